What follows belongs to an exercise in optimizing a design on an open flow for small area; a production flow would make more cautious choices. Where RTL was checked, it was by simulation tests only, not by an equivalence proof against the original. Order is by start time. A run may have started before the one above it ended, and the first run may already hold edits. Some runs may be left out. An edit can pass the tests and still lose a function that they never use. The RTL of runs 1 and 2 was laid out without a check of its function. The clock port is modelled as an ideal driver; clocking choices that lean on that would not hold on a real chip.

## config.mk

```make
export PLATFORM = sky130hd
export DESIGN_NAME = hft
export DESIGN_NICKNAME = hft
export VERILOG_FILES = /design/flow/design.v
export SDC_FILE = /design/flow/constraint.sdc
export NUM_CORES = 4
export LEC_CHECK = 0
export CAP_MARGIN = 20
export CORE_MARGIN = 2
export CORE_UTILIZATION = 40
export SLEW_MARGIN = 20
```

## constraint.sdc

```tcl
create_clock -name core_clock -period 10.0 [get_ports {clk}]
set_input_delay 2.0000 -clock core_clock [delete_from_list [all_inputs] [get_ports {clk}]]
set_output_delay 2.0000 -clock core_clock [all_outputs]
set_load 0.01 [all_outputs]
```

## design.v

```verilog
module UART_RX
  #(parameter CLKS_PER_BIT = 217)
  (
   input            i_Rst_L,
   input            i_Clock,
   input            i_RX_Serial,
   output reg       o_RX_DV,
   output reg [7:0] o_RX_Byte
   );
  localparam IDLE         = 3'b000;
  localparam RX_START_BIT = 3'b001;
  localparam RX_DATA_BITS = 3'b010;
  localparam RX_STOP_BIT  = 3'b011;
  localparam CLEANUP      = 3'b100;
  reg [$clog2(CLKS_PER_BIT)-1:0] r_Clock_Count;
  reg [2:0] r_Bit_Index;  
  reg [2:0] r_SM_Main;
  always @(posedge i_Clock)
  begin
    if (~i_Rst_L)
    begin
      r_SM_Main <= 3'b000;
      o_RX_DV   <= 1'b0;
    end
    else
    begin
      case (r_SM_Main)
      IDLE :
        begin
          o_RX_DV       <= 1'b0;
          r_Clock_Count <= 0;
          r_Bit_Index   <= 0;
          if (i_RX_Serial == 1'b0)           
            r_SM_Main <= RX_START_BIT;
          else
            r_SM_Main <= IDLE;
        end
      RX_START_BIT :
        begin
          if (r_Clock_Count == (CLKS_PER_BIT-1)/2)
          begin
            if (i_RX_Serial == 1'b0)
            begin
              r_Clock_Count <= 0;   
              r_SM_Main     <= RX_DATA_BITS;
            end
            else
              r_SM_Main <= IDLE;
          end
          else
          begin
            r_Clock_Count <= r_Clock_Count + 1;
            r_SM_Main     <= RX_START_BIT;
          end
        end  
      RX_DATA_BITS :
        begin
          if (r_Clock_Count < CLKS_PER_BIT-1)
          begin
            r_Clock_Count <= r_Clock_Count + 1;
            r_SM_Main     <= RX_DATA_BITS;
          end
          else
          begin
            r_Clock_Count          <= 0;
            o_RX_Byte[r_Bit_Index] <= i_RX_Serial;
            if (r_Bit_Index < 7)
            begin
              r_Bit_Index <= r_Bit_Index + 1;
              r_SM_Main   <= RX_DATA_BITS;
            end
            else
            begin
              r_Bit_Index <= 0;
              r_SM_Main   <= RX_STOP_BIT;
            end
          end
        end  
      RX_STOP_BIT :
        begin
          if (r_Clock_Count < CLKS_PER_BIT-1)
          begin
            r_Clock_Count <= r_Clock_Count + 1;
            r_SM_Main     <= RX_STOP_BIT;
          end
          else
          begin
            o_RX_DV       <= 1'b1;
            r_Clock_Count <= 0;
            r_SM_Main     <= CLEANUP;
          end
        end  
      CLEANUP :
        begin
          r_SM_Main <= IDLE;
          o_RX_DV   <= 1'b0;
        end
      default :
        r_SM_Main <= IDLE;
    endcase
    end  
  end  
endmodule  
module UART_TX 
  #(parameter CLKS_PER_BIT = 217)
  (
   input       i_Rst_L,
   input       i_Clock,
   input       i_TX_DV,
   input [7:0] i_TX_Byte, 
   output reg  o_TX_Active,
   output reg  o_TX_Serial,
   output reg  o_TX_Done
   );
  localparam IDLE         = 3'b000;
  localparam TX_START_BIT = 3'b001;
  localparam TX_DATA_BITS = 3'b010;
  localparam TX_STOP_BIT  = 3'b011;
  localparam CLEANUP      = 3'b100;
  reg [2:0] r_SM_Main;
  reg [$clog2(CLKS_PER_BIT):0] r_Clock_Count;
  reg [2:0] r_Bit_Index;
  reg [7:0] r_TX_Data;
  always @(posedge i_Clock)
  begin
    if (~i_Rst_L)
    begin
      r_SM_Main <= 3'b000;
      o_TX_Done <= 1'b0;
      o_TX_Active <= 1'b0;
      o_TX_Serial <= 1'b1;
    end
    else
    begin
      case (r_SM_Main)
      IDLE :
        begin
          o_TX_Serial   <= 1'b1;          
          o_TX_Done     <= 1'b0;
          r_Clock_Count <= 0;
          r_Bit_Index   <= 0;
          if (i_TX_DV == 1'b1)
          begin
            o_TX_Active <= 1'b1;
            r_TX_Data   <= i_TX_Byte;
            r_SM_Main   <= TX_START_BIT;
          end
          else
            r_SM_Main <= IDLE;
        end  
      TX_START_BIT :
        begin
          o_TX_Serial <= 1'b0;
          if (r_Clock_Count < CLKS_PER_BIT-1)
          begin
            r_Clock_Count <= r_Clock_Count + 1;
            r_SM_Main     <= TX_START_BIT;
          end
          else
          begin
            r_Clock_Count <= 0;
            r_SM_Main     <= TX_DATA_BITS;
          end
        end  
      TX_DATA_BITS :
        begin
          o_TX_Serial <= r_TX_Data[r_Bit_Index];
          if (r_Clock_Count < CLKS_PER_BIT-1)
          begin
            r_Clock_Count <= r_Clock_Count + 1;
            r_SM_Main     <= TX_DATA_BITS;
          end
          else
          begin
            r_Clock_Count <= 0;
            if (r_Bit_Index < 7)
            begin
              r_Bit_Index <= r_Bit_Index + 1;
              r_SM_Main   <= TX_DATA_BITS;
            end
            else
            begin
              r_Bit_Index <= 0;
              r_SM_Main   <= TX_STOP_BIT;
            end
          end 
        end  
      TX_STOP_BIT :
        begin
          o_TX_Serial <= 1'b1;
          if (r_Clock_Count < CLKS_PER_BIT-1)
          begin
            r_Clock_Count <= r_Clock_Count + 1;
            r_SM_Main     <= TX_STOP_BIT;
          end
          else
          begin
            o_TX_Done     <= 1'b1;
            r_Clock_Count <= 0;
            r_SM_Main     <= CLEANUP;
            o_TX_Active   <= 1'b0;
          end 
        end  
      CLEANUP :
        begin
          r_SM_Main <= IDLE;
        end
      default :
        r_SM_Main <= IDLE;
    endcase
    end  
  end  
endmodule
module uart(
input clk,
input reset_n,
input rx,
output tx,
output reg [7:0] algo_addr, 
output reg [31:0] algo_buyprice,
output reg [31:0] algo_sellprice,
output reg [31:0] algo_buyvol,
output reg [31:0] algo_sellvol,
output reg rx_dv,
input [7:0] tx_addr,
input [7:0] tx_buysell,
input [31:0] tx_timestamp,
input tx_dv,
output reg tx_busy
);
wire uart_rx_dv;
wire [7:0] uart_rx_data;
reg [4:0] rx_state;
reg [7:0] rx_start;
reg [7:0] rx_addr;
reg [31:0] rx_buyprice;
reg [31:0] rx_sellprice;
reg [31:0] rx_buyvol;
reg [31:0] rx_sellvol;
reg [7:0] rx_stop;
always@(posedge clk)
begin
if(~reset_n)
begin
	rx_state <= 0;
	rx_dv <= 0;
end
else
begin
	case (rx_state)
	0:
	begin
	rx_dv <= 0;
		if(uart_rx_dv) 
			begin
			rx_start <= uart_rx_data;
			rx_state <= 1;
			end
		else rx_state <= 0;
	end
	1:
	begin
		if(rx_start == 8'd240)  
			begin
			rx_state <= 2;
			rx_start <= 0;
			end
		else 
		begin
		rx_state <= 0;  
		rx_start <=0;
		end 
	end
	2:
	begin
		if(uart_rx_dv)
			begin
			rx_addr <= uart_rx_data;
			rx_state <= 3;
			end
		else rx_state <= 2;
	end
	3: 
	begin
		if(uart_rx_dv) 
			begin
			rx_buyprice[23:16] <= uart_rx_data;
			rx_state <= 4;
			end
		else rx_state <=3;
	end
	4:
		begin
			if(uart_rx_dv)
				begin
				rx_buyprice[31:24] <= uart_rx_data;
				rx_state <= 5;
				end
			else rx_state <= 4;
		end
	5:
		begin  
			if(uart_rx_dv)
				begin
				rx_buyprice[7:0] <= uart_rx_data;
				rx_state <= 6;
				end
			else rx_state <= 5;
		end
	6:
		begin
			if(uart_rx_dv)
				begin
				rx_buyprice[15:8] <= uart_rx_data;
				rx_state <= 7;
				end
			else rx_state <= 6;
		end
	7:  
		begin
			if(uart_rx_dv)
			begin
				rx_sellprice[23:16] <= uart_rx_data;
				rx_state <= 8;
			end
			else rx_state <= 7;
		end
	8:
		begin
			if(uart_rx_dv)
			begin
				rx_sellprice[31:24] <= uart_rx_data;
				rx_state <= 9;
			end
			else rx_state <= 8;
		end
	9:
		begin
			if(uart_rx_dv) 
			begin
				rx_sellprice[7:0] <= uart_rx_data;
				rx_state <= 10;
			end
			else rx_state <= 9;
		end
	10:
		begin
			if(uart_rx_dv)
			begin
				rx_sellprice[15:8] <= uart_rx_data;
				rx_state <= 11;
			end
			else rx_state <= 10;
		end
	11:  
		begin
			if(uart_rx_dv)
			begin
				rx_buyvol[23:16] <= uart_rx_data;
				rx_state <= 12;
			end
			else rx_state <= 11;
		end
	12:
		begin
			if(uart_rx_dv)
			begin
				rx_buyvol[31:24] <= uart_rx_data;
				rx_state <=13;
			end
			else rx_state <= 12;
		end
	13:
		begin 
			if(uart_rx_dv)
			begin
				rx_buyvol[7:0] <= uart_rx_data;
				rx_state <= 14;
			end
			else rx_state <= 13;
		end
	14:
		begin
			if(uart_rx_dv)
			begin
				rx_buyvol[15:8] <= uart_rx_data;
				rx_state <= 15;
			end
			else rx_state <= 14;
		end
	15: 
		begin
			if(uart_rx_dv)
			begin
				rx_sellvol[23:16] <= uart_rx_data;
				rx_state <= 16;
			end
			else rx_state <= 15;
		end
	16:
		begin
			if(uart_rx_dv)
			begin
				rx_sellvol[31:24] <= uart_rx_data;
				rx_state <= 17;
			end
			else rx_state <= 16;
		end
	17:
		begin 
			if(uart_rx_dv)
			begin
				rx_sellvol[7:0] <= uart_rx_data;
				rx_state <= 18;
			end
			else rx_state <= 17;
		end
	18:
		begin
			if(uart_rx_dv)
			begin
				rx_sellvol[15:8] <= uart_rx_data;
				rx_state <= 19;
			end
			else rx_state <= 18;
		end
	19:  
	begin
		if(uart_rx_dv)
		begin
			rx_stop <= uart_rx_data;
			rx_state <= 20;
		end
		else rx_state <= 19;
	end
	20:
	begin
		if(rx_stop == 8'd15)  
		begin
			algo_addr <= rx_addr;
			algo_buyprice <= rx_buyprice;
			algo_sellprice <= rx_sellprice;
			algo_buyvol <= rx_buyvol;
			algo_sellvol <= rx_sellvol;
			rx_dv <= 1;
			rx_state <= 0;
			rx_stop <=0;
		end
		else  
		begin
			algo_addr <= 0;
			algo_buyprice <= 0;
			algo_sellprice <= 0;
			algo_buyvol <= 0;
			algo_sellvol <= 0;
			rx_dv <= 0;
			rx_state <= 0;
			rx_stop <= 0;
		end
	end
	endcase
end
end
reg uart_tx_dv;
reg [7:0] uart_tx_data;
wire uart_tx_busy;
wire uart_tx_done;
reg [7:0] uart_tx_addr;
reg [7:0] uart_tx_buysell;
reg [31:0] uart_tx_timestamp;
reg [5:0] tx_state;
localparam [7:0] uart_tx_start = 8'b10000000;
localparam [7:0] uart_tx_stop =  8'b00000001;
reg [6:0] cnt;
always@(posedge clk)
begin
if(~reset_n)
begin
	tx_state <= 0;
	tx_busy <= 0;
	uart_tx_dv <= 0;
end
else
begin
	case (tx_state)
	0:
	begin
	uart_tx_dv <= 0;
		if(tx_dv)  
		begin
		uart_tx_addr <= tx_addr;
		uart_tx_buysell <= tx_buysell;
		uart_tx_timestamp <= tx_timestamp;
		tx_state <= 1;
		tx_busy <= 1;
		end
		else tx_state <= 0;
	end
	1:  
	begin
		if(!uart_tx_busy)
		begin
			uart_tx_data <= uart_tx_start;
			uart_tx_dv <= 1;
			cnt <= 2;
			tx_state <= 9;
		end
		else tx_state <= 1;
	end
	2:  
	begin
		if(uart_tx_done)
		begin
			uart_tx_data <= uart_tx_addr;
			uart_tx_dv <= 1;
			cnt <= 3;
			tx_state <= 9;
		end
		else begin
		tx_state <= 2;
		uart_tx_dv <= 0;
		end
	end
	3:  
	begin
		if(uart_tx_done)
		begin
			uart_tx_data <= uart_tx_buysell;
			uart_tx_dv <= 1;
			cnt <= 4;
			tx_state <= 9;
		end
		else begin
		tx_state <= 3;
		uart_tx_dv <= 0;
		end
	end
	4: 
	begin
		if(uart_tx_done)
		begin
			uart_tx_data <= uart_tx_timestamp[7:0];
			uart_tx_dv <= 1;
			cnt <= 5;
			tx_state <= 9;
		end
		else begin
		tx_state <= 4;
		uart_tx_dv <= 0;
		end
	end
	5:
	begin
		if(uart_tx_done)
		begin
			uart_tx_data <= uart_tx_timestamp[15:8];
			uart_tx_dv <= 1;
			cnt <= 6;
			tx_state <= 9;
		end
		else begin
		tx_state <= 5;
		uart_tx_dv <= 0;
		end
	end
	6:
	begin
		if(uart_tx_done)
		begin
			uart_tx_data <= uart_tx_timestamp[24:16];
			uart_tx_dv <= 1;
			cnt <= 7;
			tx_state <= 9;
		end
		else begin
		tx_state <= 6;
		uart_tx_dv <= 0;
		end
	end
	7:
	begin
		if(uart_tx_done)
		begin
			uart_tx_data <= uart_tx_timestamp[31:25];
			uart_tx_dv <= 1;
			cnt <= 8;
			tx_state <= 9;
		end
		else begin
		tx_state <= 7;
		uart_tx_dv <= 0;
		end
	end
	8:  
	begin
		if(uart_tx_done)
		begin
			uart_tx_data <= uart_tx_stop;
			uart_tx_dv <= 1;
			tx_state <= 0;
			tx_busy <= 0;
		end
		else begin
		tx_state <= 8;
		uart_tx_dv <= 0;
		end
	end
	9:  
	begin
		tx_state <= 10;
	end
	10:
	begin
		tx_state <= cnt;
	end
	endcase
end
end
UART_RX urx0(
.i_Rst_L (reset_n),
.i_Clock (clk),
.i_RX_Serial (rx),
.o_RX_DV (uart_rx_dv),
.o_RX_Byte (uart_rx_data)
  );
UART_TX utx0(
.i_Rst_L (reset_n),
.i_Clock (clk),
.i_TX_DV (uart_tx_dv),
.i_TX_Byte (uart_tx_data), 
.o_TX_Active (uart_tx_busy),
.o_TX_Serial (tx),
.o_TX_Done (uart_tx_done)
  );
endmodule
module rx_mux(
input clk,
input reset_n,
input [7:0] addr,
input [31:0] rx_buyprice,
input [31:0] rx_sellprice,
input [31:0] rx_buyvol,
input [31:0] rx_sellvol,
input rx_dv,
output reg [7:0] addr0,
output reg [31:0] rx_buyprice0,
output reg [31:0] rx_sellprice0,
output reg [31:0] rx_buyvol0,
output reg [31:0] rx_sellvol0,
output reg rx_dv0
);
reg [3:0] sm;
always@(posedge clk)
begin
if(~reset_n)
begin
	sm <= 0;
	rx_dv0 <= 0;
end
else
begin
	case (sm)
	0:
	begin
		if(rx_dv) 
		begin
			case(addr)
			0:
			begin
			rx_buyprice0 <= rx_buyprice;
			rx_sellprice0 <= rx_sellprice;
			rx_buyvol0 <= rx_buyvol;
			rx_sellvol0 <= rx_sellvol;
			rx_dv0 <= 1;
			sm <= 1;
			end
			endcase
		end
		else
		begin
			sm <= 0;  
		end
	end
	1:
	begin
		sm <= 2;  
		rx_buyprice0 <= 0;
		rx_sellprice0 <= 0;
		rx_buyvol0 <= 0;
		rx_sellvol0 <= 0;
		rx_dv0 <= 0;
	end
	2:
	begin
		sm <= 0;  
	end
	endcase
end
end
endmodule
module tx_mux(
input clk,
input reset_n,
input [7:0] tx_addr0,
input [7:0] tx_buysell0,
input [31:0] tx_timestamp0,
input tx_dv0,
output reg [7:0] tx_addr,
output reg [7:0] tx_buysell,
output reg [31:0] tx_timestamp,
output reg tx_dv,
input tx_busy
);
reg [3:0] sm;
always@(posedge clk)
begin
if(~reset_n)
begin
	sm <= 0;
	tx_dv <= 0;
end
else
begin
	case (sm)
	0:
	begin
		if(tx_dv0)sm <= 1;
		else sm <= 0;  
	end
	1:
	begin
	tx_addr <= tx_addr0;  
	tx_buysell <= tx_buysell0;
	tx_timestamp <= tx_timestamp0;
	tx_dv <= 1;
	sm <= 2;
	end
	2:
	begin
	tx_addr <= tx_addr0;
	tx_buysell <= tx_buysell0;
	tx_timestamp <= tx_timestamp0;
	tx_dv <= 1;
	sm <= 3;	
	end
	3:
	begin
	tx_addr <= 0;
	tx_buysell <= 0;
	tx_timestamp <= 0;
	tx_dv <= 0;	
	sm <= 0;
	end
	endcase
end
end
endmodule
module timestamp(
input clk,
input reset_n,
input rx_dv,
input tx_dv_in,  
output reg [31:0] tx_timestamp,
output reg tx_dv_out  
);
reg [31:0] counter;
reg [3:0] state;
always@(posedge clk)
begin
if(~reset_n)
begin
	state <= 0;
	counter <= 0;
	tx_dv_out <= 0;
end
else
begin
	case (state)
	0:
	begin
		if(rx_dv) state <= 1;
		else 
		begin
			state <= 0;
			counter <= 0;
			tx_dv_out <= 0;
		end
	end
	1:
	begin
		if(tx_dv_in)
		begin
			state <= 0;
			tx_timestamp <= counter;
			tx_dv_out <= 1;
		end
		else 
		begin
		counter <= counter + 1;
		state <= 1;
		tx_dv_out <= 0;
		end
	end
	endcase
end
end
endmodule
module system(
input clk,
input reset_n,
input [7:0] addr0, 
input [31:0] rx_buyprice0,
input [31:0] rx_sellprice0,
input [31:0] rx_buyvol0,
input [31:0] rx_sellvol0,
input rx_dv0,
output reg [7:0] tx_addr0,
output reg [7:0] tx_buysell0,
output  [31:0] tx_timestamp0,
output  tx_dv0
);
reg [31:0] regged_buyprice;
reg [3:0] counter;
reg loopback_test;
always@(posedge clk)
begin
if(~reset_n)
begin
	tx_addr0 <= 0;
	tx_buysell0 <= 0;
	counter <= 0;
	loopback_test <= 0;
end
else
begin
tx_addr0 <= 0;
	case (counter)
	0:
	begin
		if(rx_dv0)
		begin
			counter <= 1;
			if(rx_buyvol0 > 32'b00000000000010100000000000000000) tx_buysell0 <= 2;
			else if(rx_sellvol0 > 32'b00000000000010100000000000000000) tx_buysell0 <= 1;
		end
		else
		begin
			counter <= 0;
			tx_buysell0 <= 0;
		end
	end
	1:
	begin
		loopback_test <= 1;
		counter <= 2;
	end
	2:
	begin
	loopback_test <= 0;
		if(tx_dv0)
		begin
			counter <= 0;
		end
	end
	endcase
end
end
timestamp ts0(
.clk (clk),
.reset_n (reset_n),
.rx_dv (rx_dv0),
.tx_dv_in (loopback_test),  
.tx_timestamp (tx_timestamp0),
.tx_dv_out (tx_dv0) 
	);
endmodule
module hft(
input clk,
input rst_n,
input rx,
output tx
	);
wire [7:0] addr;
wire [31:0] rx_buyprice;
wire [31:0] rx_sellprice;
wire [31:0] rx_buyvol;
wire [31:0] rx_sellvol;
wire rx_dv;
wire [7:0] tx_addr; 
wire [7:0] tx_buysell;
wire [31:0] tx_timestamp;
wire tx_dv;
wire tx_busy;
wire [7:0] addr0; 
wire [31:0] rx_buyprice0;
wire [31:0] rx_sellprice0;
wire [31:0] rx_buyvol0;
wire [31:0] rx_sellvol0;
wire rx_dv0;
wire [7:0] tx_addr0; 
wire [7:0] tx_buysell0;
wire [31:0] tx_timestamp0;
wire tx_dv0;
wire reset_n = rst_n;
uart uu0(
.clk (clk),
.reset_n (reset_n),
.rx (rx),  
.tx (tx),
.algo_addr (addr),  
.algo_buyprice (rx_buyprice),
.algo_sellprice (rx_sellprice),
.algo_buyvol (rx_buyvol),
.algo_sellvol (rx_sellvol),
.rx_dv (rx_dv),
.tx_addr (tx_addr),  
.tx_buysell (tx_buysell),
.tx_timestamp (tx_timestamp),
.tx_dv (tx_dv),
.tx_busy (tx_busy)
	);
rx_mux rum0(
.clk (clk),
.reset_n (reset_n),
.addr (addr),  
.rx_buyprice (rx_buyprice),
.rx_sellprice (rx_sellprice),
.rx_buyvol (rx_buyvol),
.rx_sellvol (rx_sellvol),
.rx_dv (rx_dv),
.addr0 (addr0),  
.rx_buyprice0 (rx_buyprice0),
.rx_sellprice0 (rx_sellprice0),
.rx_buyvol0 (rx_buyvol0),
.rx_sellvol0 (rx_sellvol0),
.rx_dv0 (rx_dv0)
	);
tx_mux tux0(
.clk (clk),
.reset_n (reset_n),
.tx_addr0 (tx_addr0),  
.tx_buysell0 (tx_buysell0),
.tx_timestamp0 (tx_timestamp0),
.tx_dv0 (tx_dv0),
.tx_addr (tx_addr),  
.tx_buysell (tx_buysell),
.tx_timestamp (tx_timestamp),
.tx_dv (tx_dv),
.tx_busy (tx_busy)
	);
system sys0(
.clk (clk),
.reset_n (reset_n),
.addr0 (addr0),  
.rx_buyprice0 (rx_buyprice0),
.rx_sellprice0 (rx_sellprice0),
.rx_buyvol0 (rx_buyvol0),
.rx_sellvol0 (rx_sellvol0),
.rx_dv0 (rx_dv0),
.tx_addr0 (tx_addr0),  
.tx_buysell0 (tx_buysell0),
.tx_timestamp0 (tx_timestamp0),
.tx_dv0 (tx_dv0)
	);
endmodule
```

## run.sh

```bash
#!/bin/bash
# synth_recipe.tcl (not shown) runs the flow's synth.tcl, then flattens the netlist and writes it again
# the make line also repeats each setting of config.mk as NAME=value (left out here)
make -C /OpenROAD-flow-scripts/flow DESIGN_CONFIG=/design/flow/config.mk WORK_HOME=/design/flow/orfs CLKGATE_MAP_FILE= SYNTH_SCRIPT=/design/flow/synth_recipe.tcl finish
```

==> out/results.txt, run 1 <==
Status = complete, no violations
Most common cell in the synthesized netlist = edfxtp_1
IO buf count = 3
Total CTS buffers = 44
CP max FO = 31
Mux contribution to synthesized area = 2.370%
Crit end category = register
Antenna violations before repair = 1
CTS tree = done
P&R area growth vs syn = 11.87%
Post-Synth Simple-Gate Area = 16.78%
H-Tree Depth = 2
Largest family of logic cells by synthesized area = simple AND/OR/NAND/NOR gates
Synth Cell Area = 17420 um^2
Cells after Synth = 1255
Slew Limit Fails = 0
Period minus WS final = 4.079 ns
Filler cell count = 3767
RSZ-0062 raised after global routing = false
Post-synthesis adder-cell area fraction = 1.437%
GPL Wtd Cong = 0.8297
Clock Sinks = 438
DP HPWL = 18.06 mm
Main synth FF type = edfxtp_1
First-pass GRT wire length = 48.40 mm
Chip height = 212.7 um
Synth cell count leaders = 372 x edfxtp_1, 111 x nor2b_1, 101 x nor2_1
Slew headroom = 28.70%
Max-cap violations = 0
# hold bufs at CTS = 0
Crit path launch type = primary input
Clk latency of the worst-skew pair = 0.56 ns
Placed Instances = 1801
Final Skew = 0.02261 ns
Clock Tree Buf Depth = 3
Clock transition at path regs = 0.06 ns
Post-CTS sizing = 0
Ys Warns = 7
Area leader, netlist = edfxtp_1
Synth Register Bits = 438
Share of the synthesized area in the top cell type = 64.13%
Share of layout cells above drive strength 1 = 8.475%
Sequential share of the synthesized area = 71.71%
Routed vias = 9246
Initial Util = 40.44%
DRC violations left = 0
Area of the core = 43080 um^2
FP Rows = 76
Largest net degree at the start of global routing = 74
Async SR Flop Fraction = 0%
Total GRT Usage = 13.49%
Synth area leaders = edfxtp_1 64%, dfxtp_1 7.6%, nor2b_1 4.0%
Final setup viols = 0
Final WL = 29.08 mm
Hold slack final = 0.4133 ns
Die area = 45230 um^2
Root buffer cell = clkbuf_16
Register area = 12490 um^2
DR WL/cell = 15.44 um
Compound-cell area share of the yosys netlist = 4.669%
Die width = 212.7 um
Synthesized netlist net count = 1278
Multi-input logic area = 4672 um^2
Non-Filler Instances = 1883
WP data arrival = 4.26 ns
Antenna diode count = 0
Crit path kind = primary input to register
Avg Inst Size Synth = 13.88 um^2
Post-synth EDFFs = 372
Synth unique cells = 67
Drt initial violations = 573
Post-layout util = 45.24%
Worst slew pin tran = 1.061 ns
Critical Path RT = 10.18 ns
Vias in the first global route = 9155
Fmax = 0.2451 GHz
Setup bufs post-CTS = 0
Tcrit/Tclk final = 40.79%
Antenna Nets Post-Route = 0
Vias per cell = 4.910
Setup TNS = 0 ns
Synth Area in XOR/XNOR = 1.307%
IO Pins = 4
HP Class = register to register
Endpoints failing hold = 0
1st-pass router iterations = 5
Gr ovfl total = 0
Nets = 1285
## stage by stage
| stage | worst slack [ns] | instance area (um^2) |
|---|---|---|
| finish | 5.921 | 19490 |
| CTS | 5.904 | 19470 |
| floorplan | 3.945 | 17420 |
| global route | 5.810 | 19490 |
| global placement | 5.375 | 18080 |
| detailed placement | 5.323 | 18080 |
## worst paths after layout
check,start,endpoint,slack (ns),depth (start not counted)
max,rst_n,uu0.rx_sellvol[25],5.92,5
min,uu0.uart_tx_data[0],uu0.utx0.r_TX_Data[0],0.41,0
max reg2reg,uu0.rx_state[1],uu0.rx_stop[6],7.02,5
min reg2reg,uu0.uart_tx_data[0],uu0.utx0.r_TX_Data[0],0.41,0
## per-layer routing
metal / global-route usage [%] / vias to the layer above / routed length (um)
met4: 4.365 / 0 / 546
met3: 2.530 / 40 / 1212
li1: - / 4601 / -
met2: 21.74 / 156 / 13650
met5: 0 / - / 0
met1: 18.53 / 4449 / 13670
## final cells by class
type | instances | area share, %
well taps | 585 | 3.756
inverters | 24 | 0.4623
flip-flops and latches | 438 | 64.11
multi-input cells | 741 | 23.98
clock buffers | 56 | 5.933
repair buffers | 13 | 0.5394
clock inverters | 26 | 1.226
## state kept, by name, indices dropped and copies added (netlist names), 32 cells and up
| signal | count |
|---|---|
| rum0.rx_buyvol0 | 32 |
| rum0.rx_sellvol0 | 32 |
| sys0.ts0.counter | 32 |
| uu0.algo_buyvol | 32 |
| uu0.algo_sellvol | 32 |
| uu0.rx_buyvol | 32 |
| uu0.rx_sellvol | 32 |
## worst max-delay path: stages
cell and delay [ns]:
clkdlybuf4s50_1 0.45, buf_4 0.35, and2_1 0.32, nand3_1 0.22
nor3_1 0.89
## cells by family after synthesis
| logic type | Yosys count |
|---|---|
| adders and majority gates | 20 |
| xor gates and xnor gates | 26 |
| muxes | 30 |
| AOI/OAI and AO/OA | 125 |
| DFF | 438 |
| and+or+nand+nor | 539 |
| other | 1 |
| buffers and inverters | 76 |
## cells in the final DEF (no fill, tap or decap), types with 7 or more instances in the layout
cell       count
a21oi_1       32
and2_1        94
and3_1        11
buf_4         10
clkbuf_1      11
clkbuf_16     44
clkinv_1       7
clkinv_2      10
dfxtp_1       66
edfxtp_1     372
ha_1          18
inv_1         23
mux2_2        10
mux2i_1       12
mux4_2         8
nand2_1       74
nand2b_1      18
nand3_1       35
nand4_1       21
nor2_1        97
nor2b_1      111
nor3_1        21
nor4_1        23
o21ai_0       30
xnor2_1       12
xor2_1        14
Power of run 1 is not shown: the default activity estimate is doubtful for this run.
==> inputs of run 2 (changes only) <==
==> design.v (replaced) <==
module hft(
  input  clk,
  input  rst_n,
  input  rx,
  output tx
);
  reg [3:0] rph;
  reg [7:0] rcnt;
  wire rterm = (rcnt == 8'd216);
  wire rdata = (rph >= 4'd2) && (rph <= 4'd9);
  wire [2:0] ridx = rph[2:0] - 3'd2;        
  wire samp = rdata && rterm;                
  wire bev  = (rph == 4'd10) && rterm;       
  always @(posedge clk) begin
    if (!rst_n) begin
      rph <= 4'd0;
    end else begin
      case (rph)
        4'd0: begin
          rcnt <= 8'd108;
          if (!rx) rph <= 4'd1;
        end
        4'd11: rph <= 4'd0;
        default: begin
          rcnt <= rterm ? 8'd0 : rcnt + 8'd1;
          if (rterm) begin
            if (rph == 4'd1 && rx) rph <= 4'd0;
            else rph <= rph + 4'd1;
          end
        end
      endcase
    end
  end
  reg [4:0] pb;
  reg       ok;         
  reg [1:0] cmp;        
  reg       buy;        
  wire chk_start = (pb == 5'd0);
  wire chk_addr  = (pb == 5'd1);
  wire chk_stop  = (pb == 5'd18);
  wire exp_bit   = chk_start ? ridx[2] : chk_stop ? ~ridx[2] : 1'b0;
  wire vol       = (pb >= 5'd10) && (pb <= 5'd17);
  wire [1:0] vb  = pb[1:0] ^ 2'b10;          
  wire kbit      = (ridx == 3'd1) || (ridx == 3'd3);
  wire [1:0] prev = (vb == 2'd0 && ridx == 3'd0) ? 2'b00 : cmp;
  wire accept    = bev && chk_stop && ok;
  always @(posedge clk) begin
    if (!rst_n) begin
      pb <= 5'd0;
    end else begin
      if (rph == 4'd0 && chk_start) ok <= 1'b1;
      else if (samp && (chk_start || chk_addr || chk_stop) && (rx != exp_bit)) ok <= 1'b0;
      if (samp && vol) begin
        case (vb)
          2'd0: cmp <= (rx && !kbit) ? 2'b10 : (!rx && kbit) ? 2'b01 : prev;
          2'd1: if (rx) cmp <= 2'b10;
          default: if (rx && cmp == 2'b00) cmp <= 2'b10;
        endcase
      end
      if (bev && pb == 5'd13) buy <= cmp[1];
      if (bev) begin
        if (chk_start) pb <= ok ? 5'd1 : 5'd0;
        else if (chk_stop) pb <= 5'd0;
        else pb <= pb + 5'd1;
      end
    end
  end
  reg [3:0] tbi;
  reg [2:0] tby;
  reg [7:0] tcnt;
  wire tterm = (tcnt == 8'd216);
  wire sell = cmp[1];
  reg dbit;
  always @(*) begin
    case ({tby, tbi})
      {3'd0, 4'd8}: dbit = 1'b1;
      {3'd2, 4'd1}: dbit = sell & ~buy;
      {3'd2, 4'd2}: dbit = buy;
      {3'd3, 4'd1}: dbit = 1'b1;
      {3'd7, 4'd1}: dbit = 1'b1;
      default:      dbit = 1'b0;
    endcase
  end
  assign tx = (tbi == 4'd0) ? 1'b0 : (tbi >= 4'd9) ? 1'b1 : dbit;
  localparam [7:0] LEAD = 8'd216 - 8'd11;
  always @(posedge clk) begin
    if (!rst_n) begin
      tbi <= 4'd10;
    end else if (accept) begin
      tbi <= 4'd15;
      tby <= 3'd0;
      tcnt <= LEAD;
    end else if (tbi != 4'd10) begin
      tcnt <= tterm ? ((tbi == 4'd8) ? 8'd254 : 8'd0) : tcnt + 8'd1;
      if (tterm) begin
        if (tbi == 4'd9) begin
          tbi <= (tby == 3'd7) ? 4'd10 : 4'd0;
          tby <= tby + 3'd1;
        end else begin
          tbi <= tbi + 4'd1;
        end
      end
    end
  end
endmodule
==> out/results.txt, run 2 <==
Status = complete, no violations
CP max FO = 6 (-81%)
Vias per cell = 5.564 (+13%)
Final setup viols = 0 (unchanged)
Ys Warns = 1 (-6)
DRC violations left = 0 (unchanged)
Avg Inst Size Synth = 9.543 um^2 (-31%)
Routed vias = 1953 (-79%)
Synth cell count leaders = 25 x ha_1, 23 x edfxtp_1, 20 x nand2_1
Final Skew = 0.009944 ns (-0.01267 ns)
Area of the core = 6314 um^2 (-85%)
Worst slew pin tran = 0.7484 ns (-0.3130 ns)
IO buf count = 3 (unchanged)
Initial Util = 40.96% (+0.53 points)
P&R area growth vs syn = 6.822%
Async SR Flop Fraction = 0% (unchanged)
Clock Sinks = 36 (-92%)
First-pass GRT wire length = 8.956 mm (-81%)
Synth Cell Area = 2586 um^2 (-85%)
IO Pins = 4 (unchanged)
Share of the synthesized area in the top cell type = 26.71% (-37 points)
H-Tree Depth = 2 (unchanged)
Slew headroom = 50.01% (+21 points)
Synth area leaders = edfxtp_1 27%, ha_1 12%, dfxtp_1 10%
DP HPWL = 3.703 mm (-79%)
Most frequent cells in the layout = 25 x ha_1, 23 x edfxtp_1, 20 x nand2_1
Total GRT Usage = 15.51% (+2.0 points)
Crit end category = output pin
Synth unique cells = 53 (-21%)
Period minus WS final = 4.126 ns (+0.04657 ns)
Clock transition at path regs = 0.08 ns (+0.02 ns)
Clk latency of the worst-skew pair = 0.29 ns (-0.27 ns)
1st-pass router iterations = 4 (-1)
Largest net degree at the start of global routing = 22 (-70%)
Cells after Synth = 271 (-78%)
Post-CTS sizing = 0 (unchanged)
Filler cell count = 641 (-83%)
Vias in the first global route = 1873 (-80%)
Register area = 950.9 um^2 (-92%)
DR WL/cell = 14.31 um (-7.4%)
Share of layout cells above drive strength 1 = 7.664% (-0.81 points)
Total CTS buffers = 5 (-89%)
Synth Register Bits = 36 (-92%)
Antenna violations before repair = 0 (-1)
Area leader, netlist = edfxtp_1
Final WL = 5.022 mm (-83%)
Fmax = 0.2424 GHz (-1.1%)
Die area = 7125 um^2 (-84%)
Drt initial violations = 54 (-91%)
Commonest non-fill, non-tap cell in the layout = ha_1
Clock Tree Buf Depth = 2 (-1)
Multi-input logic area = 1514 um^2 (-68%)
Crit path launch type = register
Chip height = 84.41 um (-60%)
Root buffer cell = clkbuf_8
Sequential share of the synthesized area = 36.77% (-35 points)
Gr ovfl total = 0 (unchanged)
HP Class = register to register
Antenna Nets Post-Route = 0 (unchanged)
Synthesized netlist net count = 299 (-77%)
GPL Wtd Cong = 0.8667 (+4.5%)
Setup TNS = 0 ns (unchanged)
# hold bufs at CTS = 0 (unchanged)
Critical Path RT = 8.00 ns (-2.18 ns)
FP Rows = 29 (-62%)
Nets = 301 (-77%)
Most common cell in the synthesized netlist = ha_1
Post-synth EDFFs = 23 (-94%)
CTS tree = done
RSZ-0062 raised after global routing = false
Main synth FF type = edfxtp_1
Antenna diode count = 0 (unchanged)
WP data arrival = 2.13 ns (-2.13 ns)
Tcrit/Tclk final = 41.26% (+0.47 points)
Endpoints failing hold = 0 (unchanged)
Setup bufs post-CTS = 0 (unchanged)
Largest registers = rcnt x8, tcnt x8, pb x5
Max-cap violations = 0 (unchanged)
Die width = 84.41 um (-60%)
Crit path kind = register to output pin
Slew Limit Fails = 0 (unchanged)
==> run 2: final timing paths <==
path	cells past startpoint	start	to	slack [ns]
worst max-delay path	7	tbi[1]	tx	5.87
worst max register to register	6	rcnt[0]	tcnt[3]	7.28
worst min register to register	0	cmp[1]	buy	0.51
worst min-delay path	0	cmp[1]	buy	0.51
==> run 2: stage by stage <==
stage	std cells	instance area (um^2)	worst slack (ns)	hold slack [ns]	util, %
floorplan	271	2586	6.743	0.4511	-
global placement	343	2670	6.196	0.5024	42.29
detailed placement	343	2670	6.174	0.5060	42.29
CTS	351	2763	5.858	0.5238	43.76
global route	351	2763	5.688	0.5544	43.76
finish	351	2763	5.874	0.5140	43.76
==> run 2: area by class of cell <==
type | count | area share [%]
clock buffers | 6 | 2.989
clock inverters | 2 | 0.3623
inverters | 19 | 2.582
multi-input cells | 207 | 54.80
flip-flops and latches | 36 | 34.42
well taps | 77 | 3.487
repair buffers | 4 | 1.359
==> run 2: cells by family (layout without fill, tap and decap cells) <==
logic type / count (synthesis) / after routing / share of synthesized area [%]
simple gates: 110 / 110 / 26.12
compound gates: 59 / 59 / 15.63
flops: 36 / 36 / 36.77
buf+inv: 28 / 31 / 4.693
fa+ha+maj: 25 / 25 / 12.09
xor+xnor: 8 / 8 / 2.709
mux: 5 / 5 / 1.984
==> run 2: layer usage <==
layer  GRT usage, %  vias up  wire (um)
met4          5.195        0         59
met5              0        -          0
li1               -     1000          -
met1          21.93      917       2517
met2          23.95       29       2294
met3          2.950        7        152
==> run 2: critical path: stages, from the launching register on <==
cell	delay, ns
dfxtp_1	0.36
inv_1	0.12
ha_1	0.27
nand2_1	0.06
o21ai_0	0.14
a31oi_1	0.10
o31ai_1	0.20
clkdlybuf4s50_1	0.57
Power of run 2 is not shown: the default activity estimate is doubtful for this run.
==> inputs of run 3 (changes only) <==
==> design.v (replaced) <==
module hft(
  input  clk,
  input  rst_n,
  input  rx,
  output tx
);
  localparam [7:0] K_START = 8'd214;    
  localparam [7:0] K_LEAD  = 8'd58;     
  localparam [7:0] K_GAP   = 8'd182;    
  reg [3:0] rph;
  reg [7:0] rcnt;
  wire rterm = ({rcnt[7:6], rcnt[3:0]} == 6'b011100);
  wire ridle = (rph == 4'd0);
  wire [2:0] ridx = rph[2:0];
  wire samp = rph[3] && rterm;               
  wire bev  = (rph == 4'd2) && rterm;        
  always @(posedge clk) begin
    rcnt <= ridle ? K_START : {rcnt[6:0], rcnt[7] ^ rcnt[4]};
    if (!rst_n) begin
      rph <= 4'd0;
    end else begin
      case (rph)
        4'd0: if (!rx) rph <= 4'd1;
        4'd1: if (rterm) rph <= rx ? 4'd0 : 4'd8;
        4'd2: if (rterm) rph <= 4'd3;
        4'd3: rph <= 4'd0;
        4'd15: if (rterm) rph <= 4'd2;
        default: if (rterm) rph <= {1'b1, ridx[2] ^ (ridx[1] & ridx[0]), ridx[1] ^ ridx[0], ~ridx[0]};
      endcase
    end
  end
  reg [2:0] pg;
  reg [1:0] ps;
  reg       ok;         
  reg       gt, lt;     
  reg       buy;        
  wire g0 = ~pg[2] & ~pg[0];
  wire chk_start = g0 & ps[0];
  wire chk_addr  = g0 & ~ps[0];
  wire chk_stop  = pg[2] & ~pg[1];
  wire exp_bit   = chk_start ? ridx[2] : chk_stop ? ~ridx[2] : 1'b0;
  wire vol       = pg[2] & pg[1];
  wire kbit      = ridx[0] & ~ridx[2];       
  wire accept    = bev && chk_stop && ok;
  always @(posedge clk) begin
    if (ridle && chk_start) ok <= 1'b1;
    else if (samp && (g0 || chk_stop) && (rx != exp_bit)) ok <= 1'b0;
    if (samp && vol) begin
      case (ps)
        2'b00: begin                         
          if (rx != kbit) begin gt <= rx; lt <= ~rx; end
          else if (ridx == 3'd0) begin gt <= 1'b0; lt <= 1'b0; end
        end
        2'b01: if (rx) begin gt <= 1'b1; lt <= 1'b0; end    
        default: if (rx && !lt) gt <= 1'b1;                 
      endcase
    end
    if (bev && pg == 3'b111 && ps == 2'b10) buy <= gt;
    if (!rst_n) begin
      pg <= 3'b000;
      ps <= 2'b11;
    end else if (bev) begin
      if (chk_start) begin
        if (ok) ps <= 2'b10;
      end else if (chk_stop) begin
        pg <= 3'b000;
        ps <= 2'b11;
      end else begin
        ps <= {ps[0], ~ps[1]};
        if (ps == 2'b10) pg <= {pg[1:0], ~pg[2]};
      end
    end
  end
  reg [3:0] tph;
  reg [2:0] tby;
  reg [7:0] tcnt;
  wire tterm = ({tcnt[7:6], tcnt[3:0]} == 6'b011100);
  reg dbit;
  always @(*) begin
    case ({tby, tph[2:0]})
      {3'd0, 3'd7}: dbit = 1'b1;
      {3'd2, 3'd0}: dbit = gt & ~buy;
      {3'd2, 3'd1}: dbit = buy;
      {3'd3, 3'd0}: dbit = 1'b1;
      {3'd7, 3'd0}: dbit = 1'b1;
      default:      dbit = 1'b0;
    endcase
  end
  assign tx = tph[3] ? dbit : (tph != 4'd7);
  always @(posedge clk) begin
    if (accept) tcnt <= K_LEAD;
    else if (tph == 4'd1 && tterm) tcnt <= K_GAP;
    else tcnt <= {tcnt[6:0], tcnt[7] ^ tcnt[4]};
    if (!rst_n) begin
      tph <= 4'd0;
    end else if (accept) begin
      tph <= 4'd6;
      tby <= 3'd0;
    end else if (tterm) begin
      case (tph)
        4'd0: ;
        4'd1: begin
          tph <= (tby == 3'd7) ? 4'd0 : 4'd6;
          tby <= {tby[2] ^ (tby[1] & tby[0]), tby[1] ^ tby[0], ~tby[0]};
        end
        4'd6: tph <= 4'd7;
        4'd7: tph <= 4'd8;
        4'd15: tph <= 4'd1;
        default: tph <= {1'b1, tph[2] ^ (tph[1] & tph[0]), tph[1] ^ tph[0], ~tph[0]};
      endcase
    end
  end
endmodule
==> out/results.txt, run 3 <==
Clock transition at path regs = 0.07 ns (about the same)
Crit path kind = register to output pin
Routed vias = 1394 (-29%)
# hold bufs at CTS = 0 (unchanged)
Final WL = 3.426 mm (-32%)
Setup bufs post-CTS = 0 (unchanged)
Endpoints failing hold = 0 (unchanged)
Area of the core = 4384 um^2 (-31%)
Cells after Synth = 199 (-27%)
Clock Tree Buf Depth = 2 (unchanged)
GPL Wtd Cong = 0.8067 (-6.9%)
RSZ-0062 raised after global routing = false
Antenna violations before repair = 0 (unchanged)
Area leader, netlist = dfxtp_1
Status = complete, no violations
Most common cell in the synthesized netlist = dfxtp_1
First-pass GRT wire length = 5.975 mm (-33%)
Post-layout util = 45.52% (+1.8 points)
Crit path launch type = register
Share of the synthesized area in the top cell type = 32.56% (+5.9 points)
P&R area growth vs syn = 8.209%
Avg Inst Size Synth = 9.268 um^2 (-2.9%)
Setup TNS = 0 ns (unchanged)
Largest net degree at the start of global routing = 15 (-32%)
Vias in the first global route = 1336 (-29%)
Dpl cell area = 1909 um^2 (-28%)
Synth Cell Area = 1844 um^2 (-29%)
Antenna diode count = 0 (unchanged)
Tcrit/Tclk final = 41.54% (+0.29 points)
Die width = 71.90 um (-15%)
Final setup viols = 0 (unchanged)
FP Rows = 24 (-17%)
Max-cap violations = 0 (unchanged)
Total GRT Usage = 14.74% (-0.77 points)
IO buf count = 3 (unchanged)
Worst slew pin tran = 0.6452 ns (-0.1032 ns)
Antenna Nets Post-Route = 0 (unchanged)
DRC violations left = 0 (unchanged)
Main synth FF type = dfxtp_1
Synth cell count leaders = 30 x dfxtp_1, 16 x nor2_1, 12 x inv_1
HP Class = register to register
Initial Util = 42.07% (+1.1 points)
Largest registers = rcnt x8, tcnt x8
Ys Warns = 1 (unchanged)
Async SR Flop Fraction = 0% (unchanged)
Hold slack final = 0.4174 ns (-0.09660 ns)
H-Tree Depth = 2 (unchanged)
Sequential share of the synthesized area = 42.33% (+5.6 points)
Crit end category = output pin
Post-synth EDFFs = 6 (-74%)
Clk latency of the worst-skew pair = 0.28 ns (about the same)
Drt initial violations = 119 (+120%)
Gr ovfl total = 0 (unchanged)
DR WL/cell = 13.38 um (-6.5%)
WP data arrival = 2.15 ns (+0.02 ns)
Slew headroom = 56.75% (+6.7 points)
Root buffer cell = clkbuf_8
Most frequent cells in the layout = 30 x dfxtp_1, 16 x nor2_1, 12 x inv_1
Vias per cell = 5.445 (-2.1%)
Share of layout cells above drive strength 1 = 10.78% (+3.1 points)
Total CTS buffers = 5 (unchanged)
Critical Path RT = 8.00 ns (about the same)
Fmax = 0.2407 GHz (-0.69%)
Post-route cell area = 1996 um^2 (-28%)
Chip height = 71.90 um (-15%)
Die area = 5170 um^2 (-27%)
Synth Register Bits = 36 (unchanged)
Nets = 217 (-28%)
CP max FO = 7 (+1)
1st-pass router iterations = 4 (unchanged)
Final Skew = 0.008643 ns (-0.001302 ns)
Synth area leaders = dfxtp_1 33%, edfxtp_1 9.8%, ha_1 7.5%
CTS tree = done
Post-CTS sizing = 0 (unchanged)
IO Pins = 4 (unchanged)
Clock Sinks = 36 (unchanged)
Slew Limit Fails = 0 (unchanged)
DP HPWL = 2.485 mm (-33%)
Synth unique cells = 53 (unchanged)
Synthesized netlist net count = 213 (-29%)
Commonest non-fill, non-tap cell in the layout = dfxtp_1
Filler cell count = 434 (-32%)
Period minus WS final = 4.154 ns (+0.02850 ns)
[run 3: cell count changes after synthesis, sizes merged, moves of 6 or more]
| cell | before | now |
|---|---|---|
| nand3 | 12 | 4 |
| ha | 25 | 11 |
| nand3b | 9 | 1 |
| edfxtp | 23 | 6 |
| dfxtp | 13 | 30 |
| inv | 19 | 12 |
| nor3b | 7 | 1 |
| nand2 | 20 | 12 |
| or2 | 0 | 9 |
[run 3: worst paths after layout]
check	start	end	slack, ns	depth (start not counted)
setup / recovery	tph[0]	tx	5.85	6
hold / removal	rcnt[5]	rcnt[6]	0.42	1
setup reg to reg	rph[0]	tby[2]	7.56	7
hold reg to reg	rcnt[5]	rcnt[6]	0.42	1
[run 3: final cells by class]
type | count | area [um^2] | area share, %
sequential | 36 | 780.7 | 39.12
tap | 52 | 65.06 | 3.260
inverter | 12 | 45.04 | 2.257
clock buffer | 7 | 76.32 | 3.824
timing repair buffer | 3 | 30.03 | 1.505
clock inverter | 1 | 5.005 | 0.2508
multi-input combinational | 145 | 993.5 | 49.78
[run 3: per-stage QoR]
| step | cells | setup slack (ns) |
|---|---|---|
| after global placement | 248 | 6.259 |
| after detailed placement | 248 | 6.150 |
| final | 256 | 5.846 |
| after global routing | 256 | 5.662 |
| after CTS | 256 | 5.830 |
| after floorplan | 199 | 6.741 |
[run 3: metal layers]
layer / up-vias / part of all wire [%] / GRT usage, %
met3: 4 / 3.4 / 4.861
met1: 646 / 50 / 18.44
met5: - / 0 / 0
li1: 718 / - / -
met2: 26 / 45 / 23.97
met4: 0 / 1.3 / 5.031
[run 3: critical path, stage by stage (launching register included)]
cell,delay [ns]
dfxtp_1,0.45
ha_1,0.29
nand2_1,0.07
o32ai_1,0.24
a21boi_0,0.13
o21ai_0,0.15
clkdlybuf4s50_1,0.55
[run 3: cells by family (layout without fill, tap and decap cells)]
logic type	count (synthesis)	in the layout	synth area share [%]
AOI/OAI and AO/OA	49	49	18.32
xor gates and xnor gates	3	3	1.425
adders and majority gates	11	11	7.463
buffers and inverters	18	23	4.070
DFF	36	36	42.33
muxes	3	3	1.696
and+or+nand+nor	79	79	24.70
Power of run 3 is not shown: the default activity estimate is doubtful for this run.
==> inputs of run 4 (changes only) <==
--- a/design.v
+++ b/design.v
@@ -6,8 +6,10 @@
 );
-  localparam [7:0] K_START = 8'd214;    
-  localparam [7:0] K_LEAD  = 8'd58;     
-  localparam [7:0] K_GAP   = 8'd182;    
+  localparam [7:0] RP      = 8'b10101010;
+  localparam [7:0] K_START = 8'he6;     
+  localparam [7:0] T_RX    = 8'he2;     
+  localparam [7:0] T_TX    = 8'haa;     
   reg [3:0] rph;
-  reg [7:0] rcnt;
-  wire rterm = ({rcnt[7:6], rcnt[3:0]} == 6'b011100);
+  reg [7:0] rq;
+  wire [7:0] r = rq ^ RP;
+  wire rterm = ({r[7:6], r[4:0]} == {T_RX[7:6], T_RX[4:0]});
   wire ridle = (rph == 4'd0);
@@ -17,3 +19,3 @@
   always @(posedge clk) begin
-    rcnt <= ridle ? K_START : {rcnt[6:0], rcnt[7] ^ rcnt[4]};
+    rq <= (ridle ? K_START : {r[6:0], r[7] ^ r[4]}) ^ RP;
     if (!rst_n) begin
@@ -75,4 +77,6 @@
   reg [2:0] tby;
-  reg [7:0] tcnt;
-  wire tterm = ({tcnt[7:6], tcnt[3:0]} == 6'b011100);
+  reg [7:0] t;
+  wire tterm = ({t[7:2], t[0]} == {T_TX[7:2], T_TX[0]});
+  wire tidle = (tph == 4'd0);
+  wire tgap  = (tph == 4'd6);
   reg dbit;
@@ -90,5 +94,3 @@
   always @(posedge clk) begin
-    if (accept) tcnt <= K_LEAD;
-    else if (tph == 4'd1 && tterm) tcnt <= K_GAP;
-    else tcnt <= {tcnt[6:0], tcnt[7] ^ tcnt[4]};
+    t <= {t[6:0], tidle ? r[0] : (t[7] ^ (t[4] & ~tgap))};
     if (!rst_n) begin
@@ -96,3 +98,3 @@
     end else if (accept) begin
-      tph <= 4'd6;
+      tph <= 4'd5;
       tby <= 3'd0;
@@ -105,3 +107,3 @@
         end
-        4'd6: tph <= 4'd7;
+        4'd5, 4'd6: tph <= 4'd7;
         4'd7: tph <= 4'd8;
--- a/config.mk
+++ b/config.mk
@@ -10,2 +10,6 @@
 export CORE_UTILIZATION = 40
+export CTS_BUF_LIST = sky130_fd_sc_hd__clkbuf_4
+export CTS_CLUSTER_DIAMETER = 100
+export CTS_CLUSTER_SIZE = 40
+export HOLD_SLACK_MARGIN = 0
 export SLEW_MARGIN = 20
==> out/results.txt, run 4 <==
Status = complete, no violations
Clk latency of the worst-skew pair = 0.33 ns (+0.05 ns)
Crit path kind = register to output pin
Flop-to-flop setup slack = 7.99 ns (+0.43 ns)
Synth area leaders = dfxtp_1 33%, edfxtp_1 9.8%, ha_1 7.5%
Commonest non-fill, non-tap cell in the layout = dfxtp_1
Register-to-Register Path Depth = 5 (-2)
Gr ovfl total = 0 (unchanged)
Vias in the first global route = 1329 (-0.52%)
Crit path largest cell delay = 0.56 ns (about the same)
Synth cell count leaders = 30 x dfxtp_1, 14 x a21oi_1, 14 x nand2_1
Share of the synthesized area in the top cell type = 32.65% (+0.089 points)
1st-pass router iterations = 4 (unchanged)
R2r endpoint = tby[1]
Largest delay share family, worst path = simple AND/OR/NAND/NOR gates
Area of the core = 4384 um^2 (unchanged)
Die width = 71.81 um (-0.13%)
Synth Register Bits = 36 (unchanged)
Largest net degree at the start of global routing = 14 (-1)
Die area = 5157 um^2 (-0.25%)
P&R area growth vs syn = 6.463%
Clock transition at path regs = 0.10 ns (+0.03 ns)
IO Pins = 4 (unchanged)
Crit end category = output pin
Antenna violations before repair = 0 (unchanged)
Vias per cell = 5.700 (+4.7%)
Largest registers = rq x8, t x8
Post-synth EDFFs = 6 (unchanged)
Final Skew = 0.003038 ns (-0.005604 ns)
HP Class = register to register
Most frequent cells in the layout = 30 x dfxtp_1, 14 x nand2_1, 14 x a21oi_1
Clock Sinks = 36 (unchanged)
Post-CTS sizing = 0 (unchanged)
Filler cell count = 415 (-4.4%)
Root buffer cell = clkbuf_4
GPL Wtd Cong = 0.8709 (+8.0%)
Share of layout cells above drive strength 1 = 7.463% (-3.3 points)
DP HPWL = 2.566 mm (+3.3%)
Cells after Synth = 196 (-1.5%)
Critical Path RT = 8.00 ns (about the same)
Avg Inst Size Synth = 9.384 um^2 (+1.3%)
Ys Warns = 1 (unchanged)
Total GRT Usage = 14.70% (-0.045 points)
Hold Path Stages = 0 (-1)
Tcrit/Tclk final = 43.73% (+2.2 points)
Clock Tree Buf Depth = 2 (unchanged)
Synth unique cells = 52 (-1.9%)
FP Rows = 24 (unchanged)
Period minus WS final = 4.373 ns (+0.2190 ns)
Main synth FF type = dfxtp_1
First-pass GRT wire length = 5.913 mm (-1.0%)
# hold bufs at CTS = 0 (unchanged)
Initial Util = 41.95% (-0.11 points)
Slowest cell on the critical path = clkdlybuf4s50_1
Sequential share of the synthesized area = 42.45% (+0.12 points)
Slew Limit Fails = 0 (unchanged)
Async SR Flop Fraction = 0% (unchanged)
CTS tree = done
WP data arrival = 2.37 ns (+0.22 ns)
Total CTS buffers = 5 (unchanged)
Max-cap violations = 0 (unchanged)
Final setup viols = 0 (unchanged)
H-Tree Depth = 2 (unchanged)
Hold_sp = t[1]
CP max FO = 6 (-1)
R2R Path Start = rph[0]
Routed vias = 1442 (+3.4%)
Fmax = 0.2287 GHz (-5.0%)
Hold Path End = t[2]
Area leader, netlist = dfxtp_1
Most common cell in the synthesized netlist = dfxtp_1
CP Cell Sequence = ha_1 > and2_1 > nand2_1 > or4_1 > o221ai_1 > clkdlybuf4s50_1
Antenna diode count = 0 (unchanged)
Setup TNS = 0 ns (unchanged)
DR WL/cell = 13.80 um (+3.1%)
Endpoints failing hold = 0 (unchanged)
Drt initial violations = 89 (-25%)
Setup bufs post-CTS = 0 (unchanged)
Final WL = 3.491 mm (+1.9%)
CP Buf/Inv Count = 1 (unchanged)
IO buf count = 3 (unchanged)
Chip height = 71.81 um (-0.13%)
DRC violations left = 0 (unchanged)
Slew headroom = 69.20% (+12 points)
Nets = 214 (-1.4%)
RSZ-0062 raised after global routing = false
Crit path launch type = register
Worst slew pin tran = 0.4606 ns (-0.1846 ns)
Synthesized netlist net count = 210 (-1.4%)
Antenna Nets Post-Route = 0 (unchanged)
Synth Cell Area = 1839 um^2 (-0.27%)
## run 4: changes by cell type after synthesis, sizes merged, moves of 3 or more
cell / previous run / this run
inv: 12 / 9
o21a: 3 / 0
nor2: 16 / 13
or2: 9 / 1
a21oi: 10 / 16
nand2b: 10 / 7
nor2b: 3 / 6
## run 4: cell families after synthesis
family	synth area share (%)
AND/OR/NAND/NOR	25.85
XOR/XNOR	1.429
buffers and inverters	3.537
adder cells (fa/ha/maj)	7.483
multiplexers	1.633
flip-flops	42.45
AO/OA/AOI/OAI	17.62
## run 4: worst max path at each step
| stage | slack (ns) | to | cells after the start | from |
|---|---|---|---|---|
| after floorplan | 6.64 | tx | 5 | tph[0] |
| after global placement | 6.07 | tx | 6 | tph[0] |
| after detailed placement | 6.00 | tx | 6 | tph[0] |
| after CTS | 5.61 | tx | 6 | tph[0] |
| after global routing | 5.47 | tx | 6 | tph[0] |
| final | 5.63 | tx | 6 | tph[0] |
## run 4: metal layers
metal / share of wire, % / GRT usage, % / vias up / wire [um]
met4: 2.3 / 7.128 / 0 / 82
li1: - / - / 726 / -
met5: 0 / 0 / - / 0
met1: 49 / 19.34 / 673 / 1704
met3: 4.0 / 4.501 / 9 / 140
met2: 45 / 21.91 / 34 / 1563
## run 4: through the flow
| stage | utilization, % | cell area [um^2] | hold slack [ns] | worst slack [ns] | instances |
|---|---|---|---|---|---|
| after global placement | 43.41 | 1903 | 0.3132 | 6.066 | 245 |
| after CTS | 44.66 | 1958 | 0.3426 | 5.607 | 253 |
| after global routing | 44.66 | 1958 | 0.3556 | 5.469 | 253 |
| final | 44.66 | 1958 | 0.3374 | 5.627 | 253 |
| after floorplan | - | 1839 | 0.3096 | 6.641 | 196 |
| after detailed placement | 43.41 | 1903 | 0.3200 | 5.996 | 245 |
## run 4: area by class of cell
cell class                      count  area, um^2  area share (%)
Sequential cell                    36       780.7           39.87
Tap cell                           52       65.06           3.323
Clock inverter                      2       10.01          0.5112
Timing Repair Buffer                3       30.03           1.534
Clock buffer                        6       45.04           2.300
Inverter                            9       33.78           1.725
Multi-Input combinational cell    145       993.5           50.73
Power of run 4 is not shown: the default activity estimate is doubtful for this run.
==> inputs of run 5 (changes only) <==
--- a/config.mk
+++ b/config.mk
@@ -10,6 +10,2 @@
 export CORE_UTILIZATION = 40
-export CTS_BUF_LIST = sky130_fd_sc_hd__clkbuf_4
-export CTS_CLUSTER_DIAMETER = 100
-export CTS_CLUSTER_SIZE = 40
-export HOLD_SLACK_MARGIN = 0
 export SLEW_MARGIN = 20
==> out/results.txt, run 5 <==
Avg Inst Size Synth = 9.384 um^2 (unchanged)
Area leader, netlist = dfxtp_1
Die width = 71.81 um (unchanged)
Root buffer cell = clkbuf_8
Total GRT Usage = 14.67% (-0.029 points)
Commonest non-fill, non-tap cell in the layout = dfxtp_1
IO Pins = 4 (unchanged)
Period minus WS final = 4.299 ns (-0.07395 ns)
Hold_sp = t[1]
Setup bufs post-CTS = 0 (unchanged)
Flop-to-flop setup slack = 7.97 ns (-0.02 ns)
Antenna violations before repair = 0 (unchanged)
Drt initial violations = 72 (-19%)
Hold Path Stages = 0 (unchanged)
Vias in the first global route = 1339 (+0.75%)
Post-CTS sizing = 0 (unchanged)
Cells after Synth = 196 (unchanged)
IO buf count = 3 (unchanged)
Setup TNS = 0 ns (unchanged)
First-pass GRT wire length = 5.899 mm (-0.24%)
Routed vias = 1430 (-0.83%)
R2R Path Start = rph[0]
# hold bufs at CTS = 0 (unchanged)
Tcrit/Tclk final = 42.99% (-0.74 points)
Slew headroom = 69.38% (+0.18 points)
Max-cap violations = 0 (unchanged)
Largest registers = rq x8, t x8
Clock transition at path regs = 0.07 ns (-0.03 ns)
Hold Path End = t[2]
CP max FO = 6 (unchanged)
Clock Tree Buf Depth = 2 (unchanged)
Most common cell in the synthesized netlist = dfxtp_1
Final setup viols = 0 (unchanged)
R2r endpoint = tby[1]
1st-pass router iterations = 4 (unchanged)
Die area = 5157 um^2 (unchanged)
Fmax = 0.2326 GHz (+1.7%)
CTS tree = done
GPL Wtd Cong = 0.8709 (unchanged)
Worst slew pin tran = 0.4578 ns (-0.002715 ns)
Synth area leaders = dfxtp_1 33%, edfxtp_1 9.8%, ha_1 7.5%
Slew Limit Fails = 0 (unchanged)
WP data arrival = 2.30 ns (-0.07 ns)
Register-to-Register Path Depth = 5 (unchanged)
Vias per cell = 5.652 (-0.83%)
Largest net degree at the start of global routing = 14 (unchanged)
Ys Warns = 1 (unchanged)
Share of layout cells above drive strength 1 = 7.463% (unchanged)
Endpoints failing hold = 0 (unchanged)
Main synth FF type = dfxtp_1
Share of the synthesized area in the top cell type = 32.65% (unchanged)
Async SR Flop Fraction = 0% (unchanged)
Synth cell count leaders = 30 x dfxtp_1, 14 x a21oi_1, 14 x nand2_1
Crit path kind = register to output pin
Critical Path RT = 8.00 ns (about the same)
RSZ-0062 raised after global routing = false
Antenna Nets Post-Route = 0 (unchanged)
Post-route setup slack = 5.701 ns (+0.07395 ns)
Initial Util = 41.95% (unchanged)
Status = complete, no violations
Crit path launch type = register
Sequential share of the synthesized area = 42.45% (unchanged)
Post-synth EDFFs = 6 (unchanged)
P&R area growth vs syn = 8.503%
H-Tree Depth = 2 (unchanged)
Gr ovfl total = 0 (unchanged)
Most frequent cells in the layout = 30 x dfxtp_1, 14 x nand2_1, 14 x a21oi_1
Final Skew = 0.003576 ns (+0.0005381 ns)
Antenna diode count = 0 (unchanged)
Crit end category = output pin
Nets = 214 (unchanged)
Non-Filler Instances = 253 (unchanged)
Placed Instances = 245 (unchanged)
Total CTS buffers = 5 (unchanged)
Synth unique cells = 52 (unchanged)
Area of the core = 4384 um^2 (unchanged)
Chip height = 71.81 um (unchanged)
HP Class = register to register
Final WL = 3.516 mm (+0.72%)
DRC violations left = 0 (unchanged)
Synthesized netlist net count = 210 (unchanged)
DP HPWL = 2.566 mm (unchanged)
Synth Register Bits = 36 (unchanged)
FP Rows = 24 (unchanged)
Synth Cell Area = 1839 um^2 (unchanged)
Clk latency of the worst-skew pair = 0.28 ns (-0.05 ns)
Clock Sinks = 36 (unchanged)
DR WL/cell = 13.90 um (+0.72%)
Post-placement worst setup slack = 5.996 ns (unchanged)
[run 5: cell families (layout without fill, tap and decap cells)]
kind of cell	Yosys count	count (layout)	share of synthesized area [%]
and+or+nand+nor	80	80	25.85
AOI/OAI and AO/OA	48	48	17.62
DFF	36	36	42.45
buffers and inverters	15	20	3.537
adders and majority gates	11	11	7.483
xor gates and xnor gates	3	3	1.429
muxes	3	3	1.633
[run 5: area by class of cell]
cell class	instances	area, um^2
Sequential cell	36	780.7
Multi-Input combinational cell	145	993.5
Fill cell	417	2389
Inverter	9	33.78
Timing Repair Buffer	3	30.03
Clock inverter	1	6.256
Clock buffer	7	86.33
Tap cell	52	65.06
[run 5: critical path, cell delays in order (launching register included)]
cell	delay [ns]
dfxtp_1	0.42
ha_1	0.25
and2_1	0.21
nand2_1	0.08
or4_1	0.41
o221ai_1	0.08
clkdlybuf4s50_1	0.56
[run 5: metrics by stage]
stage	hold slack [ns]	instance area (um^2)	utilization [%]
2_1_floorplan	0.3096	1839	-
3_3_place_gp	0.3132	1903	43.41
3_5_place_dp	0.3200	1903	43.41
4_1_cts	0.3334	1996	45.52
5_1_grt	0.3484	1996	45.52
6_report	0.3288	1996	45.52
[run 5: routing by layer]
layer | GRT usage [%] | up-vias | part of all wire [%]
met5 | 0 | - | 0
met4 | 6.499 | 0 | 2.0
met1 | 19.07 | 676 | 49
met2 | 22.43 | 22 | 45
li1 | - | 724 | -
met3 | 4.501 | 8 | 4.2
[run 5: how the worst max path moves through the flow]
stage,start,endpoint
after floorplan,tph[0],tx
after global placement,tph[0],tx
after detailed placement,tph[0],tx
after CTS,tph[0],tx
after global routing,tph[0],tx
final,tph[0],tx
Power of run 5 is not shown: the default activity estimate is doubtful for this run.
==> inputs of run 6 (changes only) <==
==> flow/run.sh (new file) <==
#!/bin/bash
# Own layout flow: the standard synthesis, then the combinational logic of
# its netlist is re-mapped by ABC for area (registers, their names and cell
# types untouched), then the standard layout steps from the synthesized
# netlist on.
set -euo pipefail
W=$PWD
R=$W/orfs/results/sky130hd/hft/base
LIB=$FLOW_HOME/platforms/sky130hd/lib/sky130_fd_sc_hd__tt_025C_1v80.lib

bash standard.sh synth > standard_synth.log 2>&1

cp $R/1_2_yosys.v $W/std_synth_netlist.v
cat > $W/remap.ys <<EOS
read_liberty -ignore_miss_func $LIB
setattr -mod -set keep_hierarchy 1 sky130_fd_sc_hd__dfxtp_1 sky130_fd_sc_hd__edfxtp_1
read_verilog $W/std_synth_netlist.v
hierarchy -top hft
flatten
rename -hide w:*.*
opt_clean
abc -script $W/flow/area.abc -liberty $LIB $(cat $W/flow/dontuse.txt)
opt_clean
hilomap -singleton -hicell sky130_fd_sc_hd__conb_1 HI -locell sky130_fd_sc_hd__conb_1 LO
setattr -mod -set blackbox 1 sky130_fd_sc_hd__*
tee -o $W/remap_stat.log stat -liberty $LIB
write_verilog -noattr -nohex -nodec $W/remap_netlist.v
EOS
yosys -l $W/remap.log -s $W/remap.ys > /dev/null 2>&1

cp $W/remap_netlist.v $R/1_2_yosys.v
rm -f $R/1_synth.odb $R/1_synth.sdc

bash standard.sh finish > standard_finish.log 2>&1
==> flow/area.abc (new file) <==
strash
&get -n
&fraig -x
&put
dc2
dc2
&get -n
&dch -f
&nf -a -R 1000
&put
==> flow/dontuse.txt (new file) <==
-dont_use sky130_fd_sc_hd__lpflow_bleeder_1 -dont_use sky130_fd_sc_hd__lpflow_clkbufkapwr_1 -dont_use sky130_fd_sc_hd__lpflow_clkbufkapwr_16 -dont_use sky130_fd_sc_hd__lpflow_clkbufkapwr_2 -dont_use sky130_fd_sc_hd__lpflow_clkbufkapwr_4 -dont_use sky130_fd_sc_hd__lpflow_clkbufkapwr_8 -dont_use sky130_fd_sc_hd__lpflow_clkinvkapwr_1 -dont_use sky130_fd_sc_hd__lpflow_clkinvkapwr_16 -dont_use sky130_fd_sc_hd__lpflow_clkinvkapwr_2 -dont_use sky130_fd_sc_hd__lpflow_clkinvkapwr_4 -dont_use sky130_fd_sc_hd__lpflow_clkinvkapwr_8 -dont_use sky130_fd_sc_hd__lpflow_decapkapwr_12 -dont_use sky130_fd_sc_hd__lpflow_decapkapwr_3 -dont_use sky130_fd_sc_hd__lpflow_decapkapwr_4 -dont_use sky130_fd_sc_hd__lpflow_decapkapwr_6 -dont_use sky130_fd_sc_hd__lpflow_decapkapwr_8 -dont_use sky130_fd_sc_hd__lpflow_inputiso0n_1 -dont_use sky130_fd_sc_hd__lpflow_inputiso0p_1 -dont_use sky130_fd_sc_hd__lpflow_inputiso1n_1 -dont_use sky130_fd_sc_hd__lpflow_inputiso1p_1 -dont_use sky130_fd_sc_hd__lpflow_inputisolatch_1 -dont_use sky130_fd_sc_hd__lpflow_isobufsrc_1 -dont_use sky130_fd_sc_hd__lpflow_isobufsrc_16 -dont_use sky130_fd_sc_hd__lpflow_isobufsrc_2 -dont_use sky130_fd_sc_hd__lpflow_isobufsrc_4 -dont_use sky130_fd_sc_hd__lpflow_isobufsrc_8 -dont_use sky130_fd_sc_hd__lpflow_isobufsrckapwr_16 -dont_use sky130_fd_sc_hd__lpflow_lsbuf_lh_hl_isowell_tap_1 -dont_use sky130_fd_sc_hd__lpflow_lsbuf_lh_hl_isowell_tap_2 -dont_use sky130_fd_sc_hd__lpflow_lsbuf_lh_hl_isowell_tap_4 -dont_use sky130_fd_sc_hd__lpflow_lsbuf_lh_isowell_4 -dont_use sky130_fd_sc_hd__lpflow_lsbuf_lh_isowell_tap_1 -dont_use sky130_fd_sc_hd__lpflow_lsbuf_lh_isowell_tap_2 -dont_use sky130_fd_sc_hd__lpflow_lsbuf_lh_isowell_tap_4 -dont_use sky130_fd_sc_hd__probe_p_8 -dont_use sky130_fd_sc_hd__probec_p_8 
==> standard.sh (new file) <==
#!/bin/bash
# synth_recipe.tcl (not shown) runs the flow's synth.tcl, then flattens the netlist and writes it again
# the make line also repeats each setting of config.mk as NAME=value (left out here)
make -C /OpenROAD-flow-scripts/flow DESIGN_CONFIG=/design/flow/config.mk WORK_HOME=/design/flow/orfs CLKGATE_MAP_FILE= SYNTH_SCRIPT=/design/flow/synth_recipe.tcl "${@:-finish}"
removed: run.sh
==> out/results.txt, run 6 <==
IO Pins = 4 (unchanged)
Clock transition at path regs = 0.06 ns (about the same)
Die width = 65.14 um (-9.3%)
P&R area growth vs syn = 13.39%
Most frequent cells in the layout = 30 x dfxtp_1, 17 x nor2_1, 17 x nand2_1
First-pass GRT wire length = 5.071 mm (-14%)
Crit path kind = register to output pin
CTS tree = done
Hold Path Stages = 0 (unchanged)
Setup bufs post-CTS = 0 (unchanged)
Crit path largest cell delay = 0.57 ns (about the same)
Die area = 4243 um^2 (-18%)
Largest registers = rq x8, t x8
Total CTS buffers = 5 (unchanged)
Ys Warns = 1 (unchanged)
Synthesized netlist net count = 165 (-21%)
DRC violations left = 0 (unchanged)
DR WL/cell = 12.83 um (-7.7%)
Register-to-Register Path Depth = 6 (+1)
# hold bufs at CTS = 0 (unchanged)
Critical Path RT = 8.00 ns (about the same)
Clk latency of the worst-skew pair = 0.29 ns (about the same)
Period minus WS final = 4.200 ns (-0.09894 ns)
Setup TNS = 0 ns (unchanged)
Crit end category = output pin
Largest net degree at the start of global routing = 16 (+2)
Vias in the first global route = 1123 (-16%)
Clock Sinks = 36 (unchanged)
Final Skew = 0.007294 ns (+0.003717 ns)
1st-pass router iterations = 4 (unchanged)
Initial Util = 41.15% (-0.80 points)
Post-route cell area = 1695 um^2 (-15%)
Flop-to-flop setup slack = 7.57 ns (-0.40 ns)
HP Class = register to register
Avg Inst Size Synth = 9.230 um^2 (-1.6%)
Routed vias = 1214 (-15%)
Dpl cell area = 1593 um^2 (-16%)
Post-CTS sizing = 0 (unchanged)
R2R Path Start = rq[4]
Worst slew pin tran = 0.8727 ns (+0.4148 ns)
H-Tree Depth = 2 (unchanged)
Cells after Synth = 162 (-17%)
Antenna Nets Post-Route = 0 (unchanged)
Endpoints failing hold = 0 (unchanged)
DP HPWL = 2.074 mm (-19%)
Slowest cell on the critical path = clkdlybuf4s50_1
WP data arrival = 2.20 ns (-0.10 ns)
Total GRT Usage = 15.62% (+0.95 points)
IO buf count = 3 (unchanged)
RSZ-0062 raised after global routing = false
R2r endpoint = tby[1]
FP Rows = 22 (-8.3%)
Nets = 176 (-18%)
Antenna diode count = 0 (unchanged)
Final WL = 2.849 mm (-19%)
GPL Wtd Cong = 0.8469 (-2.8%)
Drt initial violations = 95 (+32%)
CP Cell Sequence = and3_1 > nand2_1 > o32a_1 > o221ai_1 > clkdlybuf4s50_1
Fmax = 0.2381 GHz (+2.4%)
Root buffer cell = clkbuf_8
Vias per cell = 5.468 (-3.3%)
Max-cap violations = 0 (unchanged)
Slew Limit Fails = 0 (unchanged)
Share of layout cells above drive strength 1 = 4.598% (-2.9 points)
Commonest non-fill, non-tap cell in the layout = dfxtp_1
Crit path launch type = register
Final setup viols = 0 (unchanged)
Hold Path End = t[2]
CP max FO = 10 (+4)
Slew headroom = 41.29% (-28 points)
Gr ovfl total = 0 (unchanged)
Area of the core = 3633 um^2 (-17%)
Clock Tree Buf Depth = 2 (unchanged)
Antenna violations before repair = 0 (unchanged)
Tcrit/Tclk final = 42.00% (-0.99 points)
Status = complete, no violations
Hold_sp = t[1]
Synth Cell Area = 1495 um^2 (-19%)
Chip height = 65.14 um (-9.3%)
-- run 6: worst max path at each step --
stage               slack (ns)    from  depth (start not counted)     end
finish                    5.80  tph[0]                          5      tx
global route              5.64  tph[2]                          5      tx
CTS                       5.79  tph[2]                          5      tx
detailed placement        5.85   rst_n                          3  tby[1]
global placement          5.98   rst_n                          3  tby[2]
floorplan                 6.74      rx                          4      gt
-- run 6: per-layer routing --
metal | share of wire [%] | global-route usage, % | routed length [um] | up-vias
met3 | 3.5 | 5.137 | 100 | 7
met2 | 45 | 23.58 | 1296 | 21
li1 | - | - | - | 622
met4 | 2.2 | 7.813 | 63 | 0
met5 | 0 | 0 | 0 | -
met1 | 49 | 20.04 | 1388 | 564
-- run 6: cell type report --
cell class | count | area (um^2)
clock buffers | 7 | 97.59
clock inverters | 1 | 5.005
fillers | 381 | 1938
inverters | 3 | 11.26
multi-input cells | 123 | 703.2
flip-flops and latches | 36 | 780.7
well taps | 48 | 60.06
repair buffers | 4 | 37.54
-- run 6: metrics by stage --
stage,hold slack [ns],instances,setup WS (ns),utilization [%]
global route,0.3545,222,5.635,46.66
global placement,0.3137,214,5.982,43.84
CTS,0.3465,222,5.792,46.66
finish,0.3479,222,5.800,46.66
floorplan,0.3096,162,6.741,-
detailed placement,0.3233,214,5.854,43.84
-- run 6: worst max-delay path: cells and delay by family, from the launching register on --
kind / cells / cell delay (ns)
AO/OA/AOI/OAI: 2 / 0.49
AND/OR/NAND/NOR: 2 / 0.35
flip-flops: 1 / 0.50
buffers and inverters: 1 / 0.57
Power of run 6 is not shown: the default activity estimate is doubtful for this run.
==> inputs of run 7 (changes only) <==
--- a/flow/run.sh
+++ b/flow/run.sh
@@ -33,2 +33,3 @@
 
+export CTS_ARGS="-sink_clustering_enable -repair_clock_nets -sink_clustering_size 40 -sink_clustering_max_diameter 200 -dont_use_dummy_load -buf_list sky130_fd_sc_hd__clkbuf_8"
 bash standard.sh finish > standard_finish.log 2>&1
==> out/results.txt, run 7 <==
Area of the core = 3633 um^2 (unchanged)
Flop-to-flop setup slack = 7.55 ns (-0.02 ns)
Hold Path Stages = 0 (unchanged)
Hold_sp = t[1]
Hold Path End = t[2]
Synth Cell Area = 1495 um^2 (unchanged)
Clock transition at path regs = 0.06 ns (about the same)
Worst slew pin tran = 0.8755 ns (+0.002884 ns)
Most frequent cells in the layout = 30 x dfxtp_1, 17 x nor2_1, 17 x nand2_1
Register-to-Register Path Depth = 6 (unchanged)
1st-pass router iterations = 4 (unchanged)
Total GRT Usage = 15.69% (+0.073 points)
Ys Warns = 1 (unchanged)
Initial Util = 41.15% (unchanged)
Chip height = 65.14 um (unchanged)
Total CTS buffers = 5 (unchanged)
R2R Path Start = rq[4]
Clock Tree Buf Depth = 2 (unchanged)
Clock Sinks = 36 (unchanged)
IO buf count = 3 (unchanged)
Die area = 4243 um^2 (unchanged)
Post-CTS sizing = 0 (unchanged)
Die width = 65.14 um (unchanged)
Cells after Synth = 162 (unchanged)
Final setup viols = 0 (unchanged)
Setup TNS = 0 ns (unchanged)
Crit end category = output pin
Clk latency of the worst-skew pair = 0.28 ns (about the same)
CP Cell Sequence = and3_1 > nand2_1 > o32a_1 > o221ai_1 > clkdlybuf4s50_1
# hold bufs at CTS = 0 (unchanged)
Fmax = 0.2376 GHz (-0.18%)
Period minus WS final = 4.208 ns (+0.007660 ns)
Crit path kind = register to output pin
Crit path largest cell delay = 0.57 ns (about the same)
WP data arrival = 2.21 ns (about the same)
CP max FO = 10 (unchanged)
Synthesized netlist net count = 165 (unchanged)
Avg Inst Size Synth = 9.230 um^2 (unchanged)
Status = complete, no violations
Commonest non-fill, non-tap cell in the layout = dfxtp_1
R2r endpoint = tby[1]
Antenna diode count = 0 (unchanged)
DP HPWL = 2.074 mm (unchanged)
Routed vias = 1203 (-0.91%)
FP Rows = 22 (unchanged)
Filler cell count = 384 (+0.79%)
Slew Limit Fails = 0 (unchanged)
P&R area growth vs syn = 11.13%
Antenna Nets Post-Route = 0 (unchanged)
IO Pins = 4 (unchanged)
Drt initial violations = 99 (+4.2%)
Gr ovfl total = 0 (unchanged)
Largest delay share family, worst path = buffers and inverters
Crit path launch type = register
Dpl cell area = 1593 um^2 (unchanged)
Slew headroom = 41.09% (-0.19 points)
Hold slack final = 0.3400 ns (-0.007870 ns)
Final Skew = 0.008356 ns (+0.001063 ns)
Root buffer cell = clkbuf_8
Antenna violations before repair = 0 (unchanged)
Endpoints failing hold = 0 (unchanged)
CP Buf/Inv Count = 1 (unchanged)
CTS tree = done
Critical Path RT = 8.00 ns (about the same)
Setup bufs post-CTS = 0 (unchanged)
GPL Wtd Cong = 0.8469 (unchanged)
DR WL/cell = 13.00 um (+1.3%)
Vias in the first global route = 1139 (+1.4%)
Max-cap violations = 0 (unchanged)
DRC violations left = 0 (unchanged)
Vias per cell = 5.493 (+0.45%)
HP Class = register to register
H-Tree Depth = 2 (unchanged)
Share of layout cells above drive strength 1 = 3.509% (-1.1 points)
Final WL = 2.846 mm (-0.11%)
Largest net degree at the start of global routing = 16 (unchanged)
Largest registers = rq x8, t x8
Post-route cell area = 1662 um^2 (-2.0%)
Nets = 176 (unchanged)
Tcrit/Tclk final = 42.08% (+0.077 points)
First-pass GRT wire length = 5.078 mm (+0.14%)
Slowest cell on the critical path = clkdlybuf4s50_1
RSZ-0062 raised after global routing = false
-- run 7: worst max path at each step --
stage            from      to  slack [ns]  cells after the start
6_report       tph[2]      tx        5.79                      5
5_1_grt        tph[2]      tx        5.64                      5
4_1_cts        tph[2]      tx        5.80                      5
3_5_place_dp    rst_n  tby[1]        5.85                      3
3_3_place_gp    rst_n  tby[2]        5.98                      3
2_1_floorplan      rx      gt        6.74                      4
-- run 7: layout make-up --
class	instances	area [um^2]	area share (%)
Sequential cell	36	780.7	46.99
Multi-Input combinational cell	123	703.2	42.32
Tap cell	48	60.06	3.614
Timing Repair Buffer	4	37.54	2.259
Inverter	3	11.26	0.6777
Clock buffer	5	68.82	4.142
-- run 7: worst reg2reg max path, stage by stage, from the launching register on --
cell     delay [ns]
dfxtp_1        0.33
or4_1          0.53
nor3_1         0.38
nor4b_1        0.29
buf_4          0.21
nand4_1        0.15
o41ai_1        0.19
-- run 7: stage by stage --
| stage | cells | util (%) | setup slack [ns] |
|---|---|---|---|
| final | 219 | 45.73 | 5.792 |
| after global routing | 219 | 45.73 | 5.638 |
| after CTS | 219 | 45.73 | 5.795 |
| after detailed placement | 214 | 43.84 | 5.854 |
| after global placement | 214 | 43.84 | 5.982 |
| after floorplan | 162 | - | 6.741 |
-- run 7: metal layers --
| layer | up-vias | global-route usage [%] | share of wire (%) | wire (um) |
|---|---|---|---|---|
| li1 | 620 | - | - | - |
| met1 | 563 | 20.04 | 48 | 1379 |
| met2 | 15 | 23.84 | 47 | 1325 |
| met3 | 5 | 4.110 | 3.3 | 94 |
| met4 | 0 | 9.375 | 1.6 | 46 |
| met5 | - | 0 | 0 | 0 |
Power of run 7 is not shown: the default activity estimate is doubtful for this run.
==> inputs of run 8 (changes only) <==
--- a/flow/run.sh
+++ b/flow/run.sh
@@ -33,2 +33,3 @@
 
+# CTS without dummy loads, clkbuf_8 only
 export CTS_ARGS="-sink_clustering_enable -repair_clock_nets -sink_clustering_size 40 -sink_clustering_max_diameter 200 -dont_use_dummy_load -buf_list sky130_fd_sc_hd__clkbuf_8"
==> out/results.txt, run 8 <==
Status = complete, no violations
Root buffer cell = clkbuf_8
Hold Path Stages = 0 (unchanged)
Clock transition at path regs = 0.06 ns (about the same)
IO buf count = 3 (unchanged)
Period minus WS final = 4.208 ns (unchanged)
HP Class = register to register
Routed vias = 1203 (unchanged)
Filler cell count = 384 (unchanged)
Crit path kind = register to output pin
M2 GR Usage = 23.84% (unchanged)
Slew Limit Fails = 0 (unchanged)
Synthesized netlist net count = 165 (unchanged)
Ys Warns = 1 (unchanged)
Drt initial violations = 99 (unchanged)
Met3 Use GR = 4.110% (unchanged)
DRC violations left = 0 (unchanged)
Share of layout cells above drive strength 1 = 3.509% (unchanged)
Clock Sinks = 36 (unchanged)
Area of the core = 3633 um^2 (unchanged)
Setup bufs post-CTS = 0 (unchanged)
Max-cap violations = 0 (unchanged)
Synth Cell Area = 1495 um^2 (unchanged)
Vias per cell = 5.493 (unchanged)
Register-to-Register Path Depth = 6 (unchanged)
1st-pass router iterations = 4 (unchanged)
First-pass GRT wire length = 5.078 mm (unchanged)
Crit path launch type = register
Vias in the first global route = 1139 (unchanged)
Hold Path End = t[2]
Post-CTS sizing = 0 (unchanged)
Antenna diode count = 0 (unchanged)
Crit end category = output pin
Chip height = 65.14 um (unchanged)
CTS tree = done
Largest registers = rq x8, t x8
Antenna Nets Post-Route = 0 (unchanged)
Avg Inst Size Synth = 9.230 um^2 (unchanged)
Antenna violations before repair = 0 (unchanged)
GPL Wtd Cong = 0.8469 (unchanged)
Most frequent cells in the layout = 30 x dfxtp_1, 17 x nor2_1, 17 x nand2_1
R2r endpoint = tby[1]
DP HPWL = 2.074 mm (unchanged)
Clock Tree Buf Depth = 2 (unchanged)
Flop-to-flop setup slack = 7.55 ns (about the same)
Cells after Synth = 162 (unchanged)
Clk latency of the worst-skew pair = 0.28 ns (about the same)
# hold bufs at CTS = 0 (unchanged)
Met1 GRT Util = 20.04% (unchanged)
Initial Util = 41.15% (unchanged)
Die area = 4243 um^2 (unchanged)
Die width = 65.14 um (unchanged)
Total GRT Usage = 15.69% (unchanged)
Critical Path RT = 8.00 ns (about the same)
Nets = 176 (unchanged)
WP data arrival = 2.21 ns (about the same)
Gr ovfl total = 0 (unchanged)
P&R area growth vs syn = 11.13% (unchanged)
Largest net degree at the start of global routing = 16 (unchanged)
FP Rows = 22 (unchanged)
IO Pins = 4 (unchanged)
Total CTS buffers = 5 (unchanged)
R2R Path Start = rq[4]
Slew headroom = 41.09% (unchanged)
Final WL = 2.846 mm (unchanged)
H-Tree Depth = 2 (unchanged)
CP max FO = 10 (unchanged)
DR WL/cell = 13.00 um (unchanged)
Tcrit/Tclk final = 42.08% (unchanged)
Worst slew pin tran = 0.8755 ns (unchanged)
RSZ-0062 raised after global routing = false
GR peak layer = met2
Register area = 780.7 um^2 (unchanged)
Final Skew = 0.008356 ns (unchanged)
Endpoints failing hold = 0 (unchanged)
Multi-input logic area = 703.2 um^2 (unchanged)
Setup TNS = 0 ns (unchanged)
Fmax = 0.2376 GHz (unchanged)
Final setup viols = 0 (unchanged)
Hold_sp = t[1]
Commonest non-fill, non-tap cell in the layout = dfxtp_1
-- run 8: metrics by stage --
stage	cell area [um^2]	instances	util (%)	hold WS [ns]	setup WS, ns
2_1_floorplan	1495	162	-	0.3096	6.741
3_3_place_gp	1593	214	43.84	0.3137	5.982
3_5_place_dp	1593	214	43.84	0.3233	5.854
4_1_cts	1662	219	45.73	0.3465	5.795
5_1_grt	1662	219	45.73	0.3545	5.638
6_report	1662	219	45.73	0.3400	5.792
-- run 8: layout make-up --
type                       instances  share of cell area (%)
sequential                        36                   46.99
timing repair buffer               4                   2.259
clock buffer                       5                   4.142
inverter                           3                  0.6777
tap                               48                   3.614
multi-input combinational        123                   42.32
-- run 8: worst max-delay path by stage --
stage / start / to / slack [ns] / cells past startpoint
after CTS: tph[2] / tx / 5.80 / 5
after floorplan: rx / gt / 6.74 / 4
after global placement: rst_n / tby[2] / 5.98 / 3
after detailed placement: rst_n / tby[1] / 5.85 / 3
after global routing: tph[2] / tx / 5.64 / 5
final: tph[2] / tx / 5.79 / 5
-- run 8: per-layer routing --
layer	part of all wire, %	wire, um	vias up
met3	3.3	94	5
met1	48	1379	563
met5	0	0	-
met4	1.6	46	0
li1	-	-	620
met2	47	1325	15
-- run 8: critical path: stages (launching register included) --
cell             delay, ns
dfxtp_1               0.51
and3_1                0.26
nand2_1               0.09
o32a_1                0.30
o221ai_1              0.19
clkdlybuf4s50_1       0.57
Power of run 8 is not shown: the default activity estimate is doubtful for this run.
==> inputs of run 9 (changes only) <==
--- a/flow/run.sh
+++ b/flow/run.sh
@@ -33,4 +33,28 @@
 
-# CTS without dummy loads, clkbuf_8 only
-export CTS_ARGS="-sink_clustering_enable -repair_clock_nets -sink_clustering_size 40 -sink_clustering_max_diameter 200 -dont_use_dummy_load -buf_list sky130_fd_sc_hd__clkbuf_8"
+bash standard.sh place > standard_place.log 2>&1
+
+# Clock tree: a few clkbuf_8 placed by hand, each driving the flip-flops of
+# one slice of the placement; the CTS step then finds no net to buffer.
+cat > $W/clkins_run.tcl <<EOS
+read_db $R/3_place.odb
+read_liberty $LIB
+read_sdc $R/3_place.sdc
+source $FLOW_HOME/platforms/sky130hd/setRC.tcl
+source $W/flow/clkins.tcl
+clk_insert sky130_fd_sc_hd__clkbuf_8 \$::env(NBUF)
+detailed_placement
+set_propagated_clock [all_clocks]
+estimate_parasitics -placement
+set mx 0
+foreach p [get_pins -hierarchical */CLK] { set s [get_property \$p slew_max]; if {\$s > \$mx} {set mx \$s} }
+puts "MAXCLKSLEW \$mx"
+if {\$mx <= 0.105} { write_db $R/3_place_clk.odb }
+EOS
+for nb in 2 3 4; do
+  NBUF=$nb openroad -no_init -exit $W/clkins_run.tcl > $W/clkins_$nb.log 2>&1
+  if [[ -f $R/3_place_clk.odb ]]; then break; fi
+done
+mv $R/3_place_clk.odb $R/3_place.odb
+
+export CTS_ARGS="-clk_nets clk -repair_clock_nets -dont_use_dummy_load -buf_list sky130_fd_sc_hd__clkbuf_8"
 bash standard.sh finish > standard_finish.log 2>&1
==> flow/clkins.tcl (new file) <==
# Drive the clock sinks from NB buffers of type BUF, each feeding the sinks of
# one vertical slice of the placement, placed at that group's centroid.
proc clk_insert {BUF NB} {
  set block [ord::get_db_block]
  set clknet [$block findNet clk]
  set master [[ord::get_db] findMaster $BUF]
  set sinks {}
  foreach it [$clknet getITerms] {
    set loc [[$it getInst] getLocation]
    lappend sinks [list [lindex $loc 0] [lindex $loc 1] $it]
  }
  set sinks [lsort -integer -index 0 $sinks]
  set n [llength $sinks]
  for {set g 0} {$g < $NB} {incr g} {
    set lo [expr {$g * $n / $NB}]
    set hi [expr {($g + 1) * $n / $NB - 1}]
    set inst [odb::dbInst_create $block $master clkbuf_root_$g]
    set net [odb::dbNet_create $block clknet_root_$g]
    $net setSigType CLOCK
    set sx 0; set sy 0; set k 0
    foreach s [lrange $sinks $lo $hi] {
      set it [lindex $s 2]
      $it disconnect
      $it connect $net
      set sx [expr {$sx + [lindex $s 0]}]; set sy [expr {$sy + [lindex $s 1]}]; incr k
    }
    [$inst findITerm A] connect $clknet
    [$inst findITerm X] connect $net
    $inst setLocation [expr {$sx / $k}] [expr {$sy / $k}]
    $inst setPlacementStatus PLACED
  }
}
==> out/results.txt, run 9 <==
Vias per cell = 5.432 (-1.1%)
Crit path launch type = register
DRC violations left = 0 (unchanged)
Synthesized netlist net count = 165 (unchanged)
Vias in the first global route = 1134 (-0.44%)
DR WL/cell = 12.80 um (-1.5%)
Largest net degree at the start of global routing = 16 (unchanged)
Antenna diode count = 0 (unchanged)
IO Pins = 4 (unchanged)
Die width = 65.14 um (unchanged)
Nets = 177 (+0.57%)
Hold Path Stages = 0 (unchanged)
Hold_sp = t[1]
Total GRT Usage = 14.67% (-1.0 points)
Die area = 4243 um^2 (unchanged)
Gr ovfl total = 0 (unchanged)
Routed vias = 1195 (-0.67%)
Setup TNS = 0 ns (unchanged)
HP Class = register to register
Final Skew = 0.01265 ns (+0.004292 ns)
Hold Path End = t[2]
Area of the core = 3633 um^2 (unchanged)
Antenna violations before repair = 0 (unchanged)
CP Launch Point = tph[2]
Ys Warns = 1 (unchanged)
Placed Instances = 214 (unchanged)
DP HPWL = 2.074 mm (unchanged)
Max-cap violations = 0 (unchanged)
Crit path kind = register to output pin
Final setup viols = 0 (unchanged)
FP Rows = 22 (unchanged)
Slew headroom = 37.68% (-3.4 points)
Critical Path RT = 8.00 ns (about the same)
Clock transition at path regs = 0.08 ns (+0.02 ns)
Largest registers = rq x8, t x8
R2r endpoint = tby[2]
WP data arrival = 2.30 ns (+0.09 ns)
Avg Inst Size Synth = 9.230 um^2 (unchanged)
Register-to-Register Path Depth = 6 (unchanged)
RSZ-0062 raised after global routing = false
Status = complete, no violations
First-pass GRT wire length = 4.995 mm (-1.6%)
Tcrit/Tclk final = 42.98% (+0.90 points)
Cells after Synth = 162 (unchanged)
Endpoints failing hold = 0 (unchanged)
Filler cell count = 387 (+0.78%)
Most frequent cells in the layout = 30 x dfxtp_1, 17 x nor2_1, 17 x nand2_1
Share of layout cells above drive strength 1 = 4.070% (+0.56 points)
Drt initial violations = 90 (-9.1%)
Final WL = 2.817 mm (-1.0%)
Crit end category = output pin
Period minus WS final = 4.298 ns (+0.08969 ns)
Worst slew pin tran = 0.9262 ns (+0.05070 ns)
1st-pass router iterations = 4 (unchanged)
P&R area growth vs syn = 12.05%
Non-Filler Instances = 220 (+0.46%)
Post-CTS sizing = 0 (unchanged)
Setup bufs post-CTS = 0 (unchanged)
Slew Limit Fails = 0 (unchanged)
Flop-to-flop setup slack = 7.53 ns (-0.02 ns)
CP max FO = 10 (unchanged)
CTS tree = done
Fmax = 0.2327 GHz (-2.1%)
Chip height = 65.14 um (unchanged)
# hold bufs at CTS = 0 (unchanged)
Clk latency of the worst-skew pair = 0.37 ns (+0.09 ns)
R2R Path Start = rq[4]
Synth Cell Area = 1495 um^2 (unchanged)
Commonest non-fill, non-tap cell in the layout = dfxtp_1
GPL Wtd Cong = 0.8469 (unchanged)
IO buf count = 3 (unchanged)
Initial Util = 41.15% (unchanged)
Antenna Nets Post-Route = 0 (unchanged)
Total CTS buffers = 3 (-2)
run 9: worst max-delay path by stage:
stage	end
finish	tx
global route	tx
CTS	tx
detailed placement	tby[1]
global placement	tby[2]
floorplan	gt
run 9: final cells by class:
class	count	area (um^2)	area share, %
Timing Repair Buffer	4	37.54	2.240
Inverter	3	11.26	0.6721
Buffer	3	41.29	2.465
Clock buffer	3	41.29	2.465
Tap cell	48	60.06	3.585
Multi-Input combinational cell	123	703.2	41.97
Sequential cell	36	780.7	46.60
run 9: layer usage:
layer / track usage (%) / part of all wire, % / up-vias
met5: 0 / 0 / -
met4: 3.385 / 0.85 / 0
met3: 4.110 / 2.1 / 4
met2: 24.10 / 47 / 11
met1: 19.30 / 50 / 556
li1: - / - / 624
run 9: stage by stage:
step	instance area [um^2]	hold WS (ns)	worst slack (ns)	util, %
final	1675	0.3467	5.702	46.11
after detailed placement	1593	0.3233	5.854	43.84
after global placement	1593	0.3137	5.982	43.84
after global routing	1675	0.3557	5.534	46.11
after floorplan	1495	0.3096	6.741	-
after CTS	1675	0.3533	5.691	46.11
run 9: critical path, cell delays in order (launching register included):
cell             delay (ns)
dfxtp_1                0.51
and3_1                 0.26
nand2_1                0.09
o32a_1                 0.30
o221ai_1               0.19
clkdlybuf4s50_1        0.57
Power of run 9 is not shown: the default activity estimate is doubtful for this run.
==> inputs of run 10 (changes only) <==
--- a/flow/run.sh
+++ b/flow/run.sh
@@ -30,3 +30,12 @@
 
-cp $W/remap_netlist.v $R/1_2_yosys.v
+# Check that the re-mapped logic equals the standard netlist's (flip-flops cut
+# into ports, then a SAT proof); keep the standard netlist otherwise.
+python3 $W/flow/cut.py $W/std_synth_netlist.v $W/cec_a.v
+python3 $W/flow/cut.py $W/remap_netlist.v $W/cec_b.v
+if yosys -l $W/cec.log -p "read_liberty -ignore_miss_func $LIB; read_verilog $W/cec_a.v; rename hft gold; read_verilog $W/cec_b.v; rename hft gate; miter -equiv -flatten -make_assert gold gate miter; hierarchy -top miter; flatten; opt -fast; sat -verify -prove-asserts miter" > /dev/null 2>&1; then
+  cp $W/remap_netlist.v $R/1_2_yosys.v
+  echo "remapped netlist used" > $W/cec_result.log
+else
+  echo "equivalence check failed: standard netlist kept" > $W/cec_result.log
+fi
 rm -f $R/1_synth.odb $R/1_synth.sdc
@@ -35,4 +44,4 @@
 
-# Clock tree: a few clkbuf_8 placed by hand, each driving the flip-flops of
-# one slice of the placement; the CTS step then finds no net to buffer.
+# Clock tree by hand (flow/clkins.tcl): a root buffer and two or more
+# clkbuf_8 leaves; the CTS step then finds no net to buffer.
 cat > $W/clkins_run.tcl <<EOS
@@ -43,3 +52,3 @@
 source $W/flow/clkins.tcl
-clk_insert sky130_fd_sc_hd__clkbuf_8 \$::env(NBUF)
+clk_insert sky130_fd_sc_hd__clkbuf_1 sky130_fd_sc_hd__clkbuf_8 \$::env(NBUF)
 detailed_placement
@@ -50,3 +59,3 @@
 puts "MAXCLKSLEW \$mx"
-if {\$mx <= 0.105} { write_db $R/3_place_clk.odb }
+if {\$mx <= 0.118} { write_db $R/3_place_clk.odb }
 EOS
==> flow/area.abc (replaced) <==
strash
dc2
&get -n
&deepsyn -T 20
&put
&get -n
&dch -f
&nf -a -R 1000
&put
==> flow/clkins.tcl (replaced) <==
# Clock tree by hand: the clock port drives one root buffer (RBUF), which
# drives NB leaf buffers (BUF); each leaf feeds the flip-flops of one vertical
# slice of the placement and sits at their centroid. The port's net then has
# a single sink, so the CTS step leaves it alone.
proc clk_insert {RBUF BUF NB} {
  set block [ord::get_db_block]
  set clknet [$block findNet clk]
  set sinks {}
  foreach it [$clknet getITerms] {
    set loc [[$it getInst] getLocation]
    lappend sinks [list [lindex $loc 0] [lindex $loc 1] $it]
  }
  set sinks [lsort -integer -index 0 $sinks]
  set n [llength $sinks]
  set rnet [odb::dbNet_create $block clknet_root]
  $rnet setSigType CLOCK
  set tx 0; set ty 0
  for {set g 0} {$g < $NB} {incr g} {
    set lo [expr {$g * $n / $NB}]
    set hi [expr {($g + 1) * $n / $NB - 1}]
    set inst [odb::dbInst_create $block [[ord::get_db] findMaster $BUF] clkbuf_leaf_$g]
    set net [odb::dbNet_create $block clknet_leaf_$g]
    $net setSigType CLOCK
    set sx 0; set sy 0; set k 0
    foreach s [lrange $sinks $lo $hi] {
      set it [lindex $s 2]
      $it disconnect
      $it connect $net
      set sx [expr {$sx + [lindex $s 0]}]; set sy [expr {$sy + [lindex $s 1]}]; incr k
    }
    [$inst findITerm A] connect $rnet
    [$inst findITerm X] connect $net
    $inst setLocation [expr {$sx / $k}] [expr {$sy / $k}]
    $inst setPlacementStatus PLACED
    set tx [expr {$tx + $sx / $k}]; set ty [expr {$ty + $sy / $k}]
  }
  set root [odb::dbInst_create $block [[ord::get_db] findMaster $RBUF] clkbuf_root]
  [$root findITerm A] connect $clknet
  [$root findITerm X] connect $rnet
  $root setLocation [expr {$tx / $NB}] [expr {$ty / $NB}]
  $root setPlacementStatus PLACED
}
==> flow/cut.py (new file) <==
# Combinational view of a netlist for the equivalence check in run.sh: each
# flip-flop becomes a top-level input (its Q) and outputs (its D and DE).
# cut.py in.v out.v : replace flop instances by top-level ports (combinational view)
import re,sys
s=open(sys.argv[1]).read()
m=re.search(r'module hft\((.*?)\);',s,re.S)
ports=[]; decl=[]; assigns=[]
def repl(mo):
    typ,name,body=mo.group(1),mo.group(2),mo.group(3)
    conns=dict(re.findall(r'\.(\w+)\(([^()]*)\)',body))
    key=re.sub(r'[^A-Za-z0-9_]','_',name.strip().lstrip('\\'))
    out=[]
    for p,n in conns.items():
        n=n.strip()
        if p=='CLK': continue
        if p=='Q':
            ports.append(f'ffq_{key}'); decl.append(f'  input ffq_{key};'); out.append(f'  assign {n} = ffq_{key} ;')
        else:
            ports.append(f'ffd_{p}_{key}'); decl.append(f'  output ffd_{p}_{key};'); out.append(f'  assign ffd_{p}_{key} = {n} ;')
    return '\n'.join(out)+'\n'
s=re.sub(r'sky130_fd_sc_hd__(e?dfxtp_\d)\s+(\\\S+\s|\S+)\s*\((.*?)\);',repl,s,flags=re.S)
ports.sort()
s=s.replace(m.group(0),'module hft('+m.group(1)+', '+', '.join(ports)+');\n'+'\n'.join(decl),1)
open(sys.argv[2],'w').write(s)
==> out/results.txt, run 10 <==
HP Class = register to register
Post-layout util = 46.12% (about the same)
DR WL/cell = 11.53 um (-10%)
Initial Util = 42.45% (+1.3 points)
Setup bufs post-CTS = 0 (unchanged)
RSZ-0062 raised after global routing = false
Final setup viols = 0 (unchanged)
Ys Warns = 1 (unchanged)
Avg Inst Size Synth = 8.789 um^2 (-4.8%)
Post-placement worst setup slack = 6.248 ns (+0.3939 ns)
CP Buf/Inv Count = 1 (unchanged)
Most frequent cells in the layout = 30 x dfxtp_1, 26 x nor2_1, 20 x nand2_1
Routed vias = 1122 (-6.1%)
Status = complete, no violations
Crit path kind = register to output pin
Antenna Nets Post-Route = 0 (unchanged)
Largest delay share family, worst path = buffers and inverters
Synth Cell Area = 1450 um^2 (-3.0%)
Hold slack final = 0.3402 ns (-0.006538 ns)
Slowest cell on the critical path = clkdlybuf4s50_1
GPL Wtd Cong = 0.7849 (-7.3%)
Commonest non-fill, non-tap cell in the layout = dfxtp_1
Crit path largest cell delay = 0.56 ns (about the same)
FP Rows = 21 (-4.5%)
1st-pass router iterations = 4 (unchanged)
Antenna diode count = 0 (unchanged)
Total GRT Usage = 12.41% (-2.3 points)
Endpoints failing hold = 0 (unchanged)
Synthesized netlist net count = 168 (+1.8%)
Drt initial violations = 64 (-29%)
IO Pins = 4 (unchanged)
Largest registers = rq x8, t x8
Worst slew pin tran = 0.8517 ns (-0.07458 ns)
Final WL = 2.502 mm (-11%)
CP Cell Sequence = o21ai_0 > o2111ai_1 > o211ai_1 > clkdlybuf4s50_1
Period minus WS final = 3.861 ns (-0.4367 ns)
Crit path launch type = register
Chip height = 64.21 um (-1.4%)
Vias in the first global route = 1003 (-12%)
Largest net degree at the start of global routing = 19 (+3)
P&R area growth vs syn = 8.628%
Die area = 4123 um^2 (-2.8%)
Gr ovfl total = 0 (unchanged)
IO buf count = 3 (unchanged)
# hold bufs at CTS = 0 (unchanged)
CP max FO = 7 (-3)
Die width = 64.21 um (-1.4%)
Post-route setup slack = 6.139 ns (+0.4367 ns)
Cells after Synth = 165 (+1.9%)
Vias per cell = 5.171 (-4.8%)
Nets = 176 (-0.56%)
Tcrit/Tclk final = 38.61% (-4.4 points)
Critical Path RT = 8.00 ns (about the same)
Max-cap violations = 0 (unchanged)
Clock transition at path regs = 0.10 ns (+0.02 ns)
First-pass GRT wire length = 4.353 mm (-13%)
Setup TNS = 0 ns (unchanged)
Clk latency of the worst-skew pair = 0.35 ns (-0.02 ns)
Slew Limit Fails = 0 (unchanged)
WP data arrival = 1.86 ns (-0.44 ns)
Area of the core = 3416 um^2 (-6.0%)
Slew headroom = 42.79% (+5.1 points)
DRC violations left = 0 (unchanged)
Crit end category = output pin
Final Skew = 0.002935 ns (-0.009713 ns)
Fmax = 0.2590 GHz (+11%)
Share of layout cells above drive strength 1 = 1.754% (-2.3 points)
Post-CTS sizing = 0 (unchanged)
Antenna violations before repair = 0 (unchanged)
DP HPWL = 1.851 mm (-11%)
-- run 10: final timing paths --
path                              from  endpoint  slack, ns  cells past startpoint
worst max-delay path            tby[0]        tx       6.14                      4
worst min-delay path              t[1]      t[2]       0.34                      0
worst max register to register   rq[4]    tby[0]       6.91                      8
worst min register to register    t[1]      t[2]       0.34                      0
-- run 10: final cells by class --
class | instances | area, um^2
Inverter | 6 | 22.52
Multi-Input combinational cell | 123 | 653.1
Buffer | 3 | 31.28
Sequential cell | 36 | 780.7
Timing Repair Buffer | 3 | 30.03
Tap cell | 46 | 57.56
Fill cell | 344 | 1841
-- run 10: per-stage QoR --
step           cells  cell area (um^2)
3_3_place_gp     214              1538
3_5_place_dp     214              1538
2_1_floorplan    165              1450
5_1_grt          217              1575
6_report         217              1575
4_1_cts          217              1569
-- run 10: per-layer routing --
layer  up-vias  share of wire (%)  global-route usage [%]
li1        602                  -                       -
met1       510                 50                   16.65
met2         8                 47                   22.53
met3         2                2.1                   1.232
met4         0               0.48                  0.7979
met5         -                  0                       0
Power of run 10 is not shown: the default activity estimate is doubtful for this run.
==> inputs of run 11 (changes only) <==
--- a/flow/run.sh
+++ b/flow/run.sh
@@ -42,2 +42,4 @@
 
+# Port buffers as in the standard flow, but the smallest buffer cell.
+export BUFFER_PORTS_ARGS="-buffer_cell sky130_fd_sc_hd__buf_1"
 bash standard.sh place > standard_place.log 2>&1
==> out/results.txt, run 11 <==
Status = complete, no violations
First-pass GRT wire length = 4.491 mm (+3.2%)
Cells after Synth = 165 (unchanged)
IO Pins = 4 (unchanged)
Largest net degree at the start of global routing = 19 (unchanged)
Slew Limit Fails = 0 (unchanged)
Most frequent cells in the layout = 30 x dfxtp_1, 26 x nor2_1, 20 x nand2_1
DP HPWL = 1.862 mm (+0.57%)
Die width = 64.21 um (unchanged)
Period minus WS final = 3.485 ns (-0.3764 ns)
Chip height = 64.21 um (unchanged)
DR WL/cell = 11.99 um (+4.0%)
1st-pass router iterations = 4 (unchanged)
CP Launch Point = tby[0]
WP data arrival = 1.48 ns (-0.38 ns)
CP Cell Sequence = o21ai_0 > o2111ai_1 > o211ai_1 > buf_1
Final Skew = 0.004163 ns (+0.001227 ns)
# hold bufs at CTS = 0 (unchanged)
Nets = 176 (unchanged)
Setup bufs post-CTS = 0 (unchanged)
Setup TNS = 0 ns (unchanged)
Avg Inst Size Synth = 8.789 um^2 (unchanged)
HP Class = register to register
Antenna Nets Post-Route = 0 (unchanged)
Crit path largest cell delay = 0.50 ns (-0.06 ns)
Worst slew pin tran = 0.7472 ns (-0.1045 ns)
Slew headroom = 49.80% (+7.0 points)
Clk latency of the worst-skew pair = 0.36 ns (about the same)
DRC violations left = 0 (unchanged)
Register area = 780.7 um^2 (unchanged)
Initial Util = 42.45% (unchanged)
Filler cell count = 365 (+6.1%)
Final WL = 2.601 mm (+4.0%)
Crit path launch type = register
Largest registers = rq x8, t x8
Antenna violations before repair = 0 (unchanged)
RSZ-0062 raised after global routing = false
P&R area growth vs syn = 7.334%
Flop-to-flop setup slack = 6.97 ns (+0.06 ns)
Endpoints failing hold = 0 (unchanged)
Final setup viols = 0 (unchanged)
IO buf count = 3 (unchanged)
Multi-input logic area = 653.1 um^2 (unchanged)
Max-cap violations = 0 (unchanged)
Synth Cell Area = 1450 um^2 (unchanged)
Crit path kind = register to output pin
Commonest non-fill, non-tap cell in the layout = dfxtp_1
Area of the core = 3416 um^2 (unchanged)
Ys Warns = 1 (unchanged)
FP Rows = 21 (unchanged)
Vias per cell = 5.327 (+3.0%)
Gr ovfl total = 0 (unchanged)
Crit end category = output pin
Die area = 4123 um^2 (unchanged)
R2R Path Start = rq[4]
Fmax = 0.2870 GHz (+11%)
Vias in the first global route = 1053 (+5.0%)
Tcrit/Tclk final = 34.85% (-3.8 points)
CP max FO = 7 (unchanged)
Total GRT Usage = 12.86% (+0.45 points)
Slowest cell on the critical path = edfxtp_1
Clock transition at path regs = 0.11 ns (about the same)
Share of layout cells above drive strength 1 = 1.754% (unchanged)
Post-CTS sizing = 0 (unchanged)
Critical Path RT = 8.00 ns (about the same)
GPL Wtd Cong = 0.8109 (+3.3%)
Antenna diode count = 0 (unchanged)
Drt initial violations = 111 (+73%)
Synthesized netlist net count = 168 (unchanged)
Hold_sp = t[1]
Routed vias = 1156 (+3.0%)
run 11: cell types whose count changed in the layout (fill, tap and decap cells not counted), sizes merged:
cell	change
buf	+3
clkdlybuf4s50	-3
run 11: area by class of cell:
class / count / area share, %
plain buffers: 3 / 2.010
inverters: 6 / 1.447
multi-input cells: 123 / 41.96
flip-flops and latches: 36 / 50.16
well taps: 46 / 3.698
repair buffers: 3 / 0.7235
run 11: worst paths after layout:
kind	end	depth (start not counted)
worst max register to register	tby[1]	8
worst min register to register	t[2]	0
worst max-delay path	tx	4
worst min-delay path	t[2]	0
run 11: routing by layer:
metal  up-vias  wire length [um]  track usage [%]
li1        602                 -                -
met1       533              1209            17.00
met2        19              1284            23.31
met3         2                94            1.585
met4         0                12            1.064
met5         -                 0                0
run 11: through the flow:
step	area (um^2)	util [%]	hold slack, ns	std cells	setup slack (ns)
floorplan	1450	-	0.3096	165	6.983
global placement	1519	44.47	0.3151	214	6.723
detailed placement	1519	44.47	0.3240	214	6.626
CTS	1550	45.38	0.3222	217	6.621
global route	1556	45.57	0.3601	217	6.332
finish	1556	45.57	0.3453	217	6.515
run 11: worst max-delay path, delay by kind of cell, from the launching register on:
family,cells,cell delay (ns)
flops,1,0.50
compound gates,3,0.46
buf+inv,1,0.17
Power of run 11 is not shown: the default activity estimate is doubtful for this run.
==> inputs of run 12 (changes only) <==
--- a/design.v
+++ b/design.v
@@ -75,2 +75,14 @@
   end
+  localparam [3:0] IDLE = 4'd15;
+  localparam [3:0] PRE = 4'd0;
+  localparam [3:0] START = 4'd1;
+  localparam [3:0] D0 = 4'd2;
+  localparam [3:0] D1 = 4'd3;
+  localparam [3:0] D2 = 4'd4;
+  localparam [3:0] D3 = 4'd5;
+  localparam [3:0] D4 = 4'd6;
+  localparam [3:0] D5 = 4'd7;
+  localparam [3:0] D6 = 4'd8;
+  localparam [3:0] D7 = 4'd9;
+  localparam [3:0] STOP = 4'd10;
   reg [3:0] tph;
@@ -79,16 +91,20 @@
   wire tterm = ({t[7:2], t[0]} == {T_TX[7:2], T_TX[0]});
-  wire tidle = (tph == 4'd0);
-  wire tgap  = (tph == 4'd6);
+  wire tidle = (tph == IDLE);
+  wire tgap  = (tph == PRE) && (tby != 3'd0);
   reg dbit;
   always @(*) begin
-    case ({tby, tph[2:0]})
-      {3'd0, 3'd7}: dbit = 1'b1;
-      {3'd2, 3'd0}: dbit = gt & ~buy;
-      {3'd2, 3'd1}: dbit = buy;
-      {3'd3, 3'd0}: dbit = 1'b1;
-      {3'd7, 3'd0}: dbit = 1'b1;
-      default:      dbit = 1'b0;
+    dbit = 1'b0;
+    case (tph)
+      START: dbit = 1'b0;
+      D0: dbit = (tby == 3'd2) ? (gt & ~buy) : (tby[1:0] == 2'b11);
+      D1: dbit = (tby == 3'd2) & buy;
+      D7: dbit = (tby == 3'd0);
+      D2, D3, D4, D5, D6: dbit = 1'b0;
+      default: dbit = 1'b1;
     endcase
   end
-  assign tx = tph[3] ? dbit : (tph != 4'd7);
+  assign tx = dbit;
+  wire tinc = tterm && (tph == STOP);
+  always @(posedge clk)
+    tby <= accept ? 3'd0 : tby ^ {tinc & tby[1] & tby[0], tinc & tby[0], tinc};
   always @(posedge clk) begin
@@ -96,17 +112,22 @@
     if (!rst_n) begin
-      tph <= 4'd0;
+      tph <= IDLE;
     end else if (accept) begin
-      tph <= 4'd5;
-      tby <= 3'd0;
+      tph <= PRE;
     end else if (tterm) begin
       case (tph)
-        4'd0: ;
-        4'd1: begin
-          tph <= (tby == 3'd7) ? 4'd0 : 4'd6;
-          tby <= {tby[2] ^ (tby[1] & tby[0]), tby[1] ^ tby[0], ~tby[0]};
+        IDLE: ;
+        STOP: begin
+          tph <= (tby == 3'd7) ? IDLE : PRE;
         end
-        4'd5, 4'd6: tph <= 4'd7;
-        4'd7: tph <= 4'd8;
-        4'd15: tph <= 4'd1;
-        default: tph <= {1'b1, tph[2] ^ (tph[1] & tph[0]), tph[1] ^ tph[0], ~tph[0]};
+        PRE: tph <= START;
+        START: tph <= D0;
+        D7: tph <= STOP;
+        D0: tph <= D1;
+        D1: tph <= D2;
+        D2: tph <= D3;
+        D3: tph <= D4;
+        D4: tph <= D5;
+        D5: tph <= D6;
+        D6: tph <= D7;
+        default: ;
       endcase
--- a/flow/run.sh
+++ b/flow/run.sh
@@ -13,3 +13,7 @@
 cp $R/1_2_yosys.v $W/std_synth_netlist.v
-cat > $W/remap.ys <<EOS
+
+remap() {
+  local S=$1
+  printf 'strash\ndc2\n&get -n\n&deepsyn -T 20 -S %s\n&put\n&get -n\n&dch -f\n&nf -a -R 1000\n&put\n' $S > $W/area_$S.abc
+  cat > $W/remap_$S.ys <<EOS
 read_liberty -ignore_miss_func $LIB
@@ -21,3 +25,3 @@
 opt_clean
-abc -script $W/flow/area.abc -liberty $LIB $(cat $W/flow/dontuse.txt)
+abc -script $W/area_$S.abc -liberty $LIB $(cat $W/flow/dontuse.txt)
 opt_clean
@@ -25,16 +29,21 @@
 setattr -mod -set blackbox 1 sky130_fd_sc_hd__*
-tee -o $W/remap_stat.log stat -liberty $LIB
-write_verilog -noattr -nohex -nodec $W/remap_netlist.v
+tee -o $W/remap_stat_$S.log stat -liberty $LIB
+write_verilog -noattr -nohex -nodec $W/remap_netlist_$S.v
 EOS
-yosys -l $W/remap.log -s $W/remap.ys > /dev/null 2>&1
-
-# Check that the re-mapped logic equals the standard netlist's (flip-flops cut
-# into ports, then a SAT proof); keep the standard netlist otherwise.
+  yosys -l $W/remap_$S.log -s $W/remap_$S.ys > /dev/null 2>&1 || return 0
+  python3 $W/flow/cut.py $W/remap_netlist_$S.v $W/cec_b_$S.v
+  if yosys -l $W/cec_$S.log -p "read_liberty -ignore_miss_func $LIB; read_verilog $W/cec_a.v; rename hft gold; read_verilog $W/cec_b_$S.v; rename hft gate; miter -equiv -flatten -make_assert gold gate miter; hierarchy -top miter; flatten; opt -fast; sat -verify -prove-asserts miter" > /dev/null 2>&1; then
+    echo "$(grep 'Chip area' $W/remap_stat_$S.log | awk '{print $NF}') $S" >> $W/remap_ok.log
+  fi
+}
 python3 $W/flow/cut.py $W/std_synth_netlist.v $W/cec_a.v
-python3 $W/flow/cut.py $W/remap_netlist.v $W/cec_b.v
-if yosys -l $W/cec.log -p "read_liberty -ignore_miss_func $LIB; read_verilog $W/cec_a.v; rename hft gold; read_verilog $W/cec_b.v; rename hft gate; miter -equiv -flatten -make_assert gold gate miter; hierarchy -top miter; flatten; opt -fast; sat -verify -prove-asserts miter" > /dev/null 2>&1; then
-  cp $W/remap_netlist.v $R/1_2_yosys.v
-  echo "remapped netlist used" > $W/cec_result.log
+: > $W/remap_ok.log
+for S in 1 2 3 4; do remap $S & done
+wait
+BEST=$(sort -n $W/remap_ok.log | head -1 | awk '{print $2}')
+if [[ -n "$BEST" ]]; then
+  cp $W/remap_netlist_$BEST.v $R/1_2_yosys.v
+  echo "remapped netlist from seed $BEST used" > $W/cec_result.log
 else
-  echo "equivalence check failed: standard netlist kept" > $W/cec_result.log
+  echo "no remapped netlist passed the check: standard netlist kept" > $W/cec_result.log
 fi
removed: flow/area.abc
==> out/results.txt, run 12 <==
Crit path launch type = register
Clk latency of the worst-skew pair = 0.37 ns (about the same)
Filler cell count = 360 (-1.4%)
Drt initial violations = 47 (-58%)
Clock transition at path regs = 0.10 ns (about the same)
Slew Limit Fails = 0 (unchanged)
Max-cap violations = 0 (unchanged)
FP Rows = 21 (unchanged)
DR WL/cell = 12.09 um (+0.87%)
Setup bufs post-CTS = 0 (unchanged)
Largest net degree at the start of global routing = 19 (unchanged)
Endpoints failing hold = 0 (unchanged)
IO Pins = 4 (unchanged)
# hold bufs at CTS = 0 (unchanged)
Final WL = 2.527 mm (-2.8%)
Nets = 168 (-4.5%)
Gr ovfl total = 0 (unchanged)
WP data arrival = 1.49 ns (about the same)
Chip height = 63.09 um (-1.8%)
Avg Inst Size Synth = 8.894 um^2 (+1.2%)
RSZ-0062 raised after global routing = false
GPL Wtd Cong = 0.8120 (+0.14%)
CP max FO = 6 (-1)
Total GRT Usage = 12.45% (-0.41 points)
Period minus WS final = 3.493 ns (+0.008590 ns)
Antenna violations before repair = 0 (unchanged)
Die width = 63.09 um (-1.8%)
Vias in the first global route = 1014 (-3.7%)
Largest registers = rq x8, t x8
IO buf count = 3 (unchanged)
DRC violations left = 0 (unchanged)
Vias per cell = 5.325 (about the same)
Crit end category = output pin
DP HPWL = 1.875 mm (+0.72%)
Crit path kind = register to output pin
HP Class = register to register
1st-pass router iterations = 4 (unchanged)
Critical Path RT = 8.00 ns (about the same)
First-pass GRT wire length = 4.236 mm (-5.7%)
Final setup viols = 0 (unchanged)
Commonest non-fill, non-tap cell in the layout = dfxtp_1
Setup TNS = 0 ns (unchanged)
Slew headroom = 39.20% (-11 points)
Antenna Nets Post-Route = 0 (unchanged)
Antenna diode count = 0 (unchanged)
Synth Cell Area = 1396 um^2 (-3.7%)
P&R area growth vs syn = 7.169%
Final Skew = 0.005476 ns (+0.001313 ns)
Tcrit/Tclk final = 34.93% (+0.086 points)
Cells after Synth = 157 (-4.8%)
Status = complete, no violations
Area of the core = 3337 um^2 (-2.3%)
Initial Util = 41.84% (-0.61 points)
Post-CTS sizing = 0 (unchanged)
Worst slew pin tran = 0.9050 ns (+0.1578 ns)
Fmax = 0.2863 GHz (-0.25%)
Routed vias = 1113 (-3.7%)
Synthesized netlist net count = 160 (-4.8%)
Most frequent cells in the layout = 33 x dfxtp_1, 25 x nor2_1, 19 x nand2_1
Ys Warns = 1 (unchanged)
Die area = 3980 um^2 (-3.5%)
Share of layout cells above drive strength 1 = 1.227% (-0.53 points)
## run 12: cell count changes in the layout (fill, tap and decap cells not counted), moves of 2 or more
cell / delta
or3_1: -2
edfxtp_1: -3
nand2b_1: -2
o211ai_1: -2
dfxtp_1: +3
a211oi_1: -2
## run 12: cell type report
| class | count | area [um^2] | area share (%) |
|---|---|---|---|
| Buffer | 3 | 31.28 | 2.090 |
| Sequential cell | 36 | 750.7 | 50.17 |
| Tap cell | 46 | 57.56 | 3.846 |
| Inverter | 6 | 22.52 | 1.505 |
| Timing Repair Buffer | 3 | 11.26 | 0.7525 |
| Multi-Input combinational cell | 115 | 623.1 | 41.64 |
## run 12: final timing paths
kind           from   end  slack, ns  cells past startpoint
max reg2reg   rq[4]   buy       6.91                      8
min reg2reg    t[1]  t[2]       0.35                      0
min            t[1]  t[2]       0.35                      0
max          tby[0]    tx       6.51                      4
## run 12: metrics by stage
stage	hold slack, ns	instances	area [um^2]	util, %	setup WS, ns
floorplan	0.3096	157	1396	-	7.060
global placement	0.3130	206	1465	43.91	6.896
detailed placement	0.3240	206	1465	43.91	6.850
CTS	0.3240	209	1496	44.84	6.856
global route	0.3631	209	1496	44.84	6.322
finish	0.3451	209	1496	44.84	6.507
## run 12: critical path: stages (launching register included)
cell      delay, ns
dfxtp_1        0.37
nor3_1         0.28
a211oi_1       0.12
a22oi_1        0.19
buf_1          0.17
## run 12: routing by layer
metal	global-route usage (%)	up-vias	part of all wire, %
li1	-	573	-
met1	16.16	523	47
met2	22.87	15	49
met3	1.250	2	2.9
met4	1.389	0	0.63
met5	0	-	0
Power of run 12 is not shown: the default activity estimate is doubtful for this run.
==> inputs of run 13 (changes only) <==
--- a/design.v
+++ b/design.v
@@ -37,3 +37,2 @@
   reg       gt, lt;     
-  reg       buy;        
   wire g0 = ~pg[2] & ~pg[0];
@@ -49,8 +48,10 @@
     else if (samp && (g0 || chk_stop) && (rx != exp_bit)) ok <= 1'b0;
-    if (samp && vol) begin
+    if (bev && pg == 3'b011 && ps == 2'b10) begin
+      gt <= 1'b0;
+      lt <= 1'b0;
+    end else if (bev && pg == 3'b111 && ps == 2'b10) begin
+      lt <= gt;
+    end else if (samp && vol && !(gt && lt)) begin
       case (ps)
-        2'b00: begin                         
-          if (rx != kbit) begin gt <= rx; lt <= ~rx; end
-          else if (ridx == 3'd0) begin gt <= 1'b0; lt <= 1'b0; end
-        end
+        2'b00: if (rx != kbit) begin gt <= rx; lt <= ~rx; end   
         2'b01: if (rx) begin gt <= 1'b1; lt <= 1'b0; end    
@@ -59,3 +60,2 @@
     end
-    if (bev && pg == 3'b111 && ps == 2'b10) buy <= gt;
     if (!rst_n) begin
@@ -98,4 +98,4 @@
       START: dbit = 1'b0;
-      D0: dbit = (tby == 3'd2) ? (gt & ~buy) : (tby[1:0] == 2'b11);
-      D1: dbit = (tby == 3'd2) & buy;
+      D0: dbit = (tby == 3'd2) ? (gt & ~lt) : (tby[1:0] == 2'b11);
+      D1: dbit = (tby == 3'd2) & gt & lt;
       D7: dbit = (tby == 3'd0);
==> out/results.txt, run 13 <==
Status = complete, no violations
DRC violations left = 0 (unchanged)
1st-pass router iterations = 5 (+1)
Setup TNS = 0 ns (unchanged)
GR peak layer = met2
CP Buf/Inv Count = 1 (unchanged)
Total GRT Usage = 13.15% (+0.70 points)
CP Cell Sequence = or4_1 > o211ai_1 > buf_1
Antenna Nets Post-Route = 0 (unchanged)
First-pass GRT wire length = 4.443 mm (+4.9%)
Tcrit/Tclk final = 36.22% (+1.3 points)
Antenna diode count = 0 (unchanged)
Chip height = 62.15 um (-1.5%)
P&R area growth vs syn = 7.400%
IO Pins = 4 (unchanged)
Ys Warns = 1 (unchanged)
IO buf count = 3 (unchanged)
Flop-to-flop setup slack = 7.11 ns (+0.20 ns)
Setup bufs post-CTS = 0 (unchanged)
Gr ovfl total = 0 (unchanged)
Non-Filler Instances = 206 (-1.4%)
Synth Cell Area = 1353 um^2 (-3.1%)
DP HPWL = 1.813 mm (-3.3%)
Clk latency of the worst-skew pair = 0.39 ns (+0.02 ns)
Max-cap violations = 0 (unchanged)
Vias in the first global route = 989 (-2.5%)
Placed Instances = 203 (-1.5%)
Slowest cell on the critical path = or4_1
Endpoints failing hold = 0 (unchanged)
Die width = 62.15 um (-1.5%)
Share of layout cells above drive strength 1 = 1.250% (+0.023 points)
Most frequent cells in the layout = 35 x dfxtp_1, 23 x nor2_1, 22 x nand2_1
Die area = 3863 um^2 (-2.9%)
Post-CTS sizing = 0 (unchanged)
Dpl cell area = 1421 um^2 (-3.0%)
Area of the core = 3284 um^2 (-1.6%)
WP data arrival = 1.62 ns (+0.13 ns)
GPL Wtd Cong = 0.8245 (+1.5%)
Initial Util = 41.18% (-0.66 points)
# hold bufs at CTS = 0 (unchanged)
Crit path largest cell delay = 0.56 ns (+0.19 ns)
Post-route cell area = 1453 um^2 (-2.9%)
Fmax = 0.2761 GHz (-3.5%)
M2 GR Usage = 22.15% (-0.73 points)
Critical Path RT = 8.00 ns (about the same)
CP max FO = 9 (+3)
Final Skew = 0.006147 ns (+0.0006711 ns)
Worst slew pin tran = 0.5946 ns (-0.3105 ns)
Met3 Use GR = 1.268% (+0.018 points)
Crit path kind = register to output pin
Commonest non-fill, non-tap cell in the layout = dfxtp_1
Slew Limit Fails = 0 (unchanged)
Largest net degree at the start of global routing = 19 (unchanged)
Final WL = 2.403 mm (-4.9%)
Routed vias = 1069 (-4.0%)
Synthesized netlist net count = 157 (-1.9%)
Antenna violations before repair = 0 (unchanged)
FP Rows = 21 (unchanged)
Largest registers = rq x8, t x8
Drt initial violations = 97 (+110%)
HP Class = register to register
Final setup viols = 0 (unchanged)
Clock transition at path regs = 0.10 ns (about the same)
Post-layout util = 44.23% (-0.62 points)
RSZ-0062 raised after global routing = false
Crit end category = output pin
DR WL/cell = 11.67 um (-3.5%)
Met1 GRT Util = 18.94% (+2.8 points)
Nets = 165 (-1.8%)
Cells after Synth = 154 (-1.9%)
Avg Inst Size Synth = 8.783 um^2 (-1.2%)
Slew headroom = 60.06% (+21 points)
Largest delay share family, worst path = simple AND/OR/NAND/NOR gates
Crit path launch type = register
Period minus WS final = 3.622 ns (+0.1285 ns)
Vias per cell = 5.189 (-2.6%)
-- run 13: area by class of cell --
| cell class | instances | area [um^2] |
|---|---|---|
| buffer | 3 | 31.28 |
| fill | 360 | 1832 |
| inverter | 2 | 7.507 |
| multi-input combinational | 117 | 644.4 |
| sequential | 35 | 700.7 |
| tap | 46 | 57.56 |
| timing repair buffer | 3 | 11.26 |
-- run 13: worst reg2reg max path, stage by stage (launching register included) --
cell	delay [ns]
dfxtp_1	0.34
or4_1	0.52
nor3_1	0.48
mux2_1	0.40
nor2_1	0.32
and3_1	0.23
nand3_1	0.13
nor2_1	0.12
nor3_1	0.07
o22a_1	0.19
-- run 13: routing by layer --
layer,part of all wire [%],vias up,wire length [um]
met5,0,-,0
met4,1.4,0,34
met3,2.8,4,67
met2,44,12,1065
met1,51,489,1235
li1,-,564,-
-- run 13: per-stage QoR --
| step | hold WS (ns) | worst slack [ns] |
|---|---|---|
| after floorplan | 0.3096 | 6.953 |
| after global placement | 0.3142 | 6.823 |
| after detailed placement | 0.3215 | 6.797 |
| after CTS | 0.3215 | 6.801 |
| after global routing | 0.3548 | 6.242 |
| final | 0.3412 | 6.378 |
-- run 13: worst paths after layout --
check	endpoint	startpoint	depth (start not counted)
setup / recovery	tx	tph[1]	3
setup reg to reg	lt	rq[4]	9
hold / removal	t[2]	t[1]	0
hold reg to reg	t[2]	t[1]	0
Power of run 13 is not shown: the default activity estimate is doubtful for this run.
==> inputs of run 14 (changes only) <==
--- a/flow/run.sh
+++ b/flow/run.sh
@@ -55,11 +55,27 @@
 
-# Clock tree by hand (flow/clkins.tcl): a root buffer and two or more
-# clkbuf_8 leaves; the CTS step then finds no net to buffer.
+# Clock tree by hand (flow/clkins.tcl): a root clkbuf_1 and one clkbuf_16
+# leaf driving every flip-flop; the CTS step then finds no net to buffer.
+# After CTS both become inverters (inv_2 root, inv_16 leaf), which are
+# smaller; CTS itself would clone inverters next to each flip-flop.
 cat > $W/clkins_run.tcl <<EOS
 read_db $R/3_place.odb
+source $W/flow/clkins.tcl
+clk_insert sky130_fd_sc_hd__clkbuf_1 sky130_fd_sc_hd__clkbuf_16 1
+detailed_placement
+write_db $R/3_place_clk.odb
+EOS
+openroad -no_init -exit $W/clkins_run.tcl > $W/clkins.log 2>&1
+mv $R/3_place_clk.odb $R/3_place.odb
+
+export CTS_ARGS="-clk_nets clk -repair_clock_nets -dont_use_dummy_load -buf_list sky130_fd_sc_hd__clkbuf_8"
+bash standard.sh cts > standard_cts.log 2>&1
+
+cat > $W/clkswap_run.tcl <<EOS
+read_db $R/4_cts.odb
 read_liberty $LIB
-read_sdc $R/3_place.sdc
+read_sdc $R/4_cts.sdc
 source $FLOW_HOME/platforms/sky130hd/setRC.tcl
-source $W/flow/clkins.tcl
-clk_insert sky130_fd_sc_hd__clkbuf_1 sky130_fd_sc_hd__clkbuf_8 \$::env(NBUF)
+source $W/flow/clkswap.tcl
+clk_swap clkbuf_root sky130_fd_sc_hd__inv_2
+clk_swap clkbuf_leaf_0 sky130_fd_sc_hd__inv_16
 detailed_placement
@@ -70,11 +86,7 @@
 puts "MAXCLKSLEW \$mx"
-if {\$mx <= 0.118} { write_db $R/3_place_clk.odb }
+if {\$mx <= 0.118} { write_db $R/4_cts_inv.odb }
 EOS
-for nb in 2 3 4; do
-  NBUF=$nb openroad -no_init -exit $W/clkins_run.tcl > $W/clkins_$nb.log 2>&1
-  if [[ -f $R/3_place_clk.odb ]]; then break; fi
-done
-mv $R/3_place_clk.odb $R/3_place.odb
+openroad -no_init -exit $W/clkswap_run.tcl > $W/clkswap.log 2>&1
+if [[ -f $R/4_cts_inv.odb ]]; then mv $R/4_cts_inv.odb $R/4_cts.odb; fi
 
-export CTS_ARGS="-clk_nets clk -repair_clock_nets -dont_use_dummy_load -buf_list sky130_fd_sc_hd__clkbuf_8"
 bash standard.sh finish > standard_finish.log 2>&1
==> flow/clkswap.tcl (new file) <==
# Replace a placed buffer by an inverter at the same spot (same input and
# output nets); the clock tree is a root and a leaf, so the two inversions
# cancel.
proc clk_swap {name master} {
  set block [ord::get_db_block]
  set old [$block findInst $name]
  set in [[$old findITerm A] getNet]
  set out [[$old findITerm X] getNet]
  set loc [$old getLocation]
  odb::dbInst_destroy $old
  set new [odb::dbInst_create $block [[ord::get_db] findMaster $master] $name]
  [$new findITerm A] connect $in
  [$new findITerm Y] connect $out
  $new setLocation [lindex $loc 0] [lindex $loc 1]
  $new setPlacementStatus PLACED
}
==> out/results.txt, run 14 <==
Status = complete, no violations
First-pass GRT wire length = 4.347 mm (-2.2%)
Register-to-Register Path Depth = 9 (unchanged)
Die width = 62.15 um (unchanged)
Flop-to-flop setup slack = 7.08 ns (-0.03 ns)
Share of layout cells above drive strength 1 = 1.258% (+0.0079 points)
Slew Limit Fails = 0 (unchanged)
M2 GR Usage = 21.74% (-0.41 points)
Crit end category = output pin
Largest registers = rq x8, t x8
Fmax = 0.2936 GHz (+6.3%)
Final Skew = 0.01289 ns (+0.006746 ns)
Tcrit/Tclk final = 34.06% (-2.2 points)
FP Rows = 21 (unchanged)
Antenna Nets Post-Route = 0 (unchanged)
GR peak layer = met2
Post-route setup slack = 6.594 ns (+0.2159 ns)
Gr ovfl total = 0 (unchanged)
Slew headroom = 58.46% (-1.6 points)
Crit path kind = register to output pin
Slowest cell on the critical path = or4_1
Antenna violations before repair = 0 (unchanged)
# hold bufs at CTS = 0 (unchanged)
CP Cell Sequence = or4_1 > o211ai_1 > buf_1
Hold slack final = 0.3421 ns (+0.0008810 ns)
Crit path largest cell delay = 0.56 ns (about the same)
Commonest non-fill, non-tap cell in the layout = dfxtp_1
Placed Instances = 203 (unchanged)
Synthesized netlist net count = 157 (unchanged)
Non-Filler Instances = 205 (-0.49%)
Most frequent cells in the layout = 35 x dfxtp_1, 23 x nor2_1, 22 x nand2_1
Nets = 164 (-0.61%)
IO Pins = 4 (unchanged)
Synth Cell Area = 1353 um^2 (unchanged)
Setup bufs post-CTS = 0 (unchanged)
Post-placement worst setup slack = 6.797 ns (unchanged)
Area of the core = 3284 um^2 (unchanged)
Endpoints failing hold = 0 (unchanged)
Met1 GRT Util = 19.05% (+0.12 points)
Clock transition at path regs = 0.11 ns (about the same)
Hold Path Stages = 0 (unchanged)
DR WL/cell = 11.45 um (-1.8%)
WP data arrival = 1.41 ns (-0.21 ns)
Setup TNS = 0 ns (unchanged)
R2r endpoint = lt
Drt initial violations = 102 (+5.2%)
Chip height = 62.15 um (unchanged)
Initial Util = 41.18% (unchanged)
Filler cell count = 362 (+0.56%)
HP Class = register to register
Vias in the first global route = 984 (-0.51%)
DP HPWL = 1.813 mm (unchanged)
RSZ-0062 raised after global routing = false
Crit path launch type = register
Final setup viols = 0 (unchanged)
Clk latency of the worst-skew pair = 0.18 ns (-0.21 ns)
Cells after Synth = 154 (unchanged)
Max-cap violations = 0 (unchanged)
DRC violations left = 0 (unchanged)
Hold_sp = t[1]
Vias per cell = 5.156 (-0.64%)
Met3 Use GR = 0.7246% (-0.54 points)
Routed vias = 1057 (-1.1%)
Hold Path End = t[2]
CP max FO = 9 (unchanged)
Post-CTS sizing = 0 (unchanged)
Period minus WS final = 3.406 ns (-0.2159 ns)
GPL Wtd Cong = 0.8245 (unchanged)
R2R Path Start = rq[4]
Total GRT Usage = 12.88% (-0.27 points)
Final WL = 2.348 mm (-2.3%)
Ys Warns = 1 (unchanged)
Avg Inst Size Synth = 8.783 um^2 (unchanged)
Largest net degree at the start of global routing = 36 (+17)
P&R area growth vs syn = 6.846%
Worst slew pin tran = 0.6183 ns (+0.02372 ns)
Die area = 3863 um^2 (unchanged)
IO buf count = 3 (unchanged)
Critical Path RT = 8.00 ns (about the same)
Antenna diode count = 0 (unchanged)
1st-pass router iterations = 5 (unchanged)
[run 14: through the flow]
| step | utilization [%] | instance area (um^2) |
|---|---|---|
| 3_5_place_dp | 43.28 | 1421 |
| 4_1_cts | 44.15 | 1450 |
| 2_1_floorplan | - | 1353 |
| 6_report | 44.00 | 1445 |
| 3_3_place_gp | 43.28 | 1421 |
| 5_1_grt | 44.00 | 1445 |
[run 14: area by class of cell]
cell class	instances	area [um^2]	share of cell area, %
Timing Repair Buffer	3	11.26	0.7792
Sequential cell	35	700.7	48.48
Inverter	4	31.28	2.164
Multi-Input combinational cell	117	644.4	44.59
Tap cell	46	57.56	3.983
[run 14: worst max path at each step]
stage,startpoint,to,slack [ns],depth (start not counted)
final,tph[1],tx,6.59,3
after detailed placement,tph[1],tx,6.80,3
after floorplan,tph[1],tx,6.95,2
after global routing,tph[1],tx,6.47,3
after global placement,tph[1],tx,6.82,3
after CTS,tph[1],tx,6.80,3
[run 14: layer usage]
metal	part of all wire (%)	vias up
li1	-	559
met1	53	489
met2	45	7
met3	1.6	2
met4	0.85	0
met5	0	-
[run 14: critical path, delay by kind of cell (launching register included)]
kind,cells,cell delay [ns]
buffers and inverters,1,0.17
AND/OR/NAND/NOR,1,0.56
flip-flops,1,0.40
AO/OA/AOI/OAI,1,0.11
Power of run 14 is not shown: the default activity estimate is doubtful for this run.
==> inputs of run 15 (changes only) <==
--- a/flow/run.sh
+++ b/flow/run.sh
@@ -78,4 +78,4 @@
 source $W/flow/clkswap.tcl
-clk_swap clkbuf_root sky130_fd_sc_hd__inv_2
-clk_swap clkbuf_leaf_0 sky130_fd_sc_hd__inv_16
+clk_swap clk_root sky130_fd_sc_hd__inv_2
+clk_swap clk_leaf_0 sky130_fd_sc_hd__inv_16
 detailed_placement
--- a/flow/clkins.tcl
+++ b/flow/clkins.tcl
@@ -20,3 +20,3 @@
     set hi [expr {($g + 1) * $n / $NB - 1}]
-    set inst [odb::dbInst_create $block [[ord::get_db] findMaster $BUF] clkbuf_leaf_$g]
+    set inst [odb::dbInst_create $block [[ord::get_db] findMaster $BUF] clk_leaf_$g]
     set net [odb::dbNet_create $block clknet_leaf_$g]
@@ -36,3 +36,3 @@
   }
-  set root [odb::dbInst_create $block [[ord::get_db] findMaster $RBUF] clkbuf_root]
+  set root [odb::dbInst_create $block [[ord::get_db] findMaster $RBUF] clk_root]
   [$root findITerm A] connect $clknet
==> out/results.txt, run 15 <==
Setup bufs post-CTS = 0 (unchanged)
Vias per cell = 5.156 (unchanged)
Crit end category = output pin
Final Skew = 0.01289 ns (unchanged)
Nets = 164 (unchanged)
# hold bufs at CTS = 0 (unchanged)
Largest net degree at the start of global routing = 36 (unchanged)
Max-cap violations = 0 (unchanged)
Setup TNS = 0 ns (unchanged)
Most frequent cells in the layout = 35 x dfxtp_1, 23 x nor2_1, 22 x nand2_1
Hold slack final = 0.3421 ns (unchanged)
Synth Cell Area = 1353 um^2 (unchanged)
Ys Warns = 1 (unchanged)
Final WL = 2.348 mm (unchanged)
Post-CTS sizing = 0 (unchanged)
Tcrit/Tclk final = 34.06% (unchanged)
Worst slew pin tran = 0.6183 ns (unchanged)
Period minus WS final = 3.406 ns (unchanged)
Endpoints failing hold = 0 (unchanged)
Gr ovfl total = 0 (unchanged)
Antenna Nets Post-Route = 0 (unchanged)
Hold Path Stages = 0 (unchanged)
Largest registers = rq x8, t x8
Slowest cell on the critical path = or4_1
CP max FO = 9 (unchanged)
WP data arrival = 1.41 ns (about the same)
First-pass GRT wire length = 4.347 mm (unchanged)
RSZ-0062 raised after global routing = false
Commonest non-fill, non-tap cell in the layout = dfxtp_1
DRC violations left = 0 (unchanged)
DP HPWL = 1.813 mm (unchanged)
IO buf count = 3 (unchanged)
Cells after Synth = 154 (unchanged)
Filler cell count = 362 (unchanged)
Post-layout util = 44.00% (unchanged)
Total GRT Usage = 12.88% (unchanged)
P&R area growth vs syn = 6.846% (unchanged)
Critical Path RT = 8.00 ns (about the same)
Crit path kind = register to output pin
Clock transition at path regs = 0.11 ns (about the same)
FP Rows = 21 (unchanged)
Register-to-Register Path Depth = 9 (unchanged)
Chip height = 62.15 um (unchanged)
Antenna violations before repair = 0 (unchanged)
Fmax = 0.2936 GHz (unchanged)
Crit path launch type = register
GPL Wtd Cong = 0.8245 (unchanged)
Slew Limit Fails = 0 (unchanged)
Slew headroom = 58.46% (unchanged)
Initial Util = 41.18% (unchanged)
1st-pass router iterations = 5 (unchanged)
Die width = 62.15 um (unchanged)
Drt initial violations = 102 (unchanged)
Routed vias = 1057 (unchanged)
Avg Inst Size Synth = 8.783 um^2 (unchanged)
Vias in the first global route = 984 (unchanged)
Antenna diode count = 0 (unchanged)
Die area = 3863 um^2 (unchanged)
IO Pins = 4 (unchanged)
Clk latency of the worst-skew pair = 0.18 ns (about the same)
Final setup viols = 0 (unchanged)
Area of the core = 3284 um^2 (unchanged)
Crit path largest cell delay = 0.56 ns (about the same)
Status = complete, no violations
DR WL/cell = 11.45 um (unchanged)
Synthesized netlist net count = 157 (unchanged)
HP Class = register to register
Share of layout cells above drive strength 1 = 1.258% (unchanged)
CP Cell Sequence = or4_1 > o211ai_1 > buf_1
[run 15: metal layers]
metal,GRT usage [%],vias up,part of all wire [%]
met3,0.7246,2,1.6
met5,0,-,0
met1,19.05,489,53
li1,-,559,-
met4,1.111,0,0.85
met2,21.74,7,45
[run 15: cell type report]
cell class,count,area [um^2],area share [%]
flip-flops and latches,35,700.7,48.48
inverters,4,31.28,2.164
well taps,46,57.56,3.983
repair buffers,3,11.26,0.7792
multi-input cells,117,644.4,44.59
[run 15: critical path: cells and delay by family, from the launching register on]
kind / cells / cell delay, ns
AOI/OAI and AO/OA: 1 / 0.11
DFF: 1 / 0.40
and+or+nand+nor: 1 / 0.56
buffers and inverters: 1 / 0.17
[run 15: final timing paths]
check,startpoint,to,slack [ns]
worst max-delay path,tph[1],tx,6.59
worst min register to register,t[1],t[2],0.34
worst max register to register,rq[4],lt,7.08
worst min-delay path,t[1],t[2],0.34
[run 15: per-stage QoR]
stage | area, um^2 | cells | worst slack [ns]
after floorplan | 1353 | 154 | 6.953
after global placement | 1421 | 203 | 6.823
after detailed placement | 1421 | 203 | 6.797
after CTS | 1450 | 205 | 6.801
after global routing | 1445 | 205 | 6.475
final | 1445 | 205 | 6.594
Power of run 15 is not shown: the default activity estimate is doubtful for this run.
==> inputs of run 16 (changes only) <==
--- a/design.v
+++ b/design.v
@@ -36,3 +36,3 @@
   reg       ok;         
-  reg       gt, lt;     
+  reg       gt, lt;
   wire g0 = ~pg[2] & ~pg[0];
--- a/flow/run.sh
+++ b/flow/run.sh
@@ -41,2 +41,4 @@
 for S in 1 2 3 4; do remap $S & done
+wait
+for S in 5 6 7 8; do remap $S & done
 wait
==> out/results.txt, run 16 <==
Crit path launch type = register
Final Skew = 0.002106 ns (-0.01079 ns)
Max-cap violations = 0 (unchanged)
Status = complete, no violations
P&R area growth vs syn = 7.414%
Dpl cell area = 1426 um^2 (+0.35%)
Post-layout util = 44.15% (+0.15 points)
Chip height = 62.10 um (about the same)
Antenna violations before repair = 0 (unchanged)
Avg Inst Size Synth = 8.599 um^2 (-2.1%)
Vias in the first global route = 935 (-5.0%)
Crit path kind = register to output pin
Final setup viols = 0 (unchanged)
Slowest cell on the critical path = dfxtp_1
CP Cell Sequence = clkinv_1 > a211oi_1 > o21ai_0 > nand4_1 > buf_1
Initial Util = 41.10% (-0.076 points)
Filler cell count = 349 (-3.6%)
GPL Wtd Cong = 0.7581 (-8.1%)
Final WL = 2.359 mm (+0.47%)
Vias per cell = 5.268 (+2.2%)
First-pass GRT wire length = 3.960 mm (-8.9%)
# hold bufs at CTS = 0 (unchanged)
Clk latency of the worst-skew pair = 0.18 ns (about the same)
Synth Cell Area = 1350 um^2 (-0.18%)
Area of the core = 3284 um^2 (unchanged)
HP Class = register to register
Synthesized netlist net count = 160 (+1.9%)
Cells after Synth = 157 (+1.9%)
Slew headroom = 41.19% (-17 points)
Clock transition at path regs = 0.10 ns (about the same)
Total GRT Usage = 12.84% (-0.040 points)
Antenna Nets Post-Route = 0 (unchanged)
Largest registers = rq x8, t x8
Die width = 62.10 um (about the same)
Gr ovfl total = 0 (unchanged)
M2 GR Usage = 23.07% (+1.3 points)
DRC violations left = 0 (unchanged)
Critical Path RT = 8.00 ns (about the same)
Share of layout cells above drive strength 1 = 1.840% (+0.58 points)
Commonest non-fill, non-tap cell in the layout = dfxtp_1
Period minus WS final = 3.416 ns (+0.009980 ns)
Setup bufs post-CTS = 0 (unchanged)
GR peak layer = met2
Multi-input logic area = 638.1 um^2 (-0.97%)
Placed Instances = 207 (+2.0%)
Post-CTS sizing = 0 (unchanged)
Slew Limit Fails = 0 (unchanged)
Most frequent cells in the layout = 35 x dfxtp_1, 23 x nand2_1, 23 x nor2_1
Crit end category = output pin
Die area = 3856 um^2 (-0.18%)
Tcrit/Tclk final = 34.16% (+0.10 points)
Worst slew pin tran = 0.8741 ns (+0.2558 ns)
CP Buf/Inv Count = 2 (+1)
IO buf count = 3 (unchanged)
Fmax = 0.2928 GHz (-0.29%)
RSZ-0062 raised after global routing = false
Drt initial violations = 70 (-31%)
Routed vias = 1101 (+4.2%)
Met1 GRT Util = 17.50% (-1.6 points)
Nets = 168 (+2.4%)
CP max FO = 10 (+1)
Post-route cell area = 1450 um^2 (+0.35%)
Largest delay share family, worst path = flip-flops
Largest net degree at the start of global routing = 36 (unchanged)
Antenna diode count = 0 (unchanged)
Met3 Use GR = 0.8282% (+0.10 points)
IO Pins = 4 (unchanged)
Register area = 700.7 um^2 (unchanged)
Crit path largest cell delay = 0.50 ns (-0.06 ns)
Ys Warns = 1 (unchanged)
DP HPWL = 1.789 mm (-1.3%)
WP data arrival = 1.42 ns (about the same)
DR WL/cell = 11.29 um (-1.5%)
Endpoints failing hold = 0 (unchanged)
Non-Filler Instances = 209 (+2.0%)
1st-pass router iterations = 4 (-1)
Setup TNS = 0 ns (unchanged)
FP Rows = 21 (unchanged)
==> run 16: layer usage <==
metal	part of all wire, %	vias to the layer above
li1	-	576
met1	50	518
met2	47	5
met3	1.9	2
met4	0.81	0
met5	0	-
==> run 16: cell type report <==
cell class                 instances  share of cell area (%)
inverter                           5                   2.416
multi-input combinational        119                   44.00
sequential                        35                   48.32
tap                               46                   3.969
timing repair buffer               4                   1.294
==> run 16: metrics by stage <==
stage / hold slack (ns) / setup WS [ns]
3_5_place_dp: 0.3165 / 6.790
6_report: 0.3370 / 6.584
5_1_grt: 0.3558 / 6.442
2_1_floorplan: 0.3096 / 6.998
4_1_cts: 0.3165 / 6.785
3_3_place_gp: 0.3144 / 6.857
==> run 16: path summary, 6_finish.rpt <==
| kind | startpoint | to | slack, ns | cells past startpoint |
|---|---|---|---|---|
| setup reg to reg | rq[4] | lt | 7.65 | 10 |
| hold / removal | t[1] | t[2] | 0.34 | 0 |
| setup / recovery | tph[0] | tx | 6.58 | 5 |
| hold reg to reg | t[1] | t[2] | 0.34 | 0 |
Power of run 16 is not shown: the default activity estimate is doubtful for this run.
==> inputs of run 17 (changes only) <==
--- a/config.mk
+++ b/config.mk
@@ -10,2 +10,3 @@
 export CORE_UTILIZATION = 40
+export GPL_TIMING_DRIVEN = 0
 export SLEW_MARGIN = 20
==> out/results.txt, run 17 <==
Critical Path RT = 8.00 ns (about the same)
R2R Path Start = rq[4]
Setup bufs post-CTS = 0 (unchanged)
Routed vias = 1121 (+1.8%)
Initial Util = 41.10% (unchanged)
# hold bufs at CTS = 0 (unchanged)
Synthesized netlist net count = 160 (unchanged)
Vias per cell = 5.389 (+2.3%)
1st-pass router iterations = 4 (unchanged)
Crit path launch type = register
Register-to-Register Path Depth = 9 (-1)
Endpoints failing hold = 0 (unchanged)
Slowest cell on the critical path = dfxtp_1
Area of the core = 3284 um^2 (unchanged)
Antenna diode count = 0 (unchanged)
DR WL/cell = 11.73 um (+3.9%)
Antenna violations before repair = 0 (unchanged)
Avg Inst Size Synth = 8.599 um^2 (unchanged)
Clock transition at path regs = 0.10 ns (about the same)
Drt initial violations = 46 (-34%)
Total GRT Usage = 14.04% (+1.2 points)
Synth Cell Area = 1350 um^2 (unchanged)
Hold_sp = t[1]
Crit path largest cell delay = 0.51 ns (about the same)
Max-cap violations = 0 (unchanged)
P&R area growth vs syn = 6.858%
Fmax = 0.2909 GHz (-0.63%)
Die area = 3856 um^2 (unchanged)
First-pass GRT wire length = 4.271 mm (+7.9%)
R2r endpoint = lt
Nets = 167 (-0.60%)
Clk latency of the worst-skew pair = 0.18 ns (about the same)
Post-CTS sizing = 0 (unchanged)
IO buf count = 3 (unchanged)
Worst slew pin tran = 0.9070 ns (+0.03299 ns)
Vias in the first global route = 997 (+6.6%)
Most frequent cells in the layout = 35 x dfxtp_1, 23 x nand2_1, 23 x nor2_1
Die width = 62.10 um (unchanged)
Gr ovfl total = 0 (unchanged)
Crit path kind = register to output pin
RSZ-0062 raised after global routing = false
CP max FO = 10 (unchanged)
Cells after Synth = 157 (unchanged)
Commonest non-fill, non-tap cell in the layout = dfxtp_1
HP Class = register to register
Largest net degree at the start of global routing = 36 (unchanged)
FP Rows = 21 (unchanged)
Final WL = 2.439 mm (+3.4%)
CP Cell Sequence = clkinv_1 > a211oi_1 > o21ai_0 > nand4_1 > buf_1
Period minus WS final = 3.437 ns (+0.02156 ns)
Setup TNS = 0 ns (unchanged)
Tcrit/Tclk final = 34.37% (+0.22 points)
Ys Warns = 1 (unchanged)
Hold Path Stages = 0 (unchanged)
IO Pins = 4 (unchanged)
Chip height = 62.10 um (unchanged)
Share of layout cells above drive strength 1 = 1.235% (-0.61 points)
Hold Path End = t[2]
Final Skew = 0.003630 ns (+0.001524 ns)
Status = complete, no violations
GPL Wtd Cong = 0.7947 (+4.8%)
Final setup viols = 0 (unchanged)
Antenna Nets Post-Route = 0 (unchanged)
DRC violations left = 0 (unchanged)
Slew headroom = 39.07% (-2.1 points)
Slew Limit Fails = 0 (unchanged)
Largest registers = rq x8, t x8
Hold slack final = 0.3461 ns (+0.009115 ns)
Crit end category = output pin
Flop-to-flop setup slack = 7.04 ns (-0.61 ns)
DP HPWL = 1.870 mm (+4.5%)
WP data arrival = 1.44 ns (+0.02 ns)
[run 17: cell count changes in the layout (fill, tap and decap cells not counted)]
cell,change
buf_4,-1
[run 17: metal layers]
metal	track usage [%]	up-vias	wire length [um]
met1	17.75	539	1159
met2	26.79	5	1217
li1	-	575	-
met3	1.035	2	43
met5	0	-	0
met4	1.216	0	19
[run 17: worst max-delay path by stage]
stage,startpoint,end,cells past startpoint
final,tph[0],tx,5
after global routing,tph[0],tx,5
after CTS,tph[0],tx,5
after detailed placement,tph[0],tx,5
after global placement,tph[0],tx,5
after floorplan,tph[1],tx,2
[run 17: metrics by stage]
step	util, %	cell area, um^2	instances	setup WS (ns)
3_3_place_gp	43.20	1419	206	6.793
5_1_grt	43.92	1443	208	6.410
3_5_place_dp	43.20	1419	206	6.784
6_report	43.92	1443	208	6.563
2_1_floorplan	-	1350	157	6.998
4_1_cts	44.08	1448	208	6.783
[run 17: layout make-up]
type                    instances  area (um^2)
fillers                       356         1842
inverters                       5        35.03
multi-input cells             119        638.1
flip-flops and latches         35        700.7
well taps                      46        57.56
repair buffers                  3        11.26
[run 17: worst max-delay path: cells and delay by family, from the launching register on]
kind                   cells  cell delay (ns)
flip-flops                 1             0.51
AND/OR/NAND/NOR            1             0.10
buffers and inverters      2             0.29
AO/OA/AOI/OAI              2             0.36
Power of run 17 is not shown: the default activity estimate is doubtful for this run.
==> inputs of run 18 (changes only) <==
--- a/flow/run.sh
+++ b/flow/run.sh
@@ -16,3 +16,3 @@
   local S=$1
-  printf 'strash\ndc2\n&get -n\n&deepsyn -T 20 -S %s\n&put\n&get -n\n&dch -f\n&nf -a -R 1000\n&put\n' $S > $W/area_$S.abc
+  printf 'strash\ndc2\n&get -n\n&deepsyn -T 20 -S %s\n&put\n&get -n\n&dch -f\n&nf -a -R 1000 -F 100 -A 100\n&put\n' $S > $W/area_$S.abc
   cat > $W/remap_$S.ys <<EOS
==> out/results.txt, run 18 <==
Status = complete, no violations
Antenna violations before repair = 0 (unchanged)
Crit end category = output pin
CP max FO = 9 (-1)
Antenna Nets Post-Route = 0 (unchanged)
Ys Warns = 1 (unchanged)
Max-cap violations = 0 (unchanged)
DRC violations left = 0 (unchanged)
Hold_sp = t[1]
Critical Path RT = 8.00 ns (about the same)
IO buf count = 3 (unchanged)
Chip height = 62.02 um (-0.13%)
R2R Path Start = rq[4]
Post-route setup slack = 6.539 ns (-0.02360 ns)
Most frequent cells in the layout = 35 x dfxtp_1, 23 x nor2_1, 15 x nand2_1
Period minus WS final = 3.461 ns (+0.02360 ns)
Final WL = 2.442 mm (+0.12%)
Placed Instances = 204 (-0.97%)
HP Class = register to register
CP Buf/Inv Count = 2 (unchanged)
Fmax = 0.2889 GHz (-0.68%)
Clk latency of the worst-skew pair = 0.18 ns (about the same)
Non-Filler Instances = 206 (-0.96%)
Drt initial violations = 53 (+15%)
First-pass GRT wire length = 4.222 mm (-1.1%)
Die area = 3846 um^2 (-0.26%)
Endpoints failing hold = 0 (unchanged)
Clock transition at path regs = 0.10 ns (about the same)
R2r endpoint = lt
Final Skew = 0.004862 ns (+0.001232 ns)
GPL Wtd Cong = 0.8410 (+5.8%)
Tcrit/Tclk final = 34.61% (+0.24 points)
Slowest cell on the critical path = dfxtp_1
Crit path launch type = register
FP Rows = 21 (unchanged)
Avg Inst Size Synth = 8.686 um^2 (+1.0%)
Area of the core = 3284 um^2 (unchanged)
WP data arrival = 1.46 ns (+0.02 ns)
Cells after Synth = 155 (-1.3%)
# hold bufs at CTS = 0 (unchanged)
Post-placement worst setup slack = 6.767 ns (-0.01716 ns)
Routed vias = 1099 (-2.0%)
DR WL/cell = 11.85 um (+1.1%)
Hold Path End = t[2]
DR top layer = met4
Die width = 62.02 um (-0.13%)
Gr ovfl total = 0 (unchanged)
Largest registers = rq x8, t x8
Initial Util = 40.99% (-0.11 points)
Register area = 700.7 um^2 (unchanged)
Nets = 165 (-1.2%)
Total GRT Usage = 13.76% (-0.27 points)
Final setup viols = 0 (unchanged)
Hold Path Stages = 0 (unchanged)
Worst slew pin tran = 0.9080 ns (+0.0009428 ns)
Filler cell count = 344 (-3.4%)
CP Cell Sequence = clkinv_1 > a211oi_1 > o21ai_0 > nand4_1 > buf_1
Crit path kind = register to output pin
DP HPWL = 1.839 mm (-1.6%)
Setup bufs post-CTS = 0 (unchanged)
WL met1 = 1.139 mm (-1.7%)
Post-CTS sizing = 0 (unchanged)
Slew headroom = 39.00% (-0.063 points)
RSZ-0062 raised after global routing = false
Vias in the first global route = 966 (-3.1%)
Largest net degree at the start of global routing = 36 (unchanged)
Met2 wire len = 1.248 mm (+2.5%)
IO Pins = 4 (unchanged)
Flop-to-flop setup slack = 6.93 ns (-0.11 ns)
Antenna diode count = 0 (unchanged)
Synth Cell Area = 1346 um^2 (-0.28%)
Slew Limit Fails = 0 (unchanged)
Largest delay share family, worst path = flip-flops
1st-pass router iterations = 4 (unchanged)
Share of layout cells above drive strength 1 = 1.250% (+0.015 points)
Met3 wire length = 41 um (-4.7%)
P&R area growth vs syn = 6.877% (about the same)
Synthesized netlist net count = 158 (-1.3%)
Register-to-Register Path Depth = 9 (unchanged)
Setup TNS = 0 ns (unchanged)
Commonest non-fill, non-tap cell in the layout = dfxtp_1
Vias per cell = 5.335 (-1.0%)
Crit path largest cell delay = 0.48 ns (-0.03 ns)
Multi-input logic area = 619.3 um^2 (-2.9%)
-- run 18: cell type report --
cell class	count	share of cell area [%]
flip-flops and latches	35	48.70
multi-input cells	113	43.04
well taps	46	4.000
inverters	9	3.478
repair buffers	3	0.7826
-- run 18: how the worst max path moves through the flow --
| stage | depth (start not counted) | start | endpoint |
|---|---|---|---|
| after global routing | 5 | tph[0] | tx |
| final | 5 | tph[0] | tx |
| after detailed placement | 5 | tph[0] | tx |
| after global placement | 5 | tph[0] | tx |
| after floorplan | 2 | tph[1] | tx |
| after CTS | 5 | tph[0] | tx |
-- run 18: metrics by stage --
stage	hold WS (ns)	instance area [um^2]	util, %
after CTS	0.3216	1444	43.96
final	0.3465	1439	43.81
after floorplan	0.3096	1346	-
after detailed placement	0.3216	1415	43.09
after global placement	0.3141	1415	43.09
after global routing	0.3517	1439	43.81
-- run 18: worst register-to-register path, stage by stage, from the launching register on --
cell      delay, ns
dfxtp_1        0.34
or4_1          0.52
nor3_1         0.71
nand4b_1       0.34
nor2_1         0.25
and2_0         0.18
nand3_1        0.12
o21ai_0        0.29
o221ai_1       0.17
o21ai_0        0.09
-- run 18: per-layer routing --
layer / up-vias / track usage [%]
met1: 521 / 18.96
met4: 0 / 1.216
met3: 2 / 1.035
li1: 569 / -
met5: - / 0
met2: 7 / 24.40
Power of run 18 is not shown: the default activity estimate is doubtful for this run.

==> what the ideal ports hide <==
How much do the figures lean on ideal ports? The routed layouts below were timed once more, with nothing changed but the port constraints.
Step 1, drivers: a clkbuf_16 drives clk and a buf_2 each remaining input, both assumed.
Step 2 times the ports against the registers' clock, not the clock port: input delays grow and output delays shrink by t, the midpoint of the rising clock arrivals with the driver on.
Three values: no drivers, after step 1, after step 2; two values: the first two.
| run | t (ns) | setup slack, ns | latest minus earliest clock arrival (ns) |
|---|---|---|---|
| run 1 | 0.601 | 5.921 / 5.948 / 5.348 | 0.023 / 0.023 |
| run 2 | 0.316 | 5.874 / 5.844 / 6.160 | 0.010 / 0.010 |
| run 3 | 0.302 | 5.846 / 5.821 / 6.123 | 0.009 / 0.009 |
| run 4 | 0.352 | 5.627 / 5.604 / 5.956 | 0.003 / 0.003 |
| run 5 | 0.306 | 5.701 / 5.675 / 5.981 | 0.003 / 0.004 |
| run 6 | 0.305 | 5.800 / 5.777 / 5.877 | 0.007 / 0.007 |
| run 7 | 0.299 | 5.792 / 5.769 / 5.857 | 0.008 / 0.008 |
| run 8 | 0.299 | 5.792 / 5.769 / 5.857 | 0.008 / 0.008 |
| run 9 | 0.391 | 5.702 / 5.680 / 5.867 | 0.013 / 0.013 |
| run 10 | 0.365 | 6.139 / 6.118 / 6.240 | 0.003 / 0.003 |
| run 11 | 0.382 | 6.515 / 6.495 / 6.604 | 0.004 / 0.004 |
| run 12 | 0.391 | 6.507 / 6.486 / 6.868 | 0.005 / 0.006 |
| run 13 | 0.410 | 6.378 / 6.356 / 6.766 | 0.007 / 0.006 |
| run 14 | 0.203 | 6.594 / 6.568 / 6.771 | 0.012 / 0.013 |
| run 15 | 0.203 | 6.594 / 6.568 / 6.771 | 0.012 / 0.013 |
| run 16 | 0.202 | 6.584 / 6.558 / 6.760 | 0.002 / 0.002 |
| run 17 | 0.203 | 6.563 / 6.536 / 6.739 | 0.003 / 0.004 |
| run 18 | 0.205 | 6.539 / 6.514 / 6.718 | 0.005 / 0.005 |
After both steps setup and hold are still met in every run listed. For run 1, which loses most, drivers alone change the setup slack by +0.027 ns; drivers and shift together by -0.573 ns.
